From an optimization exercise on the open Yosys and OpenROAD flow, aimed at small area and a short achievable clock period; shortcuts taken in it are not production practice. RTL that was checked went through simulation tests only; none was proved equivalent to the original. Runs are listed by start time; runs that overlapped did not see each other's results, and the first one shown may already differ from the original design. Not every run is shown, and edits may drop behaviour that the tests do not exercise. Only the layout flow was run in runs 2 to 8, 11 to 13, 15, 18, 19 and 21; the RTL was not checked for function there. The clock cells of runs 12 to 28 come from the design's own scripts or RTL, not from TritonCTS. The clock port is modelled as an ideal driver, which makes a skipped or thinned clock tree look cheaper than it is; a real chip needs a root buffer or a tree. No activity file was given, so power comes from the tool's default toggle rates.

$ cat config.mk
export PLATFORM = sky130hd
export DESIGN_NAME = synchronous_fifo
export DESIGN_NICKNAME = synchronous_fifo
export VERILOG_FILES = /design/flow/design.v
export SDC_FILE = /design/flow/constraint.sdc
export NUM_CORES = 4
export LEC_CHECK = 0
export CAP_MARGIN = 20
export CORE_MARGIN = 2
export CORE_UTILIZATION = 40
export SLEW_MARGIN = 20
$ cat constraint.sdc
create_clock -name core_clock -period 3.0 [get_ports {clk}]
set_input_delay 0.6000 -clock core_clock [delete_from_list [all_inputs] [get_ports {clk}]]
set_output_delay 0.6000 -clock core_clock [all_outputs]
set_load 0.01 [all_outputs]
$ cat design.v
module synchronous_fifo #(
    parameter DEPTH = 10,
    parameter DATA_WIDTH = 32
) (
    input                           clk,
    input                           rst_n,
    input                           w_en,
    input                           r_en,
    input       [DATA_WIDTH-1:0]    data_in,
    output reg  [DATA_WIDTH-1:0]    data_out,
    output                          full,
    output                          empty
);
localparam  DEPTH_NUM = $clog2(DEPTH) ;
reg [DATA_WIDTH-1 : 0] FIFO [0 : DEPTH-1]; 
reg [DEPTH_NUM-1:0] w_ptr,r_ptr;
reg [DEPTH_NUM-1:0]  count;
always @(posedge clk) begin
    if(!rst_n) begin
        count       <=  'b0;
    end
    else begin
        case({r_en & ~empty ,w_en & ~full}) 
            2'b00, 2'b11 : count <= count;
            2'b01 : count <= count + 1'b1;
            2'b10 : count <= count - 1'b1;
        endcase
    end
end
always @(posedge clk ) begin
    if(!rst_n) begin
        r_ptr       <= 'b0;
        data_out    <= 'b0;
    end
    else if(r_en & !empty ) begin
        data_out    <= FIFO[r_ptr];
        r_ptr <= (r_ptr + 1 == DEPTH) ? 0 : r_ptr + 1;
    end
end
always @(posedge clk) begin
    if(!rst_n) begin
        w_ptr <= 'b0;
    end
    else if(w_en & !full) begin
        FIFO[w_ptr] <= data_in;
        w_ptr <= (w_ptr + 1 == DEPTH) ? 0 : w_ptr + 1;
    end 
end
assign full = (count == DEPTH);
assign empty = (count == 0);
endmodule
$ cat run.sh
#!/bin/bash
# synth_recipe.tcl (not shown) runs the flow's synth.tcl, then flattens the netlist and writes it again
# the make line also repeats each setting of config.mk as NAME=value (left out here)
make -C /OpenROAD-flow-scripts/flow DESIGN_CONFIG=/design/flow/config.mk WORK_HOME=/design/flow/orfs CLKGATE_MAP_FILE= SYNTH_SCRIPT=/design/flow/synth_recipe.tcl finish
==> flow_summary.toml, run 1 <==
[status]
status = "finished clean"

[global_routing]
antenna_found_initial = 0
grt_pass1_wl_mm = 44.6
grt_max_degree = 57
first_global_vias = 7078
grtUsageTotal_pct = 16.6
grt_overflow_total = 0

[sta]
relSlewSlack_pct = 38.3
min_period_ns = 2.56
finalCritPeriodShare_pct = 85.2
fin_skew_ns = 0.0134
worstMarginPinSlew_ns = 0.925
max_freq_mhz = 391
finalHoldViolCount = 0
setup_ws_ns = 0.444
finalSetupViolCount = 0
grt_setup_unrepaired = "no"
final_max_slew_viol_count = 0

[finish]
fin_nets = 859
multi_input_area_sq_um = 3370
antenna_cells = 0
post-route-cell-area_sq_um = 16700
drive_gt1_share_pct = 19.7
final-seq-area_sq_um = 10500
synthToLayoutAreaGrowth_pct = 19.5
fill_cells = 2873

[floorplanning]
die-area_sq_um = 36500
dieHeight_um = 191
pin_count = 70
start_util_pct = 40.5
rows = 68
die_w_um = 191
core_area_sq_um = 34500

[synthesis]
yosys.area.top_type = "edfxtp_1"
synthArstFlopShare_pct = 0
synth_seq_area_share_pct = 74.9
synth_area_per_cell_sq_um = 19.8
synth_compound_gate_area_share_pct = 2.95
synth-simple-area-share_pct = 3.16
synthTopCellsByArea = "edfxtp_1 69%, mux4_2 9.2%, dfxtp_1 6.3%, mux4_1 3.8%, mux2i_1 2.7%"
ys_seq_elements = 364
synth_top_family_by_area = "multiplexers"
synthesis.area_sq_um = 14000
synth_edf_count = 320
synthXorXnorAreaFrac_pct = 0.313
yosysWarnings = 1
synth_ff_type = "edfxtp_1"
syn-num-nets = 754
synthCells = 707
synth_fa_ha_area_share_pct = 1.04
synth_cell_types = 43
synthDominantCellAreaShare_pct = 68.7
synthMuxAreaShare_pct = 15.6

[drt]
wl_per_cell_um = 22.6
route.detailed.drc = 0
routed_wl_mm = 29.3
vias = 7006
drt-vias-per-instance = 5.41
postRouteAntennaNets = 0
drt_iter0_drc = 523
first_pass_iters = 5

[setup_path]
crit_path_max_fanout = 6
critPathLaunch = "count[0]$_SDFFE_PN0N_"
path_class = "flip-flop to primary output"
r2r_start = "count[0]$_SDFFE_PN0N_"
r2r_slack_ns = 0.62
worstReg2RegEnd = "count[3]$_SDFFE_PN0N_"
cp.arrival_ns = 1.96
cp-end-kind = "primary output"
startpoint_type = "flip-flop"
cp_data_required_time_ns = 2.40
r2r_cells = 8

[clock_tree]
cts_setup_buffers = 0
root_buffer = "clkbuf_16"
cts.repair.resized = 0
cts-htree-levels = 2
cts_buffers = 37
cts_hold_buf = 0
clk_pin_slew_ns = 0.06
clock-sinks = 364
cts_tree = "done"
max-clock-path-buffers = 3
clock_latency_ns = 0.53

[place]
port_buffers = 69
dpl_cell_area_sq_um = 15500
gp_congestion = 0.728
dp_hpwl_mm = 16.1
dp_worst_setup_slack_ns = 0.261

[min_path]
min_path_type = "flip-flop to flip-flop"
min_delay_path_depth = 2
min_from = "data_out[9]$_SDFFE_PN0N_"
holdPathEnd = "data_out[9]$_SDFFE_PN0N_"

[job]
drv_cap = 0

[power_and_ir_drop]
p_per_area_nw_per_um2 = 760
vdd_drop_max_uv = 388
p_leak_uw = 0.00536
cells by family after synthesis:
kind of cell | Yosys count
AND/OR/NAND/NOR | 92
flip-flops | 364
adder cells (fa/ha/maj) | 11
buffers and inverters | 50
XOR/XNOR | 5
multiplexers | 115
AO/OA/AOI/OAI | 70
through the flow:
stage | setup TNS [ns] | hold WS [ns] | power (uW) | cells | util (%)
after floorplan | -53.05 | 0.481 | 7410 | 707 | -
after global placement | 0 | 0.442 | 8220 | 1228 | 44.9
after detailed placement | 0 | 0.446 | 8240 | 1228 | 44.9
after CTS | 0 | 0.454 | 12900 | 1296 | 48.4
after global routing | 0 | 0.485 | 13200 | 1296 | 48.4
final | 0 | 0.453 | 12700 | 1296 | 48.4
synth_stat cells (13+ instances only):
library cell,number
mux4_1,20
mux4_2,57
mux2i_1,38
buf_2,17
dfxtp_1,44
clkbuf_1,15
nand2_1,35
nor3_1,20
edfxtp_1,320
o21ai_0,22
a21oi_1,19
nor2_1,13
a31oi_1,19
worst max path at each step:
stage | slack [ns] | to | cells after the start
floorplan | -0.30 | FIFO[8][0]$_DFFE_PP_ | 3
global placement | 0.26 | count[3]$_SDFFE_PN0N_ | 9
detailed placement | 0.26 | count[3]$_SDFFE_PN0N_ | 9
CTS | 0.36 | empty | 2
global route | 0.32 | full | 3
finish | 0.44 | empty | 2
placed cells by master (no fill, tap or decap), types with 3 or more instances in the layout:
master,Yosys,final
a21oi_1,19,19
clkbuf_8,3,3
nor4_4,0,4
nor3_1,20,20
a31oi_1,19,19
buf_4,0,33
xor2_1,5,5
inv_1,8,8
dfxtp_1,44,42
buf_12,0,5
ha_1,10,10
bufinv_16,0,4
inv_6,0,3
mux4_2,57,57
clkbuf_16,0,37
o21ai_0,22,22
nand3_1,6,6
nand2_1,35,35
mux2i_1,38,38
clkinv_1,0,4
clkinv_2,0,8
clkbuf_1,15,7
mux4_1,20,20
edfxtp_1,320,320
nor2_4,0,4
clkdlybuf4s50_1,0,69
nor2_1,13,9
sequential cells by signal, indices dropped and copies added, names as in the netlist:
signal / flops
count: 4
w_ptr: 4
r_ptr: 4
data_out: 32
FIFO: 320
worst max-delay path, cell delays in order, from the launching register on:
cell and delay (ns):
dfxtp_1 0.39, nor4_1 0.43, clkdlybuf4s50_1 0.63
area by class of cell:
class                   count  share of cell area [%]
flip-flops and latches    364                    62.8
multi-input cells         293                    20.1
repair buffers            107                    6.21
clock buffers              47                    5.94
well taps                 455                    3.40
clock inverters            21                    1.37
inverters                   9                   0.202
layer usage:
| layer | vias to the layer above | wire [um] | GRT usage, % |
|---|---|---|---|
| li1 | 3106 | - | - |
| met1 | 3710 | 13400 | 23.8 |
| met2 | 157 | 14200 | 26.6 |
| met3 | 33 | 1330 | 2.77 |
| met4 | 0 | 466 | 4.08 |
| met5 | - | 0 | 0 |
power by group:
part,switching (uW),internal [uW],total [uW]
combinational,1020,1090,2110
clock,1890,2720,4610
sequential,255,5730,5980
==> run 2, diff against run 1 <==
==> design.v (replaced) <==
module synchronous_fifo #(
    parameter DEPTH = 10,
    parameter DATA_WIDTH = 32
) (
    input                           clk,
    input                           rst_n,
    input                           w_en,
    input                           r_en,
    input       [DATA_WIDTH-1:0]    data_in,
    output reg  [DATA_WIDTH-1:0]    data_out,
    output reg                      full,
    output reg                      empty
);
reg [DATA_WIDTH-1:0] FIFO [0:DEPTH-1];
reg [DEPTH-1:0] w_sel, r_sel;
reg [3:0] count;
wire wr = w_en & ~full;
wire rd = r_en & ~empty;
integer i;
always @(posedge clk) begin
    if (!rst_n) begin
        w_sel <= {{(DEPTH-1){1'b0}}, 1'b1};
        r_sel <= {{(DEPTH-1){1'b0}}, 1'b1};
        count <= 4'd0;
        full  <= 1'b0;
        empty <= 1'b1;
    end else begin
        if (wr) w_sel <= {w_sel[DEPTH-2:0], w_sel[DEPTH-1]};
        if (rd) r_sel <= {r_sel[DEPTH-2:0], r_sel[DEPTH-1]};
        if (wr & ~rd) begin
            count <= count + 4'd1;
            full  <= (count == DEPTH-1);
            empty <= 1'b0;
        end else if (rd & ~wr) begin
            count <= count - 4'd1;
            full  <= 1'b0;
            empty <= (count == 4'd1);
        end
    end
end
always @(posedge clk) begin
    for (i = 0; i < DEPTH; i = i + 1)
        if (wr & w_sel[i]) FIFO[i] <= data_in;
end
reg [DATA_WIDTH-1:0] rdata;
always @(*) begin
    rdata = {DATA_WIDTH{1'b0}};
    for (i = 0; i < DEPTH; i = i + 1)
        rdata = rdata | ({DATA_WIDTH{r_sel[i]}} & FIFO[i]);
end
always @(posedge clk) begin
    if (!rst_n)
        data_out <= {DATA_WIDTH{1'b0}};
    else if (rd)
        data_out <= rdata;
end
endmodule
--- a/config.mk
+++ b/config.mk
@@ -8,4 +8,5 @@
 export CAP_MARGIN = 20
 export CORE_MARGIN = 2
 export CORE_UTILIZATION = 40
+export SETUP_SLACK_MARGIN = 1.2
 export SLEW_MARGIN = 20
==> run 2 against run 1 <==
Compared with the run above: non-clock buffer count rose by 5; worst setup slack improved by 0.80 ns; sequential share of layout area rose by 4.3 points; first-iteration DRC count rose by 44%; final cell count rose by 2.5%; clock skew rose by 0.0037 ns; sequential power fell by 2%; critical path type unchanged.
==> flow_summary.toml, run 2 <==
[place]
dpl_cell_area_sq_um = 14700
dp_cells = 1248
port_buffers = 69
dp_hpwl_mm = 17.5
gp_congestion = 0.720

[global_routing]
antenna_found_initial = 0
grt_overflow_total = 0
grtUsageTotal_pct = 18.1
grt_max_degree = 43
grt_pass1_wl_mm = 46.7
first_global_vias = 7566

[setup_path]
cp_data_required_time_ns = 2.40
path_buf_inv = 1
crit_chain = "dlygate4sd2_1"
cpMaxStageDelayCell = "dfxtp_1"
crit_path_max_fanout = 2
cpPeakStageDelay_ns = 0.36
cp.arrival_ns = 1.16
r2r_cells = 8
critPathLaunch = "data_out[19]$_SDFFE_PN0P_"
timing.critical_path.depth = 1
path_class = "flip-flop to primary output"
r2r_start = "full$_SDFFE_PN0P_"
r2r_slack_ns = 1.28
startpoint_type = "flip-flop"
critical-path-top-delay-family = "flip-flops"
cp-end-kind = "primary output"

[sta]
worstMarginPinSlew_ns = 0.823
relSlewSlack_pct = 45.0
grt_setup_unrepaired = "no"
finalSetupViolCount = 0
finalCritPeriodShare_pct = 58.6
final_max_slew_viol_count = 0
fin_skew_ns = 0.0171
fin_tns_setup_ns = 0
max_freq_mhz = 569
finalHoldViolCount = 0
min_period_ns = 1.76

[synthesis]
synth_ff_type = "edfxtp_1"
yosysWarnings = 2
synthArstFlopShare_pct = 0
syn-num-nets = 801
synth_seq_area_share_pct = 81.0
synth_edf_count = 320
synthesis.area_sq_um = 13300
synthDominantCellAreaShare_pct = 72.3
synthTopCellsByCount = "320 x edfxtp_1, 64 x a22o_1, 58 x dfxtp_1"
ys_seq_elements = 378
synth_area_per_cell_sq_um = 17.5
synth.most_common_cell = "edfxtp_1"
synthTopCellsByArea = "edfxtp_1 72%, dfxtp_1 8.7%, a22o_1 4.2%, a222oi_1 2.4%, a221oi_1 2.1%"
synthCells = 761
yosys.area.top_type = "edfxtp_1"
synth_cell_types = 29

[clock_tree]
clock_latency_ns = 0.52
cts_hold_buf = 0
cts-htree-levels = 2
root_buffer = "clkbuf_16"
max-clock-path-buffers = 3
clock-sinks = 378
clk_pin_slew_ns = 0.06
cts_tree = "done"
cts_buffers = 39

[floorplanning]
die-area_sq_um = 34700
die_w_um = 186
core_area_sq_um = 32600
start_util_pct = 40.7
dieHeight_um = 186
pin_count = 70
rows = 66

[power_and_ir_drop]
p_leak_uw = 0.00520
p_per_area_nw_per_um2 = 682
vdd_drop_max_uv = 351

[min_path]
min_from = "full$_SDFFE_PN0P_"
min_path_type = "flip-flop to flip-flop"
min_delay_path_depth = 2

[finish]
synthToLayoutAreaGrowth_pct = 21.0
drive_gt1_share_pct = 14.7
final_cell_mix = "320 x edfxtp_1, 64 x a22o_1, 52 x dfxtp_1, 40 x clkbuf_16"
largest_reg_flops = 320
final_cells = 1329
final_common_cell = "edfxtp_1"
fin_nets = 896
post-route-cell-area_sq_um = 16100
largestRegisters = "FIFO (320), data_out (32)"
antenna_cells = 0
fin_util_pct = 49.3
top_register = "FIFO"

[drt]
wl_per_cell_um = 23.1
drt_iter0_drc = 753
drt-vias-per-instance = 5.58
routed_wl_mm = 30.7
first_pass_iters = 5
vias = 7419
route.detailed.drc = 0
postRouteAntennaNets = 0

[job]
drv_cap = 0

[status]
status = "finished clean"
run 2: cell count changes after synthesis, sizes merged, moves of 14 or more:
cell,previous run,this run
nor3,20,0
mux2i,38,3
mux4,77,0
a222oi,0,32
a221oi,0,32
clkbuf,18,35
dfxtp,44,58
a22o,0,64
a211oi,1,32
run 2: power breakdown:
part / total (uW) / switching, uW / internal [uW]
clock network: 4530 / 1900 / 2630
registers: 5870 / 65.3 / 5810
logic: 565 / 321 / 244
run 2: path summary, 6_finish.rpt:
path | to
setup / recovery | data_out[19]
setup reg to reg | FIFO[7][0]$_DFFE_PP_
hold / removal | full$_SDFFE_PN0P_
hold reg to reg | full$_SDFFE_PN0P_
run 2: cell families (layout without fill, tap and decap cells):
group                    after synthesis  after routing  share of synthesized area, %
flip-flops                           378            378                          81.0
AO/OA/AOI/OAI                        248            248                          14.2
buffers and inverters                 72            198                          2.25
AND/OR/NAND/NOR                       54             54                          1.72
adder cells (fa/ha/maj)                4              4                         0.377
multiplexers                           3              3                         0.226
XOR/XNOR                               2              2                         0.132
run 2: cell type report:
cell class                 instances  area (sq um)
fill                            2704         16500
timing repair buffer             112          1170
inverter                          14          90.1
clock inverter                    15           116
clock buffer                      57          1090
multi-input combinational        311          2280
tap                              442           553
sequential                       378         10800
run 2: layer usage:
layer / share of wire, % / vias to the layer above / track usage [%] / routed length [um]
met5: 0 / - / 0 / 0
met4: 2.1 / 0 / 4.82 / 641
met3: 5.4 / 47 / 2.49 / 1660
met2: 49 / 220 / 30.0 / 14900
met1: 44 / 3807 / 25.4 / 13500
li1: - / 3345 / - / -
run 2: stage by stage:
step / total power [uW] / setup WS (ns) / hold slack, ns
4_1_cts: 11100 / 1.21 / 0.461
5_1_grt: 11300 / 1.21 / 0.492
6_report: 11000 / 1.24 / 0.463
2_1_floorplan: 6260 / 1.01 / 0.432
3_5_place_dp: 6570 / 0.318 / 0.452
3_3_place_gp: 6570 / 0.354 / 0.446
run 2: worst reg2reg max path, delay by kind of cell (launching register included):
| family | cells | cell delay (ns) |
|---|---|---|
| DFF | 1 | 0.33 |
| buffers and inverters | 6 | 0.94 |
| and+or+nand+nor | 2 | 0.22 |
run 2: repair_timing:
item,4_1_cts,5_1_grt
gates resized for setup,43,7
hold endpoints to repair,0,0
setup endpoints to repair,363,15
gates cloned,2,0
setup buffers,5,2
pin swaps,0,2
==> run 3, diff against run 2 <==
==> flow/run.sh (new file) <==
#!/bin/bash
cp standard.sh standard_sh_copy.log
export BUFFER_PORTS_ARGS="-buffer_cell sky130_fd_sc_hd__buf_1"
bash standard.sh > standard_run.log 2>&1
==> standard.sh (new file) <==
#!/bin/bash
# synth_recipe.tcl (not shown) runs the flow's synth.tcl, then flattens the netlist and writes it again
# the make line also repeats each setting of config.mk as NAME=value (left out here)
make -C /OpenROAD-flow-scripts/flow DESIGN_CONFIG=/design/flow/config.mk WORK_HOME=/design/flow/orfs CLKGATE_MAP_FILE= SYNTH_SCRIPT=/design/flow/synth_recipe.tcl "${@:-finish}"
--- a/config.mk
+++ b/config.mk
@@ -8,5 +8,4 @@
 export CAP_MARGIN = 20
 export CORE_MARGIN = 2
 export CORE_UTILIZATION = 40
-export SETUP_SLACK_MARGIN = 1.2
 export SLEW_MARGIN = 20
removed: run.sh
==> run 3 against run 2 <==
Compared with the run above: still clean on timing, DRC and antenna; clock-buffer cell count is 1 higher; worst setup slack worse by 0.54 ns; core utilization down 2.1 points; fmax shrank 24%; sequential power about the same; cell area down 4.2%; clock skew down 0.0020 ns; clock power rose by 3%; global-route usage fell by 0.28 points; wire length is essentially flat; critical path depth up 4; highest routed layer is now met5.
==> flow_summary.toml, run 3 <==
[clock_tree]
max-clock-path-buffers = 3
cts_buffers = 39
cts_tree = "done"
cts_hold_buf = 0
clock_latency_ns = 0.52
root_buffer = "clkbuf_16"
clk_pin_slew_ns = 0.06
cts-htree-levels = 2
clock-sinks = 378
cts.repair.resized = 0
cts_setup_buffers = 0

[synthesis]
synth_ff_type = "edfxtp_1"
synthCells = 761
synth_cell_types = 29
synthTopCellsByArea = "edfxtp_1 72%, dfxtp_1 8.7%, a22o_1 4.2%, a222oi_1 2.4%, a221oi_1 2.1%"
synthesis.area_sq_um = 13300
yosys.area.top_type = "edfxtp_1"
synth_seq_area_share_pct = 81.0
synth_area_per_cell_sq_um = 17.5
yosysWarnings = 2
synth.most_common_cell = "edfxtp_1"
ys_seq_elements = 378
synthArstFlopShare_pct = 0
syn-num-nets = 801
synth-simple-area-share_pct = 1.72
synth_compound_gate_area_share_pct = 14.2
synth_fa_ha_area_share_pct = 0.377
synthTopCellsByCount = "320 x edfxtp_1, 64 x a22o_1, 58 x dfxtp_1"
synth_top_family_by_area = "compound AO/OA/AOI/OAI gates"
synth_edf_count = 320
synthXorXnorAreaFrac_pct = 0.132
synthMuxAreaShare_pct = 0.226
synthDominantCellAreaShare_pct = 72.3

[drt]
vias = 7427
dr_wl_met2_mm = 14.3
wl_met3_mm = 2.07
route.detailed.drc = 0
wl_per_cell_um = 23.3
first_pass_iters = 5
highest_layer = "met5"
wl_met1_mm = 13.9
drt_iter0_drc = 846
drt-vias-per-instance = 5.65
postRouteAntennaNets = 0
routed_wl_mm = 30.7

[sta]
finalCritPeriodShare_pct = 76.6
fin_tns_setup_ns = 0
finalHoldViolCount = 0
min_period_ns = 2.30
setup_ws_ns = 0.701
final_max_slew_viol_count = 0
max_freq_mhz = 435
worstMarginPinSlew_ns = 1.06
fin_skew_ns = 0.0151
grt_setup_unrepaired = "no"
finalSetupViolCount = 0
relSlewSlack_pct = 29.5

[setup_path]
cp_data_required_time_ns = 3.25
crit_path_max_fanout = 22
cpMaxStageDelayCell = "clkinv_1"
crit_chain = "nand2b_1 > inv_1 > nand2_1 > clkinv_1 > buf_12"
cp-end-kind = "flip-flop"
cp.arrival_ns = 2.55
cpPeakStageDelay_ns = 0.46
startpoint_type = "flip-flop"
path_class = "flip-flop to flip-flop"

[place]
dpl_cell_area_sq_um = 14200
dp_worst_setup_slack_ns = 0.420
port_buffers = 69
dp_hpwl_mm = 16.9
dp_cells = 1243
gp_congestion = 0.718

[finish]
post-route-cell-area_sq_um = 15400
largestRegisters = "FIFO (320), data_out (32)"
drive_gt1_share_pct = 10.1
largest_reg_flops = 320
fin_nets = 882
top_register = "FIFO"
final_cells = 1315
synthToLayoutAreaGrowth_pct = 15.9
fill_cells = 2757
final_cell_mix = "320 x edfxtp_1, 68 x buf_1, 64 x a22o_1, 57 x dfxtp_1, 42 x nand2_1"
final_common_cell = "edfxtp_1"

[global_routing]
first_global_vias = 7252
grtUsageTotal_pct = 17.8
antenna_found_initial = 2
grt_overflow_total = 0
grt_pass1_wl_mm = 45.8
grt_max_degree = 43

[floorplanning]
dieHeight_um = 186
die-area_sq_um = 34700
rows = 66
start_util_pct = 40.7
pin_count = 70
die_w_um = 186
core_area_sq_um = 32600

[power_and_ir_drop]
p_leak_uw = 0.00486
p_per_area_nw_per_um2 = 715
vdd_drop_max_uv = 481
power.total_uw = 11000

[job]
drv_cap = 0

[min_path]
min_path_type = "flip-flop to flip-flop"

[status]
status = "finished clean"
==> run 3: critical path, delay by kind of cell (launching register included) <==
| family | cells | cell delay, ns |
|---|---|---|
| flip-flops | 1 | 0.34 |
| AND/OR/NAND/NOR | 2 | 0.56 |
| buffers and inverters | 3 | 1.13 |
==> run 3: metrics by stage <==
step / utilization (%) / hold WS [ns]
3_3_place_gp: 43.4 / 0.448
4_1_cts: 47.2 / 0.442
6_report: 47.2 / 0.457
2_1_floorplan: - / 0.432
3_5_place_dp: 43.4 / 0.450
5_1_grt: 47.2 / 0.471
==> run 3: cell type report <==
class | instances | area, sq um | area share [%]
Inverter | 14 | 52.6 | 0.341
Antenna cell | 1 | 2.50 | 0.0162
Clock inverter | 13 | 111 | 0.723
Sequential cell | 378 | 10800 | 69.9
Tap cell | 442 | 553 | 3.59
Timing Repair Buffer | 98 | 553 | 3.59
Clock buffer | 58 | 1130 | 7.34
Multi-Input combinational cell | 311 | 2230 | 14.5
==> run 3: path summary, 6_finish.rpt <==
path | from | to | slack, ns | cells past startpoint
worst min-delay path | w_sel[7]$_SDFFE_PN0P_ | w_sel[7]$_SDFFE_PN0P_ | 0.46 | 2
worst max register to register | full$_SDFFE_PN0P_ | FIFO[6][19]$_DFFE_PP_ | 0.70 | 5
worst max-delay path | full$_SDFFE_PN0P_ | FIFO[6][19]$_DFFE_PP_ | 0.70 | 5
worst min register to register | w_sel[7]$_SDFFE_PN0P_ | w_sel[7]$_SDFFE_PN0P_ | 0.46 | 2
==> run 3: power breakdown <==
part | total, uW | switching (uW) | internal (uW) | leakage [uW]
logic | 489 | 319 | 171 | 0.000881
registers | 5870 | 58.5 | 5810 | 0.00337
clock network | 4650 | 1870 | 2780 | 0.000607
total | 11000 | 2250 | 8750 | 0.00486
==> run 3: routing by layer <==
metal | up-vias | GRT usage [%]
met4 | 2 | 4.38
met2 | 240 | 27.8
met5 | - | 0
li1 | 3308 | -
met1 | 3837 | 25.6
met3 | 40 | 3.97
==> run 3: cells by family (layout without fill, tap and decap cells) <==
| family | after synthesis | count (layout) |
|---|---|---|
| simple gates | 54 | 54 |
| buf+inv | 72 | 183 |
| flops | 378 | 378 |
| fa+ha+maj | 4 | 4 |
| other cells | 0 | 1 |
| mux | 3 | 3 |
| compound gates | 248 | 248 |
| xor+xnor | 2 | 2 |
==> run 4, diff against run 3 <==
==> flow/run.sh (replaced) <==
#!/bin/bash
bash standard.sh BUFFER_PORTS_ARGS="-buffer_cell sky130_fd_sc_hd__buf_1" \
  CTS_ARGS="-sink_clustering_enable -repair_clock_nets -sink_clustering_size 30 -sink_clustering_max_diameter 100 -buf_list sky130_fd_sc_hd__clkbuf_16 -dont_use_dummy_load" \
  > standard_run.log 2>&1
--- a/config.mk
+++ b/config.mk
@@ -7,5 +7,6 @@
 export LEC_CHECK = 0
 export CAP_MARGIN = 20
 export CORE_MARGIN = 2
-export CORE_UTILIZATION = 40
+export CORE_UTILIZATION = 55
+export SETUP_SLACK_MARGIN = 1.4
 export SLEW_MARGIN = 20
==> run 4 against run 3 <==
Compared with the run above: non-clock buffer count grew 11; still clean on timing, DRC and antenna; highest routed layer unchanged; global-route usage grew 5.8 points; wire length shrank 2.0%; core utilization grew 17 points; critical path type unchanged.
==> flow_summary.toml, run 4 <==
[status]
status = "finished clean"

[synthesis]
yosysWarnings = 2
synth_cell_types = 29
synthArstFlopShare_pct = 0
synthCells = 761
synthDominantCellAreaShare_pct = 72.3
yosys.area.top_type = "edfxtp_1"
ys_seq_elements = 378
synthesis.area_sq_um = 13300
synth_edf_count = 320
synth_area_per_cell_sq_um = 17.5
synth_ff_type = "edfxtp_1"
synthTopCellsByCount = "320 x edfxtp_1, 64 x a22o_1, 58 x dfxtp_1"
synthTopCellsByArea = "edfxtp_1 72%, dfxtp_1 8.7%, a22o_1 4.2%, a222oi_1 2.4%, a221oi_1 2.1%"
synth_seq_area_share_pct = 81.0
syn-num-nets = 801
synth.most_common_cell = "edfxtp_1"

[drt]
route.detailed.drc = 0
drt-vias-per-instance = 6.38
routed_wl_mm = 30.1
vias = 7340
wl_per_cell_um = 26.2
drt_iter0_drc = 916
first_pass_iters = 6
postRouteAntennaNets = 0

[setup_path]
startpoint_type = "flip-flop"
r2r_cells = 6
cp-end-kind = "flip-flop"
setup.worst_path.end = "count[3]$_SDFFE_PN0P_"
crit_path_max_fanout = 11
cpMaxStageDelayCell = "or4_4"
path_class = "flip-flop to flip-flop"
worstReg2RegEnd = "count[3]$_SDFFE_PN0P_"
critPathLaunch = "full$_SDFFE_PN0P_"
cpPeakStageDelay_ns = 0.42
timing.critical_path.depth = 6
critical-path-top-delay-family = "simple AND/OR/NAND/NOR gates"
path_buf_inv = 1
r2r_slack_ns = 1.38
cp.arrival_ns = 2.06
crit_chain = "nand2b_4 > inv_8 > ha_4 > or4_4 > a21oi_4 > mux2i_1"
r2r_start = "full$_SDFFE_PN0P_"
cp_data_required_time_ns = 3.43

[sta]
finalCritPeriodShare_pct = 54.0
relSlewSlack_pct = 47.2
fin_tns_setup_ns = 0
setup_ws_ns = 1.38
fin_skew_ns = 0.0289
max_freq_mhz = 617
grt_setup_unrepaired = "yes"
min_period_ns = 1.62
finalHoldViolCount = 0
final_max_slew_viol_count = 0
worstMarginPinSlew_ns = 0.791
finalSetupViolCount = 0

[floorplanning]
core_area_sq_um = 23600
dieHeight_um = 159
pin_count = 70
die-area_sq_um = 25400
start_util_pct = 56.3
die_w_um = 159
rows = 56

[finish]
post-route-cell-area_sq_um = 15100
antenna_cells = 0
top_register = "FIFO"
fin_nets = 873
final_common_cell = "edfxtp_1"
drive_gt1_share_pct = 19.6
final_cell_mix = "320 x edfxtp_1, 64 x a22o_1, 34 x buf_1, 33 x nand2_1, 33 x o21ai_0"
largestRegisters = "FIFO (320), data_out (32)"
largest_reg_flops = 320
synthToLayoutAreaGrowth_pct = 13.3

[clock_tree]
clk_pin_slew_ns = 0.12
cts_tree = "done"
max-clock-path-buffers = 3
cts-htree-levels = 1
root_buffer = "clkbuf_16"
cts_buffers = 16
clock-sinks = 378
clock_latency_ns = 0.51

[job]
drv_cap = 0

[power_and_ir_drop]
seqPwrFrac_pct = 66.3
p_per_area_nw_per_um2 = 589
internal-power_uw = 7020
power_switching_share_pct = 21.0
p_sw_uw = 1860
vdd_drop_max_uv = 440
combPwrFrac_pct = 6.5
pwr-share-clk_pct = 27.2
p_leak_uw = 0.00473

[min_path]
min_delay_path_depth = 1
min_path_type = "input pin to flip-flop"
min_from = "data_in[30]"

[place]
port_buffers = 69
dpl_cell_area_sq_um = 14100
dp_worst_setup_slack_ns = 0.593
dp_hpwl_mm = 16.2
gp_congestion = 0.726

[global_routing]
grt_max_degree = 43
antenna_found_initial = 1
first_global_vias = 7298
grt_overflow_total = 0
grtUsageTotal_pct = 23.7
grt_pass1_wl_mm = 45.1
## run 4: kinds of logic after synthesis
logic type,share of synthesized area [%]
buffers and inverters,2.25
adder cells (fa/ha/maj),0.377
flip-flops,81.0
multiplexers,0.226
AND/OR/NAND/NOR,1.72
XOR/XNOR,0.132
AO/OA/AOI/OAI,14.2
## run 4: power groups by stage
stage               combinational (uW)  clock (uW)  sequential, uW
finish                             574        2420            5880
global placement                   475           0            5980
global route                       627        2640            5900
CTS                                548        2460            5880
floorplan                          291           0            5980
detailed placement                 494           0            5990
## run 4: final cells by class
class / count / area [sq um]
repair buffers: 109 / 946
fillers: 1715 / 8550
inverters: 14 / 101
multi-input cells: 311 / 2360
well taps: 319 / 399
clock buffers: 16 / 400
flip-flops and latches: 378 / 10800
repair inverters: 3 / 21.3
## run 4: through the flow
stage	hold WS (ns)	power, uW	cells	util, %
floorplan	0.432	6270	761	-
global placement	0.446	6460	1113	59.7
detailed placement	0.452	6480	1113	59.7
CTS	0.450	8890	1147	62.9
global route	0.458	9160	1150	63.8
finish	0.466	8870	1150	63.8
## run 4: metal layers
layer	track usage, %	vias up	wire length [um]
met5	0	-	13
met4	6.82	2	792
met3	3.07	44	1740
met2	39.8	249	14700
met1	32.8	3794	12800
li1	-	3251	-
## run 4: worst min-delay path by stage
stage | endpoint
after floorplan | w_sel[9]$_SDFFE_PN0P_
after global placement | w_sel[9]$_SDFFE_PN0P_
after detailed placement | w_sel[9]$_SDFFE_PN0P_
after CTS | FIFO[2][27]$_DFFE_PP_
after global routing | FIFO[4][27]$_DFFE_PP_
final | FIFO[5][30]$_DFFE_PP_
## run 4: worst register-to-register path, cell delays in order (launching register included)
cell and delay [ns]:
dfxtp_2 0.36, nand2b_4 0.16, inv_8 0.09, ha_4 0.17, or4_4 0.43, a21oi_4 0.15, mux2i_1 0.20
## run 4: repair_timing
item / CTS / global route
cloned: 3 / 0
setup buffers: 15 / 3
resized for setup: 73 / 45
pin swaps: 1 / 0
setup endpoints to repair: 400 / 136
hold buffers: 0 / 0
==> run 5, diff against run 4 <==
==> design.v (replaced) <==
module synchronous_fifo #(
    parameter DEPTH = 10,
    parameter DATA_WIDTH = 32
) (
    input                           clk,
    input                           rst_n,
    input                           w_en,
    input                           r_en,
    input       [DATA_WIDTH-1:0]    data_in,
    output reg  [DATA_WIDTH-1:0]    data_out,
    output reg                      full,
    output reg                      empty
);
reg [DEPTH-1:0] w_sel, r_sel;
reg nfull_k;
reg [3:0] count;
wire wr = w_en & ~full;
wire rd = r_en & ~empty;
always @(posedge clk) begin
    if (!rst_n) begin
        w_sel  <= {{(DEPTH-1){1'b0}}, 1'b1};
        nfull_k <= 1'b1;
        r_sel  <= {{(DEPTH-1){1'b0}}, 1'b1};
        count  <= 4'd0;
        full   <= 1'b0;
        empty  <= 1'b1;
    end else begin
        if (wr) w_sel <= {w_sel[DEPTH-2:0], w_sel[DEPTH-1]};
        if (rd) r_sel <= {r_sel[DEPTH-2:0], r_sel[DEPTH-1]};
        if (wr & ~rd) begin
            count <= count + 4'd1;
            full  <= (count == DEPTH-1);
            nfull_k <= (count != DEPTH-1);
            empty <= 1'b0;
        end else if (rd & ~wr) begin
            count <= count - 4'd1;
            full  <= 1'b0;
            nfull_k <= 1'b1;
            empty <= (count == 4'd1);
        end
    end
end
genvar g;
wire [DATA_WIDTH-1:0] slot [0:DEPTH-1];
generate
    for (g = 0; g < DEPTH; g = g + 1) begin : row
        reg  [DATA_WIDTH-1:0] word;
        wire load = wr & w_sel[g];
        wire keep = ~(w_en & nfull_k & w_sel[g]);
        always @(posedge clk)
            word <= (data_in & {DATA_WIDTH{load}}) | (word & {DATA_WIDTH{keep}});
        assign slot[g] = word;
    end
endgenerate
integer i;
reg [DATA_WIDTH-1:0] rdata;
always @(*) begin
    rdata = {DATA_WIDTH{1'b0}};
    for (i = 0; i < DEPTH; i = i + 1)
        rdata = rdata | ({DATA_WIDTH{r_sel[i]}} & slot[i]);
end
always @(posedge clk) begin
    if (!rst_n)
        data_out <= {DATA_WIDTH{1'b0}};
    else if (rd)
        data_out <= rdata;
end
endmodule
==> flow/run.sh (replaced) <==
#!/bin/bash
bash standard.sh BUFFER_PORTS_ARGS="-buffer_cell sky130_fd_sc_hd__buf_1" \
  CTS_ARGS="-sink_clustering_enable -repair_clock_nets -sink_clustering_size 30 -sink_clustering_max_diameter 100 -buf_list sky130_fd_sc_hd__clkbuf_16 -dont_use_dummy_load" \
  POST_CTS_TCL="$(pwd)/flow/post_cts.tcl" \
  > standard_run.log 2>&1
==> flow/post_cts.tcl (new file) <==
source [file join [file dirname [info script]] unroot.tcl]
unroot_clock_tree
estimate_parasitics -placement
==> flow/unroot.tcl (new file) <==
proc unroot_clock_tree {} {
  set block [ord::get_db_block]
  set clk_net [$block findNet clk]
  set root ""
  set nin 0
  foreach it [$clk_net getITerms] {
    if {[$it isInputSignal]} { set root [$it getInst]; incr nin }
  }
  if {$nin != 1} { puts "unroot: clock port feeds $nin pins, left as is"; return }
  set root_out ""
  foreach it [$root getITerms] {
    if {[$it isOutputSignal]} { set root_out [$it getNet] }
  }
  set loads {}
  foreach it [$root_out getITerms] {
    if {[$it isInputSignal]} {
      if {![string match "sky130_fd_sc_hd__clkbuf_*" [[[$it getInst] getMaster] getName]]} {
        puts "unroot: root buffer drives a non-buffer, left as is"; return
      }
      lappend loads $it
    }
  }
  if {[llength $loads] > 4} { puts "unroot: root drives [llength $loads] pins, left as is"; return }
  foreach it $loads {
    $it disconnect
    $it connect $clk_net
  }
  foreach it [$root getITerms] { if {[$it getNet] != "NULL"} { $it disconnect } }
  odb::dbInst_destroy $root
  odb::dbNet_destroy $root_out
  puts "unroot: clock port now feeds [llength $loads] clock buffers"
}
--- a/config.mk
+++ b/config.mk
@@ -8,5 +8,5 @@
 export CAP_MARGIN = 20
 export CORE_MARGIN = 2
 export CORE_UTILIZATION = 55
-export SETUP_SLACK_MARGIN = 1.4
+export SETUP_SLACK_MARGIN = 1.5
 export SLEW_MARGIN = 20
==> run 5 against run 4 <==
Compared with the run above: total power increased by 5.3%; cell area decreased by 0.14%; flip-flop and latch count increased by 1; die area increased by 3.3%; global-route usage increased by 6.3 points; non-clock buffer count decreased by 5; largest cell class unchanged.
==> flow_summary.toml, run 5 <==
[finish]
final_cell_mix = "384 x a22o_1, 326 x dfxtp_1, 43 x dfxtp_2, 40 x buf_6, 33 x buf_1"
largest_reg_flops = 320
largestRegisters = "row.word (320), data_out (32)"
drive_gt1_share_pct = 16.3
fin_nets = 1199
top_register = "row.word"
synthToLayoutAreaGrowth_pct = 9.49
post-route-cell-area_sq_um = 15000
final_common_cell = "a22o_1"

[clock_tree]
clk_pin_slew_ns = 0.11
clock-sinks = 379
clock_latency_ns = 0.39

[power_and_ir_drop]
seqPwrFrac_pct = 62.7
p_sw_uw = 2310
vdd_drop_max_uv = 396
p_per_area_nw_per_um2 = 622
power_switching_share_pct = 24.7
internal-power_uw = 7040
pwr-share-clk_pct = 25.9
p_leak_uw = 0.00557
combPwrFrac_pct = 11.3
power.total_uw = 9350

[drt]
vias = 10400
drt-vias-per-instance = 7.05
drt_iter0_drc = 1351
wl_per_cell_um = 29.6
routed_wl_mm = 43.9
first_pass_iters = 6
route.detailed.drc = 0
postRouteAntennaNets = 0

[sta]
min_period_ns = 1.56
worstMarginPinSlew_ns = 0.708
final_max_slew_viol_count = 0
max_freq_mhz = 643
finalCritPeriodShare_pct = 51.9
fin_skew_ns = 0.0377
relSlewSlack_pct = 52.8
finalHoldViolCount = 0
grt_setup_unrepaired = "yes"
setup_ws_ns = 1.44
fin_tns_setup_ns = 0
finalSetupViolCount = 0

[synthesis]
synth_ff_type = "dfxtp_1"
synthTopCellsByCount = "384 x a22o_1, 379 x dfxtp_1, 61 x buf_2"
synthCells = 1191
synth_cell_types = 37
synth_area_per_cell_sq_um = 11.5
synthesis.area_sq_um = 13700
ys_seq_elements = 379
synth_seq_area_share_pct = 55.2
synthDominantCellAreaShare_pct = 55.2
synth_edf_count = 0
syn-num-nets = 1231
synthArstFlopShare_pct = 0
yosys.area.top_type = "dfxtp_1"
synthTopCellsByArea = "dfxtp_1 55%, a22o_1 24%, buf_6 2.5%, a222oi_1 2.3%, buf_2 2.2%"
yosysWarnings = 1
synth.most_common_cell = "a22o_1"

[setup_path]
r2r_slack_ns = 1.45
cp.arrival_ns = 1.81
cpMaxStageDelayCell = "a22o_1"
worstReg2RegEnd = "count[3]$_SDFFE_PN0P_"
cp-end-kind = "flip-flop"
cpPeakStageDelay_ns = 0.28
r2r_cells = 6
crit_path_max_fanout = 16
cp_data_required_time_ns = 3.25
r2r_start = "empty$_SDFFE_PN1P_"
crit_chain = "clkbuf_4 > and2_4 > buf_12 > nand2_8 > a22o_1"
path_class = "input pin to flip-flop"
startpoint_type = "input pin"

[floorplanning]
core_area_sq_um = 24400
start_util_pct = 56.3
die_w_um = 162
pin_count = 70
die-area_sq_um = 26200
dieHeight_um = 162
rows = 57

[global_routing]
antenna_found_initial = 1
grt_overflow_total = 0
grt_pass1_wl_mm = 60.6
grtUsageTotal_pct = 30.0
first_global_vias = 9705
grt_max_degree = 43

[min_path]
min_from = "row[4].word[11]$_DFF_P_"
holdPathEnd = "row[4].word[11]$_DFF_P_"
min_delay_path_depth = 1
min_path_type = "flip-flop to flip-flop"

[place]
dp_hpwl_mm = 20.9
dpl_cell_area_sq_um = 13800
port_buffers = 69
gp_congestion = 0.742
dp_worst_setup_slack_ns = 0.638

[job]
drv_cap = 0

[status]
status = "finished clean"
## run 5: changes by cell type in the layout (fill, tap and decap cells not counted), moves of 8 or more
cell	before	now
nor2_1	2	11
nand2_4	9	1
buf_6	22	40
nand2_8	0	18
a22o_1	64	384
buf_2	12	1
clkinvlp_4	11	0
edfxtp_1	320	0
nand2_1	33	23
dfxtp_2	31	43
dfxtp_1	21	326
## run 5: through the flow
step           instances  utilization [%]  hold slack (ns)
6_report            1482             61.6            0.493
3_3_place_gp        1447             56.6            0.461
2_1_floorplan       1191                -            0.449
3_5_place_dp        1447             56.6            0.464
5_1_grt             1482             61.6            0.506
## run 5: layout make-up
class	instances	area, sq um
fillers	1990	9350
flip-flops and latches	379	7680
multi-input cells	654	5600
repair buffers	104	960
well taps	324	405
clock buffers	15	375
inverters	5	18.8
diodes	1	2.50
## run 5: kinds of logic after synthesis
family          share of synthesized area (%)
xor+xnor                                0.128
flops                                    55.2
simple gates                             3.00
buf+inv                                  6.82
compound gates                           34.2
fa+ha+maj                               0.364
mux                                     0.219
## run 5: critical path, delay by kind of cell
kind                   cells  cell delay (ns)
AND/OR/NAND/NOR            2             0.46
buffers and inverters      2             0.45
AO/OA/AOI/OAI              1             0.28
## run 5: metal layers
layer	vias up	GRT usage (%)	routed length (um)
met5	-	0	0
met4	0	7.24	945
met3	63	3.42	3840
met2	541	48.1	19900
met1	5244	43.6	19200
li1	4593	-	-
## run 5: power by group through the flow
stage | clock network (uW) | registers (uW) | logic [uW]
after floorplan | 0 | 5860 | 746
after global placement | 0 | 5930 | 909
after detailed placement | 0 | 5930 | 929
after global routing | 2610 | 5910 | 1150
final | 2420 | 5860 | 1060
## run 5: worst max path at each step
| stage | start | end | slack [ns] | cells after the start |
|---|---|---|---|---|
| finish | w_en | row[6].word[0]$_DFF_P_ | 1.44 | 5 |
| global route | empty$_SDFFE_PN1P_ | count[3]$_SDFFE_PN0P_ | 1.40 | 6 |
| detailed placement | w_en | row[9].word[15]$_DFF_P_ | 0.64 | 5 |
| global placement | w_en | count[3]$_SDFFE_PN0P_ | 0.67 | 7 |
| floorplan | r_en | count[3]$_SDFFE_PN0P_ | 1.01 | 8 |
==> run 6, diff against run 5 <==
==> design.v (replaced) <==
module synchronous_fifo #(
    parameter DEPTH = 10,
    parameter DATA_WIDTH = 32
) (
    input                           clk,
    input                           rst_n,
    input                           w_en,
    input                           r_en,
    input       [DATA_WIDTH-1:0]    data_in,
    output reg  [DATA_WIDTH-1:0]    data_out,
    output reg                      full,
    output reg                      empty
);
function [4:0] j_up;
    input [4:0] j;
    j_up = {j[3:0], ~j[4]};
endfunction
function [4:0] j_down;
    input [4:0] j;
    j_down = {~j[0], j[4:1]};
endfunction
function j_is;
    input [4:0] j;
    input integer k;
    case (k)
        0: j_is = ~j[4] & ~j[0];
        1: j_is =  j[0] & ~j[1];
        2: j_is =  j[1] & ~j[2];
        3: j_is =  j[2] & ~j[3];
        4: j_is =  j[3] & ~j[4];
        5: j_is =  j[4] &  j[0];
        6: j_is = ~j[0] &  j[1];
        7: j_is = ~j[1] &  j[2];
        8: j_is = ~j[2] &  j[3];
        default: j_is = ~j[3] & j[4];
    endcase
endfunction
reg [4:0] w_ptr, r_ptr, occ;
reg nfull_k;
wire wr  = w_en & ~full;
wire rd  = r_en & ~empty;
wire inc = wr & ~rd;
wire dec = rd & ~wr;
always @(posedge clk) begin
    if (!rst_n) begin
        w_ptr   <= 5'd0;
        r_ptr   <= 5'd0;
        occ     <= 5'd0;
        full    <= 1'b0;
        nfull_k <= 1'b1;
        empty   <= 1'b1;
    end else begin
        if (wr) w_ptr <= j_up(w_ptr);
        if (rd) r_ptr <= j_up(r_ptr);
        if (inc) begin
            occ     <= j_up(occ);
            full    <= j_is(occ, 9);
            nfull_k <= ~j_is(occ, 9);
            empty   <= 1'b0;
        end else if (dec) begin
            occ     <= j_down(occ);
            full    <= 1'b0;
            nfull_k <= 1'b1;
            empty   <= j_is(occ, 1);
        end
    end
end
genvar g;
wire [DATA_WIDTH-1:0] slot [0:DEPTH-1];
wire [DEPTH-1:0] r_sel;
generate
    for (g = 0; g < DEPTH; g = g + 1) begin : row
        reg  [DATA_WIDTH-1:0] word;
        wire w_here = j_is(w_ptr, g);
        wire load = w_en & ~full & w_here;
        wire keep = ~(w_en & nfull_k & w_here);
        always @(posedge clk)
            word <= (data_in & {DATA_WIDTH{load}}) | (word & {DATA_WIDTH{keep}});
        assign slot[g] = word;
        assign r_sel[g] = j_is(r_ptr, g);
    end
endgenerate
integer i;
reg [DATA_WIDTH-1:0] rdata;
always @(*) begin
    rdata = {DATA_WIDTH{1'b0}};
    for (i = 0; i < DEPTH; i = i + 1)
        rdata = rdata | ({DATA_WIDTH{r_sel[i]}} & slot[i]);
end
always @(posedge clk) begin
    if (!rst_n)
        data_out <= {DATA_WIDTH{1'b0}};
    else if (rd)
        data_out <= rdata;
end
endmodule
==> run 6 against run 5 <==
Compared with the run above: clock-buffer cell count unchanged; critical path depth increased by 1; die area increased by 0.71%; largest power group unchanged.
==> flow_summary.toml, run 6 <==
[floorplanning]
die_w_um = 163
dieHeight_um = 163
die-area_sq_um = 26400
core_area_sq_um = 25000
start_util_pct = 55.4
rows = 58
pin_count = 70

[setup_path]
cp-end-kind = "flip-flop"
r2r_cells = 6
critPathLaunch = "r_ptr[3]$_SDFFE_PN0P_"
r2r_start = "r_ptr[3]$_SDFFE_PN0P_"
crit_path_max_fanout = 8
startpoint_type = "flip-flop"
path_class = "flip-flop to flip-flop"
cp.arrival_ns = 1.91
cp_data_required_time_ns = 3.29

[place]
dp_worst_setup_slack_ns = 0.549
gp_congestion = 0.776
dp_hpwl_mm = 24.8
port_buffers = 69

[sta]
finalCritPeriodShare_pct = 54.0
grt_setup_unrepaired = "yes"
finalSetupViolCount = 0
setup_ws_ns = 1.38
finalHoldViolCount = 0
min_period_ns = 1.62
worstMarginPinSlew_ns = 0.622
fin_tns_setup_ns = 0
fin_skew_ns = 0.0503
final_max_slew_viol_count = 0
relSlewSlack_pct = 58.5
max_freq_mhz = 618

[power_and_ir_drop]
p_leak_uw = 0.00615
p_per_area_nw_per_um2 = 652
vdd_drop_max_uv = 622
power.total_uw = 10400

[clock_tree]
clk_pin_slew_ns = 0.11
clock_latency_ns = 0.40
clock-sinks = 370

[global_routing]
antenna_found_initial = 1
grt_use_met3_pct = 5.32
grt_max_degree = 38
grt_pass1_wl_mm = 68.6
grtUsageTotal_pct = 34.1
grt_util_met1_pct = 47.5
grt_overflow_total = 0
gr-usage-met2_pct = 55.6
first_global_vias = 10600
grt.busiest_layer = "met2"

[finish]
largest_reg_flops = 320
antenna_cells = 0
fin_nets = 1340
final_cell_mix = "335 x a22o_1, 327 x dfxtp_1, 82 x a22oi_1, 59 x buf_4, 54 x buf_6"
drive_gt1_share_pct = 21.2
final_common_cell = "a22o_1"
top_register = "row.word"
synthToLayoutAreaGrowth_pct = 15.6
largestRegisters = "row.word (320), data_out (32)"

[drt]
postRouteAntennaNets = 0
wl_per_cell_um = 29.1
vias = 11300
route.detailed.drc = 0
first_pass_iters = 6
drt_iter0_drc = 1386
routed_wl_mm = 47.4
drt-vias-per-instance = 6.95

[synthesis]
synthArstFlopShare_pct = 0
synthDominantCellAreaShare_pct = 53.5
synthCells = 1262
ys_seq_elements = 370
synth_cell_types = 50
synthesis.area_sq_um = 13800
synth_ff_type = "dfxtp_1"
yosys.area.top_type = "dfxtp_1"
synth_seq_area_share_pct = 53.5
syn-num-nets = 1299
synthTopCellsByArea = "dfxtp_1 54%, a22o_1 21%, a22oi_1 4.8%, buf_2 1.9%, a21oi_1 1.7%"
synth.most_common_cell = "dfxtp_1"
yosysWarnings = 1
synth_edf_count = 0
synth_area_per_cell_sq_um = 11.0
synthTopCellsByCount = "370 x dfxtp_1, 335 x a22o_1, 89 x a22oi_1"

[min_path]
min_from = "row[2].word[19]$_DFF_P_"
min_delay_path_depth = 2
min_path_type = "flip-flop to flip-flop"

[job]
drv_cap = 0

[status]
status = "finished clean"
==> run 6: cell types whose count changed after synthesis, moves of 13 or more <==
cell	change
a21oi_1	+28
a211oi_1	-29
a22oi_1	+89
a31oi_1	-15
nand2_1	+13
nor2_1	+19
a222oi_1	-26
a22o_1	-49
buf_6	-14
==> run 6: final timing paths <==
kind	to	slack [ns]
max	data_out[29]$_SDFFE_PN0P_	1.38
min	data_out[19]$_SDFFE_PN0P_	0.47
max reg2reg	data_out[29]$_SDFFE_PN0P_	1.38
min reg2reg	data_out[19]$_SDFFE_PN0P_	0.47
==> run 6: where the power goes <==
group | leakage [uW] | switching (uW) | internal [uW]
logic | 0.00290 | 710 | 1020
clock network | 0.000185 | 1500 | 914
registers | 0.00307 | 511 | 5770
total | 0.00615 | 2720 | 7710
==> run 6: logic make-up (layout without fill, tap and decap cells) <==
group	Yosys count	count (layout)	share of synthesized area (%)
multiplexers	4	4	0.289
AO/OA/AOI/OAI	611	611	35.5
flip-flops	370	370	53.5
AND/OR/NAND/NOR	111	113	4.59
adder cells (fa/ha/maj)	1	1	0.0904
buffers and inverters	165	202	6.01
==> run 6: final cells by class <==
type / instances / area, sq um
fillers: 2039 / 8970
flip-flops and latches: 370 / 7480
multi-input cells: 729 / 5900
repair buffers: 178 / 1750
well taps: 330 / 413
clock buffers: 15 / 375
inverters: 9 / 72.6
==> run 6: critical path, cell delays in order, from the launching register on <==
cell and delay (ns):
dfxtp_4 0.38, buf_12 0.13, nor2b_4 0.14, buf_12 0.16, a222oi_1 0.29, o221ai_1 0.18, o221a_1 0.23
==> run 6: per-stage QoR <==
stage               util, %  area (sq um)  hold WS (ns)  cells
floorplan                 -         14000         0.440   1262
global route           64.1         16000         0.503   1631
finish                 64.1         16000         0.473   1631
detailed placement     56.9         14200         0.460   1554
global placement       56.9         14200         0.458   1554
==> run 6: metal layers <==
layer / wire (um) / vias up
met5: 15 / -
met2: 21700 / 589
met3: 4240 / 99
li1: - / 4954
met1: 20000 / 5686
met4: 1460 / 2
==> run 7, diff against run 6 <==
--- a/design.v
+++ b/design.v
@@ -35,7 +35,8 @@
         default: j_is = ~j[3] & j[4];
     endcase
 endfunction
-reg [4:0] w_ptr, r_ptr, occ;
+reg [4:0] occ;
+reg [DEPTH-1:0] w_sel, r_sel;
 reg nfull_k;
 wire wr  = w_en & ~full;
 wire rd  = r_en & ~empty;
@@ -43,15 +44,15 @@
 wire dec = rd & ~wr;
 always @(posedge clk) begin
     if (!rst_n) begin
-        w_ptr   <= 5'd0;
-        r_ptr   <= 5'd0;
+        w_sel   <= {{(DEPTH-1){1'b0}}, 1'b1};
+        r_sel   <= {{(DEPTH-1){1'b0}}, 1'b1};
         occ     <= 5'd0;
         full    <= 1'b0;
         nfull_k <= 1'b1;
         empty   <= 1'b1;
     end else begin
-        if (wr) w_ptr <= j_up(w_ptr);
-        if (rd) r_ptr <= j_up(r_ptr);
+        if (wr) w_sel <= {w_sel[DEPTH-2:0], w_sel[DEPTH-1]};
+        if (rd) r_sel <= {r_sel[DEPTH-2:0], r_sel[DEPTH-1]};
         if (inc) begin
             occ     <= j_up(occ);
             full    <= j_is(occ, 9);
@@ -67,17 +68,15 @@
 end
 genvar g;
 wire [DATA_WIDTH-1:0] slot [0:DEPTH-1];
-wire [DEPTH-1:0] r_sel;
 generate
     for (g = 0; g < DEPTH; g = g + 1) begin : row
         reg  [DATA_WIDTH-1:0] word;
-        wire w_here = j_is(w_ptr, g);
+        wire w_here = w_sel[g];
         wire load = w_en & ~full & w_here;
         wire keep = ~(w_en & nfull_k & w_here);
         always @(posedge clk)
             word <= (data_in & {DATA_WIDTH{load}}) | (word & {DATA_WIDTH{keep}});
         assign slot[g] = word;
-        assign r_sel[g] = j_is(r_ptr, g);
     end
 endgenerate
 integer i;
==> run 7 against run 6 <==
Compared with the run above: critical path type is now input pin to flip-flop; core utilization down 3.2 points; final cell count is 7.9% lower; clock power is essentially flat; highest routed layer is now met4; still clean on timing, DRC and antenna.
==> flow_summary.toml, run 7 <==
[status]
status = "finished clean"

[setup_path]
cp-end-kind = "flip-flop"
critical-path-top-delay-family = "simple AND/OR/NAND/NOR gates"
startpoint_type = "input pin"
cp.arrival_ns = 1.84
path_buf_inv = 2
cpPeakStageDelay_ns = 0.31
crit_path_max_fanout = 32
cp_data_required_time_ns = 3.29
crit_chain = "clkbuf_4 > and2_4 > buf_12 > nand2_8 > a22o_1"
cpMaxStageDelayCell = "a22o_1"
path_class = "input pin to flip-flop"

[finish]
largest_reg_flops = 320
drive_gt1_share_pct = 17.1
synthToLayoutAreaGrowth_pct = 9.09
fin_util_pct = 60.9
fin_nets = 1211
final-seq-area_sq_um = 7700
final_common_cell = "a22o_1"
largestRegisters = "row.word (320), data_out (32)"
antenna_cells = 0
multi_input_area_sq_um = 5610
fill_cells = 2075
final_cell_mix = "384 x a22o_1, 332 x dfxtp_1, 40 x buf_6, 35 x dfxtp_2"
top_register = "row.word"

[synthesis]
synthArstFlopShare_pct = 0
synthesis.area_sq_um = 14000
synth_edf_count = 0
syn-num-nets = 1228
synth_area_per_cell_sq_um = 11.8
yosys.area.top_type = "dfxtp_1"
synth.most_common_cell = "a22o_1"
synthTopCellsByArea = "dfxtp_1 54%, a22o_1 24%, buf_6 5.1%, a222oi_1 2.3%, a221oi_1 2.0%"
synth_cell_types = 32
ys_seq_elements = 380
synth_seq_area_share_pct = 54.3
synthTopCellsByCount = "384 x a22o_1, 380 x dfxtp_1, 63 x buf_6"
synthCells = 1191
synthDominantCellAreaShare_pct = 54.3
synth_ff_type = "dfxtp_1"
yosysWarnings = 1

[sta]
fin_tns_setup_ns = 0
finalHoldViolCount = 0
min_period_ns = 1.55
relSlewSlack_pct = 58.1
setup_ws_ns = 1.45
worstMarginPinSlew_ns = 0.629
finalCritPeriodShare_pct = 51.6
fin_skew_ns = 0.0435
max_freq_mhz = 646
final_max_slew_viol_count = 0
grt_setup_unrepaired = "yes"
finalSetupViolCount = 0

[global_routing]
antenna_found_initial = 0
first_global_vias = 9832
grt_overflow_total = 0
grt_pass1_wl_mm = 62.4
grt_max_degree = 43
grtUsageTotal_pct = 30.7

[job]
drv_cap = 0

[power_and_ir_drop]
p_sw_uw = 2410
p_per_area_nw_per_um2 = 627
pwr-share-clk_pct = 25.3
seqPwrFrac_pct = 62.1
vdd_drop_max_uv = 566
p_leak_uw = 0.00570
combPwrFrac_pct = 12.6
power_switching_share_pct = 25.1
internal-power_uw = 7190

[place]
port_buffers = 69
dp_worst_setup_slack_ns = 0.591
gp_congestion = 0.737
dp_hpwl_mm = 20.8

[drt]
wl_per_cell_um = 30.8
routed_wl_mm = 46.3
drt_iter0_drc = 1669
vias = 10700
first_pass_iters = 6
route.detailed.drc = 0
drt-vias-per-instance = 7.14
postRouteAntennaNets = 0

[min_path]
min_path_type = "flip-flop to flip-flop"

[floorplanning]
core_area_sq_um = 25100
die_w_um = 164
start_util_pct = 55.8
dieHeight_um = 164
pin_count = 70
rows = 58
die-area_sq_um = 26800

[clock_tree]
clock-sinks = 380
clock_latency_ns = 0.40
clk_pin_slew_ns = 0.11
==> run 7: cell types whose count changed in the layout (fill, tap and decap cells not counted), moves of 11 or more <==
| cell | before | now |
|---|---|---|
| a22oi_1 | 82 | 0 |
| a31oi_1 | 17 | 32 |
| nor2_1 | 28 | 0 |
| a21oi_1 | 39 | 12 |
| a22o_1 | 335 | 384 |
| nand2_1 | 36 | 25 |
| a221oi_1 | 12 | 32 |
| buf_6 | 54 | 40 |
| a211oi_1 | 0 | 19 |
| a222oi_1 | 6 | 32 |
| buf_4 | 59 | 24 |
| nand2_8 | 0 | 15 |
| o22a_1 | 12 | 0 |
==> run 7: logic make-up after synthesis <==
family,Yosys count,share of synthesized area [%]
muxes,3,0.214
and+or+nand+nor,70,3.24
buffers and inverters,165,8.40
adders and majority gates,1,0.0892
DFF,380,54.3
AOI/OAI and AO/OA,572,33.8
==> run 7: cell type report <==
cell class / count / share of cell area, %
multi-input cells: 655 / 36.7
well taps: 330 / 2.70
clock buffers: 15 / 2.45
repair inverters: 2 / 0.131
repair buffers: 118 / 7.54
inverters: 2 / 0.131
flip-flops and latches: 380 / 50.3
==> run 7: metal layers <==
metal  up-vias  share of wire [%]  global-route usage [%]  routed length (um)
met2       565                 46                    49.7               21100
met4         0                2.8                    6.70                1290
met5         -                  0                       0                   0
met1      5469                 43                    43.9               19800
met3        68                9.0                    4.22                4170
li1       4625                  -                       -                   -
==> run 7: power groups by stage <==
| stage | sequential [uW] | combinational [uW] | clock, uW |
|---|---|---|---|
| floorplan | 5940 | 805 | 0 |
| global placement | 6030 | 930 | 0 |
| detailed placement | 6030 | 955 | 0 |
| global route | 6010 | 1290 | 2620 |
| finish | 5960 | 1210 | 2430 |
==> run 7: stage by stage <==
stage	hold WS (ns)	power, uW	instance area (sq um)	std cells
2_1_floorplan	0.449	6740	14100	1191
5_1_grt	0.505	9930	15300	1502
3_3_place_gp	0.461	6960	13800	1440
3_5_place_dp	0.464	6980	13800	1440
6_report	0.491	9590	15300	1502
==> run 7: final timing paths <==
path,slack [ns],to,cells past startpoint,startpoint
worst max register to register,1.51,occ[2]$_SDFFE_PN0P_,8,empty$_SDFFE_PN1P_
worst max-delay path,1.45,row[7].word[17]$_DFF_P_,5,w_en
worst min register to register,0.49,row[3].word[31]$_DFF_P_,1,row[3].word[31]$_DFF_P_
worst min-delay path,0.49,row[3].word[31]$_DFF_P_,1,row[3].word[31]$_DFF_P_
==> run 8, diff against run 7 <==
--- a/config.mk
+++ b/config.mk
@@ -7,6 +7,6 @@
 export LEC_CHECK = 0
 export CAP_MARGIN = 20
 export CORE_MARGIN = 2
-export CORE_UTILIZATION = 55
-export SETUP_SLACK_MARGIN = 1.5
+export CORE_UTILIZATION = 65
+export SETUP_SLACK_MARGIN = 1.6
 export SLEW_MARGIN = 20
==> run 8 against run 7 <==
Compared with the run above: still clean; hold slack better by 0.0056 ns; clock-buffer cell count unchanged; fmax decreased by 1.5%; clock skew down 0.0099 ns; synthesized cell count did not move; combinational power rose by 13%; total power increased by 1.9%; die area shrank 15%; critical path type is now flip-flop to flip-flop.
==> flow_summary.toml, run 8 <==
[floorplanning]
dieHeight_um = 151
die_w_um = 151
core_area_sq_um = 21100
pin_count = 70
rows = 53
start_util_pct = 66.5
die-area_sq_um = 22800

[status]
status = "finished clean"

[setup_path]
path_class = "flip-flop to flip-flop"
crit_path_max_fanout = 6
cp.arrival_ns = 1.86
r2r_start = "empty$_SDFFE_PN1P_"
cp-end-kind = "flip-flop"
cp_data_required_time_ns = 3.29
critPathLaunch = "empty$_SDFFE_PN1P_"
startpoint_type = "flip-flop"

[sta]
fin_skew_ns = 0.0336
finalSetupViolCount = 0
worstMarginPinSlew_ns = 0.631
grt_setup_unrepaired = "yes"
min_period_ns = 1.57
fin_tns_setup_ns = 0
hold-worst-slack_ns = 0.496
relSlewSlack_pct = 57.9
finalHoldViolCount = 0
final_max_slew_viol_count = 0
max_freq_mhz = 636
finalCritPeriodShare_pct = 52.4
setup_ws_ns = 1.43

[power_and_ir_drop]
p_leak_uw = 0.00606
seqPwrFrac_pct = 61.1
pwr-share-clk_pct = 24.8
p_per_area_nw_per_um2 = 604
vdd_drop_max_uv = 467
p_sw_uw = 2500
combPwrFrac_pct = 14.0
internal-power_uw = 7270
power_switching_share_pct = 25.6

[clock_tree]
clock_latency_ns = 0.40
clock-sinks = 380
clk_pin_slew_ns = 0.11

[synthesis]
synthTopCellsByArea = "dfxtp_1 54%, a22o_1 24%, buf_6 5.1%, a222oi_1 2.3%, a221oi_1 2.0%"
synth_area_per_cell_sq_um = 11.8
synthTopCellsByCount = "384 x a22o_1, 380 x dfxtp_1, 63 x buf_6"
yosysWarnings = 1
synth_edf_count = 0
synthDominantCellAreaShare_pct = 54.3
synth_ff_type = "dfxtp_1"
synthesis.area_sq_um = 14000
yosys.area.top_type = "dfxtp_1"
synth_cell_types = 32
synth_seq_area_share_pct = 54.3
synthCells = 1191
ys_seq_elements = 380
syn-num-nets = 1228
synth.most_common_cell = "a22o_1"
synthArstFlopShare_pct = 0

[place]
dp_hpwl_mm = 20.9
gp_congestion = 0.764
port_buffers = 69
dp_worst_setup_slack_ns = 0.894

[global_routing]
grt_max_degree = 43
grtUsageTotal_pct = 34.6
grt_overflow_total = 0
first_global_vias = 10200
antenna_found_initial = 1
grt_pass1_wl_mm = 60.7

[finish]
top_register = "row.word"
final_common_cell = "a22o_1"
largestRegisters = "row.word (320), data_out (32)"
final_cell_mix = "384 x a22o_1, 330 x dfxtp_1, 54 x buf_6, 39 x dfxtp_2, 33 x buf_1"
synthToLayoutAreaGrowth_pct = 15.5
largest_reg_flops = 320
antenna_cells = 0
fin_nets = 1259
fin_util_pct = 76.8
drive_gt1_share_pct = 22.9

[drt]
wl_per_cell_um = 32.5
routed_wl_mm = 48.6
route.detailed.drc = 0
vias = 11400
postRouteAntennaNets = 0
drt-vias-per-instance = 7.62
first_pass_iters = 6
drt_iter0_drc = 1588

[min_path]
min_path_type = "flip-flop to flip-flop"
min_from = "row[9].word[0]$_DFF_P_"

[job]
drv_cap = 0
run 8: critical path, cell delays in order (launching register included):
cell and delay (ns):
dfxtp_4 0.36, nor2b_4 0.14, buf_12 0.14, inv_16 0.03, ha_4 0.27, nor4bb_4 0.29, a21oi_1 0.09, nor2b_1 0.16
run 8: worst paths after layout:
path,endpoint,slack (ns),depth (start not counted)
max,full$_SDFFE_PN0P_,1.43,7
min,row[9].word[0]$_DFF_P_,0.50,1
max reg2reg,full$_SDFFE_PN0P_,1.43,7
min reg2reg,row[9].word[0]$_DFF_P_,0.50,1
run 8: metal layers:
metal  share of wire [%]  global-route usage, %  wire [um]
met3                  13                   4.16       6120
met4                 5.9                   10.6       2880
met1                  37                   47.0      17900
met5               0.029                      0         14
met2                  45                   58.2      21700
run 8: cells by family after synthesis:
group,Yosys count,synth area share (%)
buffers and inverters,165,8.40
muxes,3,0.214
AOI/OAI and AO/OA,572,33.8
adders and majority gates,1,0.0892
DFF,380,54.3
and+or+nand+nor,70,3.24
run 8: through the flow:
stage                     power (uW)  cell area [sq um]  std cells
after floorplan                 6820              14300       1191
after global placement          7010              14000       1400
after detailed placement        7060              14000       1400
after global routing           10000              16200       1495
final                           9770              16200       1495
run 8: power by group through the flow:
stage,Sequential [uW],Clock [uW],Combinational [uW]
3_5_place_dp,6030,0,1030
5_1_grt,6020,2580,1450
3_3_place_gp,6010,0,1000
6_report,5980,2430,1370
2_1_floorplan,5950,0,872
run 8: layout make-up:
class,count,area [sq um]
Timing Repair Buffer,153,1640
Timing Repair inverter,2,17.5
Fill cell,1313,4900
Sequential cell,380,7700
Tap cell,275,344
Multi-Input combinational cell,668,6090
Clock buffer,15,375
Inverter,2,23.8
==> run 9, diff against run 8 <==
--- a/design.v
+++ b/design.v
@@ -36,33 +36,39 @@
     endcase
 endfunction
 reg [4:0] occ;
-reg [DEPTH-1:0] w_sel, r_sel;
-reg nfull_k;
+reg [DEPTH-1:0] r_sel;
+reg [DEPTH-1:0] w_ok, w_nok;
 wire wr  = w_en & ~full;
 wire rd  = r_en & ~empty;
 wire inc = wr & ~rd;
 wire dec = rd & ~wr;
+wire [DEPTH-1:0] w_sel  = full ? r_sel : w_ok;
+wire [DEPTH-1:0] w_next = wr ? {w_sel[DEPTH-2:0], w_sel[DEPTH-1]} : w_sel;
+reg full_next;
+always @(*) begin
+    if (inc)      full_next = j_is(occ, 9);
+    else if (dec) full_next = 1'b0;
+    else          full_next = full;
+end
 always @(posedge clk) begin
     if (!rst_n) begin
-        w_sel   <= {{(DEPTH-1){1'b0}}, 1'b1};
-        r_sel   <= {{(DEPTH-1){1'b0}}, 1'b1};
-        occ     <= 5'd0;
-        full    <= 1'b0;
-        nfull_k <= 1'b1;
-        empty   <= 1'b1;
+        w_ok  <= {{(DEPTH-1){1'b0}}, 1'b1};
+        w_nok <= {{(DEPTH-1){1'b1}}, 1'b0};
+        r_sel <= {{(DEPTH-1){1'b0}}, 1'b1};
+        occ   <= 5'd0;
+        full  <= 1'b0;
+        empty <= 1'b1;
     end else begin
-        if (wr) w_sel <= {w_sel[DEPTH-2:0], w_sel[DEPTH-1]};
+        w_ok  <= full_next ? {DEPTH{1'b0}} : w_next;
+        w_nok <= full_next ? {DEPTH{1'b1}} : ~w_next;
+        full  <= full_next;
         if (rd) r_sel <= {r_sel[DEPTH-2:0], r_sel[DEPTH-1]};
         if (inc) begin
-            occ     <= j_up(occ);
-            full    <= j_is(occ, 9);
-            nfull_k <= ~j_is(occ, 9);
-            empty   <= 1'b0;
+            occ   <= j_up(occ);
+            empty <= 1'b0;
         end else if (dec) begin
-            occ     <= j_down(occ);
-            full    <= 1'b0;
-            nfull_k <= 1'b1;
-            empty   <= j_is(occ, 1);
+            occ   <= j_down(occ);
+            empty <= j_is(occ, 1);
         end
     end
 end
@@ -71,9 +77,8 @@
 generate
     for (g = 0; g < DEPTH; g = g + 1) begin : row
         reg  [DATA_WIDTH-1:0] word;
-        wire w_here = w_sel[g];
-        wire load = w_en & ~full & w_here;
-        wire keep = ~(w_en & nfull_k & w_here);
+        wire load = w_en & w_ok[g];
+        wire keep = ~w_en | w_nok[g];
         always @(posedge clk)
             word <= (data_in & {DATA_WIDTH{load}}) | (word & {DATA_WIDTH{keep}});
         assign slot[g] = word;
==> flow/run.sh (replaced) <==
#!/bin/bash
bash standard.sh BUFFER_PORTS_ARGS="-buffer_cell sky130_fd_sc_hd__buf_1" \
  CTS_ARGS="-sink_clustering_enable -repair_clock_nets -sink_clustering_size 20 -sink_clustering_max_diameter 70 -buf_list sky130_fd_sc_hd__clkbuf_16 -dont_use_dummy_load" \
  POST_CTS_TCL="$(pwd)/flow/post_cts.tcl" \
  > standard_run.log 2>&1
--- a/config.mk
+++ b/config.mk
@@ -7,6 +7,6 @@
 export LEC_CHECK = 0
 export CAP_MARGIN = 20
 export CORE_MARGIN = 2
-export CORE_UTILIZATION = 65
-export SETUP_SLACK_MARGIN = 1.6
+export CORE_UTILIZATION = 55
+export SETUP_SLACK_MARGIN = 1.5
 export SLEW_MARGIN = 20
==> run 9 against run 8 <==
Compared with the run above: hold slack lost 0.016 ns; clock power grew 24%; global-route usage shrank 2.6 points; critical path depth shrank 6; still clean; wire length shrank 8.5%; flip-flop and latch count grew 9; die area grew 18%; synthesized cell count grew 2.8%; largest cell class unchanged; cell area shrank 4.0%.
==> flow_summary.toml, run 9 <==
[sta]
grt_setup_unrepaired = "yes"
max_freq_mhz = 668
worstMarginPinSlew_ns = 0.609
relSlewSlack_pct = 59.4
min_period_ns = 1.50
finalCritPeriodShare_pct = 49.9
finalHoldViolCount = 0
fin_skew_ns = 0.0306
final_max_slew_viol_count = 0
finalSetupViolCount = 0
fin_tns_setup_ns = 0
hold-worst-slack_ns = 0.480

[global_routing]
antenna_found_initial = 0
grt_pass1_wl_mm = 65.3
grt_overflow_total = 0
grtUsageTotal_pct = 32.0
first_global_vias = 10300
grt_max_degree = 43

[synthesis]
synthTopCellsByCount = "389 x dfxtp_1, 384 x a22o_1, 59 x buf_2"
yosys.area.top_type = "dfxtp_1"
synthTopCellsByArea = "dfxtp_1 55%, a22o_1 24%, a222oi_1 2.3%, buf_2 2.1%, a211oi_1 1.8%"
synthArstFlopShare_pct = 0
synth_area_per_cell_sq_um = 11.5
synth.most_common_cell = "dfxtp_1"
yosysWarnings = 1
synth_seq_area_share_pct = 55.3
syn-num-nets = 1262
synthesis.area_sq_um = 14100
synth_ff_type = "dfxtp_1"
synth_cell_types = 39
synthCells = 1224
synthDominantCellAreaShare_pct = 55.3
synth_edf_count = 0
ys_seq_elements = 389

[min_path]
min_path_type = "flip-flop to flip-flop"
min_from = "row[1].word[30]$_DFF_P_"

[finish]
drive_gt1_share_pct = 17.0
fin_nets = 1253
antenna_cells = 0
post-route-cell-area_sq_um = 15500
synthToLayoutAreaGrowth_pct = 10.3
multi_input_area_sq_um = 5560
fill_cells = 2048
final-seq-area_sq_um = 7870
largest_reg_flops = 320
final_cell_mix = "384 x a22o_1, 346 x dfxtp_1, 44 x buf_4, 36 x buf_6, 33 x buf_1"
final_common_cell = "a22o_1"
largestRegisters = "row.word (320), data_out (32)"
top_register = "row.word"

[setup_path]
r2r_start = "r_sel[8]$_SDFFE_PN0P_"
crit_path_max_fanout = 2
critPathLaunch = "data_out[7]$_SDFFE_PN0P_"
cpPeakStageDelay_ns = 0.37
crit_chain = "buf_6"
setup.worst_path.end = "data_out[7]"
r2r_cells = 4
cpMaxStageDelayCell = "dfxtp_4"
critical-path-top-delay-family = "flip-flops"
path_class = "flip-flop to primary output"
cp-end-kind = "primary output"
cp.arrival_ns = 0.90
r2r_slack_ns = 1.52
path_buf_inv = 1
worstReg2RegEnd = "data_out[11]$_SDFFE_PN0P_"
timing.critical_path.depth = 1
cp_data_required_time_ns = 2.40
startpoint_type = "flip-flop"

[power_and_ir_drop]
internal-power_uw = 10200
p_sw_uw = 3680
vdd_drop_max_uv = 554
seqPwrFrac_pct = 59.3
power.total_uw = 13800
p_leak_uw = 0.00608
p_per_area_nw_per_um2 = 891
power_switching_share_pct = 26.6
combPwrFrac_pct = 18.8
pwr-share-clk_pct = 21.8

[drt]
routed_wl_mm = 44.5
vias = 10800
wl_per_cell_um = 28.8
drt-vias-per-instance = 6.98
postRouteAntennaNets = 0
first_pass_iters = 6
route.detailed.drc = 0
drt_iter0_drc = 1306

[place]
port_buffers = 69
dpl_cell_area_sq_um = 14300
gp_congestion = 0.744
dp_hpwl_mm = 23.0

[job]
drv_cap = 0

[floorplanning]
pin_count = 70
start_util_pct = 56.0
die_w_um = 164
dieHeight_um = 164
core_area_sq_um = 25200
die-area_sq_um = 26900
rows = 58

[clock_tree]
clock-sinks = 389
clock_latency_ns = 0.41
clk_pin_slew_ns = 0.09

[status]
status = "finished clean"
==> run 9: cell count changes after synthesis, moves of 10 or more <==
cell / before / now
buf_6: 63 / 10
o21ai_1: 0 / 14
o21ai_0: 37 / 19
and3b_1: 10 / 0
nand2b_1: 3 / 15
nand2_4: 10 / 0
buf_4: 8 / 26
buf_2: 30 / 59
==> run 9: metal layers <==
layer	share of wire, %	vias up	global-route usage (%)
met2	46	509	50.5
met3	8.5	53	4.24
met1	44	5431	46.6
met4	1.8	0	7.81
met5	0	-	0
li1	-	4781	-
==> run 9: worst min-delay path by stage <==
stage	endpoint	slack (ns)	cells past startpoint
after floorplan	row[4].word[31]$_DFF_P_	0.45	1
after global placement	row[7].word[1]$_DFF_P_	0.46	1
after detailed placement	row[9].word[1]$_DFF_P_	0.46	1
after global routing	row[7].word[24]$_DFF_P_	0.49	1
final	row[1].word[30]$_DFF_P_	0.48	1
==> run 9: logic make-up (layout without fill, tap and decap cells) <==
logic type | Yosys count | in the layout | share of synthesized area [%]
compound gates | 577 | 579 | 34.4
fa+ha+maj | 2 | 2 | 0.178
buf+inv | 170 | 156 | 6.37
flops | 389 | 389 | 55.3
mux | 6 | 6 | 0.453
simple gates | 80 | 81 | 3.35
==> run 9: area by class of cell <==
cell class                      count  share of cell area (%)
Sequential cell                   389                    50.6
Tap cell                          330                    2.66
Timing Repair Buffer              129                    7.14
Clock buffer                       23                    3.70
Multi-Input combinational cell    668                    35.8
Inverter                            4                  0.0966
==> run 9: power by group through the flow <==
stage / Combinational (uW) / Clock, uW / Sequential, uW
finish: 2610 / 3020 / 8220
global placement: 2380 / 0 / 8230
global route: 2840 / 3220 / 8410
detailed placement: 2450 / 0 / 8240
floorplan: 2100 / 0 / 7960
==> run 9: stage by stage <==
step	instances	setup slack, ns	utilization, %
floorplan	1224	1.03	-
global placement	1495	0.797	56.9
detailed placement	1495	0.737	56.9
global route	1543	1.43	61.7
finish	1543	1.50	61.7
==> run 10, diff against run 9 <==
==> flow/run.sh (replaced) <==
#!/bin/bash
bash standard.sh BUFFER_PORTS_ARGS="-buffer_cell sky130_fd_sc_hd__buf_1" \
  CTS_ARGS="-sink_clustering_enable -repair_clock_nets -sink_clustering_size 30 -sink_clustering_max_diameter 100 -buf_list sky130_fd_sc_hd__clkbuf_16 -dont_use_dummy_load" \
  POST_CTS_TCL="$(pwd)/flow/post_cts.tcl" \
  > standard_run.log 2>&1
==> run 10 against run 9 <==
Compared with the run above: non-clock buffer count rose by 3; final cell count is 0.26% lower; critical endpoint is now w_nok[0]$_SDFF_PN0_; largest cell class unchanged; still clean on timing, DRC and antenna; via count is 0.11% higher.
==> flow_summary.toml, run 10 <==
[floorplanning]
dieHeight_um = 164
rows = 58
start_util_pct = 56.0
core_area_sq_um = 25200
die-area_sq_um = 26900
die_w_um = 164
pin_count = 70

[setup_path]
critical-path-top-delay-family = "compound AO/OA/AOI/OAI gates"
cpMaxStageDelayCell = "dfxtp_2"
startpoint_type = "flip-flop"
cpPeakStageDelay_ns = 0.35
path_buf_inv = 1
cp_data_required_time_ns = 3.27
cp-end-kind = "flip-flop"
cp.arrival_ns = 1.77
crit_path_max_fanout = 5
crit_chain = "nand2b_4 > inv_2 > ha_1 > o21ai_1 > o31a_1"
path_class = "flip-flop to flip-flop"

[synthesis]
synth.most_common_cell = "dfxtp_1"
synth_seq_area_share_pct = 55.3
synthesis.area_sq_um = 14100
synth_area_per_cell_sq_um = 11.5
synthCells = 1224
synth_cell_types = 39
synth_edf_count = 0
yosysWarnings = 1
synthTopCellsByArea = "dfxtp_1 55%, a22o_1 24%, a222oi_1 2.3%, buf_2 2.1%, a211oi_1 1.8%"
synth_fa_ha_area_share_pct = 0.178
synth_ff_type = "dfxtp_1"
synthTopCellsByCount = "389 x dfxtp_1, 384 x a22o_1, 59 x buf_2"
yosys.area.top_type = "dfxtp_1"
synth-simple-area-share_pct = 3.35
syn-num-nets = 1262
ys_seq_elements = 389
synthMuxAreaShare_pct = 0.453
synth_top_family_by_area = "compound AO/OA/AOI/OAI gates"
synth_compound_gate_area_share_pct = 34.4
synthArstFlopShare_pct = 0
synthXorXnorAreaFrac_pct = 0
synthDominantCellAreaShare_pct = 55.3

[finish]
drive_gt1_share_pct = 16.9
fin_nets = 1249
top_register = "row.word"
final_common_cell = "a22o_1"
fill_cells = 2067
synthToLayoutAreaGrowth_pct = 9.41
final_cell_mix = "384 x a22o_1, 346 x dfxtp_1, 48 x buf_4, 36 x buf_6, 33 x buf_1"
antenna_cells = 0
largestRegisters = "row.word (320), data_out (32)"
post-route-cell-area_sq_um = 15400
largest_reg_flops = 320

[place]
port_buffers = 69
gp_congestion = 0.744
dp_worst_setup_slack_ns = 0.737
dpl_cell_area_sq_um = 14300
dp_hpwl_mm = 23.0

[power_and_ir_drop]
vdd_drop_max_uv = 559
p_per_area_nw_per_um2 = 862
power.total_uw = 13300
p_leak_uw = 0.00602

[global_routing]
grt_overflow_total = 0
first_global_vias = 10100
grt_max_degree = 43
grtUsageTotal_pct = 31.8
grt_pass1_wl_mm = 64.7
antenna_found_initial = 0

[drt]
drt_iter0_drc = 1358
route.detailed.drc = 0
first_pass_iters = 6
routed_wl_mm = 44.2
postRouteAntennaNets = 0
drt-vias-per-instance = 7.01
wl_per_cell_um = 28.7
vias = 10800

[status]
status = "finished clean"

[sta]
grt_setup_unrepaired = "yes"
max_freq_mhz = 665
min_period_ns = 1.50
finalHoldViolCount = 0
worstMarginPinSlew_ns = 0.643
finalCritPeriodShare_pct = 50.1
final_max_slew_viol_count = 0
setup_ws_ns = 1.50
fin_tns_setup_ns = 0
fin_skew_ns = 0.0227
finalSetupViolCount = 0
relSlewSlack_pct = 57.1

[job]
drv_cap = 0

[clock_tree]
clk_pin_slew_ns = 0.11
clock_latency_ns = 0.39
clock-sinks = 389

[min_path]
min_path_type = "flip-flop to flip-flop"
==> run 10: cell count changes in the layout (fill, tap and decap cells not counted), sizes merged <==
| cell | change |
|---|---|
| o211a | +1 |
| buf | +5 |
| clkbuf | -10 |
==> run 10: stage by stage <==
step                hold WS [ns]  std cells  utilization [%]
detailed placement         0.464       1495             56.9
global route               0.503       1539             61.2
global placement           0.462       1495             56.9
floorplan                  0.449       1224                -
finish                     0.492       1539             61.2
==> run 10: path summary, 6_finish.rpt <==
path                                start                 endpoint  slack, ns  depth (start not counted)
setup / recovery       empty$_SDFFE_PN1P_      w_nok[0]$_SDFF_PN0_       1.50                          5
hold / removal    row[1].word[30]$_DFF_P_  row[1].word[30]$_DFF_P_       0.49                          1
setup reg to reg       empty$_SDFFE_PN1P_      w_nok[0]$_SDFF_PN0_       1.50                          5
hold reg to reg   row[1].word[30]$_DFF_P_  row[1].word[30]$_DFF_P_       0.49                          1
==> run 10: final cells by class <==
| type | count | area, sq um | area share [%] |
|---|---|---|---|
| Sequential cell | 389 | 7870 | 51.0 |
| Multi-Input combinational cell | 669 | 5600 | 36.3 |
| Timing Repair Buffer | 132 | 1150 | 7.44 |
| Tap cell | 330 | 413 | 2.68 |
| Clock buffer | 15 | 375 | 2.43 |
| Inverter | 4 | 15.0 | 0.0974 |
==> run 10: power by group <==
| group | switching [uW] | internal (uW) | leakage [uW] |
|---|---|---|---|
| clock | 1540 | 917 | 0.000185 |
| combinational | 923 | 1700 | 0.00257 |
| sequential | 1100 | 7110 | 0.00326 |
| total | 3560 | 9720 | 0.00602 |
==> run 10: per-layer routing <==
metal	track usage, %	wire length [um]	share of wire [%]	up-vias
met4	8.17	789	1.8	0
met2	49.8	20000	45	529
met3	3.69	3750	8.5	59
met1	46.7	19700	45	5436
met5	0	0	0	-
li1	-	-	-	4762
==> run 10: worst reg2reg max path, delay by kind of cell, from the launching register on <==
kind	cells	cell delay [ns]
AOI/OAI and AO/OA	2	0.49
adders and majority gates	1	0.32
buffers and inverters	1	0.08
DFF	1	0.35
and+or+nand+nor	1	0.16
==> run 10: logic make-up (layout without fill, tap and decap cells) <==
| group | after synthesis | after routing |
|---|---|---|
| multiplexers | 6 | 6 |
| flip-flops | 389 | 389 |
| AO/OA/AOI/OAI | 577 | 580 |
| AND/OR/NAND/NOR | 80 | 81 |
| adder cells (fa/ha/maj) | 2 | 2 |
| buffers and inverters | 170 | 151 |
==> run 11, diff against run 10 <==
--- a/design.v
+++ b/design.v
@@ -77,10 +77,8 @@
 generate
     for (g = 0; g < DEPTH; g = g + 1) begin : row
         reg  [DATA_WIDTH-1:0] word;
-        wire load = w_en & w_ok[g];
-        wire keep = ~w_en | w_nok[g];
         always @(posedge clk)
-            word <= (data_in & {DATA_WIDTH{load}}) | (word & {DATA_WIDTH{keep}});
+            word <= (data_in & {DATA_WIDTH{w_ok[g]}}) | (word & {DATA_WIDTH{w_nok[g]}});
         assign slot[g] = word;
     end
 endgenerate
==> flow/run.sh (replaced) <==
#!/bin/bash
bash standard.sh BUFFER_PORTS_ARGS="-buffer_cell sky130_fd_sc_hd__buf_1" \
  CTS_ARGS="-sink_clustering_enable -repair_clock_nets -sink_clustering_size 20 -sink_clustering_max_diameter 70 -buf_list sky130_fd_sc_hd__clkbuf_16 -dont_use_dummy_load" \
  POST_CTS_TCL="$(pwd)/flow/post_cts.tcl" \
  > standard_run.log 2>&1
==> run 11 against run 10 <==
Compared with the run above: still clean on timing, DRC and antenna; fmax down 11%; core utilization up 0.54 points; non-clock buffer count down 12; register-to-register slack worse by 0.19 ns; combinational power down 35%; final cell count down 1.0%; first-iteration DRC count down 0.74%; worst setup slack worse by 0.19 ns; flip-flop and latch count unchanged; hold slack worse by 0.016 ns; critical path type is now flip-flop to primary output; critical endpoint is now full; largest cell class unchanged; largest power group unchanged; highest routed layer unchanged.
==> flow_summary.toml, run 11 <==
[status]
status = "finished clean"

[synthesis]
synth_cell_types = 33
synth_edf_count = 0
synthMuxAreaShare_pct = 1.10
synth_area_per_cell_sq_um = 11.6
ys_seq_elements = 389
synthTopCellsByArea = "dfxtp_1 56%, a22o_1 24%, a221oi_2 2.9%, a222oi_1 2.3%, a211oi_1 1.8%"
yosysWarnings = 1
synth_top_family_by_area = "compound AO/OA/AOI/OAI gates"
synthXorXnorAreaFrac_pct = 0
yosys.area.top_type = "dfxtp_1"
synthArstFlopShare_pct = 0
synthesis.area_sq_um = 14000
synth_compound_gate_area_share_pct = 34.9
synthDominantCellAreaShare_pct = 55.7
synthCells = 1209
synth.most_common_cell = "dfxtp_1"
syn-num-nets = 1247
synth-simple-area-share_pct = 2.35
synthTopCellsByCount = "389 x dfxtp_1, 384 x a22o_1, 67 x clkbuf_1"
synth_seq_area_share_pct = 55.7
synth_ff_type = "dfxtp_1"
synth_fa_ha_area_share_pct = 0.179

[power_and_ir_drop]
p_per_area_nw_per_um2 = 775
vdd_drop_max_uv = 513
p_leak_uw = 0.00641
power.total_uw = 12000

[drt]
drt_iter0_drc = 1348
highest_layer = "met4"
wl_met3_mm = 3.95
postRouteAntennaNets = 0
first_pass_iters = 5
drt-vias-per-instance = 7.03
dr_wl_met2_mm = 19.6
route.detailed.drc = 0
wl_met1_mm = 19.5
wl_per_cell_um = 29.1
routed_wl_mm = 44.3
vias = 10700

[finish]
final-seq-area_sq_um = 7890
top_register = "row.word"
largestRegisters = "row.word (320), data_out (32)"
final_common_cell = "a22o_1"
final_cell_mix = "384 x a22o_1, 325 x dfxtp_1, 56 x dfxtp_2, 43 x buf_4, 37 x buf_6"
fin_nets = 1233
multi_input_area_sq_um = 5590
drive_gt1_share_pct = 20.3
antenna_cells = 0
fill_cells = 2009
synthToLayoutAreaGrowth_pct = 10.6
largest_reg_flops = 320

[sta]
worstMarginPinSlew_ns = 1.13
fin_tns_setup_ns = 0
finalSetupViolCount = 0
grt_setup_unrepaired = "yes"
relSlewSlack_pct = 24.6
min_period_ns = 1.69
fin_skew_ns = 0.0265
max_freq_mhz = 592
finalHoldViolCount = 0
final_max_slew_viol_count = 0
finalCritPeriodShare_pct = 56.3

[setup_path]
r2r_slack_ns = 1.31
r2r_cells = 10
startpoint_type = "flip-flop"
cp.arrival_ns = 1.09
cpPeakStageDelay_ns = 0.34
cp-end-kind = "primary output"
crit_chain = "buf_8 > buf_4 > buf_6"
cpMaxStageDelayCell = "dfxtp_2"
crit_path_max_fanout = 3
worstReg2RegEnd = "w_nok[2]$_SDFF_PP1_"
r2r_start = "full$_SDFF_PN0_"
cp_data_required_time_ns = 2.40
path_class = "flip-flop to primary output"

[global_routing]
grt_overflow_total = 0
grt_pass1_wl_mm = 66.5
first_global_vias = 10400
grt_max_degree = 43
antenna_found_initial = 0
grtUsageTotal_pct = 32.9

[floorplanning]
core_area_sq_um = 25000
die_w_um = 163
dieHeight_um = 163
start_util_pct = 55.8
rows = 58
pin_count = 70
die-area_sq_um = 26700

[clock_tree]
clk_pin_slew_ns = 0.08
clock_latency_ns = 0.41
clock-sinks = 389

[min_path]
min_from = "row[9].word[18]$_DFF_P_"
min_path_type = "flip-flop to flip-flop"
min_delay_path_depth = 1
holdPathEnd = "row[9].word[18]$_DFF_P_"

[place]
gp_congestion = 0.757
port_buffers = 69
dp_hpwl_mm = 23.0

[job]
drv_cap = 0
[run 11: cell types whose count changed in the layout (fill, tap and decap cells not counted), sizes merged, moves of 8 or more]
cell	change
nand2b	-20
nand2	+18
buf	-13
mux2i	+9
o21ai	+9
o311a	-9
o311ai	-9
clkbuf	+8
nor2b	-8
[run 11: cell families (layout without fill, tap and decap cells)]
| kind of cell | Yosys count | after routing |
|---|---|---|
| flip-flops | 389 | 389 |
| AND/OR/NAND/NOR | 68 | 68 |
| buffers and inverters | 166 | 147 |
| multiplexers | 15 | 15 |
| adder cells (fa/ha/maj) | 2 | 2 |
| AO/OA/AOI/OAI | 569 | 572 |
[run 11: cell type report]
cell class	count	share of cell area [%]
clock buffer	23	3.72
inverter	4	0.146
multi-input combinational	657	36.2
sequential	389	51.0
tap	330	2.67
timing repair buffer	120	6.30
[run 11: worst max path at each step]
stage,from,endpoint,slack (ns),depth (start not counted)
5_1_grt,full$_SDFF_PN0_,w_nok[7]$_SDFF_PP1_,1.24,10
3_3_place_gp,r_en,data_out[14]$_SDFFE_PN0P_,0.98,6
3_5_place_dp,r_en,data_out[1]$_SDFFE_PN0P_,0.90,6
6_report,full$_SDFF_PN0_,full,1.31,3
2_1_floorplan,r_en,w_ok[8]$_SDFF_PP0_,1.08,9
[run 11: routing by layer]
layer  vias up  track usage [%]
met5         -                0
met4         0             7.96
met3        88             3.66
met2       577             51.4
met1      5355             48.8
li1       4694                -
[run 11: critical path, delay by kind of cell (launching register included)]
kind	cells	cell delay (ns)
buf+inv	3	0.36
flops	1	0.34
[run 11: metrics by stage]
stage | std cells | cell area, sq um | setup WS (ns) | hold WS (ns) | utilization, %
2_1_floorplan | 1209 | 14000 | 1.08 | 0.439 | -
3_3_place_gp | 1478 | 14200 | 0.982 | 0.452 | 56.6
3_5_place_dp | 1478 | 14200 | 0.904 | 0.454 | 56.6
5_1_grt | 1523 | 15500 | 1.24 | 0.489 | 61.8
6_report | 1523 | 15500 | 1.31 | 0.476 | 61.8
[run 11: power breakdown]
part	internal, uW	leakage, uW	switching, uW
clock network	1360	0.000283	1630
logic	1090	0.00286	613
registers	6400	0.00327	885
total	8860	0.00641	3130
==> run 12, diff against run 11 <==
==> flow/run.sh (replaced) <==
#!/bin/bash
# The standard layout, with buf_1 cells as port buffers and the clock
# tree rebuilt after CTS as two balanced levels of clkbuf_16 (see
# post_cts.tcl); ORFS's own logs stay in orfs/logs.
bash standard.sh BUFFER_PORTS_ARGS="-buffer_cell sky130_fd_sc_hd__buf_1" \
  CTS_ARGS="-sink_clustering_enable -repair_clock_nets -sink_clustering_size 20 -sink_clustering_max_diameter 70 -buf_list sky130_fd_sc_hd__clkbuf_16 -dont_use_dummy_load" \
  POST_CTS_TCL="$(pwd)/flow/post_cts.tcl" \
  > standard_run.log 2>&1
==> flow/clock_tree.tcl (new file) <==

proc ct_split {items axis n} {
  # items: list of {x y payload}; split into n groups (power of 2)
  if {$n <= 1} { return [list $items] }
  set idx [expr {$axis == "x" ? 0 : 1}]
  set sorted [lsort -real -index $idx $items]
  set half [expr {[llength $sorted] / 2}]
  set a [lrange $sorted 0 [expr {$half - 1}]]
  set b [lrange $sorted $half end]
  set next [expr {$axis == "x" ? "y" : "x"}]
  set h [expr {$n / 2}]
  return [concat [ct_split $a $next $h] [ct_split $b $next $h]]
}

proc ct_centroid {items} {
  set sx 0.0; set sy 0.0
  foreach it $items { set sx [expr {$sx + [lindex $it 0]}]; set sy [expr {$sy + [lindex $it 1]}] }
  set n [llength $items]
  return [list [expr {$sx / $n}] [expr {$sy / $n}]]
}

proc ct_place {inst xy} {
  set m [$inst getMaster]
  set x [expr {int([lindex $xy 0] - [$m getWidth] / 2)}]
  set y [expr {int([lindex $xy 1] - [$m getHeight] / 2)}]
  $inst setLocation $x $y
  $inst setPlacementStatus PLACED
}

proc rebuild_clock_tree {n1 nleaf_per} {
  set block [ord::get_db_block]
  set master [[ord::get_db] findMaster sky130_fd_sc_hd__clkbuf_16]
  set clk_net [$block findNet clk]
  # collect register clock pins by walking the existing tree
  set sinks {}
  set bufs {}
  set nets {}
  set todo [list $clk_net]
  while {[llength $todo]} {
    set net [lindex $todo 0]; set todo [lrange $todo 1 end]
    foreach it [$net getITerms] {
      if {![$it isInputSignal]} { continue }
      set inst [$it getInst]
      set mname [[$inst getMaster] getName]
      if {[string match "sky130_fd_sc_hd__clkbuf_*" $mname] || [string match "sky130_fd_sc_hd__clkinv*" $mname] || [string match "sky130_fd_sc_hd__buf_*" $mname]} {
        lappend bufs $inst
        foreach jt [$inst getITerms] {
          if {[$jt isOutputSignal]} { lappend todo [$jt getNet]; lappend nets [$jt getNet] }
        }
      } else {
        set bb [$it getBBox]
        set x [expr {([$bb xMin] + [$bb xMax]) / 2.0}]
        set y [expr {([$bb yMin] + [$bb yMax]) / 2.0}]
        lappend sinks [list $x $y $it]
      }
    }
  }
  puts "rebuild: [llength $sinks] sinks, removing [llength $bufs] clock buffers"
  foreach s $sinks { [lindex $s 2] disconnect }
  foreach b $bufs {
    foreach jt [$b getITerms] { if {[$jt getNet] != "NULL"} { $jt disconnect } }
    odb::dbInst_destroy $b
  }
  foreach n $nets { odb::dbNet_destroy $n }
  # build the new tree
  set groups [ct_split $sinks x $n1]
  set gi 0
  foreach g $groups {
    set leaves [ct_split $g [expr {$n1 == 2 || $n1 == 8 ? "y" : "x"}] $nleaf_per]
    set top [odb::dbInst_create $block $master "ctree_top_$gi"]
    set topnet [odb::dbNet_create $block "ctree_net_top_$gi"]
    $topnet setSigType CLOCK
    [$top findITerm A] connect $clk_net
    [$top findITerm X] connect $topnet
    set lcs {}
    set li 0
    foreach l $leaves {
      set leaf [odb::dbInst_create $block $master "ctree_leaf_${gi}_$li"]
      set lnet [odb::dbNet_create $block "ctree_net_leaf_${gi}_$li"]
      $lnet setSigType CLOCK
      [$leaf findITerm A] connect $topnet
      [$leaf findITerm X] connect $lnet
      foreach s $l { [lindex $s 2] connect $lnet }
      set c [ct_centroid $l]
      ct_place $leaf $c
      lappend lcs $c
      incr li
    }
    set tc {}
    foreach c $lcs { lappend tc [list [lindex $c 0] [lindex $c 1] x] }
    ct_place $top [ct_centroid $tc]
    incr gi
  }
  puts "rebuild: $n1 first-level buffers, [expr {$n1 * $nleaf_per}] leaf buffers"
}
==> flow/post_cts.tcl (replaced) <==
# Runs at the end of ORFS's CTS step: replace TritonCTS's tree with a
# balanced two-level tree, then legalize the new buffers.
source [file join [file dirname [info script]] clock_tree.tcl]
rebuild_clock_tree 4 4
detailed_placement
check_placement -verbose
estimate_parasitics -placement
report_clock_latency
--- a/config.mk
+++ b/config.mk
@@ -8,5 +8,5 @@
 export CAP_MARGIN = 20
 export CORE_MARGIN = 2
 export CORE_UTILIZATION = 55
-export SETUP_SLACK_MARGIN = 1.5
+export SETUP_SLACK_MARGIN = 1.6
 export SLEW_MARGIN = 20
removed: flow/unroot.tcl
==> run 12 against run 11 <==
Compared with the run above: global-route usage rose by 0.19 points; final cell count up 0.26%; worst setup slack gained 0.0047 ns; still clean; clock power fell by 8.0%; sequential power hardly changed; combinational power rose by 3%; synthesized area unchanged; die area unchanged; total power fell by 1.7%; synthesized cell count unchanged; cell area rose by 1.1%.
==> flow_summary.toml, run 12 <==
[setup_path]
cp-end-kind = "flip-flop"
r2r_slack_ns = 1.31
startpoint_type = "flip-flop"
r2r_cells = 10
cp.arrival_ns = 1.95
path_class = "flip-flop to flip-flop"
crit_path_max_fanout = 5
worstReg2RegEnd = "w_nok[8]$_SDFF_PP1_"
cp_data_required_time_ns = 3.26
r2r_start = "full$_SDFF_PN0_"

[sta]
relSlewSlack_pct = 27.3
grt_setup_unrepaired = "yes"
min_period_ns = 1.69
finalHoldViolCount = 0
fin_tns_setup_ns = 0
worstMarginPinSlew_ns = 1.09
finalCritPeriodShare_pct = 56.2
max_freq_mhz = 593
fin_skew_ns = 0.00812
finalSetupViolCount = 0
final_max_slew_viol_count = 0
hold-worst-slack_ns = 0.478

[synthesis]
synthTopCellsByArea = "dfxtp_1 56%, a22o_1 24%, a221oi_2 2.9%, a222oi_1 2.3%, a211oi_1 1.8%"
synthCells = 1209
synth_edf_count = 0
synth.most_common_cell = "dfxtp_1"
ys_seq_elements = 389
synthesis.area_sq_um = 14000
synth_ff_type = "dfxtp_1"
synthTopCellsByCount = "389 x dfxtp_1, 384 x a22o_1, 67 x clkbuf_1"
yosysWarnings = 1
synth_area_per_cell_sq_um = 11.6
synth_seq_area_share_pct = 55.7
synthArstFlopShare_pct = 0
syn-num-nets = 1247
synth_cell_types = 33
synthDominantCellAreaShare_pct = 55.7
yosys.area.top_type = "dfxtp_1"

[job]
drv_cap = 0

[global_routing]
first_global_vias = 10300
grt_overflow_total = 0
grtUsageTotal_pct = 33.1
antenna_found_initial = 0
grt_pass1_wl_mm = 66.5
grt_max_degree = 43

[drt]
drt-vias-per-instance = 7.09
first_pass_iters = 8
route.detailed.drc = 0
postRouteAntennaNets = 0
routed_wl_mm = 45.0
drt_iter0_drc = 1236
vias = 10800
wl_per_cell_um = 29.5

[clock_tree]
clock_latency_ns = 0.32
clock-sinks = 389
clk_pin_slew_ns = 0.09

[status]
status = "finished clean"

[finish]
antenna_cells = 0
final_cell_mix = "384 x a22o_1, 325 x dfxtp_1, 49 x dfxtp_2, 42 x buf_6, 41 x buf_4"
final_common_cell = "a22o_1"
fill_cells = 1986
largestRegisters = "row.word (320), data_out (32)"
synthToLayoutAreaGrowth_pct = 11.9
largest_reg_flops = 320
drive_gt1_share_pct = 21.8
top_register = "row.word"
fin_nets = 1237

[floorplanning]
die-area_sq_um = 26700
core_area_sq_um = 25000
die_w_um = 163
pin_count = 70
dieHeight_um = 163
rows = 58
start_util_pct = 55.8

[power_and_ir_drop]
vdd_drop_max_uv = 489
p_per_area_nw_per_um2 = 753
p_leak_uw = 0.00646
power.total_uw = 11800

[min_path]
holdPathEnd = "row[9].word[18]$_DFF_P_"
min_delay_path_depth = 1
min_from = "row[9].word[18]$_DFF_P_"
min_path_type = "flip-flop to flip-flop"

[place]
gp_congestion = 0.757
port_buffers = 69
dp_hpwl_mm = 23.0
run 12: changes by cell type in the layout (fill, tap and decap cells not counted), moves of 2 or more:
cell	before	now
a211oi_1	21	8
a211oi_2	13	23
dfxtp_2	56	49
dfxtp_4	8	15
buf_6	37	42
a211oi_4	0	3
clkbuf_16	23	20
buf_12	2	4
buf_16	0	2
buf_4	43	41
run 12: area by class of cell:
type / count / area (sq um) / area share (%)
repair buffers: 127 / 1110 / 7.10
inverters: 4 / 25.0 / 0.160
plain buffers: 20 / 500 / 3.20
well taps: 330 / 413 / 2.64
multi-input cells: 657 / 5690 / 36.4
flip-flops and latches: 389 / 7910 / 50.5
run 12: per-stage QoR:
stage	setup WS [ns]	area, sq um	instances	utilization (%)
finish	1.31	15600	1527	62.5
global route	1.24	15600	1527	62.5
detailed placement	0.904	14200	1478	56.6
global placement	0.982	14200	1478	56.6
floorplan	1.08	14000	1209	-
run 12: worst max path at each step:
stage / start / endpoint / slack (ns) / cells past startpoint
after floorplan: r_en / w_ok[8]$_SDFF_PP0_ / 1.08 / 9
after global placement: r_en / data_out[14]$_SDFFE_PN0P_ / 0.98 / 6
after detailed placement: r_en / data_out[1]$_SDFFE_PN0P_ / 0.90 / 6
after global routing: full$_SDFF_PN0_ / w_nok[8]$_SDFF_PP1_ / 1.24 / 10
final: full$_SDFF_PN0_ / w_nok[8]$_SDFF_PP1_ / 1.31 / 10
run 12: cells by family (layout without fill, tap and decap cells):
kind of cell / Yosys count / in the layout / synth area share (%)
AOI/OAI and AO/OA: 569 / 572 / 34.9
buffers and inverters: 166 / 151 / 5.72
and+or+nand+nor: 68 / 68 / 2.35
DFF: 389 / 389 / 55.7
muxes: 15 / 15 / 1.10
adders and majority gates: 2 / 2 / 0.179
run 12: worst max-delay path, cell delays in order (launching register included):
cell and delay (ns):
dfxtp_2 0.34, buf_8 0.12, buf_6 0.12, inv_4 0.06, nand2_4 0.06, inv_4 0.06, ha_4 0.17, nand3b_1 0.25
buf_4 0.24, o211a_4 0.16, nand2_1 0.06
run 12: layer usage:
metal	global-route usage [%]	wire length (um)
met1	49.1	19900
met2	51.6	20200
met3	3.43	3830
met4	8.49	1080
met5	0	0
run 12: power by group:
part | total (uW) | internal, uW | switching [uW]
clock | 2750 | 1210 | 1540
sequential | 7290 | 6400 | 892
combinational | 1750 | 1110 | 636
total | 11800 | 8710 | 3070
==> run 13, diff against run 12 <==
--- a/design.v
+++ b/design.v
@@ -42,14 +42,14 @@
 wire rd  = r_en & ~empty;
 wire inc = wr & ~rd;
 wire dec = rd & ~wr;
-wire [DEPTH-1:0] w_sel  = full ? r_sel : w_ok;
-wire [DEPTH-1:0] w_next = wr ? {w_sel[DEPTH-2:0], w_sel[DEPTH-1]} : w_sel;
-reg full_next;
-always @(*) begin
-    if (inc)      full_next = j_is(occ, 9);
-    else if (dec) full_next = 1'b0;
-    else          full_next = full;
-end
+wire [DEPTH-1:0] w_rot = {w_ok[DEPTH-2:0], w_ok[DEPTH-1]};
+wire             w_last = j_is(occ, 9) & ~rd;
+wire [DEPTH-1:0] w_ok_next  = full ? ({DEPTH{r_en}} & r_sel)
+                            : w_en ? (w_rot & {DEPTH{~w_last}})
+                            : w_ok;
+wire [DEPTH-1:0] w_nok_next = full ? ~({DEPTH{r_en}} & r_sel)
+                            : w_en ? ~(w_rot & {DEPTH{~w_last}})
+                            : w_nok;
 always @(posedge clk) begin
     if (!rst_n) begin
         w_ok  <= {{(DEPTH-1){1'b0}}, 1'b1};
@@ -59,17 +59,13 @@
         full  <= 1'b0;
         empty <= 1'b1;
     end else begin
-        w_ok  <= full_next ? {DEPTH{1'b0}} : w_next;
-        w_nok <= full_next ? {DEPTH{1'b1}} : ~w_next;
-        full  <= full_next;
+        w_ok  <= w_ok_next;
+        w_nok <= w_nok_next;
+        full  <= full  ? ~r_en : (w_en & w_last);
+        empty <= empty ? ~w_en : (r_en & j_is(occ, 1) & ~wr);
         if (rd) r_sel <= {r_sel[DEPTH-2:0], r_sel[DEPTH-1]};
-        if (inc) begin
-            occ   <= j_up(occ);
-            empty <= 1'b0;
-        end else if (dec) begin
-            occ   <= j_down(occ);
-            empty <= j_is(occ, 1);
-        end
+        if (inc)      occ <= j_up(occ);
+        else if (dec) occ <= j_down(occ);
     end
 end
 genvar g;
==> run 13 against run 12 <==
Compared with the run above: critical path depth shrank 3; core utilization increased by 4.4 points; sequential power rose by 4.7%; critical path type unchanged; largest cell class unchanged.
==> flow_summary.toml, run 13 <==
[status]
status = "finished clean"

[sta]
fin_skew_ns = 0.0218
finalSetupViolCount = 0
max_freq_mhz = 621
fin_tns_setup_ns = 0
grt_setup_unrepaired = "yes"
setup_ws_ns = 1.39
worstMarginPinSlew_ns = 0.961
min_period_ns = 1.61
final_max_slew_viol_count = 0
relSlewSlack_pct = 36.0
finalHoldViolCount = 0
finalCritPeriodShare_pct = 53.7

[synthesis]
synth_edf_count = 0
synth_seq_area_share_pct = 56.4
synthDominantCellAreaShare_pct = 56.4
syn-num-nets = 1260
synthCells = 1223
yosysWarnings = 1
synth_area_per_cell_sq_um = 11.3
ys_seq_elements = 389
synthesis.area_sq_um = 13800
synth_cell_types = 35
synthTopCellsByCount = "389 x dfxtp_1, 384 x a22o_1, 116 x clkbuf_1"
synth_ff_type = "dfxtp_1"
synthTopCellsByArea = "dfxtp_1 56%, a22o_1 24%, clkbuf_1 3.2%, a222oi_1 2.3%, a221oi_1 2.0%"
yosys.area.top_type = "dfxtp_1"
synthArstFlopShare_pct = 0
synth.most_common_cell = "dfxtp_1"

[min_path]
holdPathEnd = "row[1].word[15]$_DFF_P_"
min_path_type = "flip-flop to flip-flop"
min_from = "row[1].word[15]$_DFF_P_"
min_delay_path_depth = 1

[finish]
final_cells = 1554
final-seq-area_sq_um = 7910
drive_gt1_share_pct = 23.2
largestRegisters = "row.word (320), data_out (32)"
fill_cells = 1875
final_common_cell = "a22o_1"
top_register = "row.word"
antenna_cells = 0
final_cell_mix = "384 x a22o_1, 333 x dfxtp_1, 50 x buf_6, 42 x buf_4, 34 x dfxtp_2"
largest_reg_flops = 320
fin_nets = 1269
multi_input_area_sq_um = 5790
post-route-cell-area_sq_um = 16300
synthToLayoutAreaGrowth_pct = 18.4

[power_and_ir_drop]
p_leak_uw = 0.00666
power.total_uw = 12600
vdd_drop_max_uv = 547
p_per_area_nw_per_um2 = 772

[clock_tree]
clock_latency_ns = 0.33
clk_pin_slew_ns = 0.10
clock-sinks = 389

[setup_path]
r2r_slack_ns = 1.39
crit_chain = "and2b_4 > buf_12 > inv_12 > ha_4 > mux2_4 > mux2i_1 > nor2_1"
cp_data_required_time_ns = 3.21
r2r_start = "empty$_SDFF_PN1_"
worstReg2RegEnd = "occ[1]$_SDFFE_PN0P_"
crit_path_max_fanout = 4
cpPeakStageDelay_ns = 0.34
critPathLaunch = "empty$_SDFF_PN1_"
path_buf_inv = 2
cp-end-kind = "flip-flop"
r2r_cells = 7
critical-path-top-delay-family = "multiplexers"
path_class = "flip-flop to flip-flop"
startpoint_type = "flip-flop"
cpMaxStageDelayCell = "dfxtp_2"
cp.arrival_ns = 1.82

[floorplanning]
dieHeight_um = 162
pin_count = 70
die_w_um = 162
start_util_pct = 56.5
die-area_sq_um = 26400
rows = 57
core_area_sq_um = 24500

[drt]
first_pass_iters = 5
wl_per_cell_um = 30.8
postRouteAntennaNets = 0
drt_iter0_drc = 1504
route.detailed.drc = 0
vias = 11200
drt-vias-per-instance = 7.21
routed_wl_mm = 47.9

[place]
gp_congestion = 0.747
dp_worst_setup_slack_ns = 0.738
dp_hpwl_mm = 21.8
port_buffers = 69
dpl_cell_area_sq_um = 14200
dp_cells = 1475

[global_routing]
antenna_found_initial = 0
grtUsageTotal_pct = 35.4
first_global_vias = 10800
grt_max_degree = 45
grt_pass1_wl_mm = 70.1
grt_overflow_total = 0

[job]
drv_cap = 0
==> run 13: area by class of cell <==
class | instances | share of cell area [%]
plain buffers | 20 | 3.06
inverters | 2 | 0.122
multi-input cells | 659 | 35.4
flip-flops and latches | 389 | 48.4
well taps | 324 | 2.48
repair buffers | 155 | 10.0
repair inverters | 5 | 0.497
==> run 13: where the power goes <==
group	total [uW]	leakage [uW]	switching (uW)	internal, uW
registers	7630	0.00328	1020	6610
clock network	2750	0.000246	1540	1210
logic	2230	0.00314	966	1260
total	12600	0.00666	3530	9090
==> run 13: through the flow <==
step / utilization [%] / hold slack, ns
after global routing: 66.8 / 0.488
after detailed placement: 57.9 / 0.453
after floorplan: - / 0.439
after global placement: 57.9 / 0.451
final: 66.8 / 0.479
==> run 13: layer usage <==
layer	vias to the layer above	wire, um	GRT usage [%]
met4	0	1570	14.2
met5	-	0	0
met3	106	4660	6.39
met2	608	21100	54.4
met1	5687	20600	49.7
li1	4800	-	-
==> run 13: how the worst max path moves through the flow <==
stage / end / cells past startpoint
floorplan: occ[1]$_SDFFE_PN0P_ / 8
detailed placement: occ[1]$_SDFFE_PN0P_ / 7
finish: occ[1]$_SDFFE_PN0P_ / 7
global placement: occ[1]$_SDFFE_PN0P_ / 7
global route: occ[1]$_SDFFE_PN0P_ / 7
==> run 13: kinds of logic after synthesis <==
family | share of synthesized area, %
simple gates | 2.37
mux | 1.19
compound gates | 34.8
buf+inv | 5.13
fa+ha+maj | 0.0906
flops | 56.4
==> run 14, diff against run 13 <==
--- a/design.v
+++ b/design.v
@@ -38,16 +38,17 @@
 reg [4:0] occ;
 reg [DEPTH-1:0] r_sel;
 reg [DEPTH-1:0] w_ok, w_nok;
-wire wr  = w_en & ~full;
-wire rd  = r_en & ~empty;
+reg nfull, nempty;
+wire wr  = w_en & nfull;
+wire rd  = r_en & nempty;
 wire inc = wr & ~rd;
 wire dec = rd & ~wr;
 wire [DEPTH-1:0] w_rot = {w_ok[DEPTH-2:0], w_ok[DEPTH-1]};
 wire             w_last = j_is(occ, 9) & ~rd;
-wire [DEPTH-1:0] w_ok_next  = full ? ({DEPTH{r_en}} & r_sel)
+wire [DEPTH-1:0] w_ok_next  = ~nfull ? ({DEPTH{r_en}} & r_sel)
                             : w_en ? (w_rot & {DEPTH{~w_last}})
                             : w_ok;
-wire [DEPTH-1:0] w_nok_next = full ? ~({DEPTH{r_en}} & r_sel)
+wire [DEPTH-1:0] w_nok_next = ~nfull ? ~({DEPTH{r_en}} & r_sel)
                             : w_en ? ~(w_rot & {DEPTH{~w_last}})
                             : w_nok;
 always @(posedge clk) begin
@@ -58,11 +59,15 @@
         occ   <= 5'd0;
         full  <= 1'b0;
         empty <= 1'b1;
+        nfull  <= 1'b1;
+        nempty <= 1'b0;
     end else begin
         w_ok  <= w_ok_next;
         w_nok <= w_nok_next;
-        full  <= full  ? ~r_en : (w_en & w_last);
-        empty <= empty ? ~w_en : (r_en & j_is(occ, 1) & ~wr);
+        full   <= ~nfull  ? ~r_en : (w_en & w_last);
+        nfull  <= ~nfull  ? r_en : ~(w_en & w_last);
+        empty  <= ~nempty ? ~w_en : (r_en & j_is(occ, 1) & ~wr);
+        nempty <= ~nempty ? w_en : ~(r_en & j_is(occ, 1) & ~wr);
         if (rd) r_sel <= {r_sel[DEPTH-2:0], r_sel[DEPTH-1]};
         if (inc)      occ <= j_up(occ);
         else if (dec) occ <= j_down(occ);
==> run 14 against run 13 <==
Compared with the run above: via count fell by 1.6%; first-iteration DRC count fell by 1.2%; critical path type is now flip-flop to primary output; worst setup slack improved by 0.19 ns; clock power barely moved; highest routed layer unchanged.
==> flow_summary.toml, run 14 <==
[finish]
final_cells = 1538
final_common_cell = "a22o_1"
fin_util_pct = 62.3
fill_cells = 1993
largest_reg_flops = 320
drive_gt1_share_pct = 17.8
largestRegisters = "row.word (320), data_out (32)"
fin_nets = 1246
top_register = "row.word"
final_cell_mix = "384 x a22o_1, 331 x dfxtp_1, 46 x dfxtp_2, 43 x buf_6, 39 x buf_4"
synthToLayoutAreaGrowth_pct = 12.3

[drt]
drt-vias-per-instance = 7.17
postRouteAntennaNets = 0
first_pass_iters = 8
wl_per_cell_um = 29.9
route.detailed.drc = 0
routed_wl_mm = 45.9
vias = 11000
drt_iter0_drc = 1486

[synthesis]
synth_ff_type = "dfxtp_1"
synthTopCellsByCount = "391 x dfxtp_1, 384 x a22o_1, 129 x clkbuf_1"
ys_seq_elements = 391
synth_cell_types = 33
synthTopCellsByArea = "dfxtp_1 57%, a22o_1 24%, clkbuf_1 3.5%, a222oi_1 2.3%, a221oi_1 2.0%"
synthDominantCellAreaShare_pct = 56.7
yosys.area.top_type = "dfxtp_1"
synthCells = 1230
yosysWarnings = 1
syn-num-nets = 1267
synth_seq_area_share_pct = 56.7
synthXorXnorAreaFrac_pct = 0
synth_fa_ha_area_share_pct = 0.0906
synthesis.area_sq_um = 13800
synth_compound_gate_area_share_pct = 35.9
synthArstFlopShare_pct = 0
synth.most_common_cell = "dfxtp_1"
synth_top_family_by_area = "compound AO/OA/AOI/OAI gates"
synth_edf_count = 0
synth_area_per_cell_sq_um = 11.2
synthMuxAreaShare_pct = 0.462
synth-simple-area-share_pct = 1.49

[sta]
setup_ws_ns = 1.58
worstMarginPinSlew_ns = 1.02
fin_tns_setup_ns = 0
max_freq_mhz = 706
min_period_ns = 1.42
finalCritPeriodShare_pct = 47.2
finalSetupViolCount = 0
fin_skew_ns = 0.0125
finalHoldViolCount = 0
relSlewSlack_pct = 31.9
final_max_slew_viol_count = 0
grt_setup_unrepaired = "yes"

[clock_tree]
clock-sinks = 391
clock_latency_ns = 0.33
clk_pin_slew_ns = 0.09

[place]
port_buffers = 69
dp_hpwl_mm = 22.8
dp_worst_setup_slack_ns = 0.864
dp_cells = 1483
gp_congestion = 0.763

[global_routing]
first_global_vias = 10200
grt_max_degree = 36
grtUsageTotal_pct = 32.8
grt_pass1_wl_mm = 65.4
grt_overflow_total = 0
antenna_found_initial = 0

[floorplanning]
rows = 58
start_util_pct = 55.5
core_area_sq_um = 24900
die-area_sq_um = 26400
die_w_um = 162
dieHeight_um = 162
pin_count = 70

[setup_path]
startpoint_type = "flip-flop"
cp_data_required_time_ns = 2.40
cp.arrival_ns = 0.82
path_buf_inv = 1
cpMaxStageDelayCell = "dfxtp_2"
cpPeakStageDelay_ns = 0.38
r2r_slack_ns = 1.59
path_class = "flip-flop to primary output"
cp-end-kind = "primary output"
crit_path_max_fanout = 2
critPathLaunch = "data_out[25]$_SDFFE_PN0P_"
r2r_start = "w_ok[9]$_SDFFE_PN0P_"
crit_chain = "buf_6"
critical-path-top-delay-family = "flip-flops"

[power_and_ir_drop]
vdd_drop_max_uv = 636
p_leak_uw = 0.00634
p_per_area_nw_per_um2 = 757

[min_path]
min_path_type = "flip-flop to flip-flop"
min_from = "row[2].word[30]$_DFF_P_"

[job]
drv_cap = 0

[status]
status = "finished clean"
[run 14: logic make-up (layout without fill, tap and decap cells)]
group / count (synthesis) / count (layout)
muxes: 6 / 6
AOI/OAI and AO/OA: 606 / 606
and+or+nand+nor: 44 / 44
adders and majority gates: 1 / 1
DFF: 391 / 391
other: 0 / 1
buffers and inverters: 182 / 159
[run 14: path summary, 6_finish.rpt]
kind                        endpoint  cells past startpoint
max                     data_out[25]                      1
min reg2reg  row[2].word[30]$_DFF_P_                      1
min          row[2].word[30]$_DFF_P_                      1
max reg2reg   row[9].word[1]$_DFF_P_                      2
[run 14: metal layers]
metal	track usage, %	wire length [um]	share of wire [%]	vias to the layer above
met5	0	0	0	-
met4	10.1	1550	3.4	0
met3	4.74	4320	9.4	100
met2	50.3	20200	44	637
met1	47.9	19900	43	5509
li1	-	-	-	4774
[run 14: per-stage QoR]
step                cell area, sq um  power [uW]  hold WS [ns]
global route                   15500       12200         0.490
floorplan                      13900        8280         0.439
global placement               14100        8780         0.451
detailed placement             14100        8830         0.453
finish                         15500       11700         0.479
[run 14: power by group]
group | leakage, uW | switching [uW] | internal, uW | total (uW)
combinational | 0.00280 | 718 | 990 | 1710
sequential | 0.00329 | 890 | 6360 | 7250
clock | 0.000246 | 1570 | 1210 | 2770
[run 14: area by class of cell]
| type | instances | area [sq um] | area share (%) |
|---|---|---|---|
| flip-flops and latches | 391 | 7940 | 51.2 |
| multi-input cells | 657 | 5390 | 34.8 |
| repair buffers | 131 | 1210 | 7.82 |
| plain buffers | 20 | 500 | 3.23 |
| well taps | 330 | 413 | 2.66 |
| inverters | 6 | 38.8 | 0.250 |
| repair inverters | 2 | 16.3 | 0.105 |
| diodes | 1 | 2.50 | 0.0161 |
==> run 15, diff against run 14 <==
--- a/design.v
+++ b/design.v
@@ -39,40 +39,57 @@
 reg [DEPTH-1:0] r_sel;
 reg [DEPTH-1:0] w_ok, w_nok;
 reg nfull, nempty;
-wire wr  = w_en & nfull;
-wire rd  = r_en & nempty;
-wire inc = wr & ~rd;
-wire dec = rd & ~wr;
+wire occ9 = j_is(occ, 9);
+wire occ1 = j_is(occ, 1);
 wire [DEPTH-1:0] w_rot = {w_ok[DEPTH-2:0], w_ok[DEPTH-1]};
-wire             w_last = j_is(occ, 9) & ~rd;
-wire [DEPTH-1:0] w_ok_next  = ~nfull ? ({DEPTH{r_en}} & r_sel)
-                            : w_en ? (w_rot & {DEPTH{~w_last}})
-                            : w_ok;
-wire [DEPTH-1:0] w_nok_next = ~nfull ? ~({DEPTH{r_en}} & r_sel)
-                            : w_en ? ~(w_rot & {DEPTH{~w_last}})
-                            : w_nok;
+wire [DEPTH-1:0] r_rot = {r_sel[DEPTH-2:0], r_sel[DEPTH-1]};
+wire [4:0]       occ_w   = nfull ? j_up(occ) : occ;
+wire             full_w  = nfull ? occ9 : 1'b1;
+wire             empty_w = 1'b0;
+wire [DEPTH-1:0] wok_w   = nfull ? (occ9 ? {DEPTH{1'b0}} : w_rot) : w_ok;
+wire [DEPTH-1:0] wnok_w  = nfull ? (occ9 ? {DEPTH{1'b1}} : ~w_rot) : w_nok;
+wire [4:0]       occ_r   = nempty ? j_down(occ) : occ;
+wire             full_r  = 1'b0;
+wire             empty_r = nempty ? occ1 : 1'b1;
+wire [DEPTH-1:0] wok_r   = nfull ? w_ok : r_sel;
+wire [DEPTH-1:0] wnok_r  = nfull ? w_nok : ~r_sel;
+wire [DEPTH-1:0] rsel_r  = nempty ? r_rot : r_sel;
+wire [4:0]       occ_b   = ~nfull ? j_down(occ) : ~nempty ? j_up(occ) : occ;
+wire [DEPTH-1:0] wok_b   = ~nfull ? r_sel : w_rot;
+wire [DEPTH-1:0] wnok_b  = ~nfull ? ~r_sel : ~w_rot;
+wire [DEPTH-1:0] rsel_b  = nempty ? r_rot : r_sel;
 always @(posedge clk) begin
     if (!rst_n) begin
-        w_ok  <= {{(DEPTH-1){1'b0}}, 1'b1};
-        w_nok <= {{(DEPTH-1){1'b1}}, 1'b0};
-        r_sel <= {{(DEPTH-1){1'b0}}, 1'b1};
-        occ   <= 5'd0;
-        full  <= 1'b0;
-        empty <= 1'b1;
+        w_ok   <= {{(DEPTH-1){1'b0}}, 1'b1};
+        w_nok  <= {{(DEPTH-1){1'b1}}, 1'b0};
+        r_sel  <= {{(DEPTH-1){1'b0}}, 1'b1};
+        occ    <= 5'd0;
+        full   <= 1'b0;
+        empty  <= 1'b1;
         nfull  <= 1'b1;
         nempty <= 1'b0;
     end else begin
-        w_ok  <= w_ok_next;
-        w_nok <= w_nok_next;
-        full   <= ~nfull  ? ~r_en : (w_en & w_last);
-        nfull  <= ~nfull  ? r_en : ~(w_en & w_last);
-        empty  <= ~nempty ? ~w_en : (r_en & j_is(occ, 1) & ~wr);
-        nempty <= ~nempty ? w_en : ~(r_en & j_is(occ, 1) & ~wr);
-        if (rd) r_sel <= {r_sel[DEPTH-2:0], r_sel[DEPTH-1]};
-        if (inc)      occ <= j_up(occ);
-        else if (dec) occ <= j_down(occ);
+        case ({w_en, r_en})
+            2'b10: begin
+                occ <= occ_w; w_ok <= wok_w; w_nok <= wnok_w;
+                full <= full_w; nfull <= ~full_w;
+                empty <= empty_w; nempty <= ~empty_w;
+            end
+            2'b01: begin
+                occ <= occ_r; w_ok <= wok_r; w_nok <= wnok_r; r_sel <= rsel_r;
+                full <= full_r; nfull <= ~full_r;
+                empty <= empty_r; nempty <= ~empty_r;
+            end
+            2'b11: begin
+                occ <= occ_b; w_ok <= wok_b; w_nok <= wnok_b; r_sel <= rsel_b;
+                full <= 1'b0; nfull <= 1'b1;
+                empty <= 1'b0; nempty <= 1'b1;
+            end
+            default: ;
+        endcase
     end
 end
+wire rd = r_en & nempty;
 genvar g;
 wire [DATA_WIDTH-1:0] slot [0:DEPTH-1];
 generate
==> run 15 against run 14 <==
Compared with the run above: still clean; clock power about the same; sequential share of layout area down 0.60 points; global-route usage down 0.083 points; final cell count up 1.6%; fmax down 1.1%; worst setup slack worse by 0.016 ns; cell area up 1.3%; synthesized area up 2.4%; hold slack worse by 0.0031 ns; critical path depth up 4; synthesized cell count up 2.5%; combinational power down 7%.
==> flow_summary.toml, run 15 <==
[min_path]
min_from = "row[0].word[8]$_DFF_P_"
min_delay_path_depth = 1
min_path_type = "flip-flop to flip-flop"
holdPathEnd = "row[0].word[8]$_DFF_P_"

[drt]
vias = 11200
route.detailed.drc = 0
first_pass_iters = 6
drt_iter0_drc = 1399
routed_wl_mm = 45.1
wl_per_cell_um = 28.9
postRouteAntennaNets = 0
drt-vias-per-instance = 7.16

[setup_path]
worstReg2RegEnd = "w_nok[1]$_SDFFE_PN1P_"
r2r_start = "w_nok[1]$_SDFFE_PN1P_"
r2r_slack_ns = 1.59
startpoint_type = "input pin"
cp_data_required_time_ns = 3.22
crit_path_max_fanout = 12
cp.arrival_ns = 1.65
r2r_cells = 1
path_class = "input pin to flip-flop"
cp-end-kind = "flip-flop"

[global_routing]
grt_max_degree = 43
grt_pass1_wl_mm = 66.7
grtUsageTotal_pct = 32.7
antenna_found_initial = 0
grt_overflow_total = 0
first_global_vias = 10500

[floorplanning]
start_util_pct = 56.2
pin_count = 70
rows = 58
dieHeight_um = 164
core_area_sq_um = 25200
die-area_sq_um = 27000
die_w_um = 164

[clock_tree]
clk_pin_slew_ns = 0.10
clock_latency_ns = 0.33
clock-sinks = 391

[sta]
finalCritPeriodShare_pct = 47.8
grt_setup_unrepaired = "yes"
max_freq_mhz = 698
finalHoldViolCount = 0
finalSetupViolCount = 0
hold-worst-slack_ns = 0.476
fin_tns_setup_ns = 0
fin_skew_ns = 0.0198
min_period_ns = 1.43
relSlewSlack_pct = 27.5
setup_ws_ns = 1.57
worstMarginPinSlew_ns = 1.09
final_max_slew_viol_count = 0

[finish]
largestRegisters = "row.word (320), data_out (32)"
fin_nets = 1270
final_common_cell = "a22o_1"
antenna_cells = 0
synthToLayoutAreaGrowth_pct = 11.2
largest_reg_flops = 320
drive_gt1_share_pct = 18.6
top_register = "row.word"
final_cell_mix = "392 x a22o_1, 328 x dfxtp_1, 46 x dfxtp_2, 44 x buf_6, 43 x buf_4"

[synthesis]
synth_cell_types = 46
synth.most_common_cell = "a22o_1"
synth_seq_area_share_pct = 55.3
synthCells = 1261
yosysWarnings = 1
synthDominantCellAreaShare_pct = 55.3
synthTopCellsByArea = "dfxtp_1 55%, a22o_1 24%, clkbuf_1 3.0%, a222oi_1 2.3%, a221oi_1 2.0%"
synth_ff_type = "dfxtp_1"
yosys.area.top_type = "dfxtp_1"
synth_edf_count = 0
syn-num-nets = 1297
ys_seq_elements = 391
synthArstFlopShare_pct = 0
synthesis.area_sq_um = 14100
synth_area_per_cell_sq_um = 11.2
synthTopCellsByCount = "392 x a22o_1, 391 x dfxtp_1, 114 x clkbuf_1"

[power_and_ir_drop]
p_sw_uw = 3030
seqPwrFrac_pct = 62.4
pwr-share-clk_pct = 23.8
p_per_area_nw_per_um2 = 732
internal-power_uw = 8470
combPwrFrac_pct = 13.8
power_switching_share_pct = 26.4
p_leak_uw = 0.00641
power.total_uw = 11500
vdd_drop_max_uv = 487

[place]
dp_worst_setup_slack_ns = 0.716
gp_congestion = 0.753
dp_hpwl_mm = 23.3
port_buffers = 69

[status]
status = "finished clean"

[job]
drv_cap = 0
==> run 15: worst max-delay path, stage by stage <==
cell and delay (ns):
buf_6 0.13, buf_8 0.13, nor2b_1 0.14, o32a_1 0.36, o32a_1 0.29
==> run 15: worst max-delay path by stage <==
stage	startpoint	endpoint	slack [ns]	cells after the start
6_report	w_en	w_nok[8]$_SDFFE_PN1P_	1.57	5
5_1_grt	w_en	w_nok[8]$_SDFFE_PN1P_	1.54	5
3_5_place_dp	r_en	w_nok[0]$_SDFFE_PN0P_	0.72	4
3_3_place_gp	r_en	w_nok[0]$_SDFFE_PN0P_	0.76	4
2_1_floorplan	r_en	w_nok[8]$_SDFFE_PN1P_	1.49	5
==> run 15: power groups by stage <==
stage / Sequential, uW / Clock (uW) / Combinational, uW
6_report: 7170 / 2740 / 1590
5_1_grt: 7280 / 2950 / 1730
3_5_place_dp: 7220 / 0 / 1470
3_3_place_gp: 7220 / 0 / 1420
2_1_floorplan: 6870 / 0 / 1310
==> run 15: per-stage QoR <==
stage          area [sq um]  util, %  instances
2_1_floorplan         14200        -       1261
3_3_place_gp          14400     57.2       1514
3_5_place_dp          14400     57.2       1514
5_1_grt               15700     62.4       1562
6_report              15700     62.4       1562
==> run 15: layer usage <==
layer  GRT usage [%]  vias to the layer above  routed length [um]
met5               0                        -                   0
met2            51.3                      592               20300
met3            5.45                       75                4120
met4            8.01                        0                1010
met1            47.0                     5616               19700
li1                -                     4898                   -
==> run 15: cell families (layout without fill, tap and decap cells) <==
family                 count (synthesis)  after routing  synth area share [%]
muxes                                 14             14                  1.12
AOI/OAI and AO/OA                    618            618                  36.4
and+or+nand+nor                       55             55                  1.84
DFF                                  391            391                  55.3
buffers and inverters                183            154                  5.29
==> run 15: cell type report <==
cell class / count / area, sq um
Buffer: 20 / 500
Multi-Input combinational cell: 687 / 5690
Timing Repair Buffer: 130 / 1160
Tap cell: 330 / 413
Sequential cell: 391 / 7950
Inverter: 4 / 16.3
Fill cell: 2058 / 9460
==> run 16, diff against run 15 <==
==> design.v: back to that of run 14 <==
--- a/config.mk
+++ b/config.mk
@@ -7,6 +7,6 @@
 export LEC_CHECK = 0
 export CAP_MARGIN = 20
 export CORE_MARGIN = 2
-export CORE_UTILIZATION = 55
+export CORE_UTILIZATION = 48
 export SETUP_SLACK_MARGIN = 1.6
 export SLEW_MARGIN = 20
==> run 16 against run 15 <==
Compared with the run above: cell area decreased by 0.78%; register-to-register slack worse by 0.16 ns; combinational power up 6%; still clean on timing, DRC and antenna; hold slack gained 0.00086 ns; first-iteration DRC count shrank 0.36%; clock skew shrank 0.0063 ns; critical path type unchanged; critical endpoint is now w_nok[6]$_SDFFE_PN1P_; synthesized area down 2.3%.
==> flow_summary.toml, run 16 <==
[clock_tree]
clk_pin_slew_ns = 0.10
clock-sinks = 391
clock_latency_ns = 0.33

[power_and_ir_drop]
p_per_area_nw_per_um2 = 751
p_leak_uw = 0.00635
vdd_drop_max_uv = 503
power.total_uw = 11700

[global_routing]
first_global_vias = 10500
antenna_found_initial = 1
grt_overflow_total = 0
grtUsageTotal_pct = 29.3
grt_max_degree = 36
grt_pass1_wl_mm = 67.9

[finish]
fin_nets = 1249
final_common_cell = "a22o_1"
synthToLayoutAreaGrowth_pct = 12.9
top_register = "row.word"
largest_reg_flops = 320
fill_cells = 2470
drive_gt1_share_pct = 18.4
largestRegisters = "row.word (320), data_out (32)"
fin_util_pct = 54.6
final_cell_mix = "384 x a22o_1, 329 x dfxtp_1, 44 x buf_6, 43 x dfxtp_2, 40 x buf_4"

[status]
status = "finished clean"

[synthesis]
synth_seq_area_share_pct = 56.7
syn-num-nets = 1267
ys_seq_elements = 391
synth_area_per_cell_sq_um = 11.2
synth.most_common_cell = "dfxtp_1"
synthArstFlopShare_pct = 0
synthCells = 1230
synth_cell_types = 33
synth_ff_type = "dfxtp_1"
synthTopCellsByArea = "dfxtp_1 57%, a22o_1 24%, clkbuf_1 3.5%, a222oi_1 2.3%, a221oi_1 2.0%"
synth_edf_count = 0
synthesis.area_sq_um = 13800
yosys.area.top_type = "dfxtp_1"
synthTopCellsByCount = "391 x dfxtp_1, 384 x a22o_1, 129 x clkbuf_1"
yosysWarnings = 1
synthDominantCellAreaShare_pct = 56.7

[setup_path]
path_buf_inv = 5
cpPeakStageDelay_ns = 0.36
path_class = "input pin to flip-flop"
cp-end-kind = "flip-flop"
cp.arrival_ns = 1.80
critical-path-top-delay-family = "buffers and inverters"
crit_path_max_fanout = 4
cp_data_required_time_ns = 3.22
startpoint_type = "input pin"
crit_chain = "buf_8 > and2_4 > buf_6 > buf_6 > buf_12 > buf_8 > o211ai_1 > a221o_1"
cpMaxStageDelayCell = "a221o_1"

[sta]
final_max_slew_viol_count = 0
relSlewSlack_pct = 23.2
setup_ws_ns = 1.41
fin_skew_ns = 0.0135
worstMarginPinSlew_ns = 1.15
max_freq_mhz = 630
min_period_ns = 1.59
finalCritPeriodShare_pct = 52.9
hold-worst-slack_ns = 0.477
finalHoldViolCount = 0
finalSetupViolCount = 0
grt_setup_unrepaired = "yes"
fin_tns_setup_ns = 0

[floorplanning]
start_util_pct = 48.4
dieHeight_um = 174
core_area_sq_um = 28500
die-area_sq_um = 30200
die_w_um = 174
pin_count = 70
rows = 62

[drt]
wl_per_cell_um = 28.7
route.detailed.drc = 0
routed_wl_mm = 45.7
first_pass_iters = 6
vias = 11000
drt-vias-per-instance = 6.90
drt_iter0_drc = 1394
postRouteAntennaNets = 0

[place]
gp_congestion = 0.743
port_buffers = 69
dp_worst_setup_slack_ns = 0.726
dp_hpwl_mm = 24.1

[min_path]
min_path_type = "flip-flop to flip-flop"

[job]
drv_cap = 0
==> run 16: layer usage <==
metal,up-vias,share of wire (%),track usage (%),routed length [um]
met4,0,3.1,8.58,1430
met3,99,8.3,4.43,3800
li1,4785,-,-,-
met5,-,0,0,0
met2,554,44,45.4,20200
met1,5573,44,42.6,20300
==> run 16: power breakdown <==
part	internal (uW)	switching, uW	total, uW
clock network	1210	1560	2770
logic	989	686	1680
registers	6360	903	7260
==> run 16: logic make-up after synthesis <==
group,count (synthesis),share of synthesized area [%]
mux,6,0.462
buf+inv,182,5.38
fa+ha+maj,1,0.0906
simple gates,44,1.49
flops,391,56.7
compound gates,606,35.9
==> run 16: per-stage QoR <==
stage	std cells	area (sq um)
global route	1595	15600
detailed placement	1539	14200
finish	1595	15600
global placement	1539	14200
floorplan	1230	13900
==> run 16: cell type report <==
cell class | instances | area [sq um] | share of cell area, %
Sequential cell | 391 | 7950 | 51.0
Multi-Input combinational cell | 658 | 5410 | 34.7
Timing Repair Buffer | 134 | 1210 | 7.76
Buffer | 20 | 500 | 3.21
Tap cell | 384 | 480 | 3.08
Inverter | 6 | 33.8 | 0.217
Timing Repair inverter | 1 | 7.51 | 0.0481
Antenna cell | 1 | 2.50 | 0.0160
==> run 16: final timing paths <==
kind	start	end	slack [ns]	cells past startpoint
min reg2reg	row[9].word[14]$_DFF_P_	row[9].word[14]$_DFF_P_	0.48	1
max	r_en	w_nok[6]$_SDFFE_PN1P_	1.41	8
max reg2reg	nempty$_SDFF_PN0_	w_nok[6]$_SDFFE_PN1P_	1.43	7
min	row[9].word[14]$_DFF_P_	row[9].word[14]$_DFF_P_	0.48	1
==> run 16: worst register-to-register path, stage by stage (launching register included) <==
cell and delay (ns):
dfxtp_4 0.35, and2_4 0.18, buf_6 0.10, buf_6 0.12
buf_12 0.11, buf_8 0.12, o211ai_1 0.12, a221o_1 0.36
==> run 17, diff against run 16 <==
--- a/config.mk
+++ b/config.mk
@@ -7,6 +7,6 @@
 export LEC_CHECK = 0
 export CAP_MARGIN = 20
 export CORE_MARGIN = 2
-export CORE_UTILIZATION = 48
+export CORE_UTILIZATION = 62
 export SETUP_SLACK_MARGIN = 1.6
 export SLEW_MARGIN = 20
==> run 17 against run 16 <==
Compared with the run above: worst setup slack improved by 0.048 ns; sequential power decreased by 0.6%; largest power group unchanged; flip-flop and latch count unchanged; synthesized cell count unchanged; die area decreased by 22%; cell area increased by 0.14%; still clean on timing, DRC and antenna; critical endpoint is now empty$_SDFF_PN1_; critical path type unchanged.
==> flow_summary.toml, run 17 <==
[status]
status = "finished clean"

[finish]
final_cell_mix = "384 x a22o_1, 335 x dfxtp_1, 54 x buf_4, 42 x buf_6, 41 x dfxtp_2"
largest_reg_flops = 320
multi_input_area_sq_um = 5520
fill_cells = 1585
post-route-cell-area_sq_um = 15600
top_register = "row.word"
fin_util_pct = 71.6
synthToLayoutAreaGrowth_pct = 13.1
final-seq-area_sq_um = 7940
final_common_cell = "a22o_1"
drive_gt1_share_pct = 20.0
fin_nets = 1259
antenna_cells = 0
largestRegisters = "row.word (320), data_out (32)"

[setup_path]
startpoint_type = "input pin"
crit_path_max_fanout = 48
cpMaxStageDelayCell = "buf_4"
critical-path-top-delay-family = "buffers and inverters"
path_buf_inv = 3
critPathLaunch = "rst_n"
cpPeakStageDelay_ns = 0.55
cp_data_required_time_ns = 3.22
path_class = "input pin to flip-flop"
crit_chain = "clkbuf_2 > buf_4 > o21ai_0 > a31oi_1 > inv_1"
r2r_start = "nempty$_SDFF_PN0_"
worstReg2RegEnd = "w_ok[0]$_SDFFE_PN1P_"
r2r_cells = 7
cp-end-kind = "flip-flop"
r2r_slack_ns = 1.48
cp.arrival_ns = 1.76

[floorplanning]
core_area_sq_um = 21800
die_w_um = 153
start_util_pct = 63.3
dieHeight_um = 153
pin_count = 70
die-area_sq_um = 23500
rows = 54

[clock_tree]
clock-sinks = 391
clock_latency_ns = 0.33
clk_pin_slew_ns = 0.09

[global_routing]
antenna_found_initial = 1
grt_pass1_wl_mm = 65.9
grt_max_degree = 49
first_global_vias = 11000
grtUsageTotal_pct = 36.0
grt_overflow_total = 0

[synthesis]
synthTopCellsByArea = "dfxtp_1 57%, a22o_1 24%, clkbuf_1 3.5%, a222oi_1 2.3%, a221oi_1 2.0%"
syn-num-nets = 1267
synthesis.area_sq_um = 13800
ys_seq_elements = 391
synthArstFlopShare_pct = 0
synth_area_per_cell_sq_um = 11.2
yosysWarnings = 1
synth_edf_count = 0
synth_seq_area_share_pct = 56.7
synthCells = 1230
synthTopCellsByCount = "391 x dfxtp_1, 384 x a22o_1, 129 x clkbuf_1"
synth_ff_type = "dfxtp_1"
synth_cell_types = 33
synth.most_common_cell = "dfxtp_1"
yosys.area.top_type = "dfxtp_1"
synthDominantCellAreaShare_pct = 56.7

[drt]
postRouteAntennaNets = 0
wl_per_cell_um = 29.4
first_pass_iters = 8
vias = 11200
route.detailed.drc = 0
drt-vias-per-instance = 7.47
routed_wl_mm = 44.2
drt_iter0_drc = 1527

[sta]
grt_setup_unrepaired = "yes"
max_freq_mhz = 650
finalSetupViolCount = 0
final_max_slew_viol_count = 0
setup_ws_ns = 1.46
worstMarginPinSlew_ns = 1.12
relSlewSlack_pct = 25.4
finalHoldViolCount = 0
fin_tns_setup_ns = 0
min_period_ns = 1.54
fin_skew_ns = 0.0183
finalCritPeriodShare_pct = 51.3

[min_path]
min_path_type = "flip-flop to flip-flop"
min_from = "row[6].word[12]$_DFF_P_"
holdPathEnd = "row[6].word[12]$_DFF_P_"
min_delay_path_depth = 1

[place]
dp_worst_setup_slack_ns = 0.798
dp_hpwl_mm = 23.1
dpl_cell_area_sq_um = 14100
port_buffers = 69
gp_congestion = 0.775

[power_and_ir_drop]
p_per_area_nw_per_um2 = 753
p_leak_uw = 0.00643
vdd_drop_max_uv = 646

[job]
drv_cap = 0
==> run 17: changes by cell type in the layout (fill, tap and decap cells not counted), sizes merged <==
cell	delta
buf	+11
clkinvlp	-2
inv	+2
bufbuf	-1
diode	-1
==> run 17: final cells by class <==
type,instances,share of cell area (%)
inverters,6,0.224
repair inverters,1,0.0721
flip-flops and latches,391,50.8
well taps,280,2.24
plain buffers,20,3.20
repair buffers,144,8.12
multi-input cells,658,35.3
==> run 17: metal layers <==
metal / share of wire (%) / vias up / track usage [%]
li1: - / 4793 / -
met3: 9.6 / 124 / 5.02
met5: 0 / - / 0
met1: 41 / 5588 / 50.8
met4: 3.8 / 0 / 13.4
met2: 45 / 706 / 56.4
==> run 17: worst max-delay path by stage <==
stage / endpoint / cells past startpoint / slack [ns]
floorplan: occ[1]$_SDFFE_PN0P_ / 8 / 1.20
global placement: occ[1]$_SDFFE_PN0P_ / 7 / 0.86
detailed placement: w_nok[8]$_SDFFE_PN1P_ / 5 / 0.80
global route: occ[2]$_SDFFE_PN0P_ / 7 / 1.41
finish: empty$_SDFF_PN1_ / 5 / 1.46
==> run 17: power breakdown <==
part           internal [uW]  switching (uW)
Clock                   1210            1550
Sequential              6360             857
Combinational           1010             771
==> run 17: cells by family (layout without fill, tap and decap cells) <==
| family | after synthesis | after routing | synth area share (%) |
|---|---|---|---|
| compound gates | 606 | 606 | 35.9 |
| fa+ha+maj | 1 | 1 | 0.0906 |
| buf+inv | 182 | 171 | 5.38 |
| flops | 391 | 391 | 56.7 |
| mux | 6 | 6 | 0.462 |
| simple gates | 44 | 45 | 1.49 |
==> run 17: per-stage QoR <==
step	hold WS [ns]	cells	total power, uW
after floorplan	0.439	1230	8280
after global placement	0.452	1438	8770
after detailed placement	0.453	1438	8830
after global routing	0.490	1500	12200
final	0.480	1500	11800
==> run 18, diff against run 17 <==
==> design.v (replaced) <==
module synchronous_fifo #(
    parameter DEPTH = 10,
    parameter DATA_WIDTH = 32
) (
    input                           clk,
    input                           rst_n,
    input                           w_en,
    input                           r_en,
    input       [DATA_WIDTH-1:0]    data_in,
    output reg  [DATA_WIDTH-1:0]    data_out,
    output reg                      full,
    output reg                      empty
);
function [4:0] j_up;
    input [4:0] j;
    j_up = {j[3:0], ~j[4]};
endfunction
function j_is;
    input [4:0] j;
    input integer k;
    case (k)
        0: j_is = ~j[4] & ~j[0];
        1: j_is =  j[0] & ~j[1];
        2: j_is =  j[1] & ~j[2];
        3: j_is =  j[2] & ~j[3];
        4: j_is =  j[3] & ~j[4];
        5: j_is =  j[4] &  j[0];
        6: j_is = ~j[0] &  j[1];
        7: j_is = ~j[1] &  j[2];
        8: j_is = ~j[2] &  j[3];
        default: j_is = ~j[3] & j[4];
    endcase
endfunction
function j_is3;
    input [4:0] j;
    input integer k;
    case (k)
        0: j_is3 = ~j[4] & ~j[0] & ~j[1];
        1: j_is3 =  j[0] & ~j[1] & ~j[2];
        2: j_is3 =  j[1] & ~j[2] &  j[0];
        3: j_is3 =  j[2] & ~j[3] &  j[1];
        4: j_is3 =  j[3] & ~j[4] &  j[2];
        5: j_is3 =  j[4] &  j[0] &  j[1];
        6: j_is3 = ~j[0] &  j[1] &  j[4];
        7: j_is3 = ~j[1] &  j[2] &  j[3];
        8: j_is3 = ~j[2] &  j[3] &  j[4];
        default: j_is3 = ~j[3] & j[4] & ~j[2];
    endcase
endfunction
reg [4:0]       w_ptr;
reg [DEPTH-1:0] r_sel;
reg nfull, nempty;
wire wr = w_en & nfull;
wire rd = r_en & nempty;
wire [DEPTH-1:0] w_at;
wire [DEPTH-1:0] occ9_t, occ1_t;
genvar g;
generate
    for (g = 0; g < DEPTH; g = g + 1) begin : ptr
        assign w_at[g]   = j_is(w_ptr, g);
        assign occ9_t[g] = w_at[g] & r_sel[(g + 1) % DEPTH];
        assign occ1_t[g] = r_sel[g] & j_is(w_ptr, (g + 1) % DEPTH);
    end
endgenerate
wire occ9 = |occ9_t;
wire occ1 = |occ1_t;
always @(posedge clk) begin
    if (!rst_n) begin
        w_ptr  <= 5'd0;
        r_sel  <= {{(DEPTH-1){1'b0}}, 1'b1};
        full   <= 1'b0;
        empty  <= 1'b1;
        nfull  <= 1'b1;
        nempty <= 1'b0;
    end else begin
        if (wr) w_ptr <= j_up(w_ptr);
        if (rd) r_sel <= {r_sel[DEPTH-2:0], r_sel[DEPTH-1]};
        full   <= ~nfull  ? ~r_en : (w_en & occ9 & ~rd);
        nfull  <= ~nfull  ? r_en : ~(w_en & occ9 & ~rd);
        empty  <= ~nempty ? ~w_en : (r_en & occ1 & ~wr);
        nempty <= ~nempty ? w_en : ~(r_en & occ1 & ~wr);
    end
end
wire [DATA_WIDTH-1:0] slot [0:DEPTH-1];
generate
    for (g = 0; g < DEPTH; g = g + 1) begin : row
        reg  [DATA_WIDTH-1:0] word;
        wire load = nfull & j_is(w_ptr, g);
        wire keep = ~(nfull & j_is3(w_ptr, g));
        always @(posedge clk)
            word <= (data_in & {DATA_WIDTH{load}}) | (word & {DATA_WIDTH{keep}});
        assign slot[g] = word;
    end
endgenerate
integer i;
reg [DATA_WIDTH-1:0] rdata;
always @(*) begin
    rdata = {DATA_WIDTH{1'b0}};
    for (i = 0; i < DEPTH; i = i + 1)
        rdata = rdata | ({DATA_WIDTH{r_sel[i]}} & slot[i]);
end
always @(posedge clk) begin
    if (!rst_n)
        data_out <= {DATA_WIDTH{1'b0}};
    else if (rd)
        data_out <= rdata;
end
endmodule
--- a/config.mk
+++ b/config.mk
@@ -7,6 +7,6 @@
 export LEC_CHECK = 0
 export CAP_MARGIN = 20
 export CORE_MARGIN = 2
-export CORE_UTILIZATION = 62
+export CORE_UTILIZATION = 55
 export SETUP_SLACK_MARGIN = 1.6
 export SLEW_MARGIN = 20
==> run 18 against run 17 <==
Compared with the run above: still clean on timing, DRC and antenna; final cell count increased by 8.0%; combinational power up 4%; fmax down 4.6%; wire length up 24%; clock skew about the same; synthesized area is 4.2% lower; via count up 7.0%; first-iteration DRC count is 45% higher; global-route usage up 0.78 points; total power fell by 4.9%; worst setup slack got worse by 0.074 ns; critical path type is now flip-flop to flip-flop.
==> flow_summary.toml, run 18 <==
[status]
status = "finished clean"

[sta]
finalHoldViolCount = 0
max_freq_mhz = 620
finalCritPeriodShare_pct = 53.7
fin_skew_ns = 0.0178
final_max_slew_viol_count = 0
grt_setup_unrepaired = "yes"
finalSetupViolCount = 0
min_period_ns = 1.61
worstMarginPinSlew_ns = 0.594
fin_tns_setup_ns = 0
relSlewSlack_pct = 60.4

[drt]
postRouteAntennaNets = 0
wl_per_cell_um = 33.8
route.detailed.drc = 0
vias = 12000
first_pass_iters = 6
drt-vias-per-instance = 7.41
routed_wl_mm = 54.7
drt_iter0_drc = 2210

[finish]
synthToLayoutAreaGrowth_pct = 28.5
drive_gt1_share_pct = 26.3
fin_util_pct = 72.3
fill_cells = 1653
final_cells = 1620
fin_nets = 1339
final-seq-area_sq_um = 7530
multi_input_area_sq_um = 5750
post-route-cell-area_sq_um = 17000
final_cell_mix = "352 x a22o_1, 322 x dfxtp_1, 94 x nand2_1, 74 x buf_6, 39 x a221oi_2"
largestRegisters = "row.word (320), data_out (32), r_sel (10)"
antenna_cells = 0
top_register = "row.word"
largest_reg_flops = 320
final_common_cell = "a22o_1"

[floorplanning]
start_util_pct = 56.2
core_area_sq_um = 23500
die-area_sq_um = 25300
rows = 56
pin_count = 70
die_w_um = 159
dieHeight_um = 159

[synthesis]
synthCells = 1207
synthArstFlopShare_pct = 0
synthTopCellsByCount = "371 x dfxtp_1, 352 x a22o_1, 103 x nand2_1"
syn-num-nets = 1243
synth_top_family_by_area = "compound AO/OA/AOI/OAI gates"
synth_seq_area_share_pct = 56.1
synth-simple-area-share_pct = 4.73
synth_ff_type = "dfxtp_1"
synth_fa_ha_area_share_pct = 0
yosysWarnings = 1
synth_area_per_cell_sq_um = 11.0
synthDominantCellAreaShare_pct = 56.1
synthesis.area_sq_um = 13200
synthXorXnorAreaFrac_pct = 0
yosys.area.top_type = "dfxtp_1"
synthMuxAreaShare_pct = 0
synth_edf_count = 0
synth_cell_types = 33
synth.most_common_cell = "dfxtp_1"
synth_compound_gate_area_share_pct = 34.0
synthTopCellsByArea = "dfxtp_1 56%, a22o_1 23%, a221oi_1 4.4%, nand2_1 2.9%, a222oi_1 2.4%"
ys_seq_elements = 371

[setup_path]
crit_chain = "buf_6 > buf_6 > nor3_4 > nand2_4 > buf_12 > buf_16 > a22o_1"
cp_data_required_time_ns = 3.22
critPathLaunch = "w_ptr[1]$_SDFFE_PN0P_"
cpPeakStageDelay_ns = 0.35
cp-end-kind = "flip-flop"
path_class = "flip-flop to flip-flop"
crit_path_max_fanout = 7
cpMaxStageDelayCell = "dfxtp_4"
startpoint_type = "flip-flop"
r2r_start = "w_ptr[1]$_SDFFE_PN0P_"
cp.arrival_ns = 1.83
cp_common_cell = "buf_6"

[power_and_ir_drop]
p_per_area_nw_per_um2 = 657
seqPwrFrac_pct = 59.2
p_leak_uw = 0.00715
power.total_uw = 11200
pwr-share-clk_pct = 24.2
p_sw_uw = 2960
internal-power_uw = 8220
combPwrFrac_pct = 16.6
vdd_drop_max_uv = 626
power_switching_share_pct = 26.5

[global_routing]
grtUsageTotal_pct = 36.7
antenna_found_initial = 1
grt_max_degree = 36
grt_pass1_wl_mm = 70.8
first_global_vias = 10700
grt_overflow_total = 0

[place]
gp_congestion = 0.770
dp_hpwl_mm = 21.6
dp_cells = 1477
dpl_cell_area_sq_um = 13600
port_buffers = 69

[job]
drv_cap = 0

[clock_tree]
clk_pin_slew_ns = 0.10
clock-sinks = 371
clock_latency_ns = 0.33

[min_path]
min_from = "row[8].word[29]$_DFF_P_"
min_path_type = "flip-flop to flip-flop"
[run 18: worst paths after layout]
kind	cells after the start	to	slack, ns
worst max-delay path	7	row[1].word[19]$_DFF_P_	1.39
worst min-delay path	1	row[8].word[29]$_DFF_P_	0.48
worst max register to register	7	row[1].word[19]$_DFF_P_	1.39
worst min register to register	1	row[8].word[29]$_DFF_P_	0.48
[run 18: through the flow]
step	setup slack, ns	hold slack [ns]
finish	1.39	0.480
global route	1.37	0.492
detailed placement	0.836	0.455
global placement	0.850	0.455
floorplan	1.52	0.442
[run 18: cells by family after synthesis]
| group | count (synthesis) |
|---|---|
| flip-flops | 371 |
| AND/OR/NAND/NOR | 134 |
| buffers and inverters | 160 |
| AO/OA/AOI/OAI | 542 |
[run 18: final cells by class]
type | instances | share of cell area (%)
Buffer | 20 | 2.94
Inverter | 6 | 0.265
Multi-Input combinational cell | 684 | 33.8
Sequential cell | 371 | 44.3
Tap cell | 319 | 2.35
Timing Repair Buffer | 220 | 16.4
[run 18: per-layer routing]
metal / wire, um / vias to the layer above / global-route usage, %
li1: - / 4906 / -
met1: 20700 / 5775 / 52.9
met2: 22900 / 1058 / 54.5
met3: 7690 / 260 / 6.90
met4: 3450 / 2 / 14.9
met5: 12 / - / 0
[run 18: worst max-delay path, delay by kind of cell (launching register included)]
family,cells,cell delay (ns)
AOI/OAI and AO/OA,1,0.18
DFF,1,0.35
buffers and inverters,4,0.58
and+or+nand+nor,2,0.39
[run 18: power by group through the flow]
stage	logic (uW)	clock network, uW	registers (uW)
after global routing	1950	2890	6700
final	1850	2710	6620
after detailed placement	1380	0	6620
after global placement	1330	0	6630
after floorplan	1120	0	6480
==> run 19, diff against run 18 <==
--- a/config.mk
+++ b/config.mk
@@ -8,5 +8,5 @@
 export CAP_MARGIN = 20
 export CORE_MARGIN = 2
 export CORE_UTILIZATION = 55
-export SETUP_SLACK_MARGIN = 1.6
+export SETUP_SLACK_MARGIN = 1.5
 export SLEW_MARGIN = 20
==> run 19 against run 18 <==
Compared with the run above: sequential share of layout area rose by 5.3 points; total power fell by 3.0%; cell area fell by 11%; final cell count fell by 4.9%; die area did not move.
==> flow_summary.toml, run 19 <==
[power_and_ir_drop]
combPwrFrac_pct = 14.7
internal-power_uw = 8090
power.total_uw = 10800
p_per_area_nw_per_um2 = 715
p_leak_uw = 0.00636
pwr-share-clk_pct = 24.7
seqPwrFrac_pct = 60.6
vdd_drop_max_uv = 603
p_sw_uw = 2760
power_switching_share_pct = 25.4

[setup_path]
cp.arrival_ns = 1.75
crit_path_max_fanout = 8
path_class = "flip-flop to flip-flop"
startpoint_type = "flip-flop"
cp-end-kind = "flip-flop"
r2r_slack_ns = 1.45
cp_data_required_time_ns = 3.20

[min_path]
min_path_type = "flip-flop to flip-flop"

[sta]
fin_tns_setup_ns = 0
finalHoldViolCount = 0
final_max_slew_viol_count = 0
min_period_ns = 1.55
finalCritPeriodShare_pct = 51.6
relSlewSlack_pct = 64.2
setup_ws_ns = 1.45
fin_skew_ns = 0.0162
worstMarginPinSlew_ns = 0.537
grt_setup_unrepaired = "yes"
max_freq_mhz = 646
hold-worst-slack_ns = 0.477
finalSetupViolCount = 0

[finish]
final_common_cell = "a22o_1"
final_cell_mix = "352 x a22o_1, 324 x dfxtp_1, 94 x nand2_1, 65 x a221oi_1, 47 x buf_6"
fin_nets = 1260
fin_util_pct = 64.4
drive_gt1_share_pct = 17.8
largestRegisters = "row.word (320), data_out (32), r_sel (10)"
synthToLayoutAreaGrowth_pct = 14.5
antenna_cells = 0
largest_reg_flops = 320
top_register = "row.word"

[drt]
drt_iter0_drc = 1895
postRouteAntennaNets = 0
routed_wl_mm = 46.1
wl_per_cell_um = 29.9
vias = 11100
route.detailed.drc = 0
drt-vias-per-instance = 7.22
first_pass_iters = 7

[status]
status = "finished clean"

[synthesis]
synthArstFlopShare_pct = 0
synthesis.area_sq_um = 13200
synthTopCellsByCount = "371 x dfxtp_1, 352 x a22o_1, 103 x nand2_1"
synth_ff_type = "dfxtp_1"
synthTopCellsByArea = "dfxtp_1 56%, a22o_1 23%, a221oi_1 4.4%, nand2_1 2.9%, a222oi_1 2.4%"
synthCells = 1207
synth.most_common_cell = "dfxtp_1"
ys_seq_elements = 371
synth_cell_types = 33
synth_edf_count = 0
synth_seq_area_share_pct = 56.1
syn-num-nets = 1243
yosysWarnings = 1
synthDominantCellAreaShare_pct = 56.1
yosys.area.top_type = "dfxtp_1"
synth_area_per_cell_sq_um = 11.0

[place]
port_buffers = 69
dp_worst_setup_slack_ns = 0.824
dp_hpwl_mm = 21.5
gp_congestion = 0.784

[floorplanning]
die-area_sq_um = 25300
start_util_pct = 56.2
rows = 56
core_area_sq_um = 23500
die_w_um = 159
pin_count = 70
dieHeight_um = 159

[clock_tree]
clk_pin_slew_ns = 0.10
clock_latency_ns = 0.32
clock-sinks = 371

[global_routing]
grt_overflow_total = 0
grt_pass1_wl_mm = 67.4
antenna_found_initial = 0
grt_max_degree = 36
first_global_vias = 10300
grtUsageTotal_pct = 34.9

[job]
drv_cap = 0
run 19: cell types whose count changed in the layout (fill, tap and decap cells not counted), sizes merged:
| cell | delta |
|---|---|
| buf | -63 |
| bufbuf | -1 |
| clkbuf | -12 |
| nand2 | -2 |
| nand2b | -1 |
run 19: critical path, cell delays in order (launching register included):
cell and delay [ns]:
dfxtp_4 0.37, buf_6 0.13, nand2b_4 0.13, a31oi_2 0.20
nor4_2 0.08, or4_1 0.52
run 19: power groups by stage:
stage                     logic, uW  clock network (uW)  registers (uW)
final                          1600                2680            6570
after global routing           1720                2870            6660
after detailed placement       1390                   0            6610
after global placement         1340                   0            6620
after floorplan                1120                   0            6480
run 19: final timing paths:
kind	depth (start not counted)	to	startpoint
max	5	nfull$_SDFF_PN1_	w_ptr[3]$_SDFFE_PN0P_
min	1	row[8].word[17]$_DFF_P_	row[8].word[17]$_DFF_P_
max reg2reg	5	nfull$_SDFF_PN1_	w_ptr[3]$_SDFFE_PN0P_
min reg2reg	1	row[8].word[17]$_DFF_P_	row[8].word[17]$_DFF_P_
run 19: layer usage:
metal	GRT usage, %	share of wire (%)	up-vias
li1	-	-	4732
met1	51.0	42	5520
met2	51.9	44	778
met3	6.54	12	94
met4	12.1	2.9	0
met5	0	0	-
run 19: logic make-up after synthesis:
group | share of synthesized area, %
compound gates | 34.0
flops | 56.1
buf+inv | 5.13
simple gates | 4.73
run 19: through the flow:
stage	std cells	instance area, sq um
final	1541	15200
after global routing	1541	15200
after detailed placement	1475	13600
after global placement	1475	13600
after floorplan	1207	13300
run 19: cell type report:
class	count	area [sq um]
inverter	6	30.0
buffer	20	500
fill	1892	8380
sequential	371	7520
tap	319	399
timing repair buffer	144	1380
multi-input combinational	681	5340
==> run 20, diff against run 19 <==
==> design.v: back to that of run 14 <==
--- a/config.mk
+++ b/config.mk
@@ -8,5 +8,5 @@
 export CAP_MARGIN = 20
 export CORE_MARGIN = 2
 export CORE_UTILIZATION = 55
-export SETUP_SLACK_MARGIN = 1.5
+export SETUP_SLACK_MARGIN = 1.55
 export SLEW_MARGIN = 20
==> run 20 against run 19 <==
Compared with the run above: still clean; sequential share of layout area is 2.3 points higher; combinational power is 2% higher; clock skew is 0.0031 ns higher; critical path type is now input pin to flip-flop.
==> flow_summary.toml, run 20 <==
[status]
status = "finished clean"

[synthesis]
syn-num-nets = 1267
yosys.area.top_type = "dfxtp_1"
synthCells = 1230
synth_seq_area_share_pct = 56.7
synthArstFlopShare_pct = 0
synth_area_per_cell_sq_um = 11.2
synth_edf_count = 0
synthDominantCellAreaShare_pct = 56.7
synth.most_common_cell = "dfxtp_1"
synthTopCellsByCount = "391 x dfxtp_1, 384 x a22o_1, 129 x clkbuf_1"
yosysWarnings = 1
synthTopCellsByArea = "dfxtp_1 57%, a22o_1 24%, clkbuf_1 3.5%, a222oi_1 2.3%, a221oi_1 2.0%"
synth_cell_types = 33
synthesis.area_sq_um = 13800
ys_seq_elements = 391
synth_ff_type = "dfxtp_1"

[floorplanning]
die-area_sq_um = 26400
start_util_pct = 55.5
rows = 58
die_w_um = 162
dieHeight_um = 162
pin_count = 70
core_area_sq_um = 24900

[setup_path]
r2r_cells = 2
r2r_slack_ns = 1.50
crit_path_max_fanout = 7
cp.arrival_ns = 1.73
startpoint_type = "input pin"
path_class = "input pin to flip-flop"
cp-end-kind = "flip-flop"
setup.worst_path.end = "empty$_SDFF_PN1_"
cp_data_required_time_ns = 3.23
worstReg2RegEnd = "row[4].word[22]$_DFF_P_"
critPathLaunch = "r_en"
r2r_start = "w_ok[4]$_SDFFE_PN0P_"

[sta]
final_max_slew_viol_count = 0
fin_tns_setup_ns = 0
max_freq_mhz = 667
relSlewSlack_pct = 24.0
finalCritPeriodShare_pct = 50.0
fin_skew_ns = 0.0193
finalSetupViolCount = 0
grt_setup_unrepaired = "yes"
finalHoldViolCount = 0
min_period_ns = 1.50
worstMarginPinSlew_ns = 1.14
setup_ws_ns = 1.50

[global_routing]
grt_util_met1_pct = 47.6
antenna_found_initial = 0
first_global_vias = 10300
grt_overflow_total = 0
grt_use_met3_pct = 5.04
grt_pass1_wl_mm = 65.7
grt.busiest_layer = "met2"
grtUsageTotal_pct = 33.1
grt_max_degree = 36
gr-usage-met2_pct = 51.9

[finish]
fin_nets = 1239
synthToLayoutAreaGrowth_pct = 10.7
drive_gt1_share_pct = 16.8
post-route-cell-area_sq_um = 15300
largestRegisters = "row.word (320), data_out (32)"
top_register = "row.word"
final_cell_mix = "384 x a22o_1, 328 x dfxtp_1, 54 x dfxtp_2, 43 x buf_4, 37 x buf_6"
largest_reg_flops = 320
final_common_cell = "a22o_1"
fill_cells = 2069
antenna_cells = 0
final_cells = 1530

[place]
dpl_cell_area_sq_um = 14100
port_buffers = 69
dp_worst_setup_slack_ns = 0.718
dp_hpwl_mm = 22.7
dp_cells = 1480
gp_congestion = 0.748

[drt]
drt_iter0_drc = 1349
postRouteAntennaNets = 0
route.detailed.drc = 0
wl_per_cell_um = 29.1
vias = 10800
drt-vias-per-instance = 7.08
first_pass_iters = 5
routed_wl_mm = 44.5

[power_and_ir_drop]
p_per_area_nw_per_um2 = 764
vdd_drop_max_uv = 603
p_leak_uw = 0.00626

[clock_tree]
clock_latency_ns = 0.33
clk_pin_slew_ns = 0.09
clock-sinks = 391

[min_path]
min_from = "row[6].word[18]$_DFF_P_"
min_path_type = "flip-flop to flip-flop"

[job]
drv_cap = 0
==> run 20: logic make-up after synthesis <==
logic type	after synthesis	share of synthesized area, %
adders and majority gates	1	0.0906
muxes	6	0.462
AOI/OAI and AO/OA	606	35.9
buffers and inverters	182	5.38
DFF	391	56.7
and+or+nand+nor	44	1.49
==> run 20: report_power, final <==
part           internal [uW]  switching (uW)  leakage [uW]
logic                    976             662       0.00272
registers               6370             914       0.00329
clock network           1210            1560      0.000246
==> run 20: area by class of cell <==
class	instances	area [sq um]	share of cell area [%]
repair buffers	124	1050	6.89
flip-flops and latches	391	7930	51.8
repair inverters	1	8.76	0.0573
plain buffers	20	500	3.27
multi-input cells	658	5360	35.0
inverters	6	35.0	0.229
well taps	330	413	2.70
==> run 20: worst min path at each step <==
stage / cells after the start / end / slack (ns)
global placement: 1 / row[8].word[12]$_DFF_P_ / 0.45
global route: 1 / row[7].word[21]$_DFF_P_ / 0.49
detailed placement: 1 / row[9].word[11]$_DFF_P_ / 0.45
finish: 1 / row[6].word[18]$_DFF_P_ / 0.48
floorplan: 1 / row[4].word[31]$_DFF_P_ / 0.44
==> run 20: worst max-delay path: stages <==
cell       delay [ns]
buf_8            0.10
and2_4           0.21
buf_6            0.14
buf_12           0.12
buf_4            0.16
clkbuf_16        0.18
a31oi_2          0.15
inv_1            0.05
==> run 20: per-layer routing <==
metal,vias to the layer above,wire (um)
met2,508,20100
met3,66,3960
met5,-,0
met1,5494,19500
li1,4759,-
met4,0,1030
==> run 20: through the flow <==
step | total power (uW) | hold WS, ns | utilization (%)
after floorplan | 8280 | 0.439 | -
after detailed placement | 8820 | 0.452 | 56.6
final | 11700 | 0.478 | 61.5
after global placement | 8780 | 0.452 | 56.6
after global routing | 12100 | 0.491 | 61.5
==> run 21, diff against run 20 <==
==> design.v: back to that of run 18 <==
--- a/config.mk
+++ b/config.mk
@@ -8,5 +8,5 @@
 export CAP_MARGIN = 20
 export CORE_MARGIN = 2
 export CORE_UTILIZATION = 55
-export SETUP_SLACK_MARGIN = 1.55
+export SETUP_SLACK_MARGIN = 1.45
 export SLEW_MARGIN = 20
==> run 21 against run 20 <==
Compared with the run above: still clean; cell area is 1.4% lower; hold slack gained 0.0053 ns; register-to-register slack worse by 0.07 ns; final cell count up 1.3%; synthesized cell count decreased by 1.9%; global-route usage increased by 0.99 points; clock power shrank 2%; critical path type is now flip-flop to flip-flop; critical endpoint is now nfull$_SDFF_PN1_; largest cell class unchanged.
==> flow_summary.toml, run 21 <==
[status]
status = "finished clean"

[sta]
worstMarginPinSlew_ns = 0.572
finalCritPeriodShare_pct = 52.2
hold-worst-slack_ns = 0.483
fin_tns_setup_ns = 0
setup_ws_ns = 1.43
finalSetupViolCount = 0
max_freq_mhz = 638
fin_skew_ns = 0.0198
grt_setup_unrepaired = "yes"
relSlewSlack_pct = 61.9
finalHoldViolCount = 0
min_period_ns = 1.57
final_max_slew_viol_count = 0

[floorplanning]
dieHeight_um = 159
die-area_sq_um = 25300
core_area_sq_um = 23500
die_w_um = 159
rows = 56
start_util_pct = 56.2
pin_count = 70

[synthesis]
synth_fa_ha_area_share_pct = 0
syn-num-nets = 1243
synth.most_common_cell = "dfxtp_1"
yosys.area.top_type = "dfxtp_1"
synth_seq_area_share_pct = 56.1
synth-simple-area-share_pct = 4.73
synthMuxAreaShare_pct = 0
yosysWarnings = 1
synth_ff_type = "dfxtp_1"
synth_edf_count = 0
ys_seq_elements = 371
synthArstFlopShare_pct = 0
synthXorXnorAreaFrac_pct = 0
synthesis.area_sq_um = 13200
synthTopCellsByArea = "dfxtp_1 56%, a22o_1 23%, a221oi_1 4.4%, nand2_1 2.9%, a222oi_1 2.4%"
synth_top_family_by_area = "compound AO/OA/AOI/OAI gates"
synth_compound_gate_area_share_pct = 34.0
synthCells = 1207
synth_cell_types = 33
synthDominantCellAreaShare_pct = 56.1
synth_area_per_cell_sq_um = 11.0
synthTopCellsByCount = "371 x dfxtp_1, 352 x a22o_1, 103 x nand2_1"

[setup_path]
crit_path_max_fanout = 3
cp_data_required_time_ns = 3.21
r2r_slack_ns = 1.43
r2r_cells = 5
worstReg2RegEnd = "nfull$_SDFF_PN1_"
startpoint_type = "flip-flop"
cp-end-kind = "flip-flop"
r2r_start = "w_ptr[3]$_SDFFE_PN0P_"
cp.arrival_ns = 1.78
path_class = "flip-flop to flip-flop"
setup.worst_path.end = "nfull$_SDFF_PN1_"
critPathLaunch = "w_ptr[3]$_SDFFE_PN0P_"

[global_routing]
grt_pass1_wl_mm = 66.4
grt_overflow_total = 0
first_global_vias = 10300
grt_max_degree = 39
antenna_found_initial = 1
grtUsageTotal_pct = 34.1

[finish]
top_register = "row.word"
final_cell_mix = "352 x a22o_1, 323 x dfxtp_1, 99 x nand2_1, 67 x a221oi_1, 52 x buf_4"
post-route-cell-area_sq_um = 15100
largest_reg_flops = 320
synthToLayoutAreaGrowth_pct = 13.9
fin_nets = 1268
final_common_cell = "a22o_1"
drive_gt1_share_pct = 17.6
largestRegisters = "row.word (320), data_out (32), r_sel (10)"

[place]
dp_hpwl_mm = 22.7
port_buffers = 69
dp_worst_setup_slack_ns = 0.881
gp_congestion = 0.778
dpl_cell_area_sq_um = 13600

[clock_tree]
clk_pin_slew_ns = 0.10
clock-sinks = 371
clock_latency_ns = 0.33

[drt]
postRouteAntennaNets = 0
drt-vias-per-instance = 7.08
drt_iter0_drc = 1793
first_pass_iters = 7
dr_wl_met2_mm = 20.2
routed_wl_mm = 45.9
route.detailed.drc = 0
wl_met1_mm = 19.3
highest_layer = "met4"
wl_per_cell_um = 29.6
wl_met3_mm = 5.08
vias = 11000

[min_path]
min_path_type = "flip-flop to flip-flop"

[job]
drv_cap = 0

[power_and_ir_drop]
p_leak_uw = 0.00629
p_per_area_nw_per_um2 = 720
vdd_drop_max_uv = 580
==> run 21: critical path, cell delays in order (launching register included) <==
cell	delay (ns)
dfxtp_4	0.39
buf_12	0.13
nand2b_1	0.13
a31oi_1	0.22
nor4_2	0.09
or4_1	0.49
==> run 21: power by group <==
part / total, uW / internal (uW) / switching [uW]
combinational: 1570 / 915 / 660
clock: 2710 / 1210 / 1500
sequential: 6570 / 5960 / 614
==> run 21: stage by stage <==
step	utilization (%)	power, uW	cells
after floorplan	-	7590	1207
after global placement	57.9	7960	1485
after detailed placement	57.9	8010	1485
after global routing	64.0	11200	1549
final	64.1	10900	1550
==> run 21: final cells by class <==
cell class / instances / area (sq um)
buffer: 20 / 500
fill: 1908 / 8460
antenna: 1 / 2.50
tap: 319 / 399
multi-input combinational: 680 / 5240
sequential: 371 / 7520
inverter: 6 / 25.0
timing repair buffer: 153 / 1380
==> run 21: how the worst min path moves through the flow <==
stage	startpoint	endpoint	slack (ns)	depth (start not counted)
finish	row[2].word[22]$_DFF_P_	row[2].word[22]$_DFF_P_	0.48	1
global route	row[5].word[6]$_DFF_P_	row[5].word[6]$_DFF_P_	0.49	1
detailed placement	row[8].word[31]$_DFF_P_	row[8].word[31]$_DFF_P_	0.45	1
global placement	row[5].word[29]$_DFF_P_	row[5].word[29]$_DFF_P_	0.46	1
floorplan	row[6].word[31]$_DFF_P_	row[6].word[31]$_DFF_P_	0.44	1
==> run 21: kinds of logic after synthesis <==
group / after synthesis
and+or+nand+nor: 134
buffers and inverters: 160
DFF: 371
AOI/OAI and AO/OA: 542
==> run 21: routing by layer <==
layer	up-vias	GRT usage, %
met3	104	6.62
met2	681	51.3
li1	4743	-
met4	0	9.92
met5	-	0
met1	5445	49.9
==> run 22, diff against run 21 <==
==> design.v: back to that of run 14 <==
--- a/config.mk
+++ b/config.mk
@@ -7,6 +7,6 @@
 export LEC_CHECK = 0
 export CAP_MARGIN = 20
 export CORE_MARGIN = 2
-export CORE_UTILIZATION = 55
-export SETUP_SLACK_MARGIN = 1.45
+export CORE_UTILIZATION = 58
+export SETUP_SLACK_MARGIN = 1.6
 export SLEW_MARGIN = 20
==> run 22 against run 21 <==
Compared with the run above: core utilization increased by 1.6 points; wire length decreased by 0.99%; largest cell class unchanged; largest power group unchanged; fmax increased by 6.9%; critical path depth increased by 2; sequential power increased by 11%; clock skew decreased by 0.011 ns.
==> flow_summary.toml, run 22 <==
[finish]
drive_gt1_share_pct = 17.0
antenna_cells = 0
fin_util_pct = 65.6
largestRegisters = "row.word (320), data_out (32)"
largest_reg_flops = 320
fin_nets = 1240
final-seq-area_sq_um = 7960
final_common_cell = "a22o_1"
fill_cells = 1899
top_register = "row.word"
synthToLayoutAreaGrowth_pct = 11.1
multi_input_area_sq_um = 5370
final_cells = 1520
final_cell_mix = "384 x a22o_1, 329 x dfxtp_1, 41 x buf_4, 40 x o21ai_0, 40 x dfxtp_2"

[synthesis]
synth_cell_types = 33
synthArstFlopShare_pct = 0
synthCells = 1230
yosysWarnings = 1
synth.most_common_cell = "dfxtp_1"
synthTopCellsByCount = "391 x dfxtp_1, 384 x a22o_1, 129 x clkbuf_1"
synth_area_per_cell_sq_um = 11.2
synth_seq_area_share_pct = 56.7
synthDominantCellAreaShare_pct = 56.7
synth_ff_type = "dfxtp_1"
synthTopCellsByArea = "dfxtp_1 57%, a22o_1 24%, clkbuf_1 3.5%, a222oi_1 2.3%, a221oi_1 2.0%"
syn-num-nets = 1267
yosys.area.top_type = "dfxtp_1"
ys_seq_elements = 391
synthesis.area_sq_um = 13800
synth_edf_count = 0

[drt]
postRouteAntennaNets = 0
first_pass_iters = 5
wl_per_cell_um = 29.9
drt_iter0_drc = 1447
route.detailed.drc = 0
drt-vias-per-instance = 7.27
routed_wl_mm = 45.5
vias = 11100

[sta]
grt_setup_unrepaired = "yes"
finalSetupViolCount = 0
relSlewSlack_pct = 30.2
final_max_slew_viol_count = 0
fin_skew_ns = 0.00918
finalHoldViolCount = 0
finalCritPeriodShare_pct = 48.9
fin_tns_setup_ns = 0
min_period_ns = 1.47
worstMarginPinSlew_ns = 1.05
max_freq_mhz = 682

[clock_tree]
clk_pin_slew_ns = 0.09
clock-sinks = 391
clock_latency_ns = 0.33

[floorplanning]
rows = 56
core_area_sq_um = 23400
dieHeight_um = 158
start_util_pct = 59.0
pin_count = 70
die-area_sq_um = 25100
die_w_um = 158

[setup_path]
cp.arrival_ns = 1.65
critPathLaunch = "r_en"
cpMaxStageDelayCell = "mux2_4"
cpPeakStageDelay_ns = 0.29
crit_chain = "buf_8 > and2_4 > inv_12 > ha_4 > mux2_4 > mux2i_1 > nor2_1"
startpoint_type = "input pin"
crit_path_max_fanout = 7
r2r_start = "nempty$_SDFF_PN0_"
cp_data_required_time_ns = 3.18
cp-end-kind = "flip-flop"
path_class = "input pin to flip-flop"

[power_and_ir_drop]
vdd_drop_max_uv = 554
p_leak_uw = 0.00627
p_per_area_nw_per_um2 = 761

[min_path]
min_path_type = "flip-flop to flip-flop"
min_from = "row[5].word[13]$_DFF_P_"

[global_routing]
grtUsageTotal_pct = 35.0
grt_overflow_total = 0
antenna_found_initial = 0
first_global_vias = 10300
grt_pass1_wl_mm = 65.3
grt_max_degree = 49

[place]
dp_cells = 1469
gp_congestion = 0.758
port_buffers = 69
dp_hpwl_mm = 22.0

[job]
drv_cap = 0

[status]
status = "finished clean"
run 22: cell types whose count changed after synthesis, moves of 16 or more:
cell      change
a211oi_1     +33
a221oi_1     -35
a22o_1       +32
buf_1        -16
buf_2        -18
clkbuf_1     +57
dfxtp_1      +20
nand2_1      -81
run 22: kinds of logic (layout without fill, tap and decap cells):
group	Yosys count	count (layout)	synth area share, %
AO/OA/AOI/OAI	606	606	35.9
buffers and inverters	182	152	5.38
AND/OR/NAND/NOR	44	45	1.49
multiplexers	6	6	0.462
flip-flops	391	391	56.7
adder cells (fa/ha/maj)	1	1	0.0906
run 22: worst paths after layout:
path	slack, ns	to	depth (start not counted)
min	0.48	row[5].word[13]$_DFF_P_	1
max	1.53	occ[3]$_SDFFE_PN0P_	7
max reg2reg	1.56	occ[3]$_SDFFE_PN0P_	6
min reg2reg	0.48	row[5].word[13]$_DFF_P_	1
run 22: critical path, delay by kind of cell:
family / cells / cell delay (ns)
fa+ha+maj: 1 / 0.19
mux: 2 / 0.41
buf+inv: 2 / 0.14
simple gates: 2 / 0.29
run 22: per-layer routing:
metal | wire length (um) | vias to the layer above | GRT usage [%] | share of wire (%)
met3 | 4810 | 102 | 6.02 | 11
li1 | - | 4772 | - | -
met4 | 1360 | 0 | 10.1 | 3.0
met2 | 19900 | 646 | 53.3 | 44
met1 | 19400 | 5531 | 51.4 | 43
met5 | 0 | - | 0 | 0
run 22: stage by stage:
stage | cell area [sq um] | total power [uW] | setup WS, ns | hold WS (ns)
final | 15400 | 11700 | 1.53 | 0.477
after global placement | 14100 | 8780 | 0.704 | 0.451
after global routing | 15400 | 12100 | 1.49 | 0.489
after detailed placement | 14100 | 8820 | 0.699 | 0.452
after floorplan | 13900 | 8280 | 1.20 | 0.439
run 22: final cells by class:
| class | count | share of cell area, % |
|---|---|---|
| Sequential cell | 391 | 51.8 |
| Multi-Input combinational cell | 658 | 35.0 |
| Timing Repair Buffer | 125 | 7.02 |
| Buffer | 20 | 3.26 |
| Tap cell | 319 | 2.60 |
| Inverter | 6 | 0.228 |
| Timing Repair inverter | 1 | 0.0570 |
run 22: where the power goes:
part	internal (uW)	switching (uW)	leakage, uW
combinational	968	670	0.00273
clock	1210	1550	0.000246
sequential	6360	920	0.00330
total	8540	3140	0.00627
==> run 23, diff against run 22 <==
--- a/config.mk
+++ b/config.mk
@@ -7,6 +7,6 @@
 export LEC_CHECK = 0
 export CAP_MARGIN = 20
 export CORE_MARGIN = 2
-export CORE_UTILIZATION = 58
-export SETUP_SLACK_MARGIN = 1.6
+export CORE_UTILIZATION = 55
+export SETUP_SLACK_MARGIN = 1.72
 export SLEW_MARGIN = 20
==> run 23 against run 22 <==
Compared with the run above: still clean; clock skew shrank 0.0033 ns; worst setup slack lost 0.036 ns; total power grew 1.0%; clock power is essentially flat; core utilization shrank 0.89 points; synthesized area is the same; cell area grew 4.9%.
==> flow_summary.toml, run 23 <==
[status]
status = "finished clean"

[finish]
final_common_cell = "a22o_1"
fill_cells = 1918
antenna_cells = 0
synthToLayoutAreaGrowth_pct = 16.6
largest_reg_flops = 320
fin_nets = 1264
final-seq-area_sq_um = 7960
drive_gt1_share_pct = 21.1
final_cell_mix = "384 x a22o_1, 327 x dfxtp_1, 46 x buf_6, 42 x dfxtp_2, 40 x buf_4"
largestRegisters = "row.word (320), data_out (32)"
top_register = "row.word"
multi_input_area_sq_um = 5630

[floorplanning]
rows = 58
dieHeight_um = 162
die_w_um = 162
die-area_sq_um = 26400
start_util_pct = 55.5
pin_count = 70
core_area_sq_um = 24900

[synthesis]
synthTopCellsByArea = "dfxtp_1 57%, a22o_1 24%, clkbuf_1 3.5%, a222oi_1 2.3%, a221oi_1 2.0%"
synth_edf_count = 0
synthTopCellsByCount = "391 x dfxtp_1, 384 x a22o_1, 129 x clkbuf_1"
yosysWarnings = 1
syn-num-nets = 1267
synth_cell_types = 33
synthCells = 1230
yosys.area.top_type = "dfxtp_1"
synthDominantCellAreaShare_pct = 56.7
ys_seq_elements = 391
synth_ff_type = "dfxtp_1"
synth.most_common_cell = "dfxtp_1"
synthArstFlopShare_pct = 0
synth_seq_area_share_pct = 56.7
synthesis.area_sq_um = 13800
synth_area_per_cell_sq_um = 11.2

[place]
gp_congestion = 0.736
port_buffers = 69
dp_worst_setup_slack_ns = 0.852
dp_hpwl_mm = 22.2

[clock_tree]
clk_pin_slew_ns = 0.09
clock-sinks = 391
clock_latency_ns = 0.32

[setup_path]
worstReg2RegEnd = "occ[2]$_SDFFE_PN0P_"
cp.arrival_ns = 1.71
cp_data_required_time_ns = 3.21
r2r_slack_ns = 1.52
critical-path-top-delay-family = "multiplexers"
r2r_start = "nempty$_SDFF_PN0_"
path_class = "input pin to flip-flop"
crit_path_max_fanout = 6
path_buf_inv = 3
cpMaxStageDelayCell = "mux2_4"
r2r_cells = 7
crit_chain = "buf_8 > and2_4 > buf_12 > inv_16 > ha_4 > mux2_4 > mux2i_1 > nor2_1"
cpPeakStageDelay_ns = 0.30
critPathLaunch = "r_en"
cp-end-kind = "flip-flop"
startpoint_type = "input pin"

[sta]
finalHoldViolCount = 0
setup_ws_ns = 1.50
fin_tns_setup_ns = 0
finalCritPeriodShare_pct = 50.0
finalSetupViolCount = 0
relSlewSlack_pct = 57.4
worstMarginPinSlew_ns = 0.640
final_max_slew_viol_count = 0
fin_skew_ns = 0.00583
min_period_ns = 1.50
max_freq_mhz = 666
grt_setup_unrepaired = "yes"
hold-worst-slack_ns = 0.478

[drt]
first_pass_iters = 6
drt-vias-per-instance = 7.12
routed_wl_mm = 45.8
wl_per_cell_um = 29.5
vias = 11100
route.detailed.drc = 0
drt_iter0_drc = 1264
postRouteAntennaNets = 0

[min_path]
min_from = "row[1].word[16]$_DFF_P_"
min_path_type = "flip-flop to flip-flop"
min_delay_path_depth = 1
holdPathEnd = "row[1].word[16]$_DFF_P_"

[power_and_ir_drop]
seqPwrFrac_pct = 61.7
pwr-share-clk_pct = 23.2
p_leak_uw = 0.00653
internal-power_uw = 8600
vdd_drop_max_uv = 508
combPwrFrac_pct = 15.1
power_switching_share_pct = 27.1
p_per_area_nw_per_um2 = 732
p_sw_uw = 3200

[global_routing]
antenna_found_initial = 0
grt_overflow_total = 0
grt_pass1_wl_mm = 67.5
grt_max_degree = 34
first_global_vias = 10800
grtUsageTotal_pct = 33.7

[job]
drv_cap = 0
==> run 23: cell counts after synthesis <==
Identical to the previous run, type by type.
==> run 23: layer usage <==
metal  vias up  global-route usage (%)  routed length [um]  part of all wire (%)
met3       107                    6.44                4240                   9.2
li1       4813                       -                   -                     -
met1      5548                    47.6               19800                    43
met2       609                    51.0               20200                    44
met5         -                       0                   0                     0
met4         0                    13.1                1600                   3.5
==> run 23: power groups by stage <==
stage / clock network (uW) / logic, uW / registers (uW)
after floorplan: 0 / 1370 / 6930
after global routing: 2970 / 1940 / 7380
after global placement: 0 / 1470 / 7300
final: 2740 / 1780 / 7270
after detailed placement: 0 / 1530 / 7290
==> run 23: per-stage QoR <==
stage          cell area, sq um  std cells  util [%]  total power [uW]
6_report                  16100       1555      64.7             11800
2_1_floorplan             14000       1230         -              8300
3_3_place_gp              14100       1477      56.6              8770
5_1_grt                   16100       1555      64.7             12300
3_5_place_dp              14100       1477      56.6              8820
==> run 23: final cells by class <==
cell class	count	share of cell area (%)
multi-input combinational	658	35.0
timing repair buffer	144	8.98
inverter	6	0.264
tap	330	2.56
sequential	391	49.4
buffer	20	3.11
timing repair inverter	6	0.683
==> run 23: worst max-delay path by stage <==
stage / end / cells past startpoint / slack (ns)
final: occ[2]$_SDFFE_PN0P_ / 8 / 1.50
after global routing: occ[2]$_SDFFE_PN0P_ / 7 / 1.47
after detailed placement: occ[2]$_SDFFE_PN0P_ / 7 / 0.85
after global placement: w_nok[5]$_SDFFE_PN1P_ / 3 / 0.88
after floorplan: occ[1]$_SDFFE_PN0P_ / 8 / 1.21
==> run 23: kinds of logic after synthesis <==
logic type,synth area share (%)
buf+inv,5.38
fa+ha+maj,0.0906
simple gates,1.49
compound gates,35.9
mux,0.462
flops,56.7
==> run 24, diff against run 23 <==
--- a/config.mk
+++ b/config.mk
@@ -8,5 +8,5 @@
 export CAP_MARGIN = 20
 export CORE_MARGIN = 2
 export CORE_UTILIZATION = 55
-export SETUP_SLACK_MARGIN = 1.72
+export SETUP_SLACK_MARGIN = 1.65
 export SLEW_MARGIN = 20
==> run 24 against run 23 <==
Compared with the run above: combinational power down 5%; flip-flop and latch count unchanged; wire length rose by 2.5%; die area is the same; total power is 0.39% lower; worst setup slack improved by 0.086 ns; clock skew increased by 0.023 ns; critical endpoint is now w_nok[8]$_SDFFE_PN1P_; fmax up 6.0%; still clean on timing, DRC and antenna; clock power barely moved; first-iteration DRC count up 27%; via count increased by 0.28%.
==> flow_summary.toml, run 24 <==
[drt]
vias = 11100
drt_iter0_drc = 1600
wl_met1_mm = 19.5
route.detailed.drc = 0
first_pass_iters = 6
routed_wl_mm = 47.0
highest_layer = "met4"
wl_per_cell_um = 30.4
wl_met3_mm = 4.97
dr_wl_met2_mm = 21.0
postRouteAntennaNets = 0
drt-vias-per-instance = 7.19

[synthesis]
yosysWarnings = 1
synthDominantCellAreaShare_pct = 56.7
synthTopCellsByCount = "391 x dfxtp_1, 384 x a22o_1, 129 x clkbuf_1"
synth_cell_types = 33
ys_seq_elements = 391
synthCells = 1230
synth_edf_count = 0
synth.most_common_cell = "dfxtp_1"
synth_ff_type = "dfxtp_1"
synth_seq_area_share_pct = 56.7
yosys.area.top_type = "dfxtp_1"
synthTopCellsByArea = "dfxtp_1 57%, a22o_1 24%, clkbuf_1 3.5%, a222oi_1 2.3%, a221oi_1 2.0%"
syn-num-nets = 1267
synthArstFlopShare_pct = 0
synth_area_per_cell_sq_um = 11.2
synthesis.area_sq_um = 13800

[sta]
finalHoldViolCount = 0
min_period_ns = 1.42
finalSetupViolCount = 0
finalCritPeriodShare_pct = 47.2
worstMarginPinSlew_ns = 1.02
grt_setup_unrepaired = "yes"
hold-worst-slack_ns = 0.477
final_max_slew_viol_count = 0
fin_skew_ns = 0.0291
max_freq_mhz = 706
fin_tns_setup_ns = 0
relSlewSlack_pct = 32.2

[finish]
synthToLayoutAreaGrowth_pct = 13.3
largestRegisters = "row.word (320), data_out (32)"
post-route-cell-area_sq_um = 15600
final_cell_mix = "384 x a22o_1, 327 x dfxtp_1, 51 x buf_4, 44 x o21ai_0"
antenna_cells = 0
top_register = "row.word"
final_common_cell = "a22o_1"
largest_reg_flops = 320
fin_nets = 1253
fin_util_pct = 62.9
drive_gt1_share_pct = 20.0

[setup_path]
crit_path_max_fanout = 14
path_class = "flip-flop to flip-flop"
cp_data_required_time_ns = 3.24
startpoint_type = "flip-flop"
cp-end-kind = "flip-flop"
critPathLaunch = "nempty$_SDFF_PN0_"
cp.arrival_ns = 1.65
r2r_start = "nempty$_SDFF_PN0_"

[job]
drv_cap = 0

[power_and_ir_drop]
power_switching_share_pct = 27.2
p_leak_uw = 0.00640
pwr-share-clk_pct = 23.5
power.total_uw = 11700
seqPwrFrac_pct = 62.1
internal-power_uw = 8560
p_per_area_nw_per_um2 = 751
vdd_drop_max_uv = 585
combPwrFrac_pct = 14.4
p_sw_uw = 3190

[min_path]
min_from = "row[5].word[28]$_DFF_P_"
min_path_type = "flip-flop to flip-flop"

[global_routing]
grtUsageTotal_pct = 34.1
grt_overflow_total = 0
grt_pass1_wl_mm = 67.3
grt_max_degree = 49
antenna_found_initial = 0
first_global_vias = 10400

[clock_tree]
clock-sinks = 391
clock_latency_ns = 0.34
clk_pin_slew_ns = 0.10

[floorplanning]
core_area_sq_um = 24900
die_w_um = 162
pin_count = 70
rows = 58
die-area_sq_um = 26400
dieHeight_um = 162
start_util_pct = 55.5

[place]
gp_congestion = 0.785
dpl_cell_area_sq_um = 14100
port_buffers = 69
dp_hpwl_mm = 23.0

[status]
status = "finished clean"
-- run 24: cell types whose count changed in the layout (fill, tap and decap cells not counted), moves of 4 or more --
cell / delta
a221oi_1: -8
a221oi_2: +8
buf_8: -5
a211oi_1: +8
a211oi_4: -17
buf_12: -8
o21ai_0: +7
buf_4: +11
o21ai_1: -7
buf_6: -4
a211oi_2: +9
-- run 24: logic make-up after synthesis --
logic type / synth area share (%)
mux: 0.462
buf+inv: 5.38
fa+ha+maj: 0.0906
compound gates: 35.9
simple gates: 1.49
flops: 56.7
-- run 24: final cells by class --
type | count | area (sq um)
Buffer | 20 | 500
Fill cell | 1938 | 9240
Inverter | 6 | 38.8
Multi-Input combinational cell | 657 | 5490
Sequential cell | 391 | 7960
Tap cell | 330 | 413
Timing Repair Buffer | 139 | 1240
Timing Repair inverter | 1 | 8.76
-- run 24: path summary, 6_finish.rpt --
check | cells past startpoint | to | slack [ns]
hold / removal | 1 | row[5].word[28]$_DFF_P_ | 0.48
hold reg to reg | 1 | row[5].word[28]$_DFF_P_ | 0.48
setup / recovery | 5 | w_nok[8]$_SDFFE_PN1P_ | 1.58
setup reg to reg | 5 | w_nok[8]$_SDFFE_PN1P_ | 1.58
-- run 24: metrics by stage --
stage                     setup WS [ns]  cells
after floorplan                    1.21   1230
after global placement            0.882   1481
after detailed placement          0.857   1481
after global routing               1.54   1544
final                              1.58   1544
-- run 24: critical path, stage by stage (launching register included) --
cell and delay, ns:
dfxtp_2 0.34, and2_4 0.21, buf_4 0.15, buf_16 0.15
o211ai_1 0.13, a221o_1 0.34
-- run 24: layer usage --
layer	vias to the layer above	GRT usage, %
li1	4794	-
met1	5488	48.5
met2	706	52.7
met3	120	6.37
met4	0	11.1
met5	-	0
-- run 24: power by group through the flow --
| stage | sequential (uW) | combinational [uW] | clock, uW |
|---|---|---|---|
| 6_report | 7290 | 1690 | 2760 |
| 3_5_place_dp | 7320 | 1530 | 0 |
| 2_1_floorplan | 6930 | 1370 | 0 |
| 3_3_place_gp | 7320 | 1480 | 0 |
| 5_1_grt | 7390 | 1830 | 2960 |
==> run 25, diff against run 24 <==
--- a/config.mk
+++ b/config.mk
@@ -5,8 +5,8 @@
 export SDC_FILE = /design/flow/constraint.sdc
 export NUM_CORES = 4
 export LEC_CHECK = 0
-export CAP_MARGIN = 20
+export CAP_MARGIN = 5
 export CORE_MARGIN = 2
 export CORE_UTILIZATION = 55
 export SETUP_SLACK_MARGIN = 1.65
-export SLEW_MARGIN = 20
+export SLEW_MARGIN = 5
==> run 25 against run 24 <==
Compared with the run above: still clean on timing, DRC and antenna; clock power about the same; synthesized area unchanged; cell area is the same; global-route usage did not move; die area unchanged; critical path depth unchanged; via count stayed put; flip-flop and latch count stayed put; critical path type unchanged; highest routed layer unchanged.
==> flow_summary.toml, run 25 <==
[global_routing]
grtUsageTotal_pct = 34.1
grt_max_degree = 49
grt_pass1_wl_mm = 67.3
first_global_vias = 10400
antenna_found_initial = 0
grt_overflow_total = 0

[power_and_ir_drop]
seqPwrFrac_pct = 62.1
p_per_area_nw_per_um2 = 751
power_switching_share_pct = 27.2
p_leak_uw = 0.00640
internal-power_uw = 8560
combPwrFrac_pct = 14.4
p_sw_uw = 3190
pwr-share-clk_pct = 23.5
vdd_drop_max_uv = 585

[finish]
antenna_cells = 0
final_cell_mix = "384 x a22o_1, 327 x dfxtp_1, 51 x buf_4, 44 x o21ai_0"
top_register = "row.word"
largest_reg_flops = 320
final_common_cell = "a22o_1"
fin_util_pct = 62.9
drive_gt1_share_pct = 20.0
largestRegisters = "row.word (320), data_out (32)"
fill_cells = 1938
synthToLayoutAreaGrowth_pct = 13.3
fin_nets = 1253

[clock_tree]
clock_latency_ns = 0.34
clock-sinks = 391
clk_pin_slew_ns = 0.10

[setup_path]
critical-path-top-delay-family = "compound AO/OA/AOI/OAI gates"
crit_path_max_fanout = 14
cp.arrival_ns = 1.65
path_buf_inv = 2
cpMaxStageDelayCell = "dfxtp_2"
startpoint_type = "flip-flop"
cp-end-kind = "flip-flop"
cp_data_required_time_ns = 3.24
cpPeakStageDelay_ns = 0.34
path_class = "flip-flop to flip-flop"
crit_chain = "and2_4 > buf_4 > buf_16 > o211ai_1 > a221o_1"

[sta]
max_freq_mhz = 706
fin_skew_ns = 0.0291
relSlewSlack_pct = 32.2
worstMarginPinSlew_ns = 1.02
finalHoldViolCount = 0
min_period_ns = 1.42
finalSetupViolCount = 0
finalCritPeriodShare_pct = 47.2
final_max_slew_viol_count = 0
grt_setup_unrepaired = "yes"
fin_tns_setup_ns = 0

[floorplanning]
dieHeight_um = 162
die-area_sq_um = 26400
start_util_pct = 55.5
rows = 58
die_w_um = 162
pin_count = 70
core_area_sq_um = 24900

[synthesis]
synth_ff_type = "dfxtp_1"
synthDominantCellAreaShare_pct = 56.7
synth_edf_count = 0
synthArstFlopShare_pct = 0
synthesis.area_sq_um = 13800
synthTopCellsByCount = "391 x dfxtp_1, 384 x a22o_1, 129 x clkbuf_1"
syn-num-nets = 1267
synthCells = 1230
synth_seq_area_share_pct = 56.7
yosys.area.top_type = "dfxtp_1"
ys_seq_elements = 391
yosysWarnings = 1
synth_cell_types = 33
synthTopCellsByArea = "dfxtp_1 57%, a22o_1 24%, clkbuf_1 3.5%, a222oi_1 2.3%, a221oi_1 2.0%"
synth_area_per_cell_sq_um = 11.2
synth.most_common_cell = "dfxtp_1"

[min_path]
min_path_type = "flip-flop to flip-flop"

[place]
gp_congestion = 0.785
dp_hpwl_mm = 23.0
port_buffers = 69

[drt]
first_pass_iters = 6
vias = 11100
postRouteAntennaNets = 0
wl_per_cell_um = 30.4
routed_wl_mm = 47.0
drt-vias-per-instance = 7.19
route.detailed.drc = 0
drt_iter0_drc = 1600

[job]
drv_cap = 0

[status]
status = "finished clean"
run 25: cell counts after synthesis:
Identical to the previous run, type by type.
run 25: logic make-up (layout without fill, tap and decap cells):
family | count (synthesis) | in the layout | share of synthesized area [%]
AO/OA/AOI/OAI | 606 | 606 | 35.9
adder cells (fa/ha/maj) | 1 | 1 | 0.0906
buffers and inverters | 182 | 166 | 5.38
flip-flops | 391 | 391 | 56.7
multiplexers | 6 | 6 | 0.462
AND/OR/NAND/NOR | 44 | 44 | 1.49
run 25: final timing paths:
check	start	to	slack (ns)	cells after the start
worst min-delay path	row[5].word[28]$_DFF_P_	row[5].word[28]$_DFF_P_	0.48	1
worst max-delay path	nempty$_SDFF_PN0_	w_nok[8]$_SDFFE_PN1P_	1.58	5
worst min register to register	row[5].word[28]$_DFF_P_	row[5].word[28]$_DFF_P_	0.48	1
worst max register to register	nempty$_SDFF_PN0_	w_nok[8]$_SDFFE_PN1P_	1.58	5
run 25: stage by stage:
step | power, uW | instances | hold slack, ns | instance area, sq um | worst slack [ns]
6_report | 11700 | 1544 | 0.477 | 15600 | 1.58
5_1_grt | 12200 | 1544 | 0.491 | 15600 | 1.54
3_5_place_dp | 8850 | 1481 | 0.453 | 14100 | 0.857
3_3_place_gp | 8800 | 1481 | 0.452 | 14100 | 0.882
2_1_floorplan | 8300 | 1230 | 0.439 | 14000 | 1.21
run 25: power by group through the flow:
stage | clock network [uW] | logic [uW] | registers, uW
2_1_floorplan | 0 | 1370 | 6930
3_3_place_gp | 0 | 1480 | 7320
3_5_place_dp | 0 | 1530 | 7320
5_1_grt | 2960 | 1830 | 7390
6_report | 2760 | 1690 | 7290
run 25: worst register-to-register path, stage by stage (launching register included):
cell and delay [ns]:
dfxtp_2 0.34, and2_4 0.21, buf_4 0.15, buf_16 0.15, o211ai_1 0.13, a221o_1 0.34
run 25: final cells by class:
| cell class | instances | area, sq um | area share, % |
|---|---|---|---|
| inverters | 6 | 38.8 | 0.248 |
| well taps | 330 | 413 | 2.64 |
| flip-flops and latches | 391 | 7960 | 50.9 |
| plain buffers | 20 | 500 | 3.20 |
| multi-input cells | 657 | 5490 | 35.1 |
| repair buffers | 139 | 1240 | 7.91 |
| repair inverters | 1 | 8.76 | 0.0560 |
run 25: routing by layer:
| layer | vias up | track usage, % | part of all wire [%] | wire [um] |
|---|---|---|---|---|
| met4 | 0 | 11.1 | 3.4 | 1580 |
| met3 | 120 | 6.37 | 11 | 4970 |
| li1 | 4794 | - | - | - |
| met1 | 5488 | 48.5 | 41 | 19500 |
| met2 | 706 | 52.7 | 45 | 21000 |
| met5 | - | 0 | 0 | 0 |
==> run 26, diff against run 25 <==
--- a/config.mk
+++ b/config.mk
@@ -5,8 +5,8 @@
 export SDC_FILE = /design/flow/constraint.sdc
 export NUM_CORES = 4
 export LEC_CHECK = 0
-export CAP_MARGIN = 5
+export CAP_MARGIN = 10
 export CORE_MARGIN = 2
 export CORE_UTILIZATION = 55
 export SETUP_SLACK_MARGIN = 1.65
-export SLEW_MARGIN = 5
+export SLEW_MARGIN = 10
==> run 26 against run 25 <==
Compared with the run above: clock skew did not move; cell area unchanged; critical endpoint unchanged; hold slack is the same; sequential share of layout area is the same; fmax did not move; highest routed layer unchanged; worst setup slack did not move; still clean on timing, DRC and antenna; largest power group unchanged.
==> flow_summary.toml, run 26 <==
[status]
status = "finished clean"

[sta]
grt_setup_unrepaired = "yes"
final_max_slew_viol_count = 0
fin_skew_ns = 0.0291
min_period_ns = 1.42
finalHoldViolCount = 0
max_freq_mhz = 706
fin_tns_setup_ns = 0
finalSetupViolCount = 0
worstMarginPinSlew_ns = 1.02
relSlewSlack_pct = 32.2
finalCritPeriodShare_pct = 47.2

[global_routing]
first_global_vias = 10400
grtUsageTotal_pct = 34.1
grt_pass1_wl_mm = 67.3
grt_overflow_total = 0
grt_max_degree = 49
antenna_found_initial = 0

[setup_path]
path_buf_inv = 2
path_class = "flip-flop to flip-flop"
crit_path_max_fanout = 14
timing.critical_path.depth = 5
r2r_slack_ns = 1.58
cp.arrival_ns = 1.65
cp-end-kind = "flip-flop"
cp_data_required_time_ns = 3.24
cpMaxStageDelayCell = "dfxtp_2"
crit_chain = "and2_4 > buf_4 > buf_16 > o211ai_1 > a221o_1"
cpPeakStageDelay_ns = 0.34
r2r_cells = 5
startpoint_type = "flip-flop"
critical-path-top-delay-family = "compound AO/OA/AOI/OAI gates"

[floorplanning]
rows = 58
start_util_pct = 55.5
die_w_um = 162
core_area_sq_um = 24900
die-area_sq_um = 26400
pin_count = 70
dieHeight_um = 162

[synthesis]
synthTopCellsByCount = "391 x dfxtp_1, 384 x a22o_1, 129 x clkbuf_1"
synth_ff_type = "dfxtp_1"
synth.most_common_cell = "dfxtp_1"
synthCells = 1230
synth_cell_types = 33
synthDominantCellAreaShare_pct = 56.7
synth_edf_count = 0
ys_seq_elements = 391
synth_area_per_cell_sq_um = 11.2
yosys.area.top_type = "dfxtp_1"
syn-num-nets = 1267
synth_seq_area_share_pct = 56.7
synthesis.area_sq_um = 13800
synthArstFlopShare_pct = 0
yosysWarnings = 1
synthTopCellsByArea = "dfxtp_1 57%, a22o_1 24%, clkbuf_1 3.5%, a222oi_1 2.3%, a221oi_1 2.0%"

[place]
gp_congestion = 0.785
port_buffers = 69
dp_hpwl_mm = 23.0

[finish]
synthToLayoutAreaGrowth_pct = 13.3
drive_gt1_share_pct = 20.0
fin_nets = 1253
largestRegisters = "row.word (320), data_out (32)"
largest_reg_flops = 320
final_common_cell = "a22o_1"
top_register = "row.word"
fill_cells = 1938
antenna_cells = 0
final_cell_mix = "384 x a22o_1, 327 x dfxtp_1, 51 x buf_4, 44 x o21ai_0"

[drt]
drt_iter0_drc = 1600
route.detailed.drc = 0
first_pass_iters = 6
postRouteAntennaNets = 0
drt-vias-per-instance = 7.19
vias = 11100
routed_wl_mm = 47.0
wl_per_cell_um = 30.4

[power_and_ir_drop]
p_leak_uw = 0.00640
vdd_drop_max_uv = 585
power.total_uw = 11700
p_per_area_nw_per_um2 = 751

[min_path]
min_delay_path_depth = 1
min_path_type = "flip-flop to flip-flop"

[clock_tree]
clk_pin_slew_ns = 0.10
clock-sinks = 391
clock_latency_ns = 0.34

[job]
drv_cap = 0
run 26: power by group:
part	leakage, uW	switching [uW]	internal, uW
sequential	0.00330	929	6360
clock	0.000246	1560	1210
combinational	0.00286	707	986
total	0.00640	3190	8560
run 26: cells by family (layout without fill, tap and decap cells):
kind of cell	after synthesis	after routing	share of synthesized area, %
AND/OR/NAND/NOR	44	44	1.49
multiplexers	6	6	0.462
adder cells (fa/ha/maj)	1	1	0.0906
AO/OA/AOI/OAI	606	606	35.9
flip-flops	391	391	56.7
buffers and inverters	182	166	5.38
run 26: path summary, 6_finish.rpt:
kind	from	to
hold / removal	row[5].word[28]$_DFF_P_	row[5].word[28]$_DFF_P_
setup reg to reg	nempty$_SDFF_PN0_	w_nok[8]$_SDFFE_PN1P_
hold reg to reg	row[5].word[28]$_DFF_P_	row[5].word[28]$_DFF_P_
setup / recovery	nempty$_SDFF_PN0_	w_nok[8]$_SDFFE_PN1P_
run 26: layer usage:
layer,GRT usage (%),routed length (um)
met1,48.5,19500
met2,52.7,21000
met3,6.37,4970
met4,11.1,1580
met5,0,0
run 26: layout make-up:
type	instances	area [sq um]	share of cell area (%)
multi-input cells	657	5490	35.1
plain buffers	20	500	3.20
repair inverters	1	8.76	0.0560
repair buffers	139	1240	7.91
inverters	6	38.8	0.248
well taps	330	413	2.64
flip-flops and latches	391	7960	50.9
run 26: worst register-to-register path: cells and delay by family, from the launching register on:
kind	cells	cell delay [ns]
buffers and inverters	2	0.30
AND/OR/NAND/NOR	1	0.21
AO/OA/AOI/OAI	2	0.47
flip-flops	1	0.34
run 26: metrics by stage:
step / setup slack, ns / cell area (sq um) / util [%] / hold slack, ns / cells
floorplan: 1.21 / 14000 / - / 0.439 / 1230
global placement: 0.882 / 14100 / 56.7 / 0.452 / 1481
detailed placement: 0.857 / 14100 / 56.7 / 0.453 / 1481
global route: 1.54 / 15600 / 62.9 / 0.491 / 1544
finish: 1.58 / 15600 / 62.9 / 0.477 / 1544
==> run 27, diff against run 26 <==
--- a/config.mk
+++ b/config.mk
@@ -5,8 +5,9 @@
 export SDC_FILE = /design/flow/constraint.sdc
 export NUM_CORES = 4
 export LEC_CHECK = 0
-export CAP_MARGIN = 10
+export CAP_MARGIN = 20
 export CORE_MARGIN = 2
 export CORE_UTILIZATION = 55
+export GPL_TIMING_DRIVEN = 0
 export SETUP_SLACK_MARGIN = 1.65
-export SLEW_MARGIN = 10
+export SLEW_MARGIN = 20
==> run 27 against run 26 <==
Compared with the run above: combinational power grew about 20%; clock skew shrank 0.020 ns; final cell count grew 6.9%; register-to-register slack lost 0.15 ns; core utilization grew 3.8 points; synthesized area is the same; critical endpoint is now occ[2]$_SDFFE_PN0P_; total power grew 0.98%; worst setup slack lost 0.16 ns; critical path depth grew 4; largest power group unchanged; sequential power shrank 2.9%; largest cell class unchanged.
==> flow_summary.toml, run 27 <==
[status]
status = "finished clean"

[floorplanning]
dieHeight_um = 162
rows = 58
pin_count = 70
core_area_sq_um = 24900
start_util_pct = 55.5
die_w_um = 162
die-area_sq_um = 26400

[setup_path]
path_class = "input pin to flip-flop"
startpoint_type = "input pin"
cp-end-kind = "flip-flop"
critPathLaunch = "r_en"
crit_path_max_fanout = 7
r2r_start = "nempty$_SDFF_PN0_"
cp_data_required_time_ns = 3.20
cp.arrival_ns = 1.77

[synthesis]
synthesis.area_sq_um = 13800
synth_edf_count = 0
yosys.area.top_type = "dfxtp_1"
synthDominantCellAreaShare_pct = 56.7
syn-num-nets = 1267
ys_seq_elements = 391
synthCells = 1230
synthTopCellsByArea = "dfxtp_1 57%, a22o_1 24%, clkbuf_1 3.5%, a222oi_1 2.3%, a221oi_1 2.0%"
synth.most_common_cell = "dfxtp_1"
synth_area_per_cell_sq_um = 11.2
yosysWarnings = 1
synth_ff_type = "dfxtp_1"
synth_seq_area_share_pct = 56.7
synthTopCellsByCount = "391 x dfxtp_1, 384 x a22o_1, 129 x clkbuf_1"
synth_cell_types = 33
synthArstFlopShare_pct = 0

[sta]
max_freq_mhz = 634
final_max_slew_viol_count = 0
worstMarginPinSlew_ns = 0.688
finalHoldViolCount = 0
finalCritPeriodShare_pct = 52.6
min_period_ns = 1.58
finalSetupViolCount = 0
fin_skew_ns = 0.00929
fin_tns_setup_ns = 0
relSlewSlack_pct = 54.1
grt_setup_unrepaired = "yes"

[min_path]
min_path_type = "flip-flop to flip-flop"
min_from = "row[9].word[9]$_DFF_P_"

[power_and_ir_drop]
power.total_uw = 11900
p_per_area_nw_per_um2 = 714
vdd_drop_max_uv = 604
p_leak_uw = 0.00699

[place]
gp_congestion = 0.843
port_buffers = 37
dp_hpwl_mm = 27.6

[drt]
postRouteAntennaNets = 0
vias = 11200
highest_layer = "met4"
wl_per_cell_um = 26.9
wl_met1_mm = 19.3
drt_iter0_drc = 1405
drt-vias-per-instance = 6.80
route.detailed.drc = 0
routed_wl_mm = 44.4
first_pass_iters = 6
dr_wl_met2_mm = 19.8
wl_met3_mm = 3.82

[finish]
final_cell_mix = "384 x a22o_1, 355 x dfxtp_1, 72 x clkbuf_2, 56 x buf_6, 34 x dfxtp_2"
largestRegisters = "row.word (320), data_out (32)"
antenna_cells = 0
top_register = "row.word"
fin_nets = 1359
largest_reg_flops = 320
fin_util_pct = 66.7
drive_gt1_share_pct = 25.7
synthToLayoutAreaGrowth_pct = 20.2
final_common_cell = "a22o_1"

[clock_tree]
clock_latency_ns = 0.32
clk_pin_slew_ns = 0.10
clock-sinks = 391

[global_routing]
grt_overflow_total = 0
first_global_vias = 10600
grt_max_degree = 26
antenna_found_initial = 0
grtUsageTotal_pct = 32.4
grt_pass1_wl_mm = 65.0

[job]
drv_cap = 0
-- run 27: cell counts after synthesis --
Identical to the previous run, type by type.
-- run 27: path summary, 6_finish.rpt --
| path | slack (ns) | to | cells past startpoint |
|---|---|---|---|
| worst min-delay path | 0.48 | row[9].word[9]$_DFF_P_ | 1 |
| worst max-delay path | 1.42 | occ[2]$_SDFFE_PN0P_ | 9 |
| worst max register to register | 1.43 | data_out[25]$_SDFFE_PN0P_ | 8 |
| worst min register to register | 0.48 | row[9].word[9]$_DFF_P_ | 1 |
-- run 27: cells by family (layout without fill, tap and decap cells) --
| family | Yosys count | in the layout | synth area share [%] |
|---|---|---|---|
| and+or+nand+nor | 44 | 44 | 1.49 |
| AOI/OAI and AO/OA | 606 | 606 | 35.9 |
| muxes | 6 | 6 | 0.462 |
| adders and majority gates | 1 | 1 | 0.0906 |
| buffers and inverters | 182 | 272 | 5.38 |
| DFF | 391 | 391 | 56.7 |
-- run 27: worst max-delay path, cell delays in order --
cell     delay [ns]
buf_6          0.09
and2_4         0.13
buf_8          0.13
inv_8          0.06
buf_8          0.10
ha_4           0.18
mux2_4         0.30
mux2i_1        0.12
nor2_1         0.05
-- run 27: per-layer routing --
metal  up-vias  global-route usage, %
met5         -                      0
met4         0                   11.1
met3        80                   5.32
met2       556                   49.8
met1      5581                   46.6
li1       5001                      -
-- run 27: layout make-up --
class / count / area [sq um]
fillers: 1908 / 8290
flip-flops and latches: 391 / 7880
multi-input cells: 657 / 5750
plain buffers: 196 / 1780
repair buffers: 70 / 759
well taps: 330 / 413
inverters: 6 / 30.0
-- run 27: power breakdown --
| group | internal [uW] | leakage, uW | switching (uW) |
|---|---|---|---|
| combinational | 1060 | 0.00345 | 965 |
| clock | 1210 | 0.000246 | 1550 |
| sequential | 6370 | 0.00329 | 713 |
-- run 27: stage by stage --
step,setup slack (ns),hold slack [ns],std cells,area [sq um]
6_report,1.42,0.479,1650,16600
3_3_place_gp,0.791,0.452,1597,14500
2_1_floorplan,1.21,0.439,1230,14000
5_1_grt,1.37,0.492,1650,16600
3_5_place_dp,0.749,0.453,1597,14500
==> run 28, diff against run 27 <==
--- a/config.mk
+++ b/config.mk
@@ -8,6 +8,6 @@
 export CAP_MARGIN = 20
 export CORE_MARGIN = 2
 export CORE_UTILIZATION = 55
-export GPL_TIMING_DRIVEN = 0
+export PLACE_DENSITY = 0.72
 export SETUP_SLACK_MARGIN = 1.65
 export SLEW_MARGIN = 20
==> run 28 against run 27 <==
Compared with the run above: critical endpoint is now w_nok[9]$_SDFFE_PN1P_; cell area shrank 5.5%; still clean; fmax grew 10%; sequential power grew 2%; die area is the same; critical path depth shrank 4; sequential share of layout area grew 3.1 points.
==> flow_summary.toml, run 28 <==
[synthesis]
synth_edf_count = 0
synthTopCellsByArea = "dfxtp_1 57%, a22o_1 24%, clkbuf_1 3.5%, a222oi_1 2.3%, a221oi_1 2.0%"
synthesis.area_sq_um = 13800
synth_top_family_by_area = "compound AO/OA/AOI/OAI gates"
synth_cell_types = 33
synth_compound_gate_area_share_pct = 35.9
synth.most_common_cell = "dfxtp_1"
yosysWarnings = 1
synthCells = 1230
synthTopCellsByCount = "391 x dfxtp_1, 384 x a22o_1, 129 x clkbuf_1"
synthArstFlopShare_pct = 0
synth_area_per_cell_sq_um = 11.2
syn-num-nets = 1267
synthXorXnorAreaFrac_pct = 0
synth-simple-area-share_pct = 1.49
synthMuxAreaShare_pct = 0.462
yosys.area.top_type = "dfxtp_1"
ys_seq_elements = 391
synth_fa_ha_area_share_pct = 0.0906
synth_ff_type = "dfxtp_1"
synthDominantCellAreaShare_pct = 56.7
synth_seq_area_share_pct = 56.7

[finish]
largest_reg_flops = 320
final_common_cell = "a22o_1"
multi_input_area_sq_um = 5480
top_register = "row.word"
synthToLayoutAreaGrowth_pct = 13.6
drive_gt1_share_pct = 19.2
final-seq-area_sq_um = 7930
final_cell_mix = "384 x a22o_1, 333 x dfxtp_1, 45 x dfxtp_2, 43 x buf_6, 37 x buf_4"
fin_nets = 1250
final_cells = 1541
largestRegisters = "row.word (320), data_out (32)"
antenna_cells = 0
fill_cells = 1971
post-route-cell-area_sq_um = 15700

[setup_path]
critPathLaunch = "nempty$_SDFF_PN0_"
cp-end-kind = "flip-flop"
startpoint_type = "flip-flop"
worstReg2RegEnd = "w_nok[9]$_SDFFE_PN1P_"
cpPeakStageDelay_ns = 0.35
crit_chain = "and2_4 > buf_12 > buf_16 > o211ai_1 > a221o_1"
cp_data_required_time_ns = 3.23
crit_path_max_fanout = 6
setup.worst_path.end = "w_nok[9]$_SDFFE_PN1P_"
path_class = "flip-flop to flip-flop"
r2r_start = "nempty$_SDFF_PN0_"
r2r_slack_ns = 1.57
r2r_cells = 5
cp.arrival_ns = 1.66
cpMaxStageDelayCell = "dfxtp_2"

[sta]
worstMarginPinSlew_ns = 1.05
min_period_ns = 1.43
fin_tns_setup_ns = 0
relSlewSlack_pct = 30.1
finalSetupViolCount = 0
finalCritPeriodShare_pct = 47.8
fin_skew_ns = 0.0223
max_freq_mhz = 698
final_max_slew_viol_count = 0
finalHoldViolCount = 0
grt_setup_unrepaired = "yes"

[drt]
route.detailed.drc = 0
first_pass_iters = 9
drt-vias-per-instance = 7.14
routed_wl_mm = 43.3
drt_iter0_drc = 1727
postRouteAntennaNets = 0
vias = 11000
wl_per_cell_um = 28.1

[global_routing]
grt_pass1_wl_mm = 64.1
first_global_vias = 10600
grt_max_degree = 48
antenna_found_initial = 0
grt_overflow_total = 0
grtUsageTotal_pct = 31.3

[place]
dp_cells = 1482
dpl_cell_area_sq_um = 14100
gp_congestion = 0.754
port_buffers = 69
dp_hpwl_mm = 22.4

[job]
drv_cap = 0

[power_and_ir_drop]
p_leak_uw = 0.00640
vdd_drop_max_uv = 468
p_per_area_nw_per_um2 = 747

[floorplanning]
die_w_um = 162
rows = 58
start_util_pct = 55.5
dieHeight_um = 162
die-area_sq_um = 26400
pin_count = 70
core_area_sq_um = 24900

[min_path]
min_path_type = "flip-flop to flip-flop"

[clock_tree]
clock-sinks = 391
clock_latency_ns = 0.33
clk_pin_slew_ns = 0.10

[status]
status = "finished clean"
run 28: cell count changes in the layout (fill, tap and decap cells not counted), moves of 11 or more:
cell      delta
clkbuf_2    -71
buf_1       +15
a211oi_4    -12
dfxtp_1     -22
a221oi_1    +16
nand2_1     +11
clkbuf_1    -28
dfxtp_2     +11
dfxtp_4     +11
a221oi_2    -16
buf_6       -13
run 28: how the worst min path moves through the flow:
stage	endpoint	start	slack [ns]	cells past startpoint
5_1_grt	row[9].word[26]$_DFF_P_	row[9].word[26]$_DFF_P_	0.49	1
2_1_floorplan	row[4].word[31]$_DFF_P_	row[4].word[31]$_DFF_P_	0.44	1
3_3_place_gp	row[7].word[21]$_DFF_P_	row[7].word[21]$_DFF_P_	0.45	1
3_5_place_dp	row[9].word[0]$_DFF_P_	row[9].word[0]$_DFF_P_	0.45	1
6_report	row[1].word[4]$_DFF_P_	row[1].word[4]$_DFF_P_	0.48	1
run 28: through the flow:
| stage | util, % | power (uW) | hold slack (ns) | worst slack (ns) |
|---|---|---|---|---|
| 2_1_floorplan | - | 8300 | 0.439 | 1.21 |
| 3_3_place_gp | 56.8 | 8750 | 0.451 | 0.890 |
| 3_5_place_dp | 56.8 | 8830 | 0.452 | 0.864 |
| 5_1_grt | 63.0 | 12200 | 0.488 | 1.54 |
| 6_report | 63.0 | 11700 | 0.480 | 1.57 |
run 28: critical path, delay by kind of cell, from the launching register on:
family	cells	cell delay, ns
compound gates	2	0.48
buf+inv	2	0.28
flops	1	0.35
simple gates	1	0.21
run 28: kinds of logic (layout without fill, tap and decap cells):
kind of cell    after synthesis  in the layout
compound gates              606            606
mux                           6              6
buf+inv                     182            163
flops                       391            391
simple gates                 44             44
fa+ha+maj                     1              1
run 28: layout make-up:
type | instances | area share [%]
Multi-Input combinational cell | 657 | 34.9
Buffer | 20 | 3.19
Timing Repair inverter | 2 | 0.0877
Inverter | 6 | 0.247
Timing Repair Buffer | 135 | 8.37
Tap cell | 330 | 2.63
Sequential cell | 391 | 50.6
run 28: power by group:
group	internal (uW)	switching, uW
logic	1010	748
registers	6360	863
clock network	1210	1530
total	8580	3140
run 28: metal layers:
layer	global-route usage [%]	share of wire, %	wire (um)	vias up
met1	44.8	42	18200	5532
li1	-	-	-	4781
met4	9.17	2.6	1140	0
met2	49.6	46	19900	609
met5	0	0	0	-
met3	4.53	9.5	4090	84

-- static timing again, ports no longer ideal --
Ports are ideal in the flow. The routed layouts listed here were re-timed in OpenROAD. Step 1, drivers: a clkbuf_16 drives clk and a buf_2 each remaining input, both assumed. Step 2 times the ports against the registers' clock, not the clock port: input delays grow and output delays shrink by t, the midpoint of the rising clock arrivals with the driver on. a / b / c = ideal ports / drivers / drivers and shift; a / b = the first two.
| run | t (ns) | setup WS [ns] | worst setup path at the end | slew at the worst register clock pin (ns) | worst data-port slew with drivers (ns) |
|---|---|---|---|---|---|
| run 1 | 0.566 | 0.444 / 0.397 / 0.240 | input to register | 0.06 / 0.06 | 0.08 |
| run 2 | 0.565 | 1.242 / 1.193 / 0.779 | input to register | 0.06 / 0.06 | 0.07 |
| run 3 | 0.560 | 0.701 / 0.701 / 0.410 | input to register | 0.06 / 0.06 | 0.08 |
| run 4 | 0.550 | 1.379 / 1.339 / 0.971 | input to register | 0.12 / 0.12 | 0.06 |
| run 5 | 0.436 | 1.444 / 1.453 / 1.048 | input to register | 0.12 / 0.12 | 0.08 |
| run 6 | 0.438 | 1.381 / 1.337 / 1.069 | input to register | 0.12 / 0.12 | 0.10 |
| run 7 | 0.442 | 1.452 / 1.450 / 1.052 | input to register | 0.12 / 0.12 | 0.06 |
| run 8 | 0.446 | 1.428 / 1.428 / 1.058 | input to register | 0.12 / 0.12 | 0.07 |
| run 9 | 0.458 | 1.503 / 1.440 / 1.125 | input to register | 0.09 / 0.09 | 0.06 |
| run 10 | 0.444 | 1.497 / 1.465 / 1.120 | input to register | 0.12 / 0.12 | 0.07 |
| run 11 | 0.468 | 1.310 / 1.242 / 0.983 | input to register | 0.08 / 0.08 | 0.06 |
| run 12 | 0.422 | 1.315 / 1.281 / 0.999 | input to register | 0.10 / 0.10 | 0.06 |
| run 13 | 0.423 | 1.389 / 1.369 / 1.079 | input to register | 0.10 / 0.10 | 0.06 |
| run 14 | 0.431 | 1.583 / 1.474 / 1.237 | input to register | 0.10 / 0.10 | 0.08 |
| run 15 | 0.422 | 1.567 / 1.474 / 1.219 | input to register | 0.10 / 0.10 | 0.06 |
| run 16 | 0.425 | 1.414 / 1.431 / 1.035 | input to register | 0.10 / 0.10 | 0.08 |
| run 17 | 0.425 | 1.462 / 1.484 / 1.116 | input to register | 0.10 / 0.10 | 0.07 |
| run 18 | 0.423 | 1.388 / 1.388 / 1.139 | input to register | 0.10 / 0.10 | 0.09 |
| run 19 | 0.420 | 1.452 / 1.452 / 1.232 | input to register | 0.10 / 0.10 | 0.08 |
| run 20 | 0.426 | 1.501 / 1.480 / 1.131 | input to register | 0.10 / 0.10 | 0.07 |
| run 21 | 0.423 | 1.433 / 1.433 / 1.194 | input to register | 0.10 / 0.10 | 0.08 |
| run 22 | 0.426 | 1.534 / 1.479 / 1.158 | input to register | 0.10 / 0.10 | 0.07 |
| run 23 | 0.416 | 1.499 / 1.492 / 1.146 | input to register | 0.10 / 0.10 | 0.08 |
| run 24 | 0.425 | 1.584 / 1.497 / 1.231 | input to register | 0.10 / 0.10 | 0.07 |
| run 25 | 0.425 | 1.584 / 1.497 / 1.231 | input to register | 0.10 / 0.10 | 0.07 |
| run 26 | 0.425 | 1.584 / 1.497 / 1.231 | input to register | 0.10 / 0.10 | 0.07 |
| run 27 | 0.426 | 1.423 / 1.430 / 1.068 | input to register | 0.10 / 0.10 | 0.06 |
| run 28 | 0.427 | 1.567 / 1.484 / 1.224 | input to register | 0.10 / 0.10 | 0.06 |
After both steps every run listed still meets setup and hold. The setup slack of run 2, which loses most, moves by -0.049 ns with the drivers and by -0.463 ns with both steps.
